This design comes from an exercise in tuning for small area on the open sky130 flow, not from production work.
The RTL was checked by simulation tests, not by an equivalence proof against the original design.
Runs are listed by start time; runs that overlapped did not see each other's results, and the first one shown may already differ from the original design.
Some runs may be left out. An edit can pass the tests and still lose a function that they never use.
The clock cells of runs 9 to 15 come from the design's own scripts or RTL, not from TritonCTS.
The flow treats the clock pin as an ideal source. Dropping or thinning the clock tree relies on that and would not hold on a real chip.
Power and IR drop assume default switching activity.

### flow/run.sh
#!/bin/bash
# synth_recipe.tcl (not shown) runs the flow's synth.tcl, then flattens the netlist and writes it again
# the make line also repeats each setting of config.mk as NAME=value (left out here)
make -C /OpenROAD-flow-scripts/flow DESIGN_CONFIG=/design/flow/config.mk WORK_HOME=/design/flow/orfs CLKGATE_MAP_FILE= SYNTH_SCRIPT=/design/flow/synth_recipe.tcl finish
### flow/config.mk
export PLATFORM = sky130hd
export DESIGN_NAME = ivn_top
export DESIGN_NICKNAME = ivn_top
export VERILOG_FILES = /design/flow/design.v
export SDC_FILE = /design/flow/constraint.sdc
export NUM_CORES = 4
export LEC_CHECK = 0
export CAP_MARGIN = 20
export CORE_MARGIN = 2
export CORE_UTILIZATION = 40
export SLEW_MARGIN = 20
### flow/constraint.sdc
create_clock -name core_clock -period 10.0 [get_ports {clk}]
set_input_delay 2.0000 -clock core_clock [delete_from_list [all_inputs] [get_ports {clk}]]
set_output_delay 2.0000 -clock core_clock [all_outputs]
set_load 0.01 [all_outputs]
### flow/design.v
module ivn_top (
    input clk,
    input reset,
    input [3:0] lane,
    input s,
    input s_valid,
    output [5:0] s_vn,
    output [5:0] s_vn_valid
);
    wire [5:0] s_store;
    wire [5:0] s_valid_store;
    wire [5:0] s_load;
    wire [5:0] s_valid_load;
    reg [3:0] reg_lane;
    reg [3:0] current_lane;
    reg wen;
    reg load;
    parameter WAIT = 2'd0;
    parameter STORE = 2'd1;
    parameter LOAD = 2'd2;
    reg [1:0] state;
    reg [1:0] next_state;
    always @(*) begin
        case(state) 
        WAIT: begin
            reg_lane = current_lane;
            wen = 1'b0;
            load = 1'b0;
            if (current_lane != lane) begin
                next_state = STORE;
            end else begin
                next_state = WAIT;
            end
        end
        STORE: begin
            reg_lane = current_lane;
            wen = 1'b1;
            load = 1'b0;
            next_state = LOAD;
        end
        LOAD: begin
            reg_lane = lane;
            wen = 1'b0;
            load = 1'b1;
            next_state = WAIT;
        end
        default: begin
            reg_lane = current_lane;
            wen = 1'b0;
            load = 1'b0;
            next_state = WAIT;
        end
        endcase
    end
    always @(posedge clk) begin
        if (reset) begin
            state <= WAIT;
            current_lane <= 0;
        end else begin
            state <= next_state;
            if (state == LOAD) begin
                current_lane <= lane;
            end
        end 
    end 
    ivn_register ivn_reg(.clk(clk), .reset(reset), .wen(wen), .lane(reg_lane), .s_store(s_store), .s_valid_store(s_valid_store),
    .s_load(s_load), .s_valid_load(s_valid_load)
    );
    ivn_logic shared_logic(.clk(clk), .reset(reset), .load(load), .s_load(s_load), .s_valid_load(s_valid_load),
    .s(s), .s_valid(s_valid), .s_vn(s_vn), .s_vn_valid(s_vn_valid), .s_store(s_store), .s_valid_store(s_valid_store)
    );
endmodule
module ivn_register (
    input clk,
    input reset,
    input wen,
    input [3:0] lane,
    input [5:0] s_store,
    input [5:0] s_valid_store,
    output [5:0] s_load,
    output [5:0] s_valid_load
);
    reg [11:0] registers [15:0];
    assign s_load = registers[lane][5:0];
    assign s_valid_load = registers[lane][11:6];
    always@(posedge clk) begin
        if (reset) begin
            registers[0] <= 0;
            registers[1] <= 0;
            registers[2] <= 0;
            registers[3] <= 0;
            registers[4] <= 0;
            registers[5] <= 0;
            registers[6] <= 0;
            registers[7] <= 0;
            registers[8] <= 0;
            registers[9] <= 0;
            registers[10] <= 0;
            registers[11] <= 0;
            registers[12] <= 0;
            registers[13] <= 0;
            registers[14] <= 0;
            registers[15] <= 0;
        end
        if (wen) begin
            registers[lane][5:0] <= s_store;
            registers[lane][11:6] <= s_valid_store;
        end
    end
endmodule
module ivn_logic (
    input clk,
    input reset,
    input load,
    input [5:0] s_load,
    input [5:0] s_valid_load,
    input s,
    input s_valid,
    output [5:0] s_store,
    output [5:0] s_valid_store,
    output [5:0] s_vn,
    output [5:0] s_vn_valid
);
    wire [2:0] s_xor;
    wire [2:0] s_xor_valid;
    wire [2:0] s_r;
    wire [2:0] s_r_valid;
    reg [5:0] s_in;
    reg [5:0] s_valid_in;
    always @(*) begin
        if (load) begin
            s_in = s_load;
            s_valid_in = s_valid_load;
        end else begin
            s_in[0] = s;
            s_valid_in[0] = s_valid;
            s_in[1] = s_xor[0];
            s_valid_in[1] = s_xor_valid[0];
            s_in[2] = s_r[0];
            s_valid_in[2] = s_r_valid[0];
            s_in[3] = s_xor[1];
            s_valid_in[3] = s_xor_valid[1];
            s_in[4] = s_r[1];
            s_valid_in[4] = s_r_valid[1];
            s_in[5] = s_xor[2];
            s_valid_in[5] = s_xor_valid[2];
        end
    end
    ivn_pe pe0(.clk(clk), .reset(reset), .s(s_in[0]), .s_valid(s_valid_in[0]),
    .s_vn(s_vn[0]), .s_vn_valid(s_vn_valid[0]), .s_xor(s_xor[0]), .s_xor_valid(s_xor_valid[0]),
    .s_r(s_r[0]), .s_r_valid(s_r_valid[0]), .s_store(s_store[0]), .s_valid_store(s_valid_store[0]));
    ivn_pe pe1(.clk(clk), .reset(reset), .s(s_in[1]), .s_valid(s_valid_in[1]),
    .s_vn(s_vn[1]), .s_vn_valid(s_vn_valid[1]), .s_xor(s_xor[1]), .s_xor_valid(s_xor_valid[1]),
    .s_r(s_r[1]), .s_r_valid(s_r_valid[1]), .s_store(s_store[1]), .s_valid_store(s_valid_store[1]));
    ivn_pe pe2(.clk(clk), .reset(reset), .s(s_in[2]), .s_valid(s_valid_in[2]),
    .s_vn(s_vn[2]), .s_vn_valid(s_vn_valid[2]), .s_xor(s_xor[2]), .s_xor_valid(s_xor_valid[2]),
    .s_r(s_r[2]), .s_r_valid(s_r_valid[2]), .s_store(s_store[2]), .s_valid_store(s_valid_store[2]));
    ivn_pe pe3(.clk(clk), .reset(reset), .s(s_in[3]), .s_valid(s_valid_in[3]),
    .s_vn(s_vn[3]), .s_vn_valid(s_vn_valid[3]), .s_xor(), .s_xor_valid(),
    .s_r(), .s_r_valid(), .s_store(s_store[3]), .s_valid_store(s_valid_store[3]));
    ivn_pe pe4(.clk(clk), .reset(reset), .s(s_in[4]), .s_valid(s_valid_in[4]),
    .s_vn(s_vn[4]), .s_vn_valid(s_vn_valid[4]), .s_xor(), .s_xor_valid(),
    .s_r(), .s_r_valid(), .s_store(s_store[4]), .s_valid_store(s_valid_store[4]));
    ivn_pe pe5(.clk(clk), .reset(reset), .s(s_in[5]), .s_valid(s_valid_in[5]),
    .s_vn(s_vn[5]), .s_vn_valid(s_vn_valid[5]), .s_xor(), .s_xor_valid(),
    .s_r(), .s_r_valid(), .s_store(s_store[5]), .s_valid_store(s_valid_store[5]));
endmodule
module ivn_pe (
    input clk,
    input reset,
    input s,
    input s_valid,
    output s_vn,
    output s_vn_valid,
    output s_xor,
    output s_xor_valid,
    output s_r,
    output s_r_valid, 
    output s_store,
    output s_valid_store
);
    reg s_reg;
    reg s_valid_reg;
    assign s_store = s_reg;
    assign s_valid_store = s_valid_reg;
    assign s_vn = s_reg;
    assign s_vn_valid = (s_valid_reg && s_valid) && (s_reg !=s);
    assign s_xor = s_reg ^ s;
    assign s_xor_valid = s_valid_reg && s_valid;
    assign s_r = s_reg;
    assign s_r_valid = (s_valid_reg && s_valid) && (s_reg ==s);
    always@(posedge clk) begin
        if (reset) begin
            s_reg <= 0;
            s_valid_reg <= 0;
        end else begin
            s_reg <= s;
            s_valid_reg <= s_valid;
        end
    end
endmodule
==> results of run 1 <==
## area by class of cell
class / instances / area [sq um]
fill: 2391 / 14300
sequential: 210 / 6130
multi-input combinational: 586 / 3990
clock buffer: 35 / 673
tap: 335 / 419
timing repair buffer: 44 / 373
clock inverter: 8 / 110
inverter: 5 / 18.8
## final timing paths
kind | start | to | slack (ns)
worst max-delay path | lane[0] | s_vn_valid[1] | 2.08
worst min-delay path | ivn_reg.registers[11][1]$_SDFFCE_PN0P_ | shared_logic.pe1.s_reg$_SDFF_PP0_ | 0.66
worst max register to register | state[1]$_SDFF_PP0_ | shared_logic.pe4.s_valid_reg$_SDFF_PP0_ | 6.15
worst min register to register | ivn_reg.registers[11][1]$_SDFFCE_PN0P_ | shared_logic.pe1.s_reg$_SDFF_PP0_ | 0.66
## cell families after synthesis
kind of cell / after synthesis
flip-flops: 210
multiplexers: 80
buffers and inverters: 92
AO/OA/AOI/OAI: 100
AND/OR/NAND/NOR: 394
XOR/XNOR: 12
## per-stage QoR
step / std cells / worst slack, ns / hold slack (ns) / util (%) / total power [mW]
global route: 1223 / 1.82 / 0.711 / 44.9 / 2.19
global placement: 1180 / 2.18 / 0.646 / 41.9 / 1.26
CTS: 1223 / 2.15 / 0.654 / 44.9 / 2.13
floorplan: 888 / 3.95 / 0.543 / - / 1.18
finish: 1223 / 2.08 / 0.661 / 44.9 / 2.13
detailed placement: 1180 / 2.18 / 0.640 / 41.9 / 1.26
## power groups by stage
stage	Clock (mW)	Combinational (mW)	Sequential (mW)
global placement	0	0.214	1.05
floorplan	0	0.156	1.02
detailed placement	0	0.215	1.05
global route	0.926	0.232	1.04
CTS	0.888	0.215	1.03
finish	0.882	0.218	1.03
## routing by layer
metal	routed length (um)	share of wire (%)
met4	946	3.2
met1	12700	42
met2	13900	47
met3	2300	7.7
met5	0	0
## cell usage after synthesis, types with 4 or more instances
library cell	n
mux4_2	9
a31oi_1	10
a221oi_1	4
a211oi_1	8
xor2_1	9
a21oi_1	16
and2_1	195
o32ai_1	4
a32oi_1	4
clkbuf_1	48
mux2_2	13
buf_2	12
buf_4	15
inv_1	5
nand3_1	11
mux2i_1	57
or2_2	17
edfxtp_1	192
a22oi_1	4
a2111oi_0	4
nor2_1	52
dfxtp_1	18
nor2b_1	5
buf_6	8
and3_1	4
nand2b_1	11
a211o_1	4
o21ai_0	13
nor3_1	5
nand2_1	70
## cells in the final DEF, fill, tap and decap left out, types with 4 or more instances in the layout
| cell type | n |
|---|---|
| inv_1 | 5 |
| or2_2 | 17 |
| clkinv_1 | 4 |
| xor2_1 | 9 |
| a22oi_1 | 4 |
| nand3_1 | 11 |
| dfxtp_1 | 18 |
| edfxtp_1 | 192 |
| nor2_1 | 52 |
| mux4_2 | 9 |
| o21ai_0 | 13 |
| nor2b_1 | 5 |
| mux2_2 | 13 |
| buf_4 | 25 |
| o32ai_1 | 4 |
| a211oi_1 | 8 |
| a211o_1 | 4 |
| and3_1 | 4 |
| nand2_1 | 70 |
| nand2b_1 | 11 |
| clkdlybuf4s50_1 | 18 |
| clkbuf_16 | 25 |
| mux2i_1 | 57 |
| a221oi_1 | 4 |
| nor3_1 | 5 |
| a2111oi_0 | 4 |
| clkbuf_1 | 9 |
| and2_1 | 195 |
| a21oi_1 | 16 |
| a32oi_1 | 4 |
| a31oi_1 | 10 |
## worst max-delay path, cell delays in order
cell,delay [ns]
buf_2,0.08
buf_4,0.47
and3b_1,0.44
a21o_1,0.51
buf_4,0.41
a211oi_1,0.13
o41ai_1,0.52
a31oi_1,0.12
xor2_1,0.16
nor3b_1,0.41
clkdlybuf4s50_1,0.63
==> impl_metrics.sql, run 1 <==
INSERT INTO impl_metrics (metric_group, metric, value, unit) VALUES
('status', 'outcome', 'no timing/DRC/antenna violations', ''),
('clock_tree', 'cts_tree', 'built', ''),
('logic_synthesis', 'ys_dominant_reg_cell', 'edfxtp_1', ''),
('setup_path', 'start_kind', 'input pin', ''),
('die', 'number_of_standard_cell_rows_in_the_floorplan', '59', ''),
('setup_path', 'depth_of_the_worst_register_to_register_path', '7', ''),
('logic_synthesis', 'synth_sequential_area_ratio', '57.8', '%'),
('setup_path', 'cp.arrival', '5.92', 'ns'),
('pwr', 'cellPowerDensity', '182', 'nW/um^2'),
('placed_design', 'finalWeightedCongestion', '0.964', ''),
('route', 'drc_errors', '0', ''),
('sta', 'final_worst_path_period_share', '79.2', '%'),
('logic_synthesis', 'synth_top_area_cell', 'edfxtp_1', ''),
('sta', 'fin_skew', '0.0104', 'ns'),
('logic_synthesis', 'postSynthCellCount', '888', ''),
('finish', 'fin_area', '11700', 'sq um'),
('logic_synthesis', 'synth-warning-count', '4', ''),
('global_route', 'met2_track_demand_over_resource_in_global_routing', '34.4', '%'),
('route', 'post_drt_wl_per_cell', '24.4', 'um'),
('finish', 'top_register', 'ivn_reg.registers', ''),
('sta', 'final_max_slew_viol_count', '0', ''),
('clock_tree', 'cts.clk_slew.worst_paths', '0.06', 'ns'),
('pwr', 'sw_frac_of_total', '24.4', '%'),
('die', 'initial_core_util', '40.7', '%'),
('global_route', 'first_global_vias', '6902', ''),
('sta', 'grt_setup_unrepaired', 'false', ''),
('die', 'core_region_area', '26100', 'sq um'),
('die', 'die_width', '167', 'um'),
('global_route', 'grt_antenna_before_repair', '0', ''),
('route', 'drtPass1Iterations', '5', ''),
('logic_synthesis', 'synth-adder-area-share', '0', '%'),
('global_route', 'grt_use_met1', '28.7', '%'),
('route', 'via_count', '6912', ''),
('sta', 'hold_violations', '0', ''),
('finish', 'largest_register_ff_count', '192', ''),
('pwr', 'power.combinational.fraction', '10.2', '%'),
('finish', 'num_antenna_cells', '0', ''),
('clock_tree', 'ctsHtreeMaxLevel', '1', ''),
('setup_path', 'crit_type', 'input pin to output pin', ''),
('logic_synthesis', 'synth_mux_area_share', '8.81', '%'),
('sta', 'tightest_slew', '1.08', 'ns'),
('route', 'antenna_nets_post_route', '0', ''),
('global_route', 'grt_pass1_wl', '44.4', 'mm'),
('clock_tree', 'cts.repair_timing.setup_buffer_count', '0', ''),
('logic_synthesis', 'synth_compound_gate_area_share', '7.09', '%'),
('sta', 'timing.final.setup_violations', '0', ''),
('logic_synthesis', 'largest_family_of_logic_cells_by_synthesized_area', 'simple AND/OR/NAND/NOR gates', ''),
('logic_synthesis', 'yosys.area.top_type_share', '54.4', '%'),
('clock_tree', 'cts.path.max_buffers', '3', ''),
('finish', 'fin_nets', '879', ''),
('pwr', 'power.share.sequential', '48.4', '%'),
('global_route', 'maximum_number_of_pins_on_one_net_before_global_route_repair', '57', ''),
('route', 'drt_first_iter_violations', '682', ''),
('clock_tree', 'clk-insertion-delay-late', '0.51', 'ns'),
('die', 'floorplan.die_area', '27800', 'sq um'),
('clock_tree', 'clock_tree.root_cell', 'clkbuf_16', ''),
('sta', 'period_minus_slack', '7.92', 'ns'),
('global_route', 'groute.usage.overall', '21.3', '%'),
('finish', 'top_regs', 'ivn_reg.registers (192), current_lane (4), state (2)', ''),
('placed_design', 'dpl-instance-area', '10900', 'sq um'),
('logic_synthesis', 'synth_enable_flop_cells', '192', ''),
('die', 'floorplan.die.height', '167', 'um'),
('global_route', 'use_met3', '4.47', '%'),
('logic_synthesis', 'synthSimpleGateAreaFrac', '20.7', '%'),
('clock_tree', 'post_cts_resize_count', '0', ''),
('logic_synthesis', 'ys_ff_latch', '210', ''),
('pwr', 'netSwitchingPower', '521', 'uW'),
('worst_hold_path', 'hold_class', 'flop to flop', ''),
('setup_path', 'endpoint_required_time_on_the_critical_path', '8.00', 'ns'),
('setup_path', 'crit_fanout', '34', ''),
('clock_tree', 'tritoncts.num_buffers', '24', '');
==> run 2, diff against run 1 <==
==> flow/design.v (replaced) <==
module ivn_top (
    input clk,
    input reset,
    input [3:0] lane,
    input s,
    input s_valid,
    output [5:0] s_vn,
    output [5:0] s_vn_valid
);
    parameter WAIT = 2'd0;
    parameter STORE = 2'd1;
    parameter LOAD = 2'd2;
    reg [1:0] state;
    reg [1:0] next_state;
    reg [3:0] current_lane;
    reg wen;
    reg load;
    always @(*) begin
        case (state)
        WAIT: begin
            wen = 1'b0;
            load = 1'b0;
            next_state = (current_lane != lane) ? STORE : WAIT;
        end
        STORE: begin
            wen = 1'b1;
            load = 1'b0;
            next_state = LOAD;
        end
        LOAD: begin
            wen = 1'b0;
            load = 1'b1;
            next_state = WAIT;
        end
        default: begin
            wen = 1'b0;
            load = 1'b0;
            next_state = WAIT;
        end
        endcase
    end
    always @(posedge clk) begin
        if (reset) begin
            state <= WAIT;
            current_lane <= 4'd0;
        end else begin
            state <= next_state;
            if (load)
                current_lane <= lane;
        end
    end
    reg [3:0] pe;
    wire b0 = pe[3];
    wire a = pe[2];
    wire c = pe[1];
    wire t = pe[0];
    wire v1 = a | c;
    wire v0 = v1 | t;
    reg [3:0] mem [0:15];
    genvar i;
    generate
        for (i = 0; i < 16; i = i + 1) begin : g_mem
            wire we = wen & (current_lane == i);
            wire hold = ~(we | reset);
            always @(posedge clk)
                mem[i] <= ({4{we}} & pe) | ({4{hold}} & mem[i]);
        end
    endgenerate
    wire [3:0] ld = mem[lane];
    wire lb0 = ld[3];
    wire la = ld[2];
    wire lc = ld[1];
    wire lt = ld[0];
    wire lv1 = la | lc;
    wire lv0 = lv1 | lt;
    wire x = s;
    wire xv = s_valid;
    wire [3:0] step;
    assign step[3] = x;
    assign step[2] = v1 & xv;
    assign step[1] = v0 & xv & (~v1 | (t ^ b0 ^ x));
    assign step[0] = xv & (~v0 | (b0 ^ x));
    always @(posedge clk) begin
        if (reset)
            pe <= 4'd0;
        else if (load)
            pe <= ld;
        else
            pe <= step;
    end
    assign s_vn = {1'b0, t, c, b0, t, b0};
    assign s_vn_valid[0] = v0 & (load ? (lv0 & (b0 ^ lb0)) : (xv & (b0 ^ x)));
    assign s_vn_valid[1] = v1 & (load ? (lv1 & (t ^ lt)) : (xv & (t ^ b0 ^ x)));
    assign s_vn_valid[2] = load & v1 & ~t & lv1 & ~lt & (b0 ^ lb0);
    assign s_vn_valid[3] = a & (load ? (la & (c ^ lc)) : (xv & (c ^ t ^ b0 ^ x)));
    assign s_vn_valid[4] = load & a & ~c & la & ~lc & (t ^ lt);
    assign s_vn_valid[5] = 1'b0;
endmodule
--- a/flow/config.mk
+++ b/flow/config.mk
@@ -5,6 +5,7 @@
 export SDC_FILE = /design/flow/constraint.sdc
 export NUM_CORES = 4
 export LEC_CHECK = 0
+export ABC_AREA = 1
 export CAP_MARGIN = 20
 export CORE_MARGIN = 2
 export CORE_UTILIZATION = 40
==> impl_metrics.sql, run 2 <==
INSERT INTO impl_metrics (metric_group, metric, value, unit) VALUES
('finish', 'proportion_of_layout_cells_with_a_drive_suffix_above_1', '3.45', '%'),
('logic_synthesis', 'syn_std_cell_area', '3400', 'sq um'),
('clock_tree', 'cts_tree', 'built', ''),
('sta', 'slew_headroom', '40.0', '%'),
('route', 'antenna_nets_post_route', '0', ''),
('clock_tree', 'cts_hold_repair.buffers', '0', ''),
('route', 'drtPass1Iterations', '5', ''),
('die', 'initial_core_util', '41.4', '%'),
('setup_path', 'crit_type', 'input pin to output pin', ''),
('worst_hold_path', 'hold_class', 'flop to flop', ''),
('route', 'via_count', '3322', ''),
('global_route', 'grt_pass1_wl', '16.2', 'mm'),
('setup_path', 'depth_of_the_worst_register_to_register_path', '5', ''),
('sta', 'timing.final.setup_violations', '0', ''),
('sta', 'final_worst_path_period_share', '66.5', '%'),
('pwr', 'intPower', '430', 'uW'),
('global_route', 'grt_antenna_before_repair', '0', ''),
('route', 'drc_errors', '0', ''),
('finish', 'area_growth_syn_to_layout', '12.0', '%'),
('die', 'core_region_area', '8220', 'sq um'),
('sta', 'fmaxAchievable', '0.150', 'GHz'),
('finish', 'final_util', '46.4', '%'),
('pwr', 'power.share.sequential', '51.4', '%'),
('finish', 'fin_nets', '525', ''),
('logic_synthesis', 'yosys.area.top_type_share', '43.5', '%'),
('route', 'drt_first_iter_violations', '268', ''),
('pwr', 'power.combinational.fraction', '8.9', '%'),
('logic_synthesis', 'ys_ff_latch', '74', ''),
('logic_synthesis', 'synth_most_common_cell', 'nand2_1', ''),
('finish', 'commonest_non_fill_non_tap_cells_in_the_layout', '138 x nand2_1, 86 x nand3_1, 74 x dfxtp_1', ''),
('setup_path', 'start_kind', 'input pin', ''),
('sta', 'totalNegativeSetupSlack', '0', 'ns'),
('global_route', 'groute.usage.overall', '23.4', '%'),
('die', 'floorplan.die.height', '96.2', 'um'),
('sta', 'tightest_slew', '0.894', 'ns'),
('setup_path', 'ff2ff_setup_slack', '8.00', 'ns'),
('logic_synthesis', 'post_synth_most_frequent_cells', '138 x nand2_1, 86 x nand3_1, 74 x dfxtp_1', ''),
('logic_synthesis', 'synth_sequential_area_ratio', '43.5', '%'),
('setup_path', 'endpoint_required_time_on_the_critical_path', '8.00', 'ns'),
('sta', 'grt_setup_unrepaired', 'false', ''),
('pwr', 'cellPowerDensity', '155', 'nW/um^2'),
('pwr', 'ir_worst_vdd', '0.121', 'mV'),
('logic_synthesis', 'ys_dominant_reg_cell', 'dfxtp_1', ''),
('pwr', 'clock_power_share', '39.6', '%'),
('logic_synthesis', 'synth-warning-count', '2', ''),
('finish', 'num_antenna_cells', '0', ''),
('clock_tree', 'cts.path.max_buffers', '2', ''),
('logic_synthesis', 'yosys.cell_types.count', '22', ''),
('sta', 'period_minus_slack', '6.65', 'ns'),
('clock_tree', 'clock_tree.root_cell', 'clkbuf_8', ''),
('logic_synthesis', 'synthArstFlopShare', '0', '%'),
('clock_tree', 'tritoncts.num_buffers', '9', ''),
('global_route', 'global_route.overflow_total', '0', ''),
('logic_synthesis', 'postSynthAreaPerCell', '6.73', 'sq um'),
('clock_tree', 'clock-sinks', '74', ''),
('status', 'outcome', 'no timing/DRC/antenna violations', ''),
('sta', 'final_max_slew_viol_count', '0', ''),
('clock_tree', 'cts.repair_timing.setup_buffer_count', '0', ''),
('setup_path', 'cp.arrival', '4.65', 'ns'),
('route', 'route.detailed.vias_per_inst', '5.30', ''),
('run', 'cap_violations', '0', ''),
('route', 'post_drt_wl_per_cell', '15.9', 'um'),
('pwr', 'total_leakage_power', '1.60', 'nW'),
('sta', 'hold_violations', '0', ''),
('die', 'top_level_ports', '20', ''),
('global_route', 'first_global_vias', '3149', ''),
('finish', 'top_register', 'mem', ''),
('placed_design', 'portBuffers', '17', ''),
('worst_hold_path', 'hold_path.startpoint', 'state[1]$_SDFF_PP0_', ''),
('logic_synthesis', 'postSynthCellCount', '506', ''),
('pwr', 'netSwitchingPower', '162', 'uW'),
('finish', 'largest_register_ff_count', '64', ''),
('setup_path', 'worst_setup_path_end_kind', 'output pin', ''),
('worst_hold_path', 'holdPathEnd', 'state[0]$_SDFF_PP0_', ''),
('clock_tree', 'ctsHtreeMaxLevel', '3', ''),
('worst_hold_path', 'worstHoldPathCells', '1', ''),
('die', 'die_width', '96.2', 'um'),
('placed_design', 'dp_hpwl', '7.05', 'mm'),
('logic_synthesis', 'synth_top_area_cell', 'dfxtp_1', ''),
('route', 'routed_wirelength', '9.97', 'mm'),
('die', 'number_of_standard_cell_rows_in_the_floorplan', '33', ''),
('logic_synthesis', 'synthTopCellsByArea', 'dfxtp_1 44%, nand2_1 15%, nand3_1 13%', ''),
('logic_synthesis', 'synth_enable_flop_cells', '0', ''),
('clock_tree', 'post_cts_resize_count', '0', ''),
('pwr', 'sw_frac_of_total', '27.3', '%'),
('clock_tree', 'cts.clk_slew.worst_paths', '0.08', 'ns'),
('setup_path', 'setup.worst_path.start', 'lane[0]', ''),
('placed_design', 'finalWeightedCongestion', '0.946', ''),
('setup_path', 'r2r-start', 'current_lane[0]$_SDFFE_PP0P_', ''),
('finish', 'top_regs', 'mem (64), current_lane (4), pe (4)', ''),
('clock_tree', 'clk-insertion-delay-late', '0.36', 'ns'),
('finish', 'layout_commonest_cell', 'nand2_1', ''),
('die', 'floorplan.die_area', '9260', 'sq um'),
('setup_path', 'crit_fanout', '8', ''),
('sta', 'fin_skew', '0.00670', 'ns'),
('setup_path', 'timing.rr.end', 'mem[9][3]$_DFF_P_', ''),
('global_route', 'maximum_number_of_pins_on_one_net_before_global_route_repair', '67', '');
-- run 2: cell count changes in the layout (fill, tap and decap cells not counted), moves of 53 or more --
cell,change
edfxtp_1,-192
mux2i_1,-57
nand3_1,+75
nand2_1,+68
dfxtp_1,+56
o21ai_0,+53
and2_1,-195
-- run 2: cell families (layout without fill, tap and decap cells) --
kind of cell / Yosys count / after routing / share of synthesized area [%]
and+or+nand+nor: 294 / 294 / 36.4
AOI/OAI and AO/OA: 78 / 78 / 11.6
xor gates and xnor gates: 7 / 7 / 1.80
other: 1 / 2 / 0.110
buffers and inverters: 52 / 67 / 6.51
DFF: 74 / 74 / 43.5
-- run 2: how the worst max path moves through the flow --
stage,depth (start not counted),to
detailed placement,14,s_vn_valid[4]
CTS,14,s_vn_valid[4]
global placement,14,s_vn_valid[4]
finish,14,s_vn_valid[4]
global route,14,s_vn_valid[4]
floorplan,9,s_vn_valid[4]
-- run 2: area by class of cell --
class / count / area [sq um]
Fill cell: 846 / 4400
Multi-Input combinational cell: 381 / 1700
Sequential cell: 74 / 1480
Timing Repair Buffer: 18 / 178
Tap cell: 105 / 131
Clock buffer: 10 / 128
Inverter: 33 / 124
Clock inverter: 6 / 66.3
-- run 2: power by group through the flow --
stage,Clock [mW],Sequential (mW),Combinational (mW)
floorplan,0,0.310,0.0349
global placement,0,0.311,0.0517
detailed placement,0,0.311,0.0520
CTS,0.237,0.304,0.0522
global route,0.249,0.305,0.0584
finish,0.234,0.304,0.0528
-- run 2: metal layers --
| metal | global-route usage [%] | wire length [um] |
|---|---|---|
| met4 | 7.74 | 206 |
| met3 | 5.64 | 580 |
| met2 | 36.6 | 4430 |
| met1 | 31.6 | 4760 |
| met5 | 0 | 0 |
-- run 2: stage by stage --
| step | total power, mW | cell area (sq um) | hold slack [ns] | worst slack (ns) | cells |
|---|---|---|---|---|---|
| detailed placement | 0.363 | 3620 | 0.410 | 3.38 | 611 |
| CTS | 0.593 | 3810 | 0.421 | 3.37 | 627 |
| floorplan | 0.345 | 3410 | 0.397 | 4.82 | 507 |
| global placement | 0.363 | 3620 | 0.406 | 3.40 | 611 |
| global route | 0.613 | 3810 | 0.443 | 3.14 | 627 |
| finish | 0.591 | 3810 | 0.418 | 3.35 | 627 |
-- run 2: critical path, cell delays in order --
cell	delay (ns)
clkdlybuf4s50_1	0.52
nor2_2	0.37
inv_1	0.18
nor2_1	0.17
nand2_1	0.07
nand2_1	0.08
nor2_1	0.05
nand2_1	0.12
nor2_1	0.08
nand2_1	0.11
nand2_1	0.06
nand2_1	0.09
nor3b_1	0.18
clkdlybuf4s50_1	0.56
==> run 3, diff against run 2 <==
==> flow/flow/run.sh (new file) <==
#!/bin/bash
# Own layout flow: the standard flow (standard.sh) with
#  - synthesis running ABC on an area script (flow/abc.script),
#  - port buffers of the smallest buffer cell,
#  - a clock tree of small clock buffers without dummy loads.
# Each step's full output goes to a log file of its own in this folder.
set -euo pipefail
W=$(pwd)
export OWN_ABC_SCRIPT=$W/flow/abc.script
bash standard.sh SYNTH_SCRIPT=$W/flow/synth.tcl synth > $W/log_synth.txt 2>&1
bash standard.sh SYNTH_SCRIPT=$W/flow/synth.tcl \
  "BUFFER_PORTS_ARGS=-buffer_cell sky130_fd_sc_hd__buf_1" \
  "CTS_ARGS=-sink_clustering_enable -repair_clock_nets -dont_use_dummy_load -buf_list {sky130_fd_sc_hd__clkbuf_2 sky130_fd_sc_hd__clkbuf_4}" \
  finish > $W/log_layout.txt 2>&1
==> flow/flow/abc.script (new file) <==
strash; dc2; &get -n; &st; &dch -f; &nf -R 1000 -a; &put
==> flow/flow/synth.tcl (new file) <==
# The standard synthesis script (synth_recipe.tcl), with Yosys's abc
# pass run on an area-oriented ABC script instead of ORFS's.
proc synth {args} { yosys synth -nofsm -noshare {*}$args }
proc abc {args} {
  set i [lsearch -exact $args -script]
  if {$i >= 0} { lset args [expr {$i + 1}] $::env(OWN_ABC_SCRIPT) }
  yosys abc {*}$args
}
source $::env(SCRIPTS_DIR)/synth.tcl
# left out here: clear keep_hierarchy, flatten, clean up, hide names made inside functions, write 1_2_yosys.v
==> flow/standard.sh (new file) <==
#!/bin/bash
# synth_recipe.tcl (not shown) runs the flow's synth.tcl, then flattens the netlist and writes it again
# the make line also repeats each setting of config.mk as NAME=value (left out here)
make -C /OpenROAD-flow-scripts/flow DESIGN_CONFIG=/design/flow/config.mk WORK_HOME=/design/flow/orfs CLKGATE_MAP_FILE= SYNTH_SCRIPT=/design/flow/synth_recipe.tcl "${@:-finish}"
removed: flow/run.sh
==> impl_metrics.sql, run 3 <==
INSERT INTO impl_metrics (metric_group, metric, value, unit) VALUES
('clock_tree', 'ctsHtreeMaxLevel', '3', ''),
('die', 'top_level_ports', '20', ''),
('pwr', 'ir_worst_vdd', '0.0803', 'mV'),
('clock_tree', 'post_cts_resize_count', '0', ''),
('sta', 'final_worst_path_period_share', '65.5', '%'),
('global_route', 'grt_antenna_before_repair', '0', ''),
('logic_synthesis', 'synthArstFlopShare', '0', '%'),
('sta', 'totalNegativeSetupSlack', '0', 'ns'),
('setup_path', 'crit_fanout', '9', ''),
('logic_synthesis', 'syn_std_cell_area', '3010', 'sq um'),
('pwr', 'cellPowerDensity', '147', 'nW/um^2'),
('clock_tree', 'cts.clk_slew.worst_paths', '0.10', 'ns'),
('sta', 'timing.final.setup_violations', '0', ''),
('global_route', 'groute.usage.overall', '21.2', '%'),
('sta', 'postLayoutSetupSlackWorst', '3.45', 'ns'),
('logic_synthesis', 'yosys.area.top_type_share', '49.1', '%'),
('sta', 'hold_violations', '0', ''),
('pwr', 'power.combinational.fraction', '7.9', '%'),
('clock_tree', 'clock_tree.root_cell', 'clkbuf_4', ''),
('setup_path', 'cp.arrival', '4.55', 'ns'),
('logic_synthesis', 'ys_dominant_reg_cell', 'dfxtp_1', ''),
('placed_design', 'dpl-instance-area', '3170', 'sq um'),
('finish', 'proportion_of_layout_cells_with_a_drive_suffix_above_1', '3.33', '%'),
('route', 'antenna_nets_post_route', '0', ''),
('worst_hold_path', 'worstHoldPathCells', '1', ''),
('setup_path', 'depth_of_the_worst_register_to_register_path', '5', ''),
('route', 'drc_errors', '0', ''),
('sta', 'fmaxAchievable', '0.153', 'GHz'),
('finish', 'fin_area', '3240', 'sq um'),
('clock_tree', 'cts.repair_timing.setup_buffer_count', '0', ''),
('route', 'routed_wirelength', '8.30', 'mm'),
('global_route', 'grt_pass1_wl', '13.4', 'mm'),
('clock_tree', 'cts_tree', 'built', ''),
('die', 'number_of_standard_cell_rows_in_the_floorplan', '31', ''),
('pwr', 'total_leakage_power', '1.13', 'nW'),
('finish', 'post_layout_nonfiller_instances', '429', ''),
('logic_synthesis', 'yosys.cell_types.count', '28', ''),
('route', 'route.detailed.vias_per_inst', '6.04', ''),
('finish', 'commonest_non_fill_non_tap_cells_in_the_layout', '74 x dfxtp_1, 68 x a22o_1, 40 x nor2_1', ''),
('logic_synthesis', 'postSynthAreaPerCell', '9.79', 'sq um'),
('pwr', 'intPower', '352', 'uW'),
('finish', 'largest_register_ff_count', '64', ''),
('sta', 'tightest_slew', '1.09', 'ns'),
('die', 'core_region_area', '7290', 'sq um'),
('pwr', 'sw_frac_of_total', '26.0', '%'),
('logic_synthesis', 'synth_top_area_cell', 'dfxtp_1', ''),
('finish', 'fin_nets', '340', ''),
('route', 'post_drt_wl_per_cell', '19.3', 'um'),
('placed_design', 'placed_cells_incl_taps', '420', ''),
('setup_path', 'slowest_stage', 'nor3_1', ''),
('global_route', 'maximum_number_of_pins_on_one_net_before_global_route_repair', '27', ''),
('clock_tree', 'clk-insertion-delay-late', '0.42', 'ns'),
('setup_path', 'cp_slowest_stage_delay', '0.51', 'ns'),
('setup_path', 'worst_setup_path_end_kind', 'output pin', ''),
('route', 'drt_first_iter_violations', '267', ''),
('pwr', 'netSwitchingPower', '124', 'uW'),
('clock_tree', 'clock-sinks', '74', ''),
('die', 'floorplan.die.height', '90.8', 'um'),
('logic_synthesis', 'post_synth_most_frequent_cells', '74 x dfxtp_1, 68 x a22o_1, 40 x nor2_1', ''),
('logic_synthesis', 'synth_sequential_area_ratio', '49.1', '%'),
('sta', 'holdWs', '0.468', 'ns'),
('setup_path', 'crit_cells', '14', ''),
('finish', 'area_growth_syn_to_layout', '7.35', '%'),
('logic_synthesis', 'synth_most_common_cell', 'dfxtp_1', ''),
('pwr', 'clock_power_share', '27.4', '%'),
('global_route', 'global_route.overflow_total', '0', ''),
('logic_synthesis', 'synth-warning-count', '2', ''),
('worst_hold_path', 'hold_class', 'flop to flop', ''),
('setup_path', 'start_kind', 'input pin', ''),
('run', 'cap_violations', '0', ''),
('logic_synthesis', 'ys_ff_latch', '74', ''),
('finish', 'final_util', '44.4', '%'),
('status', 'outcome', 'no timing/DRC/antenna violations', ''),
('setup_path', 'endpoint_required_time_on_the_critical_path', '8.00', 'ns'),
('clock_tree', 'cts_hold_repair.buffers', '0', ''),
('placed_design', 'portBuffers', '17', ''),
('die', 'floorplan.die_area', '8250', 'sq um'),
('pwr', 'total_power', '476', 'uW'),
('setup_path', 'crit_path_cell_trace', 'buf_1 -> nand2_1 -> nor3_1 -> a22o_1 -> a221oi_1 -> nand4_1 -> a221oi_1 -> nand4_1 -> o21ai_0 -> nor2_1 -> nor2_1 -> a211oi_1 -> a21o_1 -> buf_1', ''),
('setup_path', 'crit_type', 'input pin to output pin', ''),
('placed_design', 'dp_hpwl', '5.69', 'mm'),
('clock_tree', 'tritoncts.num_buffers', '9', ''),
('sta', 'fin_skew', '0.0324', 'ns'),
('logic_synthesis', 'postSynthCellCount', '308', ''),
('finish', 'layout_commonest_cell', 'dfxtp_1', ''),
('route', 'drtPass1Iterations', '5', ''),
('logic_synthesis', 'synthTopCellsByArea', 'dfxtp_1 49%, a22o_1 20%, nor2_1 5.0%', ''),
('sta', 'final_max_slew_viol_count', '0', ''),
('global_route', 'first_global_vias', '2446', ''),
('sta', 'period_minus_slack', '6.55', 'ns'),
('route', 'via_count', '2591', ''),
('setup_path', 'cp_num_buf_inv', '2', ''),
('setup_path', 'critPathTopFamily', 'simple AND/OR/NAND/NOR gates', ''),
('die', 'die_width', '90.8', 'um'),
('finish', 'top_regs', 'mem (64), current_lane (4), pe (4)', ''),
('sta', 'grt_setup_unrepaired', 'false', ''),
('finish', 'top_register', 'mem', ''),
('placed_design', 'place_worst_setup_slack', '3.49', 'ns'),
('finish', 'num_antenna_cells', '0', ''),
('logic_synthesis', 'synth_enable_flop_cells', '0', ''),
('placed_design', 'finalWeightedCongestion', '0.908', ''),
('clock_tree', 'cts.path.max_buffers', '2', ''),
('sta', 'slew_headroom', '27.5', '%'),
('pwr', 'power.share.sequential', '64.7', '%'),
('die', 'initial_core_util', '41.3', '%');
-- run 3: per-layer routing --
metal | GRT usage (%) | share of wire (%) | vias to the layer above
li1 | - | - | 1242
met1 | 29.5 | 48 | 1252
met2 | 32.3 | 44 | 81
met3 | 5.34 | 6.2 | 16
met4 | 6.94 | 2.0 | 0
met5 | 0 | 0 | -
-- run 3: power by group through the flow --
stage / logic (mW) / registers [mW] / clock network, mW
floorplan: 0.0267 / 0.311 / 0
global placement: 0.0369 / 0.315 / 0
detailed placement: 0.0374 / 0.315 / 0
CTS: 0.0374 / 0.308 / 0.135
global route: 0.0419 / 0.309 / 0.151
finish: 0.0377 / 0.308 / 0.131
-- run 3: worst paths after layout --
| check | from | to | slack (ns) |
|---|---|---|---|
| min | state[0]$_SDFF_PP0_ | state[0]$_SDFF_PP0_ | 0.47 |
| max reg2reg | state[0]$_SDFF_PP0_ | mem[14][3]$_DFF_P_ | 7.92 |
| max | lane[2] | s_vn_valid[0] | 3.45 |
| min reg2reg | state[0]$_SDFF_PP0_ | state[0]$_SDFF_PP0_ | 0.47 |
-- run 3: cell type report --
cell class / count / area [sq um]
timing repair buffer: 19 / 78.8
clock buffer: 9 / 67.6
sequential: 74 / 1480
tap: 99 / 124
inverter: 2 / 7.51
fill: 742 / 4060
multi-input combinational: 226 / 1480
-- run 3: worst reg2reg max path: stages (launching register included) --
cell and delay [ns]:
dfxtp_1 0.37, nor2b_1 0.39, nand3_1 0.26, nor3b_1 0.56
nor2_1 0.19, a22o_1 0.22
-- run 3: cell families (layout without fill, tap and decap cells) --
logic type | after synthesis | after routing | share of synthesized area [%]
AO/OA/AOI/OAI | 111 | 111 | 29.6
AND/OR/NAND/NOR | 103 | 103 | 16.2
flip-flops | 74 | 74 | 49.1
XOR/XNOR | 10 | 10 | 2.91
buffers and inverters | 9 | 30 | 1.99
other | 1 | 2 | 0.124
==> run 4, diff against run 3 <==
==> flow/flow/abc.script (replaced) <==
strash; dc2; &get -n; &st; &dch; &nf -R 1000 -a; &put
--- a/flow/config.mk
+++ b/flow/config.mk
@@ -8,5 +8,7 @@
 export ABC_AREA = 1
 export CAP_MARGIN = 20
 export CORE_MARGIN = 2
-export CORE_UTILIZATION = 40
+export CORE_UTILIZATION = 70
+export GPL_TIMING_DRIVEN = 0
+export PLACE_DENSITY = 0.8
 export SLEW_MARGIN = 20
==> impl_metrics.sql, run 4 <==
INSERT INTO impl_metrics (metric_group, metric, value, unit) VALUES
('clock_tree', 'tritoncts.num_buffers', '9', ''),
('global_route', 'grt.busiest_layer', 'met2', ''),
('route', 'antenna_nets_post_route', '0', ''),
('die', 'number_of_standard_cell_rows_in_the_floorplan', '23', ''),
('sta', 'totalNegativeSetupSlack', '0', 'ns'),
('global_route', 'maximum_number_of_pins_on_one_net_before_global_route_repair', '27', ''),
('logic_synthesis', 'synth_sequential_area_ratio', '49.1', '%'),
('die', 'core_region_area', '4090', 'sq um'),
('placed_design', 'dp_hpwl', '5.47', 'mm'),
('pwr', 'total_power', '488', 'uW'),
('sta', 'hold_violations', '0', ''),
('finish', 'num_antenna_cells', '0', ''),
('sta', 'fin_skew', '0.0254', 'ns'),
('placed_design', 'finalWeightedCongestion', '1.04', ''),
('clock_tree', 'clock_tree.root_cell', 'clkbuf_4', ''),
('finish', 'top_register', 'mem', ''),
('finish', 'final_util', '78.6', '%'),
('setup_path', 'r2r-start', 'state[0]$_SDFF_PP0_', ''),
('finish', 'fin_nets', '345', ''),
('logic_synthesis', 'synth_most_common_cell', 'dfxtp_1', ''),
('clock_tree', 'clk-insertion-delay-late', '0.43', 'ns'),
('logic_synthesis', 'post_synth_most_frequent_cells', '74 x dfxtp_1, 67 x a22o_1, 49 x nor2_1', ''),
('route', 'drc_errors', '0', ''),
('logic_synthesis', 'synth-adder-area-share', '0', '%'),
('setup_path', 'ff2ff_setup_slack', '8.04', 'ns'),
('global_route', 'grt_pass1_wl', '12.9', 'mm'),
('clock_tree', 'cts.repair_timing.setup_buffer_count', '0', ''),
('placed_design', 'placed_cells_incl_taps', '376', ''),
('setup_path', 'setup.worst_path.start', 'lane[3]', ''),
('setup_path', 'start_kind', 'input pin', ''),
('logic_synthesis', 'synthArstFlopShare', '0', '%'),
('route', 'via_count', '2660', ''),
('finish', 'commonest_non_fill_non_tap_cells_in_the_layout', '74 x dfxtp_1, 67 x a22o_1, 49 x nor2_1', ''),
('sta', 'timing.final.setup_violations', '0', ''),
('setup_path', 'critPathTopFamily', 'simple AND/OR/NAND/NOR gates', ''),
('global_route', 'grt_antenna_before_repair', '0', ''),
('die', 'die_width', '69.6', 'um'),
('finish', 'top_regs', 'mem (64), current_lane (4), pe (4)', ''),
('setup_path', 'worst_setup_path_end_kind', 'output pin', ''),
('logic_synthesis', 'postSynthCellCount', '308', ''),
('setup_path', 'crit_path_cell_trace', 'buf_1 -> nand2b_1 -> nor3_1 -> a22oi_1 -> nand4_1 -> a221oi_1 -> nand3_1 -> o21ai_0 -> or2_0 -> a21o_1 -> nor4b_1 -> buf_1', ''),
('worst_hold_path', 'worstHoldPathCells', '1', ''),
('placed_design', 'portBuffers', '17', ''),
('die', 'floorplan.die_area', '4850', 'sq um'),
('status', 'outcome', 'no timing/DRC/antenna violations', ''),
('finish', 'post_layout_nonfiller_instances', '385', ''),
('global_route', 'global_route.overflow_total', '0', ''),
('setup_path', 'endpoint_required_time_on_the_critical_path', '8.00', 'ns'),
('route', 'post_drt_wl_per_cell', '20.9', 'um'),
('die', 'top_level_ports', '20', ''),
('clock_tree', 'cts_tree', 'built', ''),
('clock_tree', 'post_cts_resize_count', '0', ''),
('global_route', 'first_global_vias', '2475', ''),
('sta', 'final_worst_path_period_share', '66.3', '%'),
('sta', 'tightest_slew', '0.997', 'ns'),
('logic_synthesis', 'syn_std_cell_area', '3010', 'sq um'),
('pwr', 'ir_worst_vdd', '0.113', 'mV'),
('global_route', 'use_met3', '5.96', '%'),
('setup_path', 'cell_repeated_most_along_the_worst_path', 'buf_1', ''),
('setup_path', 'timing.rr.end', 'mem[2][1]$_DFF_P_', ''),
('setup_path', 'crit_type', 'input pin to output pin', ''),
('logic_synthesis', 'yosys.area.top_type_share', '49.1', '%'),
('clock_tree', 'ctsHtreeMaxLevel', '3', ''),
('logic_synthesis', 'synth_top_area_cell', 'dfxtp_1', ''),
('logic_synthesis', 'synth_mux_area_share', '0', '%'),
('worst_hold_path', 'holdPathEnd', 'state[0]$_SDFF_PP0_', ''),
('clock_tree', 'cts_hold_repair.buffers', '0', ''),
('finish', 'layout_commonest_cell', 'dfxtp_1', ''),
('sta', 'final_max_slew_viol_count', '0', ''),
('logic_synthesis', 'largest_family_of_logic_cells_by_synthesized_area', 'compound AO/OA/AOI/OAI gates', ''),
('setup_path', 'depth_of_the_worst_register_to_register_path', '5', ''),
('logic_synthesis', 'synthSimpleGateAreaFrac', '16.4', '%'),
('clock_tree', 'cts.path.max_buffers', '2', ''),
('logic_synthesis', 'synthTopCellsByArea', 'dfxtp_1 49%, a22o_1 19%, nor2_1 6.1%', ''),
('setup_path', 'crit_fanout', '10', ''),
('die', 'initial_core_util', '73.8', '%'),
('finish', 'area_growth_syn_to_layout', '6.60', '%'),
('pwr', 'cellPowerDensity', '152', 'nW/um^2'),
('global_route', 'groute.usage.overall', '34.4', '%'),
('logic_synthesis', 'fraction_of_synthesized_cell_area_in_xor_and_xnor_cells', '2.91', '%'),
('clock_tree', 'cts.clk_slew.worst_paths', '0.12', 'ns'),
('logic_synthesis', 'postSynthAreaPerCell', '9.79', 'sq um'),
('route', 'drt_first_iter_violations', '337', ''),
('setup_path', 'slowest_stage', 'nor3_1', ''),
('run', 'cap_violations', '0', ''),
('logic_synthesis', 'synth-warning-count', '2', ''),
('setup_path', 'cp_slowest_stage_delay', '0.43', 'ns'),
('route', 'drtPass1Iterations', '8', ''),
('sta', 'slew_headroom', '33.4', '%'),
('global_route', 'met2_track_demand_over_resource_in_global_routing', '53.0', '%'),
('logic_synthesis', 'ys_dominant_reg_cell', 'dfxtp_1', ''),
('worst_hold_path', 'hold_class', 'flop to flop', ''),
('sta', 'fmaxAchievable', '0.151', 'GHz'),
('finish', 'proportion_of_layout_cells_with_a_drive_suffix_above_1', '5.07', '%'),
('route', 'route.detailed.vias_per_inst', '6.91', ''),
('logic_synthesis', 'synth_enable_flop_cells', '0', ''),
('finish', 'largest_register_ff_count', '64', ''),
('setup_path', 'cp.arrival', '4.63', 'ns'),
('global_route', 'grt_use_met1', '47.3', '%'),
('setup_path', 'cp_num_buf_inv', '2', ''),
('logic_synthesis', 'ys_ff_latch', '74', ''),
('pwr', 'total_leakage_power', '1.17', 'nW'),
('logic_synthesis', 'yosys.cell_types.count', '31', ''),
('worst_hold_path', 'hold_path.startpoint', 'state[1]$_SDFF_PP0_', ''),
('logic_synthesis', 'synth_compound_gate_area_share', '29.4', '%'),
('sta', 'grt_setup_unrepaired', 'false', ''),
('clock_tree', 'clock-sinks', '74', ''),
('die', 'floorplan.die.height', '69.6', 'um'),
('sta', 'period_minus_slack', '6.63', 'ns'),
('route', 'routed_wirelength', '8.03', 'mm');
[run 4: worst max path at each step]
stage | cells after the start | to | slack, ns
final | 12 | s_vn_valid[2] | 3.37
after global routing | 12 | s_vn_valid[2] | 3.15
after global placement | 12 | s_vn_valid[2] | 3.49
after floorplan | 10 | s_vn_valid[2] | 4.20
after CTS | 12 | s_vn_valid[2] | 3.43
after detailed placement | 12 | s_vn_valid[2] | 3.45
[run 4: final cells by class]
| cell class | count | area (sq um) |
|---|---|---|
| Buffer | 7 | 52.6 |
| Clock buffer | 9 | 67.6 |
| Fill cell | 302 | 873 |
| Inverter | 2 | 7.51 |
| Multi-Input combinational cell | 226 | 1480 |
| Sequential cell | 74 | 1480 |
| Tap cell | 50 | 62.6 |
| Timing Repair Buffer | 17 | 65.1 |
[run 4: power by group]
part	switching, mW	internal [mW]	leakage, nW	total, mW
logic	0.0285	0.0161	0.527	0.0446
clock network	0.0900	0.0418	0.0414	0.132
registers	0.0120	0.299	0.598	0.311
[run 4: cells by family (layout without fill, tap and decap cells)]
group / after synthesis / count (layout)
buffers and inverters: 9 / 35
AO/OA/AOI/OAI: 110 / 110
XOR/XNOR: 10 / 10
other: 1 / 2
flip-flops: 74 / 74
AND/OR/NAND/NOR: 104 / 104
[run 4: routing by layer]
layer | up-vias | share of wire (%)
met5 | - | 0
met4 | 0 | 3.3
met3 | 27 | 8.7
met2 | 150 | 45
met1 | 1243 | 43
li1 | 1240 | -
[run 4: metrics by stage]
| stage | hold slack (ns) | setup slack, ns | cell area (sq um) |
|---|---|---|---|
| after detailed placement | 0.457 | 3.45 | 3150 |
| after CTS | 0.458 | 3.43 | 3210 |
| after global routing | 0.485 | 3.15 | 3210 |
| final | 0.457 | 3.37 | 3210 |
| after global placement | 0.444 | 3.49 | 3140 |
| after floorplan | 0.425 | 4.20 | 3020 |
==> run 5, diff against run 4 <==
--- a/flow/flow/run.sh
+++ b/flow/flow/run.sh
@@ -10,5 +10,5 @@
 bash standard.sh SYNTH_SCRIPT=$W/flow/synth.tcl synth > $W/log_synth.txt 2>&1
 bash standard.sh SYNTH_SCRIPT=$W/flow/synth.tcl \
   "BUFFER_PORTS_ARGS=-buffer_cell sky130_fd_sc_hd__buf_1" \
-  "CTS_ARGS=-sink_clustering_enable -repair_clock_nets -dont_use_dummy_load -buf_list {sky130_fd_sc_hd__clkbuf_2 sky130_fd_sc_hd__clkbuf_4}" \
+  "CTS_ARGS=-sink_clustering_enable -repair_clock_nets -dont_use_dummy_load -sink_clustering_size 30 -sink_clustering_max_diameter 100 -buf_list {sky130_fd_sc_hd__clkbuf_4 sky130_fd_sc_hd__clkbuf_8}" \
   finish > $W/log_layout.txt 2>&1
--- a/flow/config.mk
+++ b/flow/config.mk
@@ -8,7 +8,5 @@
 export ABC_AREA = 1
 export CAP_MARGIN = 20
 export CORE_MARGIN = 2
-export CORE_UTILIZATION = 70
-export GPL_TIMING_DRIVEN = 0
-export PLACE_DENSITY = 0.8
+export CORE_UTILIZATION = 40
 export SLEW_MARGIN = 20
==> impl_metrics.sql, run 5 <==
INSERT INTO impl_metrics (metric_group, metric, value, unit) VALUES
('die', 'initial_core_util', '41.3', '%'),
('clock_tree', 'cts.repair_timing.setup_buffer_count', '0', ''),
('sta', 'hold_violations', '0', ''),
('sta', 'totalNegativeSetupSlack', '0', 'ns'),
('global_route', 'grt_use_met1', '28.5', '%'),
('finish', 'num_antenna_cells', '0', ''),
('logic_synthesis', 'yosys.cell_types.count', '31', ''),
('setup_path', 'worst_setup_path_end_kind', 'output pin', ''),
('sta', 'final_max_slew_viol_count', '0', ''),
('setup_path', 'endpoint_required_time_on_the_critical_path', '8.00', 'ns'),
('sta', 'grt_setup_unrepaired', 'false', ''),
('logic_synthesis', 'synth_sequential_area_ratio', '49.1', '%'),
('route', 'drc_errors', '0', ''),
('global_route', 'grt.busiest_layer', 'met2', ''),
('route', 'route.detailed.vias_per_inst', '6.00', ''),
('route', 'drt_first_iter_violations', '150', ''),
('run', 'cap_violations', '0', ''),
('logic_synthesis', 'post_synth_most_frequent_cells', '74 x dfxtp_1, 67 x a22o_1, 49 x nor2_1', ''),
('clock_tree', 'post_cts_resize_count', '0', ''),
('finish', 'top_regs', 'mem (64), current_lane (4), pe (4)', ''),
('pwr', 'cellPowerDensity', '161', 'nW/um^2'),
('global_route', 'use_met3', '6.01', '%'),
('clock_tree', 'cts_hold_repair.buffers', '0', ''),
('finish', 'fin_nets', '339', ''),
('logic_synthesis', 'synth_enable_flop_cells', '0', ''),
('global_route', 'first_global_vias', '2426', ''),
('placed_design', 'finalWeightedCongestion', '0.927', ''),
('global_route', 'met2_track_demand_over_resource_in_global_routing', '33.7', '%'),
('die', 'core_region_area', '7290', 'sq um'),
('sta', 'timing.final.setup_violations', '0', ''),
('clock_tree', 'cts_tree', 'built', ''),
('route', 'drtPass1Iterations', '5', ''),
('die', 'floorplan.die_area', '8250', 'sq um'),
('global_route', 'grt_pass1_wl', '13.6', 'mm'),
('finish', 'layout_commonest_cell', 'dfxtp_1', ''),
('placed_design', 'dp_hpwl', '5.87', 'mm'),
('logic_synthesis', 'ys_dominant_reg_cell', 'dfxtp_1', ''),
('setup_path', 'cp.arrival', '4.48', 'ns'),
('sta', 'fin_skew', '0.0121', 'ns'),
('setup_path', 'cp_num_buf_inv', '2', ''),
('logic_synthesis', 'synth_most_common_cell', 'dfxtp_1', ''),
('die', 'floorplan.die.height', '90.8', 'um'),
('worst_hold_path', 'hold_class', 'flop to flop', ''),
('pwr', 'total_leakage_power', '1.15', 'nW'),
('logic_synthesis', 'synthArstFlopShare', '0', '%'),
('placed_design', 'dpl-instance-area', '3160', 'sq um'),
('setup_path', 'cell_repeated_most_along_the_worst_path', 'buf_1', ''),
('sta', 'tightest_slew', '1.01', 'ns'),
('sta', 'fmaxAchievable', '0.154', 'GHz'),
('placed_design', 'portBuffers', '17', ''),
('die', 'number_of_standard_cell_rows_in_the_floorplan', '31', ''),
('sta', 'period_minus_slack', '6.48', 'ns'),
('finish', 'final_util', '45.0', '%'),
('logic_synthesis', 'postSynthAreaPerCell', '9.79', 'sq um'),
('logic_synthesis', 'ys_ff_latch', '74', ''),
('logic_synthesis', 'yosys.area.top_type_share', '49.1', '%'),
('setup_path', 'crit_fanout', '10', ''),
('status', 'outcome', 'no timing/DRC/antenna violations', ''),
('logic_synthesis', 'synthTopCellsByArea', 'dfxtp_1 49%, a22o_1 19%, nor2_1 6.1%', ''),
('finish', 'proportion_of_layout_cells_with_a_drive_suffix_above_1', '3.04', '%'),
('die', 'top_level_ports', '20', ''),
('clock_tree', 'cts.path.max_buffers', '2', ''),
('route', 'antenna_nets_post_route', '0', ''),
('sta', 'final_worst_path_period_share', '64.8', '%'),
('route', 'post_drt_wl_per_cell', '19.7', 'um'),
('route', 'via_count', '2568', ''),
('clock_tree', 'tritoncts.num_buffers', '9', ''),
('pwr', 'ir_worst_vdd', '0.0626', 'mV'),
('clock_tree', 'cts.clk_slew.worst_paths', '0.07', 'ns'),
('global_route', 'maximum_number_of_pins_on_one_net_before_global_route_repair', '27', ''),
('setup_path', 'slowest_stage', 'buf_1', ''),
('setup_path', 'crit_type', 'input pin to output pin', ''),
('sta', 'slew_headroom', '32.5', '%'),
('finish', 'fin_area', '3280', 'sq um'),
('route', 'routed_wirelength', '8.42', 'mm'),
('setup_path', 'cp_slowest_stage_delay', '0.37', 'ns'),
('logic_synthesis', 'synth-warning-count', '2', ''),
('clock_tree', 'ctsHtreeMaxLevel', '3', ''),
('setup_path', 'crit_path_cell_trace', 'buf_1 -> nand2b_1 -> nor2_1 -> a22oi_1 -> nand4_1 -> a221oi_1 -> nand3_1 -> o21ai_0 -> or2_0 -> a21o_1 -> nor4b_1 -> buf_1', ''),
('logic_synthesis', 'syn_std_cell_area', '3010', 'sq um'),
('setup_path', 'start_kind', 'input pin', ''),
('die', 'die_width', '90.8', 'um'),
('setup_path', 'critPathTopFamily', 'simple AND/OR/NAND/NOR gates', ''),
('logic_synthesis', 'synth_top_area_cell', 'dfxtp_1', ''),
('clock_tree', 'clk-insertion-delay-late', '0.35', 'ns'),
('clock_tree', 'clock-sinks', '74', ''),
('global_route', 'groute.usage.overall', '21.5', '%'),
('global_route', 'global_route.overflow_total', '0', ''),
('logic_synthesis', 'postSynthCellCount', '308', ''),
('finish', 'area_growth_syn_to_layout', '8.97', '%'),
('finish', 'commonest_non_fill_non_tap_cells_in_the_layout', '74 x dfxtp_1, 67 x a22o_1, 49 x nor2_1', ''),
('finish', 'top_register', 'mem', ''),
('finish', 'layout.filler_cells', '760', ''),
('global_route', 'grt_antenna_before_repair', '0', ''),
('clock_tree', 'clock_tree.root_cell', 'clkbuf_8', ''),
('finish', 'largest_register_ff_count', '64', '');
run 5: cell counts after synthesis:
No cell type changed its count.
run 5: cells by family after synthesis:
logic type,Yosys count,share of synthesized area (%)
xor gates and xnor gates,10,2.91
other,1,0.124
DFF,74,49.1
AOI/OAI and AO/OA,110,29.4
and+or+nand+nor,104,16.4
buffers and inverters,9,1.99
run 5: area by class of cell:
cell class	instances	area [sq um]	area share (%)
Timing Repair Buffer	18	71.3	2.17
Clock buffer	9	124	3.77
Tap cell	99	124	3.77
Multi-Input combinational cell	226	1480	45.0
Inverter	2	7.51	0.229
Sequential cell	74	1480	45.1
run 5: per-stage QoR:
| step | power [mW] | worst slack, ns | instances | hold slack (ns) |
|---|---|---|---|---|
| finish | 0.529 | 3.52 | 428 | 0.472 |
| detailed placement | 0.360 | 3.59 | 419 | 0.456 |
| global route | 0.552 | 3.25 | 428 | 0.490 |
| CTS | 0.533 | 3.57 | 428 | 0.471 |
| floorplan | 0.344 | 4.20 | 309 | 0.425 |
| global placement | 0.360 | 3.52 | 419 | 0.446 |
run 5: worst reg2reg max path, stage by stage (launching register included):
cell,delay [ns]
dfxtp_1,0.36
nor2b_1,0.30
nand3b_1,0.28
nor3_1,0.54
nor2_1,0.18
a22o_1,0.22
run 5: worst paths after layout:
check                      startpoint                  end  slack (ns)  depth (start not counted)
setup / recovery              lane[1]        s_vn_valid[2]        3.52                         12
hold / removal    state[0]$_SDFF_PP0_  state[0]$_SDFF_PP0_        0.47                          1
setup reg to reg  state[0]$_SDFF_PP0_    mem[1][1]$_DFF_P_        8.01                          5
hold reg to reg   state[0]$_SDFF_PP0_  state[0]$_SDFF_PP0_        0.47                          1
run 5: routing by layer:
layer  vias to the layer above  wire length, um
met3                        15              553
met4                         0              157
met2                       100             3860
met1                      1223             3840
met5                         -                0
li1                       1230                -
run 5: power breakdown:
part	internal (mW)	switching, mW	total (mW)
logic	0.0141	0.0277	0.0417
registers	0.299	0.0125	0.312
clock network	0.0802	0.0949	0.175
total	0.394	0.135	0.529
==> run 6, diff against run 5 <==
--- a/flow/flow/run.sh
+++ b/flow/flow/run.sh
@@ -10,5 +10,5 @@
 bash standard.sh SYNTH_SCRIPT=$W/flow/synth.tcl synth > $W/log_synth.txt 2>&1
 bash standard.sh SYNTH_SCRIPT=$W/flow/synth.tcl \
   "BUFFER_PORTS_ARGS=-buffer_cell sky130_fd_sc_hd__buf_1" \
-  "CTS_ARGS=-sink_clustering_enable -repair_clock_nets -dont_use_dummy_load -sink_clustering_size 30 -sink_clustering_max_diameter 100 -buf_list {sky130_fd_sc_hd__clkbuf_4 sky130_fd_sc_hd__clkbuf_8}" \
+  "CTS_ARGS=-sink_clustering_enable -repair_clock_nets -dont_use_dummy_load -sink_clustering_size 20 -sink_clustering_max_diameter 60 -buf_list {sky130_fd_sc_hd__clkbuf_2 sky130_fd_sc_hd__clkbuf_4}" \
   finish > $W/log_layout.txt 2>&1
==> impl_metrics.sql, run 6 <==
INSERT INTO impl_metrics (metric_group, metric, value, unit) VALUES
('die', 'initial_core_util', '41.3', '%'),
('placed_design', 'placed_cells_incl_taps', '419', ''),
('route', 'via_count', '2563', ''),
('setup_path', 'worst_setup_path_end_kind', 'output pin', ''),
('pwr', 'intPower', '355', 'uW'),
('route', 'antenna_nets_post_route', '0', ''),
('placed_design', 'portBuffers', '17', ''),
('logic_synthesis', 'postSynthCellCount', '308', ''),
('logic_synthesis', 'synth_mux_area_share', '0', '%'),
('logic_synthesis', 'synthTopCellsByArea', 'dfxtp_1 49%, a22o_1 19%, nor2_1 6.1%', ''),
('finish', 'commonest_non_fill_non_tap_cells_in_the_layout', '74 x dfxtp_1, 67 x a22o_1, 49 x nor2_1', ''),
('logic_synthesis', 'synthSimpleGateAreaFrac', '16.4', '%'),
('die', 'die_width', '90.8', 'um'),
('placed_design', 'finalWeightedCongestion', '0.927', ''),
('pwr', 'ir_worst_vdd', '0.0759', 'mV'),
('route', 'route.detailed.vias_per_inst', '5.99', ''),
('route', 'drc_errors', '0', ''),
('pwr', 'clock_power_share', '26.7', '%'),
('worst_hold_path', 'worstHoldPathCells', '1', ''),
('finish', 'num_antenna_cells', '0', ''),
('logic_synthesis', 'postSynthAreaPerCell', '9.79', 'sq um'),
('setup_path', 'endpoint_required_time_on_the_critical_path', '8.00', 'ns'),
('sta', 'tightest_slew', '0.996', 'ns'),
('route', 'wl_met1', '3.88', 'mm'),
('route', 'wl_met2', '3.83', 'mm'),
('run', 'cap_violations', '0', ''),
('route', 'routed_wirelength', '8.35', 'mm'),
('setup_path', 'depth_of_the_worst_register_to_register_path', '5', ''),
('logic_synthesis', 'yosys.area.top_type_share', '49.1', '%'),
('logic_synthesis', 'synth_compound_gate_area_share', '29.4', '%'),
('sta', 'final_max_slew_viol_count', '0', ''),
('finish', 'proportion_of_layout_cells_with_a_drive_suffix_above_1', '3.04', '%'),
('logic_synthesis', 'largest_family_of_logic_cells_by_synthesized_area', 'compound AO/OA/AOI/OAI gates', ''),
('global_route', 'global_route.overflow_total', '0', ''),
('die', 'core_region_area', '7290', 'sq um'),
('logic_synthesis', 'synth-warning-count', '2', ''),
('sta', 'fmaxAchievable', '0.155', 'GHz'),
('clock_tree', 'cts.path.max_buffers', '2', ''),
('logic_synthesis', 'synth_top_area_cell', 'dfxtp_1', ''),
('clock_tree', 'cts_tree', 'built', ''),
('die', 'floorplan.die_area', '8250', 'sq um'),
('finish', 'top_register', 'mem', ''),
('die', 'number_of_standard_cell_rows_in_the_floorplan', '31', ''),
('logic_synthesis', 'synth_enable_flop_cells', '0', ''),
('clock_tree', 'post_cts_resize_count', '0', ''),
('logic_synthesis', 'fraction_of_synthesized_cell_area_in_xor_and_xnor_cells', '2.91', '%'),
('global_route', 'maximum_number_of_pins_on_one_net_before_global_route_repair', '27', ''),
('clock_tree', 'cts.repair_timing.setup_buffer_count', '0', ''),
('sta', 'totalNegativeSetupSlack', '0', 'ns'),
('logic_synthesis', 'yosys.cell_types.count', '31', ''),
('global_route', 'grt_pass1_wl', '13.5', 'mm'),
('clock_tree', 'ctsHtreeMaxLevel', '3', ''),
('sta', 'grt_setup_unrepaired', 'false', ''),
('pwr', 'power.share.sequential', '64.6', '%'),
('sta', 'hold_violations', '0', ''),
('logic_synthesis', 'post_synth_most_frequent_cells', '74 x dfxtp_1, 67 x a22o_1, 49 x nor2_1', ''),
('route', 'post_drt_wl_per_cell', '19.5', 'um'),
('setup_path', 'crit_type', 'input pin to output pin', ''),
('route', 'highest_layer', 'met4', ''),
('route', 'dr_wl_met3', '479', 'um'),
('placed_design', 'dpl-instance-area', '3160', 'sq um'),
('logic_synthesis', 'ys_ff_latch', '74', ''),
('worst_hold_path', 'hold_class', 'flop to flop', ''),
('die', 'top_level_ports', '20', ''),
('pwr', 'power.combinational.fraction', '8.6', '%'),
('die', 'floorplan.die.height', '90.8', 'um'),
('pwr', 'netSwitchingPower', '127', 'uW'),
('finish', 'area_growth_syn_to_layout', '7.10', '%'),
('route', 'drtPass1Iterations', '5', ''),
('finish', 'top_regs', 'mem (64), current_lane (4), pe (4)', ''),
('sta', 'timing.final.setup_violations', '0', ''),
('clock_tree', 'cts_hold_repair.buffers', '0', ''),
('status', 'outcome', 'no timing/DRC/antenna violations', ''),
('logic_synthesis', 'ys_dominant_reg_cell', 'dfxtp_1', ''),
('logic_synthesis', 'synth-adder-area-share', '0', '%'),
('logic_synthesis', 'synth_most_common_cell', 'dfxtp_1', ''),
('sta', 'slew_headroom', '33.5', '%'),
('finish', 'fin_nets', '339', ''),
('pwr', 'sw_frac_of_total', '26.3', '%'),
('logic_synthesis', 'synthArstFlopShare', '0', '%'),
('clock_tree', 'cts.clk_slew.worst_paths', '0.11', 'ns'),
('global_route', 'groute.usage.overall', '21.3', '%'),
('finish', 'fin_area', '3230', 'sq um'),
('clock_tree', 'clock_tree.root_cell', 'clkbuf_4', ''),
('sta', 'final_worst_path_period_share', '64.7', '%'),
('placed_design', 'dp_hpwl', '5.87', 'mm'),
('pwr', 'cellPowerDensity', '149', 'nW/um^2'),
('clock_tree', 'clock-sinks', '74', ''),
('sta', 'period_minus_slack', '6.47', 'ns'),
('global_route', 'first_global_vias', '2435', ''),
('logic_synthesis', 'synth_sequential_area_ratio', '49.1', '%'),
('setup_path', 'crit_fanout', '10', ''),
('clock_tree', 'clk-insertion-delay-late', '0.40', 'ns'),
('finish', 'largest_register_ff_count', '64', ''),
('sta', 'fin_skew', '0.0225', 'ns'),
('pwr', 'total_leakage_power', '1.13', 'nW'),
('finish', 'layout_commonest_cell', 'dfxtp_1', ''),
('finish', 'post_layout_nonfiller_instances', '428', ''),
('clock_tree', 'tritoncts.num_buffers', '9', ''),
('setup_path', 'start_kind', 'input pin', ''),
('setup_path', 'cp.arrival', '4.47', 'ns'),
('route', 'drt_first_iter_violations', '127', ''),
('global_route', 'grt_antenna_before_repair', '0', ''),
('logic_synthesis', 'syn_std_cell_area', '3010', 'sq um');
## run 6: cell counts after synthesis
No cell type changed its count.
## run 6: per-stage QoR
step / hold slack [ns] / total power [mW] / setup slack [ns] / util [%]
floorplan: 0.425 / 0.344 / 4.20 / -
global placement: 0.446 / 0.360 / 3.52 / 43.3
detailed placement: 0.456 / 0.360 / 3.59 / 43.3
CTS: 0.477 / 0.487 / 3.57 / 44.3
global route: 0.500 / 0.507 / 3.25 / 44.3
finish: 0.475 / 0.482 / 3.53 / 44.3
## run 6: power groups by stage
| stage | combinational (mW) | clock, mW | sequential, mW |
|---|---|---|---|
| after global routing | 0.0466 | 0.147 | 0.313 |
| after detailed placement | 0.0414 | 0 | 0.318 |
| after global placement | 0.0412 | 0 | 0.318 |
| after floorplan | 0.0310 | 0 | 0.313 |
| final | 0.0417 | 0.129 | 0.312 |
| after CTS | 0.0417 | 0.134 | 0.312 |
## run 6: worst paths after layout
check	slack, ns	endpoint	from
worst min register to register	0.48	state[0]$_SDFF_PP0_	state[0]$_SDFF_PP0_
worst max register to register	8.05	mem[1][2]$_DFF_P_	state[0]$_SDFF_PP0_
worst max-delay path	3.53	s_vn_valid[2]	lane[1]
worst min-delay path	0.48	state[0]$_SDFF_PP0_	state[0]$_SDFF_PP0_
## run 6: cells by family after synthesis
| group | after synthesis |
|---|---|
| compound gates | 110 |
| xor+xnor | 10 |
| buf+inv | 9 |
| flops | 74 |
| other cells | 1 |
| simple gates | 104 |
## run 6: layout make-up
cell class	count	area, sq um
inverters	2	7.51
well taps	99	124
multi-input cells	226	1480
repair buffers	18	71.3
clock buffers	9	67.6
fillers	766	4060
flip-flops and latches	74	1480
## run 6: worst max-delay path: stages
cell and delay [ns]:
buf_1 0.35, nand2b_1 0.20, nor2_1 0.36, a22oi_1 0.16, nand4_1 0.14, a221oi_1 0.07, nand3_1 0.11, o21ai_0 0.15
or2_0 0.28, a21o_1 0.21, nor4b_1 0.25, buf_1 0.18
## run 6: layer usage
metal  vias up  global-route usage [%]
met5         -                       0
met2        88                    33.6
met4         0                    6.06
met3        12                    6.43
li1       1241                       -
met1      1222                    28.3
==> run 7, diff against run 6 <==
--- a/flow/design.v
+++ b/flow/design.v
@@ -57,16 +57,21 @@
     wire v1 = a | c;
     wire v0 = v1 | t;
     reg [3:0] mem [0:15];
+    wire [3:0] addr = load ? lane : current_lane;
+    wire [3:0] rd [0:15];
     genvar i;
     generate
         for (i = 0; i < 16; i = i + 1) begin : g_mem
-            wire we = wen & (current_lane == i);
+            wire sel = (addr == i);
+            wire we = wen & sel;
+            assign rd[i] = {4{sel}} & mem[i];
             wire hold = ~(we | reset);
             always @(posedge clk)
                 mem[i] <= ({4{we}} & pe) | ({4{hold}} & mem[i]);
         end
     endgenerate
-    wire [3:0] ld = mem[lane];
+    wire [3:0] ld = rd[0] | rd[1] | rd[2] | rd[3] | rd[4] | rd[5] | rd[6] | rd[7]
+        | rd[8] | rd[9] | rd[10] | rd[11] | rd[12] | rd[13] | rd[14] | rd[15];
     wire lb0 = ld[3];
     wire la = ld[2];
     wire lc = ld[1];
==> impl_metrics.sql, run 7 <==
INSERT INTO impl_metrics (metric_group, metric, value, unit) VALUES
('status', 'outcome', 'no timing/DRC/antenna violations', ''),
('clock_tree', 'cts_hold_repair.buffers', '0', ''),
('pwr', 'total_leakage_power', '1.16', 'nW'),
('sta', 'tightest_slew', '1.03', 'ns'),
('die', 'initial_core_util', '41.1', '%'),
('setup_path', 'crit_fanout', '8', ''),
('pwr', 'total_power', '481', 'uW'),
('sta', 'slew_headroom', '31.0', '%'),
('clock_tree', 'clock_tree.root_cell', 'clkbuf_4', ''),
('route', 'route.detailed.vias_per_inst', '6.03', ''),
('logic_synthesis', 'synthSimpleGateAreaFrac', '14.7', '%'),
('global_route', 'grt_antenna_before_repair', '0', ''),
('finish', 'fin_nets', '323', ''),
('run', 'cap_violations', '0', ''),
('logic_synthesis', 'synthArstFlopShare', '0', '%'),
('setup_path', 'crit_path_cell_trace', 'buf_1 -> mux2i_1 -> or2_0 -> nor2_1 -> a22o_1 -> a221oi_1 -> nand4_1 -> nor2_1 -> or2_0 -> nand3_1 -> a32o_1 -> buf_1', ''),
('worst_hold_path', 'hold_path.startpoint', 'state[1]$_SDFF_PP0_', ''),
('logic_synthesis', 'postSynthAreaPerCell', '10.2', 'sq um'),
('route', 'antenna_nets_post_route', '0', ''),
('clock_tree', 'tritoncts.num_buffers', '9', ''),
('finish', 'top_regs', 'mem (64), current_lane (4), pe (4)', ''),
('sta', 'hold_violations', '0', ''),
('setup_path', 'slowest_stage', 'or2_0', ''),
('sta', 'period_minus_slack', '6.58', 'ns'),
('logic_synthesis', 'synth_mux_area_share', '1.35', '%'),
('setup_path', 'timing.rr.end', 'pe[0]$_SDFF_PP0_', ''),
('sta', 'fin_skew', '0.0260', 'ns'),
('die', 'number_of_standard_cell_rows_in_the_floorplan', '31', ''),
('global_route', 'groute.usage.overall', '21.0', '%'),
('finish', 'layout_commonest_cell', 'dfxtp_1', ''),
('clock_tree', 'post_cts_resize_count', '0', ''),
('clock_tree', 'cts.repair_timing.setup_buffer_count', '0', ''),
('route', 'via_count', '2486', ''),
('clock_tree', 'cts.path.max_buffers', '2', ''),
('finish', 'commonest_non_fill_non_tap_cells_in_the_layout', '74 x dfxtp_1, 67 x a22o_1, 41 x nor2_1', ''),
('pwr', 'netSwitchingPower', '127', 'uW'),
('logic_synthesis', 'yosys.area.top_type_share', '50.0', '%'),
('worst_hold_path', 'hold_class', 'flop to flop', ''),
('setup_path', 'cp.arrival', '4.58', 'ns'),
('logic_synthesis', 'yosys.cell_types.count', '30', ''),
('global_route', 'maximum_number_of_pins_on_one_net_before_global_route_repair', '27', ''),
('pwr', 'sw_frac_of_total', '26.3', '%'),
('logic_synthesis', 'synth_enable_flop_cells', '0', ''),
('global_route', 'grt_pass1_wl', '13.4', 'mm'),
('clock_tree', 'ctsHtreeMaxLevel', '3', ''),
('sta', 'fmaxAchievable', '0.152', 'GHz'),
('setup_path', 'crit_type', 'input pin to output pin', ''),
('die', 'top_level_ports', '20', ''),
('setup_path', 'ff2ff_setup_slack', '6.84', 'ns'),
('route', 'routed_wirelength', '8.15', 'mm'),
('logic_synthesis', 'largest_family_of_logic_cells_by_synthesized_area', 'compound AO/OA/AOI/OAI gates', ''),
('clock_tree', 'cts_tree', 'built', ''),
('pwr', 'clock_power_share', '26.4', '%'),
('die', 'core_region_area', '7210', 'sq um'),
('sta', 'final_worst_path_period_share', '65.8', '%'),
('logic_synthesis', 'synth_sequential_area_ratio', '50.0', '%'),
('placed_design', 'finalWeightedCongestion', '0.968', ''),
('logic_synthesis', 'synth-adder-area-share', '0', '%'),
('finish', 'final_util', '44.1', '%'),
('pwr', 'cellPowerDensity', '151', 'nW/um^2'),
('global_route', 'global_route.overflow_total', '0', ''),
('finish', 'top_register', 'mem', ''),
('worst_hold_path', 'worstHoldPathCells', '1', ''),
('logic_synthesis', 'fraction_of_synthesized_cell_area_in_xor_and_xnor_cells', '2.96', '%'),
('placed_design', 'dp_hpwl', '5.54', 'mm'),
('finish', 'largest_register_ff_count', '64', ''),
('setup_path', 'critPathTopFamily', 'simple AND/OR/NAND/NOR gates', ''),
('worst_hold_path', 'holdPathEnd', 'state[0]$_SDFF_PP0_', ''),
('setup_path', 'start_kind', 'input pin', ''),
('sta', 'grt_setup_unrepaired', 'false', ''),
('logic_synthesis', 'ys_ff_latch', '74', ''),
('pwr', 'intPower', '355', 'uW'),
('route', 'drt_first_iter_violations', '307', ''),
('die', 'floorplan.die_area', '8110', 'sq um'),
('setup_path', 'r2r-start', 'state[0]$_SDFF_PP0_', ''),
('global_route', 'first_global_vias', '2507', ''),
('clock_tree', 'clock-sinks', '74', ''),
('setup_path', 'endpoint_required_time_on_the_critical_path', '8.00', 'ns'),
('pwr', 'power.share.sequential', '63.5', '%'),
('die', 'floorplan.die.height', '90.1', 'um'),
('logic_synthesis', 'syn_std_cell_area', '2960', 'sq um'),
('logic_synthesis', 'postSynthCellCount', '291', ''),
('sta', 'final_max_slew_viol_count', '0', ''),
('setup_path', 'depth_of_the_worst_register_to_register_path', '10', ''),
('logic_synthesis', 'synth-warning-count', '2', ''),
('placed_design', 'portBuffers', '17', ''),
('logic_synthesis', 'synth_most_common_cell', 'dfxtp_1', ''),
('route', 'drc_errors', '0', ''),
('route', 'post_drt_wl_per_cell', '19.8', 'um'),
('logic_synthesis', 'ys_dominant_reg_cell', 'dfxtp_1', ''),
('finish', 'num_antenna_cells', '0', ''),
('die', 'die_width', '90.1', 'um'),
('sta', 'totalNegativeSetupSlack', '0', 'ns'),
('pwr', 'ir_worst_vdd', '0.0470', 'mV'),
('logic_synthesis', 'synth_top_area_cell', 'dfxtp_1', ''),
('pwr', 'power.combinational.fraction', '10.1', '%'),
('sta', 'timing.final.setup_violations', '0', ''),
('setup_path', 'cp_num_buf_inv', '2', ''),
('clock_tree', 'clk-insertion-delay-late', '0.41', 'ns'),
('logic_synthesis', 'synthTopCellsByArea', 'dfxtp_1 50%, a22o_1 20%, nor2_1 5.2%', ''),
('setup_path', 'worst_setup_path_end_kind', 'output pin', ''),
('logic_synthesis', 'post_synth_most_frequent_cells', '74 x dfxtp_1, 67 x a22o_1, 41 x nor2_1', ''),
('route', 'drtPass1Iterations', '6', ''),
('clock_tree', 'cts.clk_slew.worst_paths', '0.10', 'ns'),
('finish', 'proportion_of_layout_cells_with_a_drive_suffix_above_1', '3.51', '%'),
('finish', 'area_growth_syn_to_layout', '7.47', '%'),
('logic_synthesis', 'synth_compound_gate_area_share', '28.8', '%'),
('setup_path', 'cp_slowest_stage_delay', '0.43', 'ns');
[run 7: worst max path at each step]
stage	start	to	slack, ns	depth (start not counted)
after floorplan	lane[3]	s_vn_valid[4]	4.07	9
after global placement	lane[3]	s_vn_valid[0]	3.46	12
after detailed placement	lane[3]	s_vn_valid[0]	3.47	12
after CTS	lane[2]	s_vn_valid[0]	3.46	12
after global routing	lane[3]	s_vn_valid[4]	3.22	11
final	lane[3]	s_vn_valid[0]	3.42	12
[run 7: cell families (layout without fill, tap and decap cells)]
| logic type | count (synthesis) | count (layout) |
|---|---|---|
| buffers and inverters | 9 | 30 |
| and+or+nand+nor | 93 | 93 |
| DFF | 74 | 74 |
| muxes | 4 | 4 |
| other | 1 | 2 |
| xor gates and xnor gates | 10 | 10 |
| AOI/OAI and AO/OA | 100 | 100 |
[run 7: area by class of cell]
type                            count  area [sq um]
Clock buffer                        9          67.6
Multi-Input combinational cell    209          1430
Sequential cell                    74          1480
Tap cell                           99           124
Fill cell                         721          4030
Inverter                            2          7.51
Timing Repair Buffer               19          78.8
[run 7: per-stage QoR]
step	hold WS, ns	setup WS, ns	cell area [sq um]	cells
2_1_floorplan	0.411	4.07	2970	292
3_3_place_gp	0.423	3.46	3120	403
3_5_place_dp	0.430	3.47	3120	403
4_1_cts	0.445	3.46	3180	412
5_1_grt	0.483	3.22	3180	412
6_report	0.444	3.42	3180	412
[run 7: per-layer routing]
metal	GRT usage, %	up-vias	share of wire, %
li1	-	1188	-
met1	27.2	1194	47
met2	33.1	86	45
met3	4.19	18	4.8
met4	11.2	0	2.8
met5	0	-	0
[run 7: power by group through the flow]
stage          logic (mW)  clock network (mW)  registers, mW
2_1_floorplan      0.0338                   0          0.311
3_3_place_gp       0.0474                   0          0.312
3_5_place_dp       0.0481                   0          0.312
4_1_cts            0.0484               0.132          0.306
5_1_grt            0.0536               0.143          0.307
6_report           0.0487               0.127          0.306
==> run 8, diff against run 7 <==
--- a/flow/config.mk
+++ b/flow/config.mk
@@ -6,7 +6,7 @@
 export NUM_CORES = 4
 export LEC_CHECK = 0
 export ABC_AREA = 1
-export CAP_MARGIN = 20
+export CAP_MARGIN = 0
 export CORE_MARGIN = 2
 export CORE_UTILIZATION = 40
-export SLEW_MARGIN = 20
+export SLEW_MARGIN = 0
==> impl_metrics.sql, run 8 <==
INSERT INTO impl_metrics (metric_group, metric, value, unit) VALUES
('status', 'outcome', 'no timing/DRC/antenna violations', ''),
('placed_design', 'finalWeightedCongestion', '0.968', ''),
('route', 'antenna_nets_post_route', '0', ''),
('route', 'via_count', '2486', ''),
('clock_tree', 'cts_hold_repair.buffers', '0', ''),
('clock_tree', 'cts.path.max_buffers', '2', ''),
('setup_path', 'critPathTopFamily', 'simple AND/OR/NAND/NOR gates', ''),
('die', 'top_level_ports', '20', ''),
('setup_path', 'start_kind', 'input pin', ''),
('finish', 'top_regs', 'mem (64), current_lane (4), pe (4)', ''),
('clock_tree', 'clk-insertion-delay-late', '0.41', 'ns'),
('run', 'cap_violations', '0', ''),
('clock_tree', 'cts.clk_slew.worst_paths', '0.10', 'ns'),
('setup_path', 'crit_path_cell_trace', 'buf_1 -> mux2i_1 -> or2_0 -> nor2_1 -> a22o_1 -> a221oi_1 -> nand4_1 -> nor2_1 -> or2_0 -> nand3_1 -> a32o_1 -> buf_1', ''),
('placed_design', 'dp_hpwl', '5.54', 'mm'),
('placed_design', 'portBuffers', '17', ''),
('setup_path', 'crit_type', 'input pin to output pin', ''),
('logic_synthesis', 'synthArstFlopShare', '0', '%'),
('worst_hold_path', 'holdPathEnd', 'state[0]$_SDFF_PP0_', ''),
('sta', 'final_max_slew_viol_count', '0', ''),
('sta', 'fin_skew', '0.0260', 'ns'),
('clock_tree', 'cts_tree', 'built', ''),
('logic_synthesis', 'syn_std_cell_area', '2960', 'sq um'),
('finish', 'commonest_non_fill_non_tap_cells_in_the_layout', '74 x dfxtp_1, 67 x a22o_1, 41 x nor2_1', ''),
('pwr', 'total_leakage_power', '1.16', 'nW'),
('finish', 'layout_commonest_cell', 'dfxtp_1', ''),
('setup_path', 'cp_slowest_stage_delay', '0.43', 'ns'),
('sta', 'period_minus_slack', '6.58', 'ns'),
('logic_synthesis', 'synth_most_common_cell', 'dfxtp_1', ''),
('global_route', 'first_global_vias', '2507', ''),
('logic_synthesis', 'yosys.cell_types.count', '30', ''),
('finish', 'post_layout_nonfiller_instances', '412', ''),
('sta', 'grt_setup_unrepaired', 'false', ''),
('route', 'drtPass1Iterations', '6', ''),
('sta', 'fmaxAchievable', '0.152', 'GHz'),
('finish', 'fin_nets', '323', ''),
('worst_hold_path', 'worstHoldPathCells', '1', ''),
('route', 'drt_first_iter_violations', '307', ''),
('pwr', 'ir_worst_vdd', '0.0470', 'mV'),
('setup_path', 'slowest_stage', 'or2_0', ''),
('global_route', 'global_route.overflow_total', '0', ''),
('setup_path', 'endpoint_required_time_on_the_critical_path', '8.00', 'ns'),
('finish', 'area_growth_syn_to_layout', '7.47', '%'),
('global_route', 'maximum_number_of_pins_on_one_net_before_global_route_repair', '27', ''),
('finish', 'proportion_of_layout_cells_with_a_drive_suffix_above_1', '3.51', '%'),
('sta', 'timing.final.setup_violations', '0', ''),
('global_route', 'grt_pass1_wl', '13.4', 'mm'),
('logic_synthesis', 'synth-warning-count', '2', ''),
('logic_synthesis', 'synthTopCellsByArea', 'dfxtp_1 50%, a22o_1 20%, nor2_1 5.2%', ''),
('logic_synthesis', 'synth_enable_flop_cells', '0', ''),
('setup_path', 'cp.arrival', '4.58', 'ns'),
('setup_path', 'crit_fanout', '8', ''),
('finish', 'largest_register_ff_count', '64', ''),
('global_route', 'grt_antenna_before_repair', '0', ''),
('sta', 'totalNegativeSetupSlack', '0', 'ns'),
('route', 'drc_errors', '0', ''),
('setup_path', 'r2r-start', 'state[0]$_SDFF_PP0_', ''),
('logic_synthesis', 'synth_top_area_cell', 'dfxtp_1', ''),
('die', 'die_width', '90.1', 'um'),
('placed_design', 'placed_cells_incl_taps', '403', ''),
('clock_tree', 'post_cts_resize_count', '0', ''),
('setup_path', 'ff2ff_setup_slack', '6.84', 'ns'),
('global_route', 'groute.usage.overall', '21.0', '%'),
('logic_synthesis', 'postSynthAreaPerCell', '10.2', 'sq um'),
('logic_synthesis', 'ys_ff_latch', '74', ''),
('setup_path', 'depth_of_the_worst_register_to_register_path', '10', ''),
('sta', 'tightest_slew', '1.03', 'ns'),
('logic_synthesis', 'yosys.area.top_type_share', '50.0', '%'),
('route', 'routed_wirelength', '8.15', 'mm'),
('die', 'initial_core_util', '41.1', '%'),
('pwr', 'cellPowerDensity', '151', 'nW/um^2'),
('finish', 'top_register', 'mem', ''),
('clock_tree', 'cts.repair_timing.setup_buffer_count', '0', ''),
('clock_tree', 'tritoncts.num_buffers', '9', ''),
('logic_synthesis', 'synth_sequential_area_ratio', '50.0', '%'),
('setup_path', 'cp_num_buf_inv', '2', ''),
('sta', 'hold_violations', '0', ''),
('die', 'number_of_standard_cell_rows_in_the_floorplan', '31', ''),
('die', 'floorplan.die_area', '8110', 'sq um'),
('logic_synthesis', 'post_synth_most_frequent_cells', '74 x dfxtp_1, 67 x a22o_1, 41 x nor2_1', ''),
('finish', 'layout.filler_cells', '721', ''),
('logic_synthesis', 'ys_dominant_reg_cell', 'dfxtp_1', ''),
('logic_synthesis', 'postSynthCellCount', '291', ''),
('clock_tree', 'clock-sinks', '74', ''),
('sta', 'final_worst_path_period_share', '65.8', '%'),
('route', 'post_drt_wl_per_cell', '19.8', 'um'),
('sta', 'slew_headroom', '31.0', '%'),
('setup_path', 'worst_setup_path_end_kind', 'output pin', ''),
('die', 'core_region_area', '7210', 'sq um'),
('route', 'route.detailed.vias_per_inst', '6.03', ''),
('worst_hold_path', 'hold_path.startpoint', 'state[1]$_SDFF_PP0_', ''),
('setup_path', 'timing.rr.end', 'pe[0]$_SDFF_PP0_', ''),
('finish', 'num_antenna_cells', '0', ''),
('clock_tree', 'clock_tree.root_cell', 'clkbuf_4', ''),
('clock_tree', 'ctsHtreeMaxLevel', '3', ''),
('worst_hold_path', 'hold_class', 'flop to flop', ''),
('die', 'floorplan.die.height', '90.1', 'um');
==> run 8: per-stage QoR <==
stage | instance area (sq um) | util (%) | hold slack [ns] | power (mW) | worst slack, ns
finish | 3180 | 44.1 | 0.444 | 0.481 | 3.42
global route | 3180 | 44.1 | 0.483 | 0.503 | 3.22
CTS | 3180 | 44.1 | 0.445 | 0.486 | 3.46
detailed placement | 3120 | 43.2 | 0.430 | 0.360 | 3.47
global placement | 3120 | 43.2 | 0.423 | 0.360 | 3.46
floorplan | 2970 | - | 0.411 | 0.345 | 4.07
==> run 8: cells by family (layout without fill, tap and decap cells) <==
family                 count (synthesis)  count (layout)  share of synthesized area, %
buffers and inverters                  9              30                          2.03
multiplexers                           4               4                          1.35
AO/OA/AOI/OAI                        100             100                          28.8
AND/OR/NAND/NOR                       93              93                          14.7
other                                  1               2                         0.127
flip-flops                            74              74                          50.0
XOR/XNOR                              10              10                          2.96
==> run 8: report_power, final <==
| part | leakage (nW) | internal (mW) | switching [mW] | total (mW) |
|---|---|---|---|---|
| sequential | 0.597 | 0.299 | 0.00699 | 0.306 |
| clock | 0.0414 | 0.0418 | 0.0854 | 0.127 |
| combinational | 0.525 | 0.0144 | 0.0343 | 0.0487 |
| total | 1.16 | 0.355 | 0.127 | 0.481 |
==> run 8: cell type report <==
type | instances | area [sq um] | area share [%]
clock buffers | 9 | 67.6 | 2.12
flip-flops and latches | 74 | 1480 | 46.5
inverters | 2 | 7.51 | 0.236
repair buffers | 19 | 78.8 | 2.48
multi-input cells | 209 | 1430 | 44.8
well taps | 99 | 124 | 3.89
==> run 8: worst max path at each step <==
stage               startpoint       endpoint  slack, ns  cells after the start
detailed placement     lane[3]  s_vn_valid[0]       3.47                     12
finish                 lane[3]  s_vn_valid[0]       3.42                     12
CTS                    lane[2]  s_vn_valid[0]       3.46                     12
floorplan              lane[3]  s_vn_valid[4]       4.07                      9
global placement       lane[3]  s_vn_valid[0]       3.46                     12
global route           lane[3]  s_vn_valid[4]       3.22                     11
==> run 8: layer usage <==
| layer | track usage, % | vias up | wire length (um) | part of all wire [%] |
|---|---|---|---|---|
| li1 | - | 1188 | - | - |
| met1 | 27.2 | 1194 | 3830 | 47 |
| met2 | 33.1 | 86 | 3700 | 45 |
| met3 | 4.19 | 18 | 389 | 4.8 |
| met4 | 11.2 | 0 | 226 | 2.8 |
| met5 | 0 | - | 0 | 0 |
==> run 9, diff against run 8 <==
==> flow/flow/run.sh (replaced) <==
#!/bin/bash
# Own layout flow: the standard flow (standard.sh) with
#  - synthesis running ABC on an area script (flow/abc.script),
#  - port buffers of the smallest buffer cell,
#  - a one-level clock tree of four clock buffers (flow/clock.tcl) in place
#    of TritonCTS.
# Each step's full output goes to a log file of its own in this folder.
set -euo pipefail
W=$(pwd)
export OWN_ABC_SCRIPT=$W/flow/abc.script
export OWN_CLKBUF=sky130_fd_sc_hd__clkbuf_8
export PRE_CTS_TCL=$W/flow/clock.tcl
bash standard.sh SYNTH_SCRIPT=$W/flow/synth.tcl synth > $W/log_synth.txt 2>&1
bash standard.sh SYNTH_SCRIPT=$W/flow/synth.tcl \
  "BUFFER_PORTS_ARGS=-buffer_cell sky130_fd_sc_hd__buf_1" \
  PRE_CTS_TCL=$W/flow/clock.tcl \
  finish > $W/log_layout.txt 2>&1
==> flow/flow/clock.tcl (new file) <==
# PRE_CTS hook: replaces TritonCTS with a one-level clock tree. The clock
# sinks are split into four groups (by x, then by y); each group is driven
# by one clock buffer placed at its centroid, and the clock port drives
# the four buffers.
proc own_sink_xy {p} {
  set b [[[sta::sta_to_db_pin $p] getInst] getBBox]
  return [list [expr {([$b xMin] + [$b xMax]) / 2}] [expr {([$b yMin] + [$b yMax]) / 2}]]
}
proc own_split {items idx} {
  set s [lsort -integer -index $idx $items]
  set h [expr {[llength $s] / 2}]
  return [list [lrange $s 0 [expr {$h - 1}]] [lrange $s $h end]]
}
proc clock_tree_synthesis {args} {
  set items {}
  foreach p [get_pins -of_objects [get_nets clk] -filter "direction == input"] {
    set xy [own_sink_xy $p]
    lappend items [list [lindex $xy 0] [lindex $xy 1] [get_full_name $p]]
  }
  set groups {}
  foreach h [own_split $items 0] {
    foreach g [own_split $h 1] { lappend groups $g }
  }
  set k 0
  foreach g $groups {
    set sx 0
    set sy 0
    set pins {}
    foreach it $g {
      set sx [expr {$sx + [lindex $it 0]}]
      set sy [expr {$sy + [lindex $it 1]}]
      lappend pins [get_pins [lindex $it 2]]
    }
    set n [llength $g]
    set loc [list [expr {$sx / $n / 1000.0}] [expr {$sy / $n / 1000.0}]]
    puts "clock group $k: $n sinks, buffer at $loc"
    insert_buffer -buffer_cell $::env(OWN_CLKBUF) -net clk -load_pins $pins \
      -location $loc -buffer_name clkbuf_leaf_$k -net_name clknet_leaf_$k
    incr k
  }
  foreach net [[ord::get_db_block] getNets] {
    if {[string match clknet_leaf_* [$net getName]] || [$net getName] eq "clk"} {
      $net setSigType CLOCK
    }
  }
  set_propagated_clock [all_clocks]
}
--- a/flow/config.mk
+++ b/flow/config.mk
@@ -6,7 +6,7 @@
 export NUM_CORES = 4
 export LEC_CHECK = 0
 export ABC_AREA = 1
-export CAP_MARGIN = 0
+export CAP_MARGIN = 20
 export CORE_MARGIN = 2
 export CORE_UTILIZATION = 40
-export SLEW_MARGIN = 0
+export SLEW_MARGIN = 20
==> impl_metrics.sql, run 9 <==
INSERT INTO impl_metrics (metric_group, metric, value, unit) VALUES
('die', 'die_width', '90.1', 'um'),
('sta', 'timing.final.setup_violations', '0', ''),
('sta', 'slew_headroom', '29.4', '%'),
('setup_path', 'worst_setup_path_end_kind', 'output pin', ''),
('logic_synthesis', 'postSynthAreaPerCell', '10.2', 'sq um'),
('finish', 'area_growth_syn_to_layout', '7.05', '%'),
('logic_synthesis', 'synth_most_common_cell', 'dfxtp_1', ''),
('status', 'outcome', 'no timing/DRC/antenna violations', ''),
('sta', 'final_worst_path_period_share', '65.7', '%'),
('sta', 'holdWs', '0.446', 'ns'),
('placed_design', 'portBuffers', '17', ''),
('pwr', 'cellPowerDensity', '146', 'nW/um^2'),
('sta', 'tightest_slew', '1.06', 'ns'),
('clock_tree', 'clk-insertion-delay-late', '0.17', 'ns'),
('global_route', 'maximum_number_of_pins_on_one_net_before_global_route_repair', '27', ''),
('sta', 'fmaxAchievable', '0.152', 'GHz'),
('logic_synthesis', 'synth-warning-count', '2', ''),
('logic_synthesis', 'synth_sequential_area_ratio', '50.0', '%'),
('die', 'floorplan.die.height', '90.1', 'um'),
('run', 'cap_violations', '0', ''),
('finish', 'num_antenna_cells', '0', ''),
('clock_tree', 'cts.clk_slew.worst_paths', '0.11', 'ns'),
('logic_synthesis', 'syn_std_cell_area', '2960', 'sq um'),
('sta', 'hold_violations', '0', ''),
('route', 'drt_first_iter_violations', '253', ''),
('global_route', 'grt_pass1_wl', '13.3', 'mm'),
('sta', 'grt_setup_unrepaired', 'false', ''),
('worst_hold_path', 'hold_class', 'flop to flop', ''),
('setup_path', 'cp.arrival', '4.57', 'ns'),
('global_route', 'global_route.overflow_total', '0', ''),
('die', 'floorplan.die_area', '8110', 'sq um'),
('logic_synthesis', 'synth_top_area_cell', 'dfxtp_1', ''),
('sta', 'totalNegativeSetupSlack', '0', 'ns'),
('setup_path', 'start_kind', 'input pin', ''),
('die', 'core_region_area', '7210', 'sq um'),
('route', 'routed_wirelength', '8.04', 'mm'),
('global_route', 'grt_antenna_before_repair', '0', ''),
('route', 'via_count', '2467', ''),
('sta', 'fin_skew', '0.00544', 'ns'),
('logic_synthesis', 'ys_dominant_reg_cell', 'dfxtp_1', ''),
('route', 'post_drt_wl_per_cell', '19.8', 'um'),
('pwr', 'ir_worst_vdd', '0.0575', 'mV'),
('logic_synthesis', 'synth_enable_flop_cells', '0', ''),
('logic_synthesis', 'synthArstFlopShare', '0', '%'),
('logic_synthesis', 'ys_ff_latch', '74', ''),
('global_route', 'first_global_vias', '2464', ''),
('sta', 'final_max_slew_viol_count', '0', ''),
('die', 'number_of_standard_cell_rows_in_the_floorplan', '31', ''),
('sta', 'period_minus_slack', '6.57', 'ns'),
('placed_design', 'finalWeightedCongestion', '0.968', ''),
('placed_design', 'place_worst_setup_slack', '3.47', 'ns'),
('finish', 'proportion_of_layout_cells_with_a_drive_suffix_above_1', '1.95', '%'),
('die', 'top_level_ports', '20', ''),
('die', 'initial_core_util', '41.1', '%'),
('clock_tree', 'cts.repair_timing.setup_buffer_count', '0', ''),
('global_route', 'groute.usage.overall', '19.7', '%'),
('placed_design', 'dp_hpwl', '5.54', 'mm'),
('logic_synthesis', 'post_synth_most_frequent_cells', '74 x dfxtp_1, 67 x a22o_1, 41 x nor2_1', ''),
('pwr', 'total_leakage_power', '1.15', 'nW'),
('route', 'drtPass1Iterations', '5', ''),
('setup_path', 'crit_fanout', '8', ''),
('route', 'route.detailed.vias_per_inst', '6.06', ''),
('route', 'antenna_nets_post_route', '0', ''),
('route', 'drc_errors', '0', ''),
('sta', 'postLayoutSetupSlackWorst', '3.43', 'ns'),
('finish', 'largest_register_ff_count', '64', ''),
('logic_synthesis', 'yosys.area.top_type_share', '50.0', '%'),
('finish', 'top_regs', 'mem (64), current_lane (4), pe (4)', ''),
('finish', 'fin_nets', '318', ''),
('finish', 'top_register', 'mem', ''),
('finish', 'post_layout_nonfiller_instances', '407', ''),
('logic_synthesis', 'synthTopCellsByArea', 'dfxtp_1 50%, a22o_1 20%, nor2_1 5.2%', ''),
('clock_tree', 'cts_hold_repair.buffers', '0', ''),
('setup_path', 'crit_type', 'input pin to output pin', ''),
('placed_design', 'placed_cells_incl_taps', '403', ''),
('finish', 'layout_commonest_cell', 'dfxtp_1', ''),
('logic_synthesis', 'postSynthCellCount', '291', ''),
('logic_synthesis', 'yosys.cell_types.count', '30', ''),
('setup_path', 'endpoint_required_time_on_the_critical_path', '8.00', 'ns'),
('finish', 'commonest_non_fill_non_tap_cells_in_the_layout', '74 x dfxtp_1, 67 x a22o_1, 41 x nor2_1', ''),
('clock_tree', 'post_cts_resize_count', '0', '');
==> run 9: cell counts after synthesis <==
Identical to the previous run, type by type.
==> run 9: report_power, final <==
group	total [mW]	internal, mW	switching (mW)
Combinational	0.0484	0.0144	0.0340
Sequential	0.306	0.299	0.00706
Clock	0.110	0.0374	0.0728
==> run 9: cell families after synthesis <==
| family | Yosys count | synth area share (%) |
|---|---|---|
| AO/OA/AOI/OAI | 100 | 28.8 |
| AND/OR/NAND/NOR | 93 | 14.7 |
| flip-flops | 74 | 50.0 |
| XOR/XNOR | 10 | 2.96 |
| buffers and inverters | 9 | 2.03 |
| multiplexers | 4 | 1.35 |
| other | 1 | 0.127 |
==> run 9: cell type report, clock buffers not listed <==
| cell class | instances | area (sq um) |
|---|---|---|
| fillers | 719 | 4040 |
| inverters | 2 | 7.51 |
| multi-input cells | 209 | 1430 |
| flip-flops and latches | 74 | 1480 |
| well taps | 99 | 124 |
| repair buffers | 19 | 78.8 |
==> run 9: worst paths after layout <==
check | startpoint | slack, ns | to | cells past startpoint
setup / recovery | lane[3] | 3.43 | s_vn_valid[0] | 12
setup reg to reg | state[0]$_SDFF_PP0_ | 6.85 | pe[0]$_SDFF_PP0_ | 10
hold reg to reg | state[1]$_SDFF_PP0_ | 0.45 | state[0]$_SDFF_PP0_ | 1
hold / removal | state[1]$_SDFF_PP0_ | 0.45 | state[0]$_SDFF_PP0_ | 1
==> run 9: stage by stage <==
stage | util, % | instance area, sq um | power (mW)
after global placement | 43.2 | 3120 | 0.360
after CTS | 44.0 | 3170 | 0.466
after floorplan | - | 2970 | 0.345
after global routing | 44.0 | 3170 | 0.487
final | 44.0 | 3170 | 0.464
after detailed placement | 43.2 | 3120 | 0.360
==> run 9: metal layers <==
| layer | routed length, um | part of all wire (%) | up-vias | track usage (%) |
|---|---|---|---|---|
| met5 | 0 | 0 | - | 0 |
| met4 | 123 | 1.5 | 0 | 4.36 |
| met3 | 395 | 4.9 | 11 | 1.59 |
| met2 | 3680 | 46 | 83 | 32.6 |
| met1 | 3850 | 48 | 1195 | 28.1 |
| li1 | - | - | 1178 | - |
==> run 9: worst max-delay path, stage by stage <==
cell and delay, ns:
buf_1 0.09, mux2i_1 0.29, or2_0 0.43, nor2_1 0.20, a22o_1 0.28, a221oi_1 0.22
nand4_1 0.12, nor2_1 0.25, or2_0 0.21, nand3_1 0.10, a32o_1 0.25, buf_1 0.12
==> run 10, diff against run 9 <==
==> flow/flow/run.sh (replaced) <==
#!/bin/bash
# Own layout flow: the standard flow (standard.sh) with
#  - synthesis running ABC on an area script (flow/abc.script),
#  - port buffers of the smallest buffer cell,
#  - synthesis buffers removed before placement (flow/preplace.tcl),
#  - a one-level clock tree of four clock buffers (flow/clock.tcl) in place
#    of TritonCTS.
# Each step's full output goes to a log file of its own in this folder.
set -euo pipefail
W=$(pwd)
export OWN_ABC_SCRIPT=$W/flow/abc.script
export OWN_CLKBUF=sky130_fd_sc_hd__clkbuf_8
export PRE_CTS_TCL=$W/flow/clock.tcl
export PRE_GLOBAL_PLACE_TCL=$W/flow/preplace.tcl
bash standard.sh SYNTH_SCRIPT=$W/flow/synth.tcl synth > $W/log_synth.txt 2>&1
bash standard.sh SYNTH_SCRIPT=$W/flow/synth.tcl \
  "BUFFER_PORTS_ARGS=-buffer_cell sky130_fd_sc_hd__buf_1" \
  PRE_CTS_TCL=$W/flow/clock.tcl PRE_GLOBAL_PLACE_TCL=$W/flow/preplace.tcl \
  finish > $W/log_layout.txt 2>&1
==> flow/flow/preplace.tcl (new file) <==
# PRE_GLOBAL_PLACE hook: remove synthesis's buffers (as timing-driven global
# placement does) before the ports get their buffers.
remove_buffers
--- a/flow/config.mk
+++ b/flow/config.mk
@@ -9,4 +9,5 @@
 export CAP_MARGIN = 20
 export CORE_MARGIN = 2
 export CORE_UTILIZATION = 40
+export GPL_TIMING_DRIVEN = 0
 export SLEW_MARGIN = 20
==> impl_metrics.sql, run 10 <==
INSERT INTO impl_metrics (metric_group, metric, value, unit) VALUES
('status', 'outcome', 'no timing/DRC/antenna violations', ''),
('logic_synthesis', 'synthArstFlopShare', '0', '%'),
('logic_synthesis', 'synthTopCellsByArea', 'dfxtp_1 50%, a22o_1 20%, nor2_1 5.2%', ''),
('die', 'floorplan.die_area', '8110', 'sq um'),
('global_route', 'first_global_vias', '2416', ''),
('placed_design', 'place_worst_setup_slack', '3.39', 'ns'),
('sta', 'hold_violations', '0', ''),
('die', 'number_of_standard_cell_rows_in_the_floorplan', '31', ''),
('placed_design', 'dpl-instance-area', '3100', 'sq um'),
('sta', 'holdWs', '0.448', 'ns'),
('logic_synthesis', 'ys_ff_latch', '74', ''),
('finish', 'proportion_of_layout_cells_with_a_drive_suffix_above_1', '1.63', '%'),
('logic_synthesis', 'synth_top_area_cell', 'dfxtp_1', ''),
('placed_design', 'portBuffers', '17', ''),
('setup_path', 'critPathTopFamily', 'compound AO/OA/AOI/OAI gates', ''),
('setup_path', 'worstSetupEndpoint', 's_vn_valid[0]', ''),
('setup_path', 'crit_fanout', '8', ''),
('sta', 'grt_setup_unrepaired', 'false', ''),
('logic_synthesis', 'synth_enable_flop_cells', '0', ''),
('pwr', 'total_power', '465', 'uW'),
('route', 'drtPass1Iterations', '5', ''),
('finish', 'largest_register_ff_count', '64', ''),
('sta', 'timing.final.setup_violations', '0', ''),
('global_route', 'grt_pass1_wl', '12.8', 'mm'),
('setup_path', 'r2r-start', 'state[0]$_SDFF_PP0_', ''),
('run', 'cap_violations', '0', ''),
('die', 'initial_core_util', '41.1', '%'),
('logic_synthesis', 'synth_most_common_cell', 'dfxtp_1', ''),
('logic_synthesis', 'yosys.area.top_type_share', '50.0', '%'),
('die', 'floorplan.die.height', '90.1', 'um'),
('finish', 'top_regs', 'mem (64), current_lane (4), pe (4)', ''),
('sta', 'postLayoutSetupSlackWorst', '3.40', 'ns'),
('placed_design', 'finalWeightedCongestion', '0.841', ''),
('logic_synthesis', 'postSynthCellCount', '291', ''),
('global_route', 'global_route.overflow_total', '0', ''),
('logic_synthesis', 'synth_sequential_area_ratio', '50.0', '%'),
('logic_synthesis', 'yosys.cell_types.count', '30', ''),
('clock_tree', 'post_cts_resize_count', '0', ''),
('setup_path', 'worst_setup_path_end_kind', 'output pin', ''),
('setup_path', 'timing.rr.end', 'pe[2]$_SDFF_PP0_', ''),
('route', 'post_drt_wl_per_cell', '19.3', 'um'),
('setup_path', 'slowest_stage', 'or2_0', ''),
('setup_path', 'setup.worst_path.start', 'lane[3]', ''),
('finish', 'layout.filler_cells', '707', ''),
('finish', 'layout_commonest_cell', 'dfxtp_1', ''),
('die', 'die_width', '90.1', 'um'),
('finish', 'top_register', 'mem', ''),
('clock_tree', 'cts_hold_repair.buffers', '0', ''),
('setup_path', 'cp_slowest_stage_delay', '0.45', 'ns'),
('setup_path', 'cp.arrival', '4.60', 'ns'),
('setup_path', 'endpoint_required_time_on_the_critical_path', '8.00', 'ns'),
('logic_synthesis', 'ys_dominant_reg_cell', 'dfxtp_1', ''),
('setup_path', 'start_kind', 'input pin', ''),
('global_route', 'groute.usage.overall', '19.0', '%'),
('sta', 'final_max_slew_viol_count', '0', ''),
('sta', 'slew_headroom', '28.8', '%'),
('finish', 'fin_area', '3160', 'sq um'),
('setup_path', 'crit_type', 'input pin to output pin', ''),
('finish', 'commonest_non_fill_non_tap_cells_in_the_layout', '74 x dfxtp_1, 67 x a22o_1, 41 x nor2_1', ''),
('sta', 'final_worst_path_period_share', '66.0', '%'),
('clock_tree', 'cts.clk_slew.worst_paths', '0.10', 'ns'),
('global_route', 'grt_antenna_before_repair', '0', ''),
('setup_path', 'crit_path_cell_trace', 'buf_1 -> mux2i_1 -> or2_0 -> nor2_1 -> a222oi_1 -> nand3_1 -> a221oi_1 -> a31o_1 -> nand3_1 -> a32o_1 -> buf_1', ''),
('pwr', 'clock_power_share', '23.9', '%'),
('route', 'route.detailed.vias_per_inst', '6.06', ''),
('sta', 'tightest_slew', '1.07', 'ns'),
('setup_path', 'depth_of_the_worst_register_to_register_path', '9', ''),
('pwr', 'intPower', '350', 'uW'),
('finish', 'num_antenna_cells', '0', ''),
('sta', 'fmaxAchievable', '0.152', 'GHz'),
('sta', 'fin_skew', '0.0101', 'ns'),
('route', 'drt_first_iter_violations', '193', ''),
('route', 'drc_errors', '0', ''),
('setup_path', 'cp_num_buf_inv', '2', ''),
('worst_hold_path', 'hold_class', 'flop to flop', ''),
('placed_design', 'dp_hpwl', '5.28', 'mm'),
('global_route', 'maximum_number_of_pins_on_one_net_before_global_route_repair', '27', ''),
('logic_synthesis', 'postSynthAreaPerCell', '10.2', 'sq um'),
('route', 'via_count', '2455', ''),
('die', 'core_region_area', '7210', 'sq um'),
('pwr', 'power.combinational.fraction', '9.9', '%'),
('pwr', 'cellPowerDensity', '147', 'nW/um^2'),
('clock_tree', 'cts.repair_timing.setup_buffer_count', '0', ''),
('route', 'antenna_nets_post_route', '0', ''),
('die', 'top_level_ports', '20', ''),
('pwr', 'ir_worst_vdd', '0.0561', 'mV'),
('pwr', 'sw_frac_of_total', '24.8', '%'),
('finish', 'fin_nets', '316', ''),
('sta', 'totalNegativeSetupSlack', '0', 'ns'),
('setup_path', 'ff2ff_setup_slack', '6.79', 'ns'),
('logic_synthesis', 'post_synth_most_frequent_cells', '74 x dfxtp_1, 67 x a22o_1, 41 x nor2_1', ''),
('logic_synthesis', 'synth-warning-count', '2', ''),
('logic_synthesis', 'syn_std_cell_area', '2960', 'sq um'),
('route', 'routed_wirelength', '7.80', 'mm'),
('pwr', 'total_leakage_power', '1.14', 'nW'),
('setup_path', 'crit_cells', '11', ''),
('sta', 'period_minus_slack', '6.60', 'ns'),
('clock_tree', 'clk-insertion-delay-late', '0.17', 'ns'),
('pwr', 'power.share.sequential', '66.3', '%'),
('finish', 'area_growth_syn_to_layout', '6.59', '%'),
('pwr', 'netSwitchingPower', '115', 'uW');
[run 10: kinds of logic (layout without fill, tap and decap cells)]
| group | Yosys count | in the layout | share of synthesized area [%] |
|---|---|---|---|
| compound gates | 100 | 100 | 28.8 |
| simple gates | 93 | 93 | 14.7 |
| flops | 74 | 74 | 50.0 |
| xor+xnor | 10 | 10 | 2.96 |
| buf+inv | 9 | 23 | 2.03 |
| mux | 4 | 4 | 1.35 |
| other cells | 1 | 2 | 0.127 |
[run 10: final cells by class, clock buffers not listed]
| cell class | count | area (sq um) | area share (%) |
|---|---|---|---|
| sequential | 74 | 1480 | 46.9 |
| multi-input combinational | 209 | 1430 | 45.1 |
| tap | 99 | 124 | 3.92 |
| timing repair buffer | 17 | 65.1 | 2.06 |
| inverter | 2 | 7.51 | 0.238 |
[run 10: routing by layer]
metal / vias up / GRT usage (%) / routed length, um
li1: 1177 / - / -
met3: 11 / 1.17 / 503
met5: - / 0 / 0
met1: 1177 / 28.1 / 3690
met4: 0 / 3.21 / 128
met2: 90 / 31.0 / 3480
[run 10: worst reg2reg max path: stages, from the launching register on]
cell and delay (ns):
dfxtp_1 0.36, nand2b_1 0.47, mux2i_1 0.43, or2_0 0.45
nor2_1 0.20, a222oi_1 0.38, nand3_1 0.14, a221oi_1 0.27
a31o_1 0.29, a21oi_1 0.09
[run 10: through the flow]
step                cells  util (%)
finish                405      43.8
global route          405      43.8
CTS                   405      43.8
detailed placement    401      43.0
global placement      401      43.0
floorplan             292         -
[run 10: worst min-delay path by stage]
stage,to,slack [ns],from,cells past startpoint
floorplan,state[0]$_SDFF_PP0_,0.41,state[0]$_SDFF_PP0_,1
global placement,state[0]$_SDFF_PP0_,0.42,state[1]$_SDFF_PP0_,1
detailed placement,state[0]$_SDFF_PP0_,0.43,state[0]$_SDFF_PP0_,1
CTS,state[0]$_SDFF_PP0_,0.45,state[0]$_SDFF_PP0_,1
global route,state[0]$_SDFF_PP0_,0.49,state[0]$_SDFF_PP0_,1
finish,state[0]$_SDFF_PP0_,0.45,state[0]$_SDFF_PP0_,1
[run 10: power groups by stage]
stage          registers (mW)  logic, mW  clock network, mW
6_report                0.308     0.0459              0.111
5_1_grt                 0.309     0.0506              0.123
4_1_cts                 0.308     0.0454              0.113
3_5_place_dp            0.315     0.0450                  0
3_3_place_gp            0.315     0.0449                  0
2_1_floorplan           0.311     0.0338                  0
==> run 11, diff against run 10 <==
--- a/flow/design.v
+++ b/flow/design.v
@@ -59,15 +59,21 @@
     reg [3:0] mem [0:15];
     wire [3:0] addr = load ? lane : current_lane;
     wire [3:0] rd [0:15];
+    reg wr;
+    always @(*) begin
+        wr = ~reset;
+        if (wen)
+            wr = 1'b1;
+    end
+    wire [3:0] wdata = {4{wr}} & pe;
     genvar i;
     generate
         for (i = 0; i < 16; i = i + 1) begin : g_mem
             wire sel = (addr == i);
-            wire we = wen & sel;
             assign rd[i] = {4{sel}} & mem[i];
-            wire hold = ~(we | reset);
+            wire hold = ~(sel | reset);
             always @(posedge clk)
-                mem[i] <= ({4{we}} & pe) | ({4{hold}} & mem[i]);
+                mem[i] <= ({4{sel}} & wdata) | ({4{hold}} & mem[i]);
         end
     endgenerate
     wire [3:0] ld = rd[0] | rd[1] | rd[2] | rd[3] | rd[4] | rd[5] | rd[6] | rd[7]
@@ -93,11 +99,19 @@
         else
             pe <= step;
     end
+    wire ib0 = load ? lb0 : x;
+    wire ib1 = load ? lt : (b0 ^ x);
+    wire ib3 = load ? lc : (t ^ b0 ^ x);
+    wire iv0 = load ? lv0 : xv;
+    wire iv1 = load ? lv1 : xv;
+    wire iv3 = load ? la : xv;
+    wire e0 = b0 ^ ib0;
+    wire e1 = t ^ ib1;
     assign s_vn = {1'b0, t, c, b0, t, b0};
-    assign s_vn_valid[0] = v0 & (load ? (lv0 & (b0 ^ lb0)) : (xv & (b0 ^ x)));
-    assign s_vn_valid[1] = v1 & (load ? (lv1 & (t ^ lt)) : (xv & (t ^ b0 ^ x)));
-    assign s_vn_valid[2] = load & v1 & ~t & lv1 & ~lt & (b0 ^ lb0);
-    assign s_vn_valid[3] = a & (load ? (la & (c ^ lc)) : (xv & (c ^ t ^ b0 ^ x)));
-    assign s_vn_valid[4] = load & a & ~c & la & ~lc & (t ^ lt);
+    assign s_vn_valid[0] = v0 & iv0 & e0;
+    assign s_vn_valid[1] = v1 & iv1 & e1;
+    assign s_vn_valid[2] = load & v1 & ~t & lv1 & ~lt & e0;
+    assign s_vn_valid[3] = a & iv3 & (c ^ ib3);
+    assign s_vn_valid[4] = load & a & ~c & la & ~lc & e1;
     assign s_vn_valid[5] = 1'b0;
 endmodule
==> impl_metrics.sql, run 11 <==
INSERT INTO impl_metrics (metric_group, metric, value, unit) VALUES
('route', 'post_drt_wl_per_cell', '17.8', 'um'),
('global_route', 'maximum_number_of_pins_on_one_net_before_global_route_repair', '28', ''),
('setup_path', 'crit_fanout', '9', ''),
('pwr', 'ir_worst_vdd', '0.0604', 'mV'),
('die', 'die_width', '89.1', 'um'),
('setup_path', 'cp.arrival', '4.71', 'ns'),
('global_route', 'first_global_vias', '2121', ''),
('logic_synthesis', 'synth_top_area_cell', 'dfxtp_1', ''),
('pwr', 'sw_frac_of_total', '24.7', '%'),
('sta', 'fin_skew', '0.0119', 'ns'),
('logic_synthesis', 'synth_sequential_area_ratio', '51.1', '%'),
('worst_hold_path', 'hold_path.startpoint', 'state[1]$_SDFF_PP0_', ''),
('die', 'initial_core_util', '40.6', '%'),
('clock_tree', 'cts_hold_repair.buffers', '0', ''),
('clock_tree', 'clk-insertion-delay-late', '0.17', 'ns'),
('pwr', 'cellPowerDensity', '151', 'nW/um^2'),
('logic_synthesis', 'postSynthAreaPerCell', '10.1', 'sq um'),
('setup_path', 'timing.rr.end', 'pe[0]$_SDFF_PP0_', ''),
('logic_synthesis', 'synth-warning-count', '2', ''),
('placed_design', 'placed_cells_incl_taps', '397', ''),
('sta', 'fmaxAchievable', '0.149', 'GHz'),
('pwr', 'intPower', '353', 'uW'),
('setup_path', 'crit_path_cell_trace', 'buf_1 -> mux2i_1 -> or2_0 -> nor2_1 -> a222oi_1 -> nand3_1 -> a221oi_1 -> nand2_1 -> nand2_1 -> xor2_1 -> nor3_1 -> buf_1', ''),
('global_route', 'grt_antenna_before_repair', '0', ''),
('setup_path', 'depth_of_the_worst_register_to_register_path', '8', ''),
('route', 'route.detailed.vias_per_inst', '5.74', ''),
('placed_design', 'portBuffers', '17', ''),
('pwr', 'power.share.sequential', '65.0', '%'),
('route', 'antenna_nets_post_route', '0', ''),
('logic_synthesis', 'yosys.area.top_type_share', '51.1', '%'),
('logic_synthesis', 'synth_enable_flop_cells', '0', ''),
('die', 'core_region_area', '7140', 'sq um'),
('finish', 'fin_nets', '312', ''),
('route', 'routed_wirelength', '7.12', 'mm'),
('global_route', 'grt_pass1_wl', '11.3', 'mm'),
('finish', 'fin_area', '3090', 'sq um'),
('sta', 'totalNegativeSetupSlack', '0', 'ns'),
('setup_path', 'cp_slowest_stage_delay', '0.42', 'ns'),
('sta', 'grt_setup_unrepaired', 'false', ''),
('logic_synthesis', 'syn_std_cell_area', '2900', 'sq um'),
('logic_synthesis', 'synth_most_common_cell', 'dfxtp_1', ''),
('pwr', 'power.combinational.fraction', '11.1', '%'),
('status', 'outcome', 'no timing/DRC/antenna violations', ''),
('logic_synthesis', 'synthArstFlopShare', '0', '%'),
('finish', 'area_growth_syn_to_layout', '6.73', '%'),
('logic_synthesis', 'ys_dominant_reg_cell', 'dfxtp_1', ''),
('route', 'drtPass1Iterations', '4', ''),
('pwr', 'total_leakage_power', '1.13', 'nW'),
('placed_design', 'finalWeightedCongestion', '0.839', ''),
('placed_design', 'dpl-instance-area', '3040', 'sq um'),
('finish', 'top_regs', 'mem (64), current_lane (4), pe (4)', ''),
('logic_synthesis', 'postSynthCellCount', '287', ''),
('clock_tree', 'post_cts_resize_count', '0', ''),
('clock_tree', 'cts.clk_slew.worst_paths', '0.12', 'ns'),
('finish', 'commonest_non_fill_non_tap_cells_in_the_layout', '74 x dfxtp_1, 64 x a22o_1, 50 x nor2_1', ''),
('sta', 'tightest_slew', '1.11', 'ns'),
('setup_path', 'start_kind', 'input pin', ''),
('sta', 'slew_headroom', '26.0', '%'),
('logic_synthesis', 'ys_ff_latch', '74', ''),
('setup_path', 'worst_setup_path_end_kind', 'output pin', ''),
('logic_synthesis', 'yosys.cell_types.count', '25', ''),
('worst_hold_path', 'holdPathEnd', 'state[0]$_SDFF_PP0_', ''),
('logic_synthesis', 'post_synth_most_frequent_cells', '74 x dfxtp_1, 64 x a22o_1, 50 x nor2_1', ''),
('global_route', 'global_route.overflow_total', '0', ''),
('worst_hold_path', 'hold_class', 'flop to flop', ''),
('worst_hold_path', 'worstHoldPathCells', '1', ''),
('die', 'number_of_standard_cell_rows_in_the_floorplan', '31', ''),
('clock_tree', 'cts.repair_timing.setup_buffer_count', '0', ''),
('pwr', 'clock_power_share', '23.9', '%'),
('sta', 'final_max_slew_viol_count', '0', ''),
('finish', 'proportion_of_layout_cells_with_a_drive_suffix_above_1', '1.66', '%'),
('die', 'floorplan.die_area', '7940', 'sq um'),
('route', 'via_count', '2303', ''),
('global_route', 'groute.usage.overall', '18.0', '%'),
('pwr', 'netSwitchingPower', '116', 'uW'),
('finish', 'top_register', 'mem', ''),
('sta', 'period_minus_slack', '6.71', 'ns'),
('finish', 'largest_register_ff_count', '64', ''),
('route', 'drt_first_iter_violations', '201', ''),
('setup_path', 'ff2ff_setup_slack', '6.90', 'ns'),
('die', 'top_level_ports', '20', ''),
('placed_design', 'dp_hpwl', '4.88', 'mm'),
('finish', 'num_antenna_cells', '0', ''),
('die', 'floorplan.die.height', '89.1', 'um'),
('run', 'cap_violations', '0', ''),
('setup_path', 'slowest_stage', 'a222oi_1', ''),
('finish', 'layout_commonest_cell', 'dfxtp_1', ''),
('logic_synthesis', 'synthTopCellsByArea', 'dfxtp_1 51%, a22o_1 19%, nor2_1 6.5%', ''),
('setup_path', 'endpoint_required_time_on_the_critical_path', '8.00', 'ns'),
('route', 'drc_errors', '0', ''),
('setup_path', 'r2r-start', 'state[1]$_SDFF_PP0_', ''),
('sta', 'final_worst_path_period_share', '67.1', '%'),
('sta', 'timing.final.setup_violations', '0', ''),
('setup_path', 'crit_type', 'input pin to output pin', ''),
('sta', 'hold_violations', '0', ''),
('finish', 'post_layout_nonfiller_instances', '401', '');
## run 11: logic make-up (layout without fill, tap and decap cells)
group | count (synthesis) | count (layout) | share of synthesized area, %
simple gates | 95 | 95 | 14.7
mux | 4 | 4 | 1.38
other cells | 1 | 2 | 0.129
buf+inv | 7 | 21 | 1.81
flops | 74 | 74 | 51.1
compound gates | 97 | 97 | 28.1
xor+xnor | 9 | 9 | 2.72
## run 11: metrics by stage
stage	setup WS (ns)	hold WS [ns]	total power [mW]	utilization (%)
floorplan	4.11	0.425	0.349	-
global placement	3.39	0.445	0.362	42.6
detailed placement	3.35	0.452	0.363	42.6
CTS	3.33	0.468	0.470	43.4
global route	2.97	0.496	0.487	43.4
finish	3.29	0.466	0.468	43.4
## run 11: cell type report, clock buffers not listed
type	count	area [sq um]
fill	735	4040
multi-input combinational	207	1370
timing repair buffer	17	65.1
sequential	74	1480
tap	99	124
## run 11: worst max path at each step
stage,start,to,slack [ns],cells past startpoint
finish,lane[1],s_vn_valid[1],3.29,12
global route,lane[0],s_vn_valid[2],2.97,12
CTS,lane[0],s_vn_valid[1],3.33,12
detailed placement,lane[1],s_vn_valid[1],3.35,12
global placement,lane[1],s_vn_valid[1],3.39,12
floorplan,lane[1],s_vn_valid[1],4.11,10
## run 11: worst max-delay path, delay by kind of cell
family	cells	cell delay, ns
AOI/OAI and AO/OA	2	0.81
xor gates and xnor gates	1	0.09
buffers and inverters	2	0.26
muxes	1	0.37
and+or+nand+nor	6	1.17
## run 11: metal layers
metal / vias up / track usage [%] / routed length, um
met5: - / 0 / 0
met4: 0 / 3.93 / 153
met3: 9 / 1.57 / 332
met2: 54 / 28.1 / 3050
met1: 1113 / 27.1 / 3580
li1: 1127 / - / -
## run 11: power by group through the flow
stage	Clock, mW	Sequential (mW)	Combinational, mW
2_1_floorplan	0	0.310	0.0388
3_3_place_gp	0	0.311	0.0512
3_5_place_dp	0	0.311	0.0514
4_1_cts	0.114	0.305	0.0517
5_1_grt	0.123	0.305	0.0583
6_report	0.112	0.304	0.0521
==> run 12, diff against run 11 <==
--- a/flow/flow/run.sh
+++ b/flow/flow/run.sh
@@ -1,6 +1,6 @@
 #!/bin/bash
 # Own layout flow: the standard flow (standard.sh) with
-#  - synthesis running ABC on an area script (flow/abc.script),
+#  - synthesis running ABC on several area scripts (flow/abc/) and keeping the smallest result,
 #  - port buffers of the smallest buffer cell,
 #  - synthesis buffers removed before placement (flow/preplace.tcl),
 #  - a one-level clock tree of four clock buffers (flow/clock.tcl) in place
@@ -8,7 +8,7 @@
 # Each step's full output goes to a log file of its own in this folder.
 set -euo pipefail
 W=$(pwd)
-export OWN_ABC_SCRIPT=$W/flow/abc.script
+export OWN_ABC_DIR=$W/flow/abc
 export OWN_CLKBUF=sky130_fd_sc_hd__clkbuf_8
 export PRE_CTS_TCL=$W/flow/clock.tcl
 export PRE_GLOBAL_PLACE_TCL=$W/flow/preplace.tcl
==> flow/flow/abc/abc1.script (new file) <==
strash; dc2; &get -n; &st; &dch; &nf -R 1000 -a; &put
==> flow/flow/abc/abc10.script (new file) <==
strash; dch; map -a; strash; &get -n; &st; &dch; &nf -R 1000 -a; &put
==> flow/flow/abc/abc12.script (new file) <==
strash; dc2; &get -n; &st; &dch; &nf -R 1000 -a; &put; strash; &get -n; &st; &dch; &nf -R 1000 -a; &put
==> flow/flow/abc/abc3.script (new file) <==
strash; dc2; &get -n; &st; &dch -f; &nf -R 1000 -a; &put
==> flow/flow/abc/abc5.script (new file) <==
strash; dc2; dch -f; map -a; strash; dc2; &get -n; &st; &dch -f; &nf -R 1000 -a; &put
==> flow/flow/abc/abc8.script (new file) <==
strash; dc2; &get -n; &st; &dch; &nf -R 3000 -a -p; &put
==> flow/flow/synth.tcl (replaced) <==
# The standard synthesis script (synth_recipe.tcl), with Yosys's abc
# pass run on each area-oriented ABC script in $OWN_ABC_DIR; the smallest
# fully mapped result is kept.
proc synth {args} { yosys synth -nofsm -noshare {*}$args }
proc own_area {args} {
  set f $::env(OBJECTS_DIR)/own_abc_stat.txt
  yosys tee -q -o $f stat {*}$args
  set fh [open $f r]
  set txt [read $fh]
  close $fh
  if {[string first {$_} $txt] >= 0} { return 1e30 }
  if {![regexp {Chip area for module [^:]*: ([0-9.]+)} $txt -> a]} { return 1e30 }
  return $a
}
proc abc {args} {
  set i [expr {[lsearch -exact $args -script] + 1}]
  set j [lsearch -exact $args -liberty]
  set lib [lindex $args [expr {$j + 1}]]
  yosys design -save own_pre_abc
  set best ""
  set best_area 1e30
  foreach s [lsort [glob $::env(OWN_ABC_DIR)/*.script]] {
    yosys design -load own_pre_abc
    lset args $i $s
    yosys abc {*}$args
    set a [own_area -liberty $lib]
    puts "own abc: $s area $a"
    if {$a < $best_area} {
      set best_area $a
      set best $s
    }
  }
  puts "own abc: using $best"
  yosys design -load own_pre_abc
  lset args $i $best
  yosys abc {*}$args
}
source $::env(SCRIPTS_DIR)/synth.tcl
# left out here: clear keep_hierarchy, flatten, clean up, hide names made inside functions, write 1_2_yosys.v
removed: flow/flow/abc.script
==> impl_metrics.sql, run 12 <==
INSERT INTO impl_metrics (metric_group, metric, value, unit) VALUES
('status', 'outcome', 'no timing/DRC/antenna violations', ''),
('setup_path', 'start_kind', 'input pin', ''),
('placed_design', 'place_worst_setup_slack', '3.44', 'ns'),
('die', 'floorplan.die_area', '7920', 'sq um'),
('finish', 'num_antenna_cells', '0', ''),
('setup_path', 'crit_fanout', '9', ''),
('sta', 'final_worst_path_period_share', '66.0', '%'),
('sta', 'totalNegativeSetupSlack', '0', 'ns'),
('logic_synthesis', 'ys_dominant_reg_cell', 'dfxtp_1', ''),
('pwr', 'cellPowerDensity', '152', 'nW/um^2'),
('setup_path', 'timing.rr.end', 'pe[2]$_SDFF_PP0_', ''),
('route', 'post_drt_wl_per_cell', '18.4', 'um'),
('setup_path', 'setup.worst_path.start', 'lane[0]', ''),
('pwr', 'netSwitchingPower', '115', 'uW'),
('pwr', 'sw_frac_of_total', '24.5', '%'),
('placed_design', 'finalWeightedCongestion', '0.804', ''),
('global_route', 'maximum_number_of_pins_on_one_net_before_global_route_repair', '28', ''),
('route', 'drtPass1Iterations', '6', ''),
('clock_tree', 'cts.clk_slew.worst_paths', '0.11', 'ns'),
('logic_synthesis', 'synthTopCellsByArea', 'dfxtp_1 51%, a22o_1 20%, nor2_1 5.8%', ''),
('logic_synthesis', 'synth_sequential_area_ratio', '51.2', '%'),
('pwr', 'power.combinational.fraction', '10.8', '%'),
('finish', 'layout_commonest_cell', 'dfxtp_1', ''),
('run', 'cap_violations', '0', ''),
('clock_tree', 'post_cts_resize_count', '0', ''),
('finish', 'final_util', '44.6', '%'),
('die', 'top_level_ports', '20', ''),
('route', 'antenna_nets_post_route', '0', ''),
('die', 'core_region_area', '6910', 'sq um'),
('finish', 'commonest_non_fill_non_tap_cells_in_the_layout', '74 x dfxtp_1, 66 x a22o_1, 45 x nor2_1', ''),
('setup_path', 'ff2ff_setup_slack', '6.85', 'ns'),
('finish', 'fin_nets', '303', ''),
('pwr', 'power.share.sequential', '65.2', '%'),
('logic_synthesis', 'synth_compound_gate_area_share', '29.6', '%'),
('finish', 'area_taken_by_multi_input_logic_gates', '1360', 'sq um'),
('placed_design', 'dp_hpwl', '4.83', 'mm'),
('finish', 'proportion_of_layout_cells_with_a_drive_suffix_above_1', '1.71', '%'),
('route', 'drt_first_iter_violations', '220', ''),
('global_route', 'groute.usage.overall', '18.6', '%'),
('setup_path', 'worst_setup_path_end_kind', 'output pin', ''),
('setup_path', 'r2r-start', 'state[0]$_SDFF_PP0_', ''),
('sta', 'period_minus_slack', '6.60', 'ns'),
('logic_synthesis', 'synth_most_common_cell', 'dfxtp_1', ''),
('finish', 'ff_latch_area', '1480', 'sq um'),
('logic_synthesis', 'synth-warning-count', '2', ''),
('sta', 'holdWs', '0.476', 'ns'),
('finish', 'layout.filler_cells', '697', ''),
('logic_synthesis', 'yosys.area.top_type_share', '51.2', '%'),
('sta', 'fmaxAchievable', '0.152', 'GHz'),
('pwr', 'intPower', '353', 'uW'),
('finish', 'post_layout_nonfiller_instances', '389', ''),
('pwr', 'clock_power_share', '24.0', '%'),
('pwr', 'total_leakage_power', '1.15', 'nW'),
('logic_synthesis', 'synth_mux_area_share', '1.38', '%'),
('logic_synthesis', 'synthSimpleGateAreaFrac', '13.4', '%'),
('global_route', 'grt_antenna_before_repair', '0', ''),
('pwr', 'ir_worst_vdd', '0.0586', 'mV'),
('global_route', 'first_global_vias', '2191', ''),
('die', 'initial_core_util', '41.9', '%'),
('logic_synthesis', 'synthArstFlopShare', '0', '%'),
('logic_synthesis', 'postSynthAreaPerCell', '10.4', 'sq um'),
('finish', 'largest_register_ff_count', '64', ''),
('sta', 'postLayoutSetupSlackWorst', '3.40', 'ns'),
('sta', 'hold_violations', '0', ''),
('clock_tree', 'clk-insertion-delay-late', '0.17', 'ns'),
('route', 'drc_errors', '0', ''),
('finish', 'top_regs', 'mem (64), current_lane (4), pe (4)', ''),
('setup_path', 'crit_type', 'input pin to output pin', ''),
('sta', 'final_max_slew_viol_count', '0', ''),
('clock_tree', 'cts.repair_timing.setup_buffer_count', '0', ''),
('global_route', 'global_route.overflow_total', '0', ''),
('finish', 'top_register', 'mem', ''),
('logic_synthesis', 'post_synth_most_frequent_cells', '74 x dfxtp_1, 66 x a22o_1, 45 x nor2_1', ''),
('setup_path', 'depth_of_the_worst_register_to_register_path', '9', ''),
('sta', 'fin_skew', '0.00931', 'ns'),
('setup_path', 'worstSetupEndpoint', 's_vn_valid[1]', ''),
('die', 'die_width', '89.0', 'um'),
('finish', 'area_growth_syn_to_layout', '6.62', '%'),
('route', 'route.detailed.vias_per_inst', '5.98', ''),
('logic_synthesis', 'yosys.cell_types.count', '32', ''),
('placed_design', 'placed_cells_incl_taps', '385', ''),
('global_route', 'grt_pass1_wl', '11.7', 'mm'),
('setup_path', 'cp.arrival', '4.60', 'ns'),
('logic_synthesis', 'postSynthCellCount', '278', ''),
('worst_hold_path', 'hold_class', 'flop to flop', ''),
('sta', 'slew_headroom', '22.3', '%'),
('logic_synthesis', 'synth_top_area_cell', 'dfxtp_1', ''),
('die', 'number_of_standard_cell_rows_in_the_floorplan', '30', ''),
('sta', 'grt_setup_unrepaired', 'false', ''),
('die', 'floorplan.die.height', '89.0', 'um'),
('logic_synthesis', 'syn_std_cell_area', '2890', 'sq um'),
('route', 'routed_wirelength', '7.16', 'mm'),
('clock_tree', 'cts_hold_repair.buffers', '0', ''),
('logic_synthesis', 'ys_ff_latch', '74', ''),
('route', 'via_count', '2327', ''),
('logic_synthesis', 'synth_enable_flop_cells', '0', ''),
('sta', 'timing.final.setup_violations', '0', ''),
('sta', 'tightest_slew', '1.16', 'ns'),
('setup_path', 'endpoint_required_time_on_the_critical_path', '8.00', 'ns'),
('placed_design', 'portBuffers', '17', ''),
('logic_synthesis', 'fraction_of_synthesized_cell_area_in_xor_and_xnor_cells', '2.42', '%'),
('logic_synthesis', 'synth-adder-area-share', '0', '%'),
('logic_synthesis', 'largest_family_of_logic_cells_by_synthesized_area', 'compound AO/OA/AOI/OAI gates', '');
-- run 12: worst min-delay path by stage --
stage | from | end | slack (ns) | cells after the start
after floorplan | state[1]$_SDFF_PP0_ | state[0]$_SDFF_PP0_ | 0.43 | 1
final | state[0]$_SDFF_PP0_ | state[0]$_SDFF_PP0_ | 0.48 | 1
after global placement | state[0]$_SDFF_PP0_ | state[0]$_SDFF_PP0_ | 0.45 | 1
after global routing | mem[11][0]$_DFF_P_ | mem[11][0]$_DFF_P_ | 0.50 | 1
after CTS | state[0]$_SDFF_PP0_ | state[0]$_SDFF_PP0_ | 0.48 | 1
after detailed placement | state[1]$_SDFF_PP0_ | state[0]$_SDFF_PP0_ | 0.45 | 1
-- run 12: layer usage --
layer / GRT usage, % / share of wire (%) / vias up
met5: 0 / 0 / -
met4: 2.17 / 1.2 / 0
met3: 2.22 / 6.0 / 7
met2: 29.5 / 43 / 76
met1: 28.1 / 49 / 1126
li1: - / - / 1118
-- run 12: critical path, stage by stage --
cell and delay (ns):
buf_1 0.09, mux2i_1 0.30, nand2b_1 0.17, nor2_1 0.59, a22o_1 0.27, a221oi_1 0.06
and4_1 0.28, nand3_1 0.14, o21ai_0 0.13, xor2_1 0.18, a311oi_1 0.21, buf_1 0.18
-- run 12: cell families after synthesis --
kind of cell / count (synthesis)
other cells: 1
xor+xnor: 8
flops: 74
mux: 4
compound gates: 100
simple gates: 84
buf+inv: 7
-- run 12: through the flow --
step | total power [mW] | cell area, sq um
2_1_floorplan | 0.348 | 2900
3_3_place_gp | 0.361 | 3030
3_5_place_dp | 0.362 | 3030
4_1_cts | 0.470 | 3080
5_1_grt | 0.487 | 3080
6_report | 0.467 | 3080
-- run 12: layout make-up, clock buffers not listed --
| cell class | count | area share [%] |
|---|---|---|
| sequential | 74 | 48.1 |
| tap | 96 | 3.90 |
| timing repair buffer | 17 | 2.11 |
| multi-input combinational | 198 | 44.2 |
-- run 12: power groups by stage --
stage          Clock [mW]  Combinational (mW)  Sequential (mW)
5_1_grt             0.125              0.0567            0.306
3_5_place_dp            0              0.0505            0.311
6_report            0.112              0.0504            0.305
2_1_floorplan           0              0.0379            0.310
4_1_cts             0.115              0.0507            0.305
3_3_place_gp            0              0.0501            0.311
==> run 13, diff against run 12 <==
--- a/flow/flow/run.sh
+++ b/flow/flow/run.sh
@@ -4,7 +4,8 @@
 #  - port buffers of the smallest buffer cell,
 #  - synthesis buffers removed before placement (flow/preplace.tcl),
 #  - a one-level clock tree of four clock buffers (flow/clock.tcl) in place
-#    of TritonCTS.
+#    of TritonCTS,
+#  - one tie cell for both constant outputs (SKIP_REPAIR_TIE_FANOUT).
 # Each step's full output goes to a log file of its own in this folder.
 set -euo pipefail
 W=$(pwd)
@@ -16,4 +17,5 @@
 bash standard.sh SYNTH_SCRIPT=$W/flow/synth.tcl \
   "BUFFER_PORTS_ARGS=-buffer_cell sky130_fd_sc_hd__buf_1" \
   PRE_CTS_TCL=$W/flow/clock.tcl PRE_GLOBAL_PLACE_TCL=$W/flow/preplace.tcl \
+  SKIP_REPAIR_TIE_FANOUT=1 \
   finish > $W/log_layout.txt 2>&1
==> impl_metrics.sql, run 13 <==
INSERT INTO impl_metrics (metric_group, metric, value, unit) VALUES
('logic_synthesis', 'post_synth_most_frequent_cells', '74 x dfxtp_1, 66 x a22o_1, 45 x nor2_1', ''),
('global_route', 'global_route.overflow_total', '0', ''),
('setup_path', 'cp_slowest_stage_delay', '0.57', 'ns'),
('route', 'drt_first_iter_violations', '236', ''),
('setup_path', 'r2r-start', 'state[0]$_SDFF_PP0_', ''),
('die', 'floorplan.die_area', '7920', 'sq um'),
('die', 'number_of_standard_cell_rows_in_the_floorplan', '30', ''),
('placed_design', 'place_worst_setup_slack', '3.46', 'ns'),
('finish', 'area_growth_syn_to_layout', '6.88', '%'),
('finish', 'layout_commonest_cell', 'dfxtp_1', ''),
('setup_path', 'timing.rr.end', 'pe[2]$_SDFF_PP0_', ''),
('setup_path', 'depth_of_the_worst_register_to_register_path', '9', ''),
('logic_synthesis', 'synth-warning-count', '2', ''),
('pwr', 'sw_frac_of_total', '24.4', '%'),
('sta', 'fmaxAchievable', '0.152', 'GHz'),
('finish', 'fin_nets', '303', ''),
('pwr', 'netSwitchingPower', '114', 'uW'),
('sta', 'holdWs', '0.470', 'ns'),
('sta', 'tightest_slew', '1.09', 'ns'),
('worst_hold_path', 'hold_class', 'flop to flop', ''),
('route', 'antenna_nets_post_route', '0', ''),
('pwr', 'cellPowerDensity', '151', 'nW/um^2'),
('clock_tree', 'clk-insertion-delay-late', '0.17', 'ns'),
('route', 'post_drt_wl_per_cell', '18.5', 'um'),
('finish', 'commonest_non_fill_non_tap_cells_in_the_layout', '74 x dfxtp_1, 66 x a22o_1, 45 x nor2_1', ''),
('sta', 'final_max_slew_viol_count', '0', ''),
('sta', 'timing.final.setup_violations', '0', ''),
('finish', 'final_util', '44.7', '%'),
('worst_hold_path', 'holdPathEnd', 'state[0]$_SDFF_PP0_', ''),
('pwr', 'clock_power_share', '23.8', '%'),
('logic_synthesis', 'synth_enable_flop_cells', '0', ''),
('setup_path', 'slowest_stage', 'nor2_1', ''),
('sta', 'postLayoutSetupSlackWorst', '3.42', 'ns'),
('finish', 'ff_latch_area', '1480', 'sq um'),
('global_route', 'first_global_vias', '2131', ''),
('sta', 'hold_violations', '0', ''),
('die', 'die_width', '89.0', 'um'),
('finish', 'top_register', 'mem', ''),
('logic_synthesis', 'postSynthAreaPerCell', '10.4', 'sq um'),
('logic_synthesis', 'yosys.area.top_type_share', '51.2', '%'),
('global_route', 'grt_antenna_before_repair', '0', ''),
('finish', 'largest_register_ff_count', '64', ''),
('clock_tree', 'post_cts_resize_count', '0', ''),
('sta', 'final_worst_path_period_share', '65.8', '%'),
('setup_path', 'cell_repeated_most_along_the_worst_path', 'buf_1', ''),
('pwr', 'ir_worst_vdd', '0.0674', 'mV'),
('clock_tree', 'cts.repair_timing.setup_buffer_count', '0', ''),
('finish', 'num_antenna_cells', '0', ''),
('finish', 'area_taken_by_multi_input_logic_gates', '1360', 'sq um'),
('global_route', 'grt_pass1_wl', '11.7', 'mm'),
('setup_path', 'worst_setup_path_end_kind', 'output pin', ''),
('logic_synthesis', 'syn_std_cell_area', '2890', 'sq um'),
('clock_tree', 'cts.clk_slew.worst_paths', '0.12', 'ns'),
('clock_tree', 'cts_hold_repair.buffers', '0', ''),
('die', 'initial_core_util', '41.9', '%'),
('logic_synthesis', 'postSynthCellCount', '278', ''),
('finish', 'fin_area', '3090', 'sq um'),
('logic_synthesis', 'synthTopCellsByArea', 'dfxtp_1 51%, a22o_1 20%, nor2_1 5.8%', ''),
('logic_synthesis', 'ys_ff_latch', '74', ''),
('route', 'drc_errors', '0', ''),
('sta', 'fin_skew', '0.0144', 'ns'),
('route', 'route.detailed.vias_per_inst', '5.99', ''),
('logic_synthesis', 'ys_dominant_reg_cell', 'dfxtp_1', ''),
('route', 'routed_wirelength', '7.20', 'mm'),
('finish', 'layout.filler_cells', '691', ''),
('setup_path', 'crit_path_cell_trace', 'buf_1 -> mux2i_1 -> nand2b_1 -> nor2_1 -> a22o_1 -> a221oi_1 -> and4_1 -> nand3_1 -> o21ai_0 -> xor2_1 -> a311oi_1 -> buf_1', ''),
('worst_hold_path', 'hold_path.startpoint', 'state[0]$_SDFF_PP0_', ''),
('global_route', 'maximum_number_of_pins_on_one_net_before_global_route_repair', '28', ''),
('placed_design', 'portBuffers', '17', ''),
('logic_synthesis', 'synth_top_area_cell', 'dfxtp_1', ''),
('placed_design', 'finalWeightedCongestion', '0.814', ''),
('finish', 'top_regs', 'mem (64), current_lane (4), pe (4)', ''),
('die', 'top_level_ports', '20', ''),
('pwr', 'power.share.sequential', '65.2', '%'),
('sta', 'totalNegativeSetupSlack', '0', 'ns'),
('die', 'core_region_area', '6910', 'sq um'),
('run', 'cap_violations', '0', ''),
('setup_path', 'start_kind', 'input pin', ''),
('setup_path', 'crit_type', 'input pin to output pin', ''),
('pwr', 'power.combinational.fraction', '11.0', '%'),
('die', 'floorplan.die.height', '89.0', 'um'),
('sta', 'slew_headroom', '27.0', '%'),
('route', 'drtPass1Iterations', '9', ''),
('placed_design', 'dpl-instance-area', '3020', 'sq um'),
('worst_hold_path', 'worstHoldPathCells', '1', ''),
('logic_synthesis', 'synth_most_common_cell', 'dfxtp_1', ''),
('placed_design', 'dp_hpwl', '4.85', 'mm'),
('setup_path', 'cp.arrival', '4.58', 'ns'),
('sta', 'period_minus_slack', '6.58', 'ns'),
('finish', 'proportion_of_layout_cells_with_a_drive_suffix_above_1', '2.05', '%'),
('sta', 'grt_setup_unrepaired', 'false', ''),
('logic_synthesis', 'yosys.cell_types.count', '32', ''),
('logic_synthesis', 'synthArstFlopShare', '0', '%'),
('setup_path', 'endpoint_required_time_on_the_critical_path', '8.00', 'ns'),
('setup_path', 'ff2ff_setup_slack', '6.84', 'ns'),
('pwr', 'intPower', '353', 'uW'),
('setup_path', 'crit_fanout', '9', ''),
('route', 'via_count', '2331', ''),
('logic_synthesis', 'synth_sequential_area_ratio', '51.2', '%'),
('status', 'outcome', 'no timing/DRC/antenna violations', ''),
('pwr', 'total_leakage_power', '1.15', 'nW'),
('global_route', 'groute.usage.overall', '18.7', '%');
-- run 13: changes by cell type in the layout (fill, tap and decap cells not counted) --
cell / delta
buf_6: +1
conb_1: -1
-- run 13: worst max-delay path by stage --
stage / from / end / slack [ns] / cells past startpoint
after detailed placement: lane[0] / s_vn_valid[1] / 3.46 / 12
after floorplan: lane[0] / s_vn_valid[1] / 4.08 / 10
after CTS: lane[0] / s_vn_valid[1] / 3.42 / 12
after global routing: lane[0] / s_vn_valid[1] / 3.08 / 12
final: lane[0] / s_vn_valid[1] / 3.42 / 12
after global placement: lane[3] / s_vn_valid[1] / 3.49 / 11
-- run 13: through the flow --
| step | power, mW | instances |
|---|---|---|
| detailed placement | 0.362 | 384 |
| global route | 0.489 | 389 |
| CTS | 0.469 | 388 |
| global placement | 0.361 | 384 |
| finish | 0.467 | 389 |
| floorplan | 0.348 | 278 |
-- run 13: power by group through the flow --
stage | registers (mW) | clock network [mW] | logic [mW]
floorplan | 0.310 | 0 | 0.0379
detailed placement | 0.311 | 0 | 0.0504
global route | 0.306 | 0.126 | 0.0579
CTS | 0.305 | 0.114 | 0.0506
global placement | 0.311 | 0 | 0.0500
finish | 0.305 | 0.111 | 0.0515
-- run 13: cell families (layout without fill, tap and decap cells) --
kind of cell              Yosys count  count (layout)  synth area share, %
xor gates and xnor gates            8               8                 2.42
buffers and inverters               7              22                 1.82
and+or+nand+nor                    84              84                 13.4
muxes                               4               4                 1.38
DFF                                74              74                 51.2
AOI/OAI and AO/OA                 100             100                 29.6
other                               1               1                0.130
-- run 13: layout make-up, clock buffers not listed --
type | instances | share of cell area, %
multi-input combinational | 197 | 43.9
timing repair buffer | 18 | 2.47
tap | 96 | 3.89
sequential | 74 | 47.9
-- run 13: per-layer routing --
layer	vias up	wire (um)	global-route usage (%)
li1	1123	-	-
met1	1114	3510	29.0
met2	91	3090	29.2
met3	3	553	2.31
met4	0	49	1.36
met5	-	0	0
-- run 13: worst max-delay path: cells and delay by family --
kind | cells | cell delay (ns)
AO/OA/AOI/OAI | 4 | 0.65
XOR/XNOR | 1 | 0.18
buffers and inverters | 2 | 0.27
multiplexers | 1 | 0.31
AND/OR/NAND/NOR | 4 | 1.16
==> run 14, diff against run 13 <==
--- a/flow/flow/run.sh
+++ b/flow/flow/run.sh
@@ -4,8 +4,7 @@
 #  - port buffers of the smallest buffer cell,
 #  - synthesis buffers removed before placement (flow/preplace.tcl),
 #  - a one-level clock tree of four clock buffers (flow/clock.tcl) in place
-#    of TritonCTS,
-#  - one tie cell for both constant outputs (SKIP_REPAIR_TIE_FANOUT).
+#    of TritonCTS.
 # Each step's full output goes to a log file of its own in this folder.
 set -euo pipefail
 W=$(pwd)
@@ -17,5 +16,4 @@
 bash standard.sh SYNTH_SCRIPT=$W/flow/synth.tcl \
   "BUFFER_PORTS_ARGS=-buffer_cell sky130_fd_sc_hd__buf_1" \
   PRE_CTS_TCL=$W/flow/clock.tcl PRE_GLOBAL_PLACE_TCL=$W/flow/preplace.tcl \
-  SKIP_REPAIR_TIE_FANOUT=1 \
   finish > $W/log_layout.txt 2>&1
--- a/flow/config.mk
+++ b/flow/config.mk
@@ -8,6 +8,6 @@
 export ABC_AREA = 1
 export CAP_MARGIN = 20
 export CORE_MARGIN = 2
-export CORE_UTILIZATION = 40
+export CORE_UTILIZATION = 55
 export GPL_TIMING_DRIVEN = 0
 export SLEW_MARGIN = 20
==> impl_metrics.sql, run 14 <==
INSERT INTO impl_metrics (metric_group, metric, value, unit) VALUES
('die', 'die_width', '76.5', 'um'),
('finish', 'proportion_of_layout_cells_with_a_drive_suffix_above_1', '1.71', '%'),
('finish', 'area_taken_by_multi_input_logic_gates', '1360', 'sq um'),
('clock_tree', 'cts.clk_slew.worst_paths', '0.12', 'ns'),
('logic_synthesis', 'yosys.area.top_type_share', '51.2', '%'),
('global_route', 'grt_pass1_wl', '10.7', 'mm'),
('finish', 'final_util', '60.1', '%'),
('pwr', 'total_power', '465', 'uW'),
('setup_path', 'endpoint_required_time_on_the_critical_path', '8.00', 'ns'),
('logic_synthesis', 'ys_dominant_reg_cell', 'dfxtp_1', ''),
('finish', 'layout.filler_cells', '448', ''),
('sta', 'final_worst_path_period_share', '66.2', '%'),
('run', 'cap_violations', '0', ''),
('sta', 'final_max_slew_viol_count', '0', ''),
('setup_path', 'start_kind', 'input pin', ''),
('pwr', 'sw_frac_of_total', '24.3', '%'),
('route', 'drtPass1Iterations', '5', ''),
('worst_hold_path', 'hold_class', 'flop to flop', ''),
('route', 'drt_first_iter_violations', '198', ''),
('finish', 'largest_register_ff_count', '64', ''),
('global_route', 'grt_antenna_before_repair', '0', ''),
('pwr', 'ir_worst_vdd', '0.109', 'mV'),
('logic_synthesis', 'synth_top_area_cell', 'dfxtp_1', ''),
('logic_synthesis', 'postSynthCellCount', '278', ''),
('sta', 'holdWs', '0.470', 'ns'),
('sta', 'totalNegativeSetupSlack', '0', 'ns'),
('die', 'number_of_standard_cell_rows_in_the_floorplan', '26', ''),
('global_route', 'maximum_number_of_pins_on_one_net_before_global_route_repair', '28', ''),
('logic_synthesis', 'synthArstFlopShare', '0', '%'),
('route', 'routed_wirelength', '6.94', 'mm'),
('die', 'floorplan.die_area', '5850', 'sq um'),
('logic_synthesis', 'synth_enable_flop_cells', '0', ''),
('sta', 'period_minus_slack', '6.62', 'ns'),
('status', 'outcome', 'no timing/DRC/antenna violations', ''),
('placed_design', 'finalWeightedCongestion', '0.800', ''),
('die', 'core_region_area', '5070', 'sq um'),
('setup_path', 'crit_type', 'input pin to output pin', ''),
('pwr', 'power.combinational.fraction', '11.0', '%'),
('placed_design', 'placed_cells_incl_taps', '359', ''),
('setup_path', 'worst_setup_path_end_kind', 'output pin', ''),
('logic_synthesis', 'syn_std_cell_area', '2890', 'sq um'),
('finish', 'num_antenna_cells', '0', ''),
('finish', 'commonest_non_fill_non_tap_cells_in_the_layout', '74 x dfxtp_1, 66 x a22o_1, 45 x nor2_1', ''),
('route', 'antenna_nets_post_route', '0', ''),
('finish', 'layout_commonest_cell', 'dfxtp_1', ''),
('sta', 'slew_headroom', '25.7', '%'),
('logic_synthesis', 'postSynthAreaPerCell', '10.4', 'sq um'),
('logic_synthesis', 'synth-warning-count', '2', ''),
('setup_path', 'crit_fanout', '9', ''),
('sta', 'tightest_slew', '1.11', 'ns'),
('sta', 'fin_skew', '0.0184', 'ns'),
('route', 'drc_errors', '0', ''),
('logic_synthesis', 'ys_ff_latch', '74', ''),
('pwr', 'intPower', '352', 'uW'),
('route', 'via_count', '2269', ''),
('logic_synthesis', 'post_synth_most_frequent_cells', '74 x dfxtp_1, 66 x a22o_1, 45 x nor2_1', ''),
('placed_design', 'portBuffers', '17', ''),
('clock_tree', 'cts_hold_repair.buffers', '0', ''),
('die', 'floorplan.die.height', '76.5', 'um'),
('global_route', 'global_route.overflow_total', '0', ''),
('logic_synthesis', 'synthTopCellsByArea', 'dfxtp_1 51%, a22o_1 20%, nor2_1 5.8%', ''),
('finish', 'ff_latch_area', '1480', 'sq um'),
('finish', 'top_regs', 'mem (64), current_lane (4), pe (4)', ''),
('sta', 'grt_setup_unrepaired', 'false', ''),
('logic_synthesis', 'yosys.cell_types.count', '32', ''),
('global_route', 'first_global_vias', '2051', ''),
('sta', 'fmaxAchievable', '0.151', 'GHz'),
('logic_synthesis', 'synth_most_common_cell', 'dfxtp_1', ''),
('route', 'post_drt_wl_per_cell', '19.1', 'um'),
('finish', 'post_layout_nonfiller_instances', '363', ''),
('global_route', 'groute.usage.overall', '22.7', '%'),
('clock_tree', 'clk-insertion-delay-late', '0.17', 'ns'),
('sta', 'timing.final.setup_violations', '0', ''),
('clock_tree', 'cts.repair_timing.setup_buffer_count', '0', ''),
('placed_design', 'dp_hpwl', '4.74', 'mm'),
('die', 'initial_core_util', '57.0', '%'),
('finish', 'fin_nets', '303', ''),
('pwr', 'netSwitchingPower', '113', 'uW'),
('finish', 'area_growth_syn_to_layout', '5.50', '%'),
('clock_tree', 'post_cts_resize_count', '0', ''),
('finish', 'top_register', 'mem', ''),
('route', 'route.detailed.vias_per_inst', '6.25', ''),
('pwr', 'power.share.sequential', '65.5', '%'),
('logic_synthesis', 'synth_sequential_area_ratio', '51.2', '%'),
('setup_path', 'cp.arrival', '4.62', 'ns'),
('pwr', 'cellPowerDensity', '153', 'nW/um^2'),
('pwr', 'clock_power_share', '23.6', '%'),
('pwr', 'total_leakage_power', '1.14', 'nW'),
('sta', 'hold_violations', '0', ''),
('die', 'top_level_ports', '20', '');
## run 14: metal layers
layer / part of all wire, % / GRT usage [%]
met3: 5.4 / 0.829
met2: 45 / 37.9
met5: 0 / 0
met1: 49 / 34.1
met4: 1.2 / 2.00
## run 14: cell families (layout without fill, tap and decap cells)
group | count (synthesis) | after routing | synth area share (%)
other | 1 | 2 | 0.130
AO/OA/AOI/OAI | 100 | 100 | 29.6
flip-flops | 74 | 74 | 51.2
XOR/XNOR | 8 | 8 | 2.42
multiplexers | 4 | 4 | 1.38
AND/OR/NAND/NOR | 84 | 84 | 13.4
buffers and inverters | 7 | 21 | 1.82
## run 14: area by class of cell, clock buffers not listed
cell class	instances	share of cell area, %
Tap cell	70	2.87
Multi-Input combinational cell	198	44.6
Sequential cell	74	48.6
Timing Repair Buffer	17	2.13
## run 14: power groups by stage
stage	clock network, mW	logic [mW]	registers (mW)
after detailed placement	0	0.0505	0.311
after global placement	0	0.0501	0.311
after floorplan	0	0.0379	0.310
after global routing	0.125	0.0562	0.305
after CTS	0.113	0.0509	0.304
final	0.110	0.0511	0.305
## run 14: path summary, 6_finish.rpt
kind	to	depth (start not counted)	from	slack (ns)
hold / removal	state[0]$_SDFF_PP0_	1	state[1]$_SDFF_PP0_	0.47
hold reg to reg	state[0]$_SDFF_PP0_	1	state[1]$_SDFF_PP0_	0.47
setup / recovery	s_vn_valid[1]	12	lane[0]	3.38
setup reg to reg	pe[2]$_SDFF_PP0_	9	state[0]$_SDFF_PP0_	6.77
## run 14: worst max-delay path, cell delays in order
cell,delay (ns)
buf_1,0.09
mux2i_1,0.33
nand2b_1,0.17
nor2_1,0.56
a22o_1,0.25
a221oi_1,0.07
and4_1,0.27
nand3_1,0.16
o21ai_0,0.14
xor2_1,0.18
a311oi_1,0.22
buf_1,0.18
## run 14: metrics by stage
step	cell area (sq um)	worst slack, ns
floorplan	2900	4.08
global placement	2990	3.47
detailed placement	3000	3.45
CTS	3050	3.41
global route	3050	3.18
finish	3050	3.38
==> run 15, diff against run 14 <==
--- a/flow/config.mk
+++ b/flow/config.mk
@@ -8,6 +8,7 @@
 export ABC_AREA = 1
 export CAP_MARGIN = 20
 export CORE_MARGIN = 2
-export CORE_UTILIZATION = 55
+export CORE_UTILIZATION = 40
 export GPL_TIMING_DRIVEN = 0
+export PLACE_DENSITY = 0.75
 export SLEW_MARGIN = 20
==> impl_metrics.sql, run 15 <==
INSERT INTO impl_metrics (metric_group, metric, value, unit) VALUES
('placed_design', 'placed_cells_incl_taps', '385', ''),
('logic_synthesis', 'yosys.area.top_type_share', '51.2', '%'),
('sta', 'grt_setup_unrepaired', 'false', ''),
('placed_design', 'finalWeightedCongestion', '0.876', ''),
('route', 'antenna_nets_post_route', '0', ''),
('logic_synthesis', 'post_synth_most_frequent_cells', '74 x dfxtp_1, 66 x a22o_1, 45 x nor2_1', ''),
('global_route', 'global_route.overflow_total', '0', ''),
('global_route', 'grt_pass1_wl', '10.8', 'mm'),
('logic_synthesis', 'synthArstFlopShare', '0', '%'),
('logic_synthesis', 'syn_std_cell_area', '2890', 'sq um'),
('logic_synthesis', 'synth_enable_flop_cells', '0', ''),
('sta', 'tightest_slew', '1.09', 'ns'),
('sta', 'period_minus_slack', '6.51', 'ns'),
('sta', 'hold_violations', '0', ''),
('logic_synthesis', 'synth_top_area_cell', 'dfxtp_1', ''),
('sta', 'final_worst_path_period_share', '65.1', '%'),
('global_route', 'first_global_vias', '2177', ''),
('finish', 'area_growth_syn_to_layout', '6.62', '%'),
('logic_synthesis', 'postSynthCellCount', '278', ''),
('finish', 'proportion_of_layout_cells_with_a_drive_suffix_above_1', '1.71', '%'),
('die', 'top_level_ports', '20', ''),
('setup_path', 'cp.arrival', '4.51', 'ns'),
('logic_synthesis', 'synth_sequential_area_ratio', '51.2', '%'),
('logic_synthesis', 'synthTopCellsByArea', 'dfxtp_1 51%, a22o_1 20%, nor2_1 5.8%', ''),
('finish', 'final_util', '44.6', '%'),
('setup_path', 'start_kind', 'input pin', ''),
('finish', 'top_register', 'mem', ''),
('setup_path', 'cell_repeated_most_along_the_worst_path', 'buf_1', ''),
('die', 'initial_core_util', '41.9', '%'),
('global_route', 'maximum_number_of_pins_on_one_net_before_global_route_repair', '28', ''),
('route', 'drc_errors', '0', ''),
('sta', 'holdWs', '0.473', 'ns'),
('sta', 'timing.final.setup_violations', '0', ''),
('global_route', 'groute.usage.overall', '16.9', '%'),
('logic_synthesis', 'synth-warning-count', '2', ''),
('setup_path', 'crit_fanout', '9', ''),
('finish', 'largest_register_ff_count', '64', ''),
('die', 'floorplan.die.height', '89.0', 'um'),
('finish', 'fin_nets', '303', ''),
('finish', 'fin_area', '3080', 'sq um'),
('setup_path', 'cp_slowest_stage_delay', '0.47', 'ns'),
('clock_tree', 'post_cts_resize_count', '0', ''),
('placed_design', 'dpl-instance-area', '3030', 'sq um'),
('sta', 'fin_skew', '0.00917', 'ns'),
('finish', 'layout_commonest_cell', 'dfxtp_1', ''),
('logic_synthesis', 'ys_ff_latch', '74', ''),
('clock_tree', 'cts.clk_slew.worst_paths', '0.10', 'ns'),
('placed_design', 'portBuffers', '17', ''),
('die', 'number_of_standard_cell_rows_in_the_floorplan', '30', ''),
('setup_path', 'crit_path_cell_trace', 'buf_1 -> mux2i_1 -> nand2b_1 -> nor2_1 -> a22o_1 -> a221oi_1 -> and4_1 -> nand3_1 -> o21ai_0 -> xor2_1 -> nor3_1 -> buf_1', ''),
('logic_synthesis', 'yosys.cell_types.count', '32', ''),
('status', 'outcome', 'no timing/DRC/antenna violations', ''),
('sta', 'totalNegativeSetupSlack', '0', 'ns'),
('route', 'drt_first_iter_violations', '310', ''),
('pwr', 'ir_worst_vdd', '0.0547', 'mV'),
('route', 'routed_wirelength', '6.86', 'mm'),
('worst_hold_path', 'hold_class', 'flop to flop', ''),
('route', 'drtPass1Iterations', '5', ''),
('finish', 'layout.filler_cells', '695', ''),
('setup_path', 'worst_setup_path_end_kind', 'output pin', ''),
('setup_path', 'crit_type', 'input pin to output pin', ''),
('finish', 'post_layout_nonfiller_instances', '389', ''),
('pwr', 'total_leakage_power', '1.14', 'nW'),
('finish', 'top_regs', 'mem (64), current_lane (4), pe (4)', ''),
('route', 'via_count', '2361', ''),
('logic_synthesis', 'ys_dominant_reg_cell', 'dfxtp_1', ''),
('clock_tree', 'cts_hold_repair.buffers', '0', ''),
('pwr', 'cellPowerDensity', '151', 'nW/um^2'),
('placed_design', 'dp_hpwl', '4.79', 'mm'),
('finish', 'num_antenna_cells', '0', ''),
('sta', 'slew_headroom', '27.3', '%'),
('clock_tree', 'cts.repair_timing.setup_buffer_count', '0', ''),
('run', 'cap_violations', '0', ''),
('global_route', 'grt_antenna_before_repair', '0', ''),
('logic_synthesis', 'synth_most_common_cell', 'dfxtp_1', ''),
('sta', 'fmaxAchievable', '0.154', 'GHz'),
('sta', 'final_max_slew_viol_count', '0', ''),
('clock_tree', 'clk-insertion-delay-late', '0.17', 'ns'),
('route', 'route.detailed.vias_per_inst', '6.07', ''),
('logic_synthesis', 'postSynthAreaPerCell', '10.4', 'sq um'),
('setup_path', 'endpoint_required_time_on_the_critical_path', '8.00', 'ns'),
('die', 'floorplan.die_area', '7920', 'sq um'),
('setup_path', 'slowest_stage', 'nor2_1', ''),
('route', 'post_drt_wl_per_cell', '17.6', 'um'),
('die', 'die_width', '89.0', 'um'),
('finish', 'commonest_non_fill_non_tap_cells_in_the_layout', '74 x dfxtp_1, 66 x a22o_1, 45 x nor2_1', ''),
('die', 'core_region_area', '6910', 'sq um');
==> run 15: cell counts after synthesis <==
No cell type changed its count.
==> run 15: cells by family (layout without fill, tap and decap cells) <==
logic type             Yosys count  in the layout  share of synthesized area, %
flip-flops                      74             74                          51.2
AND/OR/NAND/NOR                 84             84                          13.4
other                            1              2                         0.130
multiplexers                     4              4                          1.38
buffers and inverters            7             21                          1.82
XOR/XNOR                         8              8                          2.42
AO/OA/AOI/OAI                  100            100                          29.6
==> run 15: power breakdown <==
group / total [mW] / internal, mW / switching, mW
sequential: 0.305 / 0.300 / 0.00460
clock: 0.111 / 0.0374 / 0.0732
combinational: 0.0509 / 0.0150 / 0.0359
total: 0.466 / 0.352 / 0.114
==> run 15: layout make-up, clock buffers not listed <==
class                      instances  area [sq um]  share of cell area, %
multi-input combinational        198          1360                   44.2
sequential                        74          1480                   48.1
tap                               96           120                   3.90
timing repair buffer              17          65.1                   2.11
==> run 15: final timing paths <==
path / startpoint / end / slack [ns] / cells after the start
worst max-delay path: lane[2] / s_vn_valid[4] / 3.49 / 12
worst min-delay path: state[1]$_SDFF_PP0_ / state[0]$_SDFF_PP0_ / 0.47 / 1
worst max register to register: state[0]$_SDFF_PP0_ / pe[2]$_SDFF_PP0_ / 6.84 / 9
worst min register to register: state[1]$_SDFF_PP0_ / state[0]$_SDFF_PP0_ / 0.47 / 1
==> run 15: worst max-delay path, delay by kind of cell <==
kind	cells	cell delay [ns]
compound gates	3	0.43
xor+xnor	1	0.18
mux	1	0.33
buf+inv	2	0.26
simple gates	5	1.31
==> run 15: metrics by stage <==
step	total power, mW	setup slack (ns)
2_1_floorplan	0.348	4.08
3_3_place_gp	0.361	3.55
3_5_place_dp	0.362	3.51
4_1_cts	0.466	3.51
5_1_grt	0.484	3.24
6_report	0.466	3.49
==> run 15: metal layers <==
layer	wire length [um]	track usage, %
met2	3270	28.8
met4	82	2.44
met1	3210	24.2
met5	0	0
met3	290	1.29

==> separate check: timing with driven ports <==
In the flow no input, the clock included, has a driving cell. The finished layouts below were timed again as built, in two steps. Step 1 sets driving cells, clkbuf_16 on the clock port and buf_2 on the other inputs (assumed; they add their load-dependent delay and slew). Step 2 moves the port delays by t, midway between the first and last clock arrival at a register: inputs arrive t later, outputs are due t later. That takes back most of the time a late clock gives input paths. Three values: ideal, step 1, step 2; two values: the first two.
run	t, ns	setup WS [ns]	hold WS [ns]
run 1	0.557	2.077 / 2.052 / 2.052	0.661 / 0.661 / 0.661
run 2	0.388	3.347 / 3.327 / 3.327	0.418 / 0.418 / 0.418
run 3	0.428	3.446 / 3.424 / 3.424	0.468 / 0.468 / 0.468
run 4	0.440	3.368 / 3.344 / 3.344	0.457 / 0.457 / 0.457
run 5	0.374	3.519 / 3.494 / 3.494	0.472 / 0.472 / 0.472
run 6	0.424	3.528 / 3.503 / 3.503	0.475 / 0.475 / 0.475
run 7	0.431	3.418 / 3.391 / 3.391	0.444 / 0.444 / 0.444
run 8	0.431	3.418 / 3.391 / 3.391	0.444 / 0.444 / 0.444
run 9	0.227	3.426 / 3.400 / 3.400	0.446 / 0.446 / 0.446
run 10	0.228	3.405 / 3.385 / 3.385	0.448 / 0.448 / 0.448
run 11	0.225	3.289 / 3.268 / 3.268	0.466 / 0.466 / 0.466
run 12	0.221	3.401 / 3.382 / 3.382	0.476 / 0.476 / 0.476
run 13	0.218	3.421 / 3.401 / 3.401	0.470 / 0.470 / 0.470
run 14	0.224	3.376 / 3.354 / 3.354	0.470 / 0.470 / 0.470
run 15	0.223	3.487 / 3.463 / 3.463	0.473 / 0.473 / 0.473
After both steps every run listed still meets setup and hold.
